This is an optimization exercise on Yosys and OpenROAD, whose aim is small area, not a production implementation. RTL that was checked went through simulation tests only; none was proved equivalent to the original. The runs stand in the order in which they began. Some may have run side by side, so a run need not build on the results above it, and the first need not be the original design. Some runs may be left out. An edit can pass the tests and still lose a function that they never use. Only the layout flow was run in run 2; the RTL was not checked for function there.

File: design/flow/run.sh
#!/bin/bash
# synth_recipe.tcl (not shown) runs the flow's synth.tcl, then flattens the netlist and writes it again
# the make line also repeats each setting of config.mk as NAME=value (left out here)
make -C /OpenROAD-flow-scripts/flow DESIGN_CONFIG=/design/flow/config.mk WORK_HOME=/design/flow/orfs CLKGATE_MAP_FILE= SYNTH_SCRIPT=/design/flow/synth_recipe.tcl finish
File: design/flow/config.mk
export PLATFORM = sky130hd
export DESIGN_NAME = posit_mult_32_4
export DESIGN_NICKNAME = posit_mult_32_4
export VERILOG_FILES = /design/flow/design.v
export SDC_FILE = /design/flow/constraint.sdc
export NUM_CORES = 4
export LEC_CHECK = 0
export CAP_MARGIN = 20
export CORE_MARGIN = 2
export CORE_UTILIZATION = 40
export SLEW_MARGIN = 20
File: design/flow/design.v
module posit_mult_32_4 (
  input  wire        clk,
  input  wire [31:0] in1,
  input  wire [31:0] in2,
  input  wire        start,
  output wire [31:0] out,
  output wire        inf,
  output wire        zero,
  output wire        done
);
  reg [6:0] cnt;
  wire last = (cnt >= 7'd98);
  always @(posedge clk) cnt <= last ? 7'd0 : cnt + 7'd1;
  wire ph_fill = (cnt[6:5] == 2'b00);           
  wire ph_out  = (cnt >= 7'd65);                
  wire s1 = in1[31], s2 = in2[31];
  wire nz1 = |in1[30:0], nz2 = |in2[30:0];
  assign inf  = (s1 & ~nz1) | (s2 & ~nz2);
  assign zero = ~s1 & ~nz1 & ~s2 & ~nz2;
  assign done = start;
  wire special = inf | ~nz1 | ~nz2;
  wire ms = s1 ^ s2;
  reg  [4:0]  F1;       
  reg         A1;       
  reg         N1;       
  reg  [31:0] M1;       
  wire [31:0] v1 = {in1[30], in1[30:0]};
  wire [4:0]  idx1 = A1 ? F1 : ~cnt[4:0];
  wire        raw1 = v1[idx1];
  wire        term1 = ph_fill & ~A1 & (raw1 ^ in1[30]);
  wire        x1bit = A1 & (raw1 ^ (s1 & N1));
  always @(posedge clk) begin
    if (last) begin
      A1 <= 1'b0; F1 <= 5'd31; N1 <= 1'b0;
    end else begin
      if (term1) A1 <= 1'b1;
      if (ph_fill & (A1 | term1)) F1 <= F1 + 5'd1;
      if (ph_fill & A1) N1 <= N1 | raw1;
    end
    if (ph_fill) M1 <= {x1bit, M1[31:1]};
  end
  reg  [5:0]  J2;       
  reg         A2;
  reg         N2;
  reg  [3:0]  E2;       
  wire        frac2 = A2 & J2[5] & ~(&J2[5:2]) & (cnt <= 7'd63);
  wire [31:0] v2 = {in2[30], in2[30:0]};
  wire [4:0]  idx2 = frac2 ? J2[4:0] : ~cnt[4:0];
  wire        mux2 = v2[idx2];
  wire        raw2 = mux2 & (frac2 | ph_fill);
  wire        term2 = ~A2 & (cnt <= 7'd32) & (raw2 ^ in2[30]);
  wire        e2rd = A2 & (&J2[5:2]);
  wire        x2bit = mux2 ^ (s2 & N2);
  always @(posedge clk) begin
    if (last) begin
      A2 <= 1'b0; J2 <= 6'd60; N2 <= 1'b0;
    end else begin
      if (term2) A2 <= 1'b1;
      if (A2 & (cnt <= 7'd64)) J2 <= J2 + 6'd1;
      if (frac2) N2 <= N2 | mux2;
      if (e2rd) E2 <= {E2[2:0], raw2 ^ s2};
    end
  end
  wire        bq = frac2 ? x2bit : (cnt == 7'd64);
  reg  [28:0] acc;
  reg         S, D0, D1;
  wire [29:0] sum = {1'b0, acc} + (bq ? {2'b01, M1[27:0]} : 30'd0);
  reg         ovf;
  always @(posedge clk) if (cnt == 7'd65) ovf <= acc[28];
  wire        rc1 = in1[30] ^ s1, rc2 = in2[30] ^ s2;
  wire [6:0]  k1 = {2'b0, 5'd30 - F1};
  wire [6:0]  k2 = {2'b0, 5'd27 - J2[4:0]};        
  wire [6:0]  r1 = rc1 ? k1 - 7'd1 : 7'd0 - k1;
  wire [6:0]  r2 = rc2 ? k2 - 7'd1 : 7'd0 - k2;
  wire        c1 = s1 & ~N1, c2 = s2 & ~N2;
  wire [5:0]  esum = {2'b0, M1[31:28]} + {2'b0, E2} + {5'd0, c2} + {5'd0, ovf};
  wire [6:0]  Rp = r1 + r2 + {6'd0, c1} + {5'd0, esum[5:4]};
  wire [3:0]  e_o = esum[3:0];
  wire        sg = Rp[6];
  wire [6:0]  a = Rp ^ {7{sg}};
  wire [4:0]  bsh = (a >= 7'd31) ? 5'd31 : a[4:0] + 5'd1;
  wire        rnd_en = (a < 7'd25);
  wire [5:0]  t = cnt[5:0] - 6'd1;                 
  wire        esel = ph_out & (t >= {5'd0, ovf} + 6'd27);
  wire [5:0]  u = t - 6'd27 - {5'd0, ovf};
  wire        ebit = (u == 6'd0) ? e_o[0] : (u == 6'd1) ? e_o[1] :
                     (u == 6'd2) ? e_o[2] : (u == 6'd3) ? e_o[3] :
                     (u == 6'd4) ? sg : ~sg;
  wire        src = esel ? ebit : sum[0];
  always @(posedge clk) begin
    acc <= sum[29:1];
    D1 <= src;
    D0 <= D1;
    S  <= (cnt == 7'd33) ? 1'b0 : (S | D0);
  end
  wire [4:0]  oi = t[4:0] - 5'd1 - {4'd0, ovf} - bsh;
  wire        wen = ph_out & (t >= {5'd0, ovf} + 6'd1) & (t <= {5'd0, ovf} + 6'd32);
  reg         W, C;
  wire        L = src, G = D1, R = D0, St = S;
  wire        ulp = rnd_en & G & (L | R | St);
  wire        cin = (oi == 5'd0) ? ((G ^ ms) & (ulp ^ ms)) : C;
  wire        yv = (L ^ ms) ^ cin;
  wire        val = ~special & (W ? yv : (~sg ^ ms));
  reg  [30:0] outr;
  always @(posedge clk) begin
    W <= (cnt == 7'd65) ? 1'b0 : (W | (wen & (oi == 5'd31)));
    C <= (L ^ ms) & cin;
  end
  genvar gi;
  generate for (gi = 0; gi < 31; gi = gi + 1) begin : g_out
    always @(posedge clk) if (wen & (oi == gi)) outr[gi] <= val;
  end endgenerate
  assign out = {special ? inf : ms, outr};
endmodule
File: design/flow/constraint.sdc
create_clock -name core_clock -period 10.0 [get_ports {clk}]
set_input_delay 2.0000 -clock core_clock [delete_from_list [all_inputs] [get_ports {clk}]]
set_output_delay 2.0000 -clock core_clock [all_outputs]
set_load 0.01 [all_outputs]
==> results of run 1 <==
cells in the mapped netlist, types with 7 or more instances:
library cell and n:
fa_1 7, nand3_1 27, dfxtp_1 56, o21a_1 9, xor2_1 16, nand2_1 54, o31ai_1 10, nand2b_1 12
nor2_1 92, nor2b_1 11, mux2i_1 13, nor3_1 18, mux4_2 9, a21o_1 16, buf_2 8, a21oi_1 41
edfxtp_1 68, or3_1 7, nor4_1 16, xnor2_1 61, o21ai_0 32, a211oi_1 16, nand4_1 7, a311oi_1 10
clkbuf_1 14, inv_1 49, and2_1 35, ha_1 78
logic make-up (layout without fill, tap and decap cells):
family | count (synthesis) | after routing | share of synthesized area
multiplexers | 23 | 23 | 0.0404
AO/OA/AOI/OAI | 190 | 190 | 0.155
XOR/XNOR | 77 | 77 | 0.0792
AND/OR/NAND/NOR | 313 | 313 | 0.184
buffers and inverters | 77 | 187 | 0.0392
adder cells (fa/ha/maj) | 85 | 85 | 0.131
flip-flops | 124 | 124 | 0.371
final timing paths:
kind	from	to	slack, ns	cells past startpoint
min	D1$_DFF_P_	D0$_DFF_P_	0.36	0
max	in2[31]	outr[10]$_DFFE_PP_	0.68	33
min reg2reg	D1$_DFF_P_	D0$_DFF_P_	0.36	0
max reg2reg	M1[28]$_DFFE_PP_	outr[10]$_DFFE_PP_	2.35	31
area by class of cell:
class / instances / area (um^2)
Fill cell: 2041 / 10600
Multi-Input combinational cell: 688 / 5050
Sequential cell: 124 / 3160
Timing Repair Buffer: 106 / 1060
Clock buffer: 24 / 492
Tap cell: 275 / 344
Inverter: 49 / 184
Clock inverter: 8 / 115
layer usage:
layer	wire (um)	GRT usage	vias to the layer above	share of wire
li1	-	-	3440	-
met1	9300	0.239	3085	0.49
met2	8750	0.291	163	0.46
met3	774	0.0338	20	0.041
met4	221	0.0505	0	0.012
met5	0	0	-	0
worst max-delay path, delay by kind of cell:
kind                     cells  cell delay (ns)
adder cells (fa/ha/maj)      9             3.00
AO/OA/AOI/OAI               11             1.94
AND/OR/NAND/NOR              5             1.00
buffers and inverters        5             0.95
XOR/XNOR                     3             0.57
per-stage QoR:
stage | cell area (um^2) | setup slack [ns] | utilization
final | 10400 | 0.676 | 0.497
after CTS | 10400 | 0.428 | 0.495
after global routing | 10400 | 0.109 | 0.497
after detailed placement | 9760 | 0.0332 | 0.466
after floorplan | 8520 | 0.343 | -
after global placement | 9760 | 0.234 | 0.466
sequential cells by signal, summed over array words and instances, names as in the netlist:
register	flops
D1	1
ovf	1
A1	1
cnt	7
D0	1
E2	4
A2	1
F1	5
outr	31
N1	1
N2	1
M1	32
W	1
J2	6
C	1
S	1
acc	29
==> impl_results.md, run 1 <==
- Critical path arrival: 9.45 ns
- CTS root buf: clkbuf_16
- Vias per Instance: 5.27
- Netlist cell types: 75
- Port Buffers: between 90 and 100
- Unrepaired setup endpoints after global routing: no
- Max Clk Rate: 0.107 GHz
- Period utilization: 0.932
- Cts bufs inserted: 17
- Vias: about 6700
- Setup CP Type: primary input to flop
- Slew Limit Fails: 0
- Post-Route WL: 19000 um
- CP required: slightly above 10 ns
- Clk_skew: a little over 0.007 ns
- Hold Fails Final Rpt: 0
- EDFF count, synth: around 70
- Most common cell after layout, fill and taps aside: clkdlybuf4s50_1
- Vias in the first global route: between 6000 and 7000
- Detailed Route Iter0 Violations: 313
- Worst-Margin Slew: roughly 0.8 ns
- WL/cell: 14.9 um
- Outcome: timing/DRC/antenna clean
- Hold_ws: 0.363 ns
- Post-Place Cells: roughly 1200
- Max H-tree Level: 4
- Post-synth top area share: 0.240
- Register area share after synthesis: 0.371
- Setup TNS: 0 ns
- Die Y: approximately 150 um
- Async SR Flop Fraction: 0
- Non-Filler Instances: about 1300
- Hold_buf cts: 0
- Setup Fix Bufs, Post-CTS: 0
- Post-synthesis net count: 1040
- Post-route ant nets: 0
- Ant. Diodes: 0
- Worst Setup Start Kind: primary input
- Area Growth Syn to Fin: 22.1%
- Top cell by count, worst path: fa_1
- Slew headroom: 0.463
- Min cycle time layout: 9.32 ns
- Avg Synthesized Cell Area: 9.58 um^2
- Global-route wire length before repair: 32100 um
- Cell Area, Synth: about 0.0085 mm^2
- Initial antenna violation count: 0
- Yosys top cell by area: edfxtp_1
- Yosys reg bits: 124
- Final setup viols: 0
- Predominant post-synthesis flop cell: edfxtp_1
- Synth warn: 1
- Initial core utilization: 0.407
- Routability Congestion: 0.870
- Most frequent cells in the layout: 98 x clkdlybuf4s50_1, 91 x nor2_1, 78 x ha_1, 68 x edfxtp_1, 60 x xnor2_1
- Cells after Synth: 889
- Top cells by area, synth: edfxtp_1 24%, dfxtp_1 13%, ha_1 11%
- Max incr delay on CP: 0.51 ns
- Hold crit path type: flop to flop
- Largest net degree at the start of global routing: 37
- Grt total ovfl: 0
- Post_cts resized: 0
- Die ar.: 0.0225 mm^2
- Final nets: 1137
- Worst-path maximum fanout: 31
- Clock transition at path regs: ~0.05 ns
- Total GRT Usage: 0.177
- Skew-Pair Late Insertion Delay: between 0.4 and 0.5 ns
- Final routed DRC violation total: 0
- Rows: between 50 and 60
- Max-cap violations: 0
- Chip Width: 150 um
- Half-perimeter wire length after placement: around 15000 um
- CTS tree: built
- Ports: 101
- Max clock buf depth: 2
- Core area: about 0.021 mm^2
- Element type at the critical path end: flop
- First-pass detailed-route iteration total: 5
- Share of cells above drive strength 1: 0.0651
- CP max stage cell: clkdlybuf4s50_1
- CTS sink cnt: 124
Power of run 1 is not shown: the default activity estimate is doubtful for this run.
==> run 2, diff against run 1 <==
==> design/flow/design.v (replaced) <==
module posit_mult_32_4 (
  input  wire        clk,
  input  wire [31:0] in1,
  input  wire [31:0] in2,
  input  wire        start,
  output wire [31:0] out,
  output wire        inf,
  output wire        zero,
  output wire        done
);
  reg  [6:0] cnt;
  wire [6:0] cnt_inc;
  pm_inc #(7) u_cinc (.a(cnt), .s(cnt_inc));
  wire c_lo_0  = (cnt[4:0] == 5'd0);
  wire ph_fill = ~cnt[6] & ~cnt[5];                   
  wire ph_wr   = cnt[6] & cnt[5];                     
  wire at64    = cnt[6] & ~cnt[5] & c_lo_0;           
  wire at65    = cnt[6] & ~cnt[5] & (cnt[4:0] == 5'd1);
  wire last    = ph_wr & (&cnt[4:0]);                 
  reg  [28:0] acc;
  always @(posedge clk)
    cnt <= at65 ? (acc[28] ? 7'd65 : 7'd96) : cnt_inc;
  wire s1 = in1[31], s2 = in2[31];
  wire nz1 = |in1[30:0], nz2 = |in2[30:0];
  assign inf  = (s1 & ~nz1) | (s2 & ~nz2);
  assign zero = ~s1 & ~nz1 & ~s2 & ~nz2;
  assign done = start;
  wire special = inf | ~nz1 | ~nz2;
  wire ms = s1 ^ s2;
  reg  [4:0]  F1;       
  reg         A1;       
  reg         N1;       
  reg  [31:0] M1;       
  wire [4:0]  F1_inc;
  pm_inc #(5) u_finc (.a(F1), .s(F1_inc));
  wire [31:0] v1 = {in1[30], in1[30:0]};
  wire [4:0]  idx1 = A1 ? F1 : ~cnt[4:0];
  wire        raw1 = v1[idx1];
  wire        term1 = ph_fill & ~A1 & (raw1 ^ in1[30]);
  wire        x1bit = A1 & (raw1 ^ (s1 & N1));
  always @(posedge clk) begin
    if (last) begin
      A1 <= 1'b0; F1 <= 5'd31; N1 <= 1'b0;
    end else if (ph_fill) begin
      if (term1) A1 <= 1'b1;
      if (A1 | term1) F1 <= F1_inc;
      if (A1) N1 <= N1 | raw1;
    end
    if (ph_fill) M1 <= {x1bit, M1[31:1]};
  end
  reg  [5:0]  J2;       
  reg         A2;
  reg         N2;
  reg  [3:0]  E2;       
  wire [5:0]  J2_inc;
  pm_inc #(6) u_jinc (.a(J2), .s(J2_inc));
  wire        e2rd  = A2 & (&J2[5:2]);                
  wire        frac2 = A2 & J2[5] & ~(&J2[5:2]) & ~cnt[6];
  wire        scan2 = ph_fill | (~cnt[6] & cnt[5] & c_lo_0);    
  wire [31:0] v2 = {in2[30], in2[30:0]};
  wire [4:0]  idx2 = frac2 ? J2[4:0] : ~cnt[4:0];
  wire        mux2 = v2[idx2];
  wire        raw2 = mux2 & (frac2 | ph_fill);
  wire        term2 = ~A2 & scan2 & (raw2 ^ in2[30]);
  wire        x2bit = mux2 ^ (s2 & N2);
  always @(posedge clk) begin
    if (last) begin
      A2 <= 1'b0; J2 <= 6'd60; N2 <= 1'b0;
    end else begin
      if (term2) A2 <= 1'b1;
      if (A2 & (~cnt[6] | at64)) J2 <= J2_inc;
      if (frac2) N2 <= N2 | mux2;
      if (e2rd) E2 <= {E2[2:0], raw2 ^ s2};
    end
  end
  wire        bq = frac2 ? x2bit : at64;
  reg         S, D0, D1;
  wire [28:0] addend = {bq, M1[27:0] & {28{bq}}};
  wire [28:0] sum;
  wire        sum_co;
  pm_add #(29) u_acc (.a(acc), .b(addend), .ci(1'b0), .s(sum), .co(sum_co));
  reg         ovf;
  always @(posedge clk) if (at64) ovf <= sum_co;
  wire        rc1 = in1[30] ^ s1, rc2 = in2[30] ^ s2;
  wire        c1 = s1 & ~N1, c2 = s2 & ~N2;
  wire [4:0]  es;
  wire        es_co;
  pm_add #(4) u_es (.a(M1[31:28]), .b(E2), .ci(c2), .s(es[3:0]), .co(es_co));
  wire [3:0]  e_o;
  wire        eo_co;
  pm_inc1 #(4) u_eo (.a(es[3:0]), .ci(ovf), .s(e_o), .co(eo_co));
  wire        f_neg = &F1;
  wire [6:0]  opA = {f_neg, f_neg, F1} ^ {7{rc1}};
  wire [6:0]  opB = {1'b0, J2} ^ {7{rc2}};
  wire        w0 = c1 ^ es_co ^ eo_co;
  wire        w1 = (c1 & es_co) | (eo_co & (c1 ^ es_co));
  reg  [6:0]  kk;       
  always @(*) begin
    case ({rc1, rc2, w1, w0})
      4'b1100: kk = 7'd89;  4'b1101: kk = 7'd90;  4'b1110: kk = 7'd91;  4'b1111: kk = 7'd92;
      4'b1000: kk = 7'd99;  4'b1001: kk = 7'd100; 4'b1010: kk = 7'd101; 4'b1011: kk = 7'd102;
      4'b0100: kk = 7'd29;  4'b0101: kk = 7'd30;  4'b0110: kk = 7'd31;  4'b0111: kk = 7'd32;
      4'b0000: kk = 7'd39;  4'b0001: kk = 7'd40;  4'b0010: kk = 7'd41;  default: kk = 7'd42;
    endcase
  end
  wire [6:0]  cs_s, cs_c;
  pm_csa #(7) u_csa (.a(opA), .b(opB), .c(kk), .s(cs_s), .cy(cs_c));
  wire [6:0]  Rp;
  wire        rp_co;
  pm_add #(7) u_rp (.a(cs_s), .b({cs_c[5:0], 1'b0}), .ci(1'b0), .s(Rp), .co(rp_co));
  wire        sg = Rp[6];
  wire [6:0]  am = Rp ^ {7{sg}};                      
  wire        big = am[6] | am[5] | (&am[4:1]);        
  wire [4:0]  bsh_m1 = big ? 5'd30 : am[4:0];           
  wire        rnd_en = ~am[6] & ~am[5] & ~(am[4] & am[3] & (|am[2:0]));    
  wire [4:0]  cl = cnt[4:0];
  wire        esel = ph_wr & cl[4] & cl[3] & (cl[2:1] != 2'b00);    
  wire        ebit = cl[2] ? (cl[1] ? (cl[0] ? ~sg : sg) : (cl[0] ? e_o[3] : e_o[2]))
                           : (cl[0] ? e_o[1] : e_o[0]);
  wire        src = esel ? ebit : sum[0];
  always @(posedge clk) begin
    acc <= {sum_co, sum[28:1]};
    D1 <= src;
    D0 <= D1;
    S  <= ~ph_fill & (S | D0);
  end
  wire [4:0]  oi;
  wire        oi_co;
  pm_add #(5) u_oi (.a(cl), .b(~bsh_m1), .ci(1'b0), .s(oi), .co(oi_co));
  reg         C;
  wire        L = src, G = D1, R = D0, St = S;
  wire        ulp = rnd_en & G & (L | R | St);
  wire        first = (oi == 5'd0);
  wire        cin = first ? ((G ^ ms) & (ulp ^ ms)) : C;
  wire        yv = (L ^ ms) ^ cin;
  wire        val = ~special & (oi_co ? yv : (~sg ^ ms));
  reg  [30:0] outr;
  always @(posedge clk) C <= (L ^ ms) & cin;
  genvar gi;
  generate for (gi = 0; gi < 31; gi = gi + 1) begin : g_out
    always @(posedge clk) if (ph_wr & (oi == gi)) outr[gi] <= val;
  end endgenerate
  assign out = {special ? inf : ms, outr};
endmodule
module pm_add #(parameter W = 4) (
  input  wire [W-1:0] a, b,
  input  wire         ci,
  output wire [W-1:0] s,
  output wire         co
);
  wire [W:0] c;
  assign c[0] = ci;
  genvar i;
  generate for (i = 0; i < W; i = i + 1) begin : g
    assign s[i] = a[i] ^ b[i] ^ c[i];
    assign c[i+1] = (a[i] & b[i]) | (c[i] & (a[i] ^ b[i]));
  end endgenerate
  assign co = c[W];
endmodule
module pm_csa #(parameter W = 4) (
  input  wire [W-1:0] a, b, c,
  output wire [W-1:0] s, cy
);
  assign s  = a ^ b ^ c;
  assign cy = (a & b) | (c & (a ^ b));
endmodule
module pm_inc #(parameter W = 4) (
  input  wire [W-1:0] a,
  output wire [W-1:0] s
);
  wire [W:0] c;
  assign c[0] = 1'b1;
  genvar i;
  generate for (i = 0; i < W; i = i + 1) begin : g
    assign s[i] = a[i] ^ c[i];
    assign c[i+1] = a[i] & c[i];
  end endgenerate
endmodule
module pm_inc1 #(parameter W = 4) (
  input  wire [W-1:0] a,
  input  wire         ci,
  output wire [W-1:0] s,
  output wire         co
);
  wire [W:0] c;
  assign c[0] = ci;
  genvar i;
  generate for (i = 0; i < W; i = i + 1) begin : g
    assign s[i] = a[i] ^ c[i];
    assign c[i+1] = a[i] & c[i];
  end endgenerate
  assign co = c[W];
endmodule
==> run 2 against run 1 <==
Effect of this change: now fails the layout checks on negative setup slack; utilization rose by 8.1 points; first-iteration DRC count grew 5.1%; cell count fell by 12%; synthesized cell count shrank 25%; wire length is 2.0% higher; register-to-register slack worse by 4.5 ns; die area decreased by 12%; non-clock buffer count grew 114; sequential share of layout area shrank 0.43 points; hold slack improved by 0.0097 ns; global-route usage increased by 2.5 points; critical endpoint is now ovf$_DFFE_PP_.
==> impl_results.md, run 2 <==
- Setup CP Type: primary input to flop
- Die Y: 141 um (-6.2%)
- Reg2reg end: ovf$_DFFE_PP_
- Max incr delay on CP: 0.35 ns (-0.16 ns)
- Initial antenna violation count: 0 (unchanged)
- Worst Setup Start Kind: primary input
- Vias per Instance: 5.31 (+0.87%)
- Synth warn: 1 (unchanged)
- Post-synth top area share: 0.273 (+0.0336)
- Synth top cells by count: 69 x nor2_1, 68 x edfxtp_1, 55 x dfxtp_1
- Chip Width: 141 um (-6.2%)
- Slew headroom: 0.436 (-0.0272)
- Post-Route WL: 19400 um (+2.0%)
- Avg Synthesized Cell Area: 11.2 um^2 (+17%)
- WHS Path Cells: 0 (unchanged)
- Worst Reg-to-Reg Cells: 42 (+35%)
- Max H-tree Level: 4 (unchanged)
- Max Clk Rate: 0.0784 GHz (-27%)
- Predominant post-synthesis flop cell: edfxtp_1
- FF-to-FF setup slack: -2.14 ns (-4.49 ns)
- Max clock buf depth: 2 (unchanged)
- Area Growth Syn to Fin: 40.4%
- Clk_skew: 0.0108 ns (+0.00364 ns)
- Yosys top cell by area: edfxtp_1
- Worst Setup Slack, final: -2.75 ns (-3.43 ns)
- CP max stage cell: o311a_1
- Most frequent cells in the layout: 110 x buf_4, 70 x clkdlybuf4s50_1, 68 x edfxtp_1, 55 x dfxtp_1, 54 x nor2_1
- Period utilization: 1.28 (+0.343)
- Routability Congestion: 0.900 (+3.4%)
- Post-synthesis net count: 807 (-22%)
- Netlist cell types: 74 (-1.3%)
- CTS tree: built
- Slew Limit Fails: 0 (unchanged)
- Rows: 49 (-7.5%)
- Total GRT Usage: 0.202 (+0.0249)
- Min cycle time layout: 12.75 ns (+3.43 ns)
- Cts bufs inserted: 17 (unchanged)
- CTS root buf: clkbuf_16
- Hold_buf cts: 0 (unchanged)
- Unrepaired setup endpoints after global routing: yes
- Ant. Diodes: 0 (unchanged)
- Share of cells above drive strength 1: 0.371 (+0.306)
- CTS sink cnt: 123 (-0.81%)
- Top-count cell post-synth: nor2_1
- Outcome: failed layout checks
- Most common cell after layout, fill and taps aside: buf_4
- Critical path arrival: 12.92 ns (+3.47 ns)
- Worst-Margin Slew: 0.822 ns (+0.0234 ns)
- CP required: 10.17 ns (+0.04 ns)
- Post-route ant nets: 0 (unchanged)
- Max FFs per register: 32 (unchanged)
- Core area: 0.0181 mm^2 (-13%)
- Async SR Flop Fraction: 0 (unchanged)
- Ports: 101 (unchanged)
- Final routed DRC violation total: 0 (unchanged)
- Cells after Synth: 669 (-25%)
- Top cells by area, synth: edfxtp_1 27%, dfxtp_1 15%, fa_1 13%
- First-pass detailed-route iteration total: 5 (unchanged)
- Detailed Route Iter0 Violations: 329 (+5.1%)
- Yosys reg bits: 123 (-0.81%)
- Die ar.: 0.0198 mm^2 (-12%)
- WL/cell: 17.3 um (+16%)
- Setup Slack @ Placement: -3.70 ns (-3.73 ns)
- Hold Fails Final Rpt: 0 (unchanged)
- Final nets: 1017 (-11%)
- Largest net degree at the start of global routing: 37 (unchanged)
- Initial core utilization: 0.412 (+0.00519)
- Register area share after synthesis: 0.421 (+0.0494)
- R2r startpoint: A2$_SDFFE_PP0P_
- EDFF count, synth: 68 (unchanged)
- Top Registers: M1 (32), outr (31), acc (29)
- Skew-Pair Late Insertion Delay: 0.42 ns (about the same)
- Top cell by count, worst path: fa_2
- Port Buffers: 98 (unchanged)
- Clock transition at path regs: 0.06 ns (about the same)
- Half-perimeter wire length after placement: 14600 um (+0.28%)
- Vias: 5954 (-11%)
- Cell Area, Synth: 0.00747 mm^2 (-12%)
- Hold Crit Start: D1$_DFF_P_
- Biggest register: M1
- Grt total ovfl: 0 (unchanged)
- Violated checks: negative setup slack
- Global-route wire length before repair: 31600 um (-1.6%)
- Hold crit path type: flop to flop
- Final setup viols: 50 (+50)
- Worst-path maximum fanout: 4 (-87%)
- Hold Path End: D0$_DFF_P_
- Max-cap violations: 0 (unchanged)
- Element type at the critical path end: flop
- Vias in the first global route: 6214 (-6.7%)
## run 2: cell types whose count changed after synthesis, moves of 10 or more
| cell | previous run | this run |
|---|---|---|
| a21boi_2 | 0 | 19 |
| a21o_1 | 16 | 1 |
| a21oi_1 | 41 | 14 |
| and2_1 | 35 | 8 |
| fa_1 | 7 | 47 |
| ha_1 | 78 | 25 |
| nand2_1 | 54 | 41 |
| nand3_1 | 27 | 17 |
| nor2_1 | 92 | 69 |
| o21ai_0 | 32 | 18 |
| xnor2_1 | 61 | 22 |
| xor2_1 | 16 | 6 |
## run 2: critical path: cells and delay by family
family	cells	cell delay, ns
adder cells (fa/ha/maj)	29	9.34
AO/OA/AOI/OAI	5	0.83
buffers and inverters	5	0.46
AND/OR/NAND/NOR	1	0.28
## run 2: cell families (layout without fill, tap and decap cells)
family | Yosys count | in the layout | synth area share
and+or+nand+nor | 221 | 222 | 0.150
xor gates and xnor gates | 28 | 28 | 0.0328
muxes | 23 | 23 | 0.0417
DFF | 123 | 123 | 0.421
adders and majority gates | 72 | 72 | 0.168
AOI/OAI and AO/OA | 126 | 126 | 0.136
buffers and inverters | 76 | 298 | 0.0506
## run 2: routing by layer
metal | global-route usage | share of wire | up-vias
met4 | 0.0563 | 0.015 | 0
met1 | 0.264 | 0.44 | 2908
met2 | 0.342 | 0.49 | 209
met3 | 0.0428 | 0.053 | 23
li1 | - | - | 2814
met5 | 0 | 0 | -
## run 2: worst max path at each step
stage	start	to
after floorplan	in2[4]	ovf$_DFFE_PP_
after global placement	in2[4]	ovf$_DFFE_PP_
after detailed placement	in2[4]	ovf$_DFFE_PP_
after CTS	in2[7]	ovf$_DFFE_PP_
after global routing	in2[24]	ovf$_DFFE_PP_
final	in2[24]	ovf$_DFFE_PP_
## run 2: through the flow
step	setup TNS [ns]	hold slack [ns]	util	area [um^2]	instances
final	-43.18	0.373	0.578	10500	1121
after global routing	-67.11	0.390	0.578	10500	1121
after CTS	-43.18	0.374	0.570	10300	1116
after detailed placement	-143.88	0.367	0.525	9530	1069
after global placement	-130.87	0.366	0.525	9530	1069
after floorplan	-58.79	0.352	-	7700	669
## run 2: repair_timing
item | 4_1_cts | 5_1_grt
gates cloned | 2 | 1
endpoints found under the setup margin | 75 | 74
buffers inserted | 13 | 4
gates resized for setup | 122 | 32
pin swaps | 35 | 5
## run 2: final cells by class
class | instances | area (um^2)
clock buffers | 19 | 443
clock inverters | 13 | 90.1
fillers | 1506 | 7660
inverters | 46 | 173
multi-input cells | 471 | 4410
flip-flops and latches | 123 | 3140
well taps | 229 | 287
repair buffers | 220 | 1940
Power of run 2 is not shown: the default activity estimate is doubtful for this run.
==> run 3, diff against run 2 <==
==> design/flow/design.v (replaced) <==
module posit_mult_32_4 (
  input  wire        clk,
  input  wire [31:0] in1,
  input  wire [31:0] in2,
  input  wire        start,
  output wire [31:0] out,
  output wire        inf,
  output wire        zero,
  output wire        done
);
  reg  [6:0] cnt;
  wire [6:0] cnt_inc;
  pm_inc #(7) u_cinc (.a(cnt), .s(cnt_inc));
  wire c_lo_0  = (cnt[4:0] == 5'd0);
  wire ph_fill = ~cnt[6] & ~cnt[5];                   
  wire ph_wr   = cnt[6] & cnt[5];                     
  wire ph_b    = cnt[6] & ~cnt[5];                    
  wire at32    = ~cnt[6] & cnt[5] & c_lo_0;
  wire at64    = ph_b & c_lo_0;                       
  wire at65    = ph_b & (cnt[4:0] == 5'd1);           
  wire at66    = ph_b & (cnt[4:0] == 5'd2);           
  wire last    = ph_wr & (&cnt[4:0]);                 
  reg  [28:0] acc;
  always @(posedge clk)
    cnt <= at66 ? (acc[28] ? 7'd66 : 7'd96) : cnt_inc;
  wire s1 = in1[31], s2 = in2[31];
  wire nz1 = |in1[30:0], nz2 = |in2[30:0];
  assign inf  = (s1 & ~nz1) | (s2 & ~nz2);
  assign zero = ~s1 & ~nz1 & ~s2 & ~nz2;
  assign done = start;
  wire special = inf | ~nz1 | ~nz2;
  wire ms = s1 ^ s2;
  wire rc1 = in1[30] ^ s1, rc2 = in2[30] ^ s2;
  reg  [4:0]  F1;       
  reg         A1;       
  reg         N1;       
  reg  [31:0] M1;       
  wire [4:0]  F1_inc;
  pm_inc #(5) u_finc (.a(F1), .s(F1_inc));
  wire [31:0] v1 = {in1[30], in1[30:0]};
  wire [4:0]  idx1 = A1 ? F1 : ~cnt[4:0];
  wire        raw1 = v1[idx1];
  wire        term1 = ph_fill & ~A1 & (raw1 ^ in1[30]);
  wire        run1 = ph_fill & ~A1 & ~term1 & ~c_lo_0;     
  wire        x1bit = A1 & (raw1 ^ (s1 & N1));
  always @(posedge clk) begin
    if (last) begin
      A1 <= 1'b0; F1 <= 5'd0; N1 <= 1'b0;
    end else if (ph_fill) begin
      if (term1) A1 <= 1'b1;
      if (A1) F1 <= F1_inc;
      if (A1) N1 <= N1 | raw1;
    end
    if (ph_fill) M1 <= {x1bit, M1[31:1]};
  end
  reg  [5:0]  J2;       
  reg         A2;
  reg         N2;
  reg  [3:0]  E2;       
  wire [5:0]  J2_inc;
  pm_inc #(6) u_jinc (.a(J2), .s(J2_inc));
  wire        e2rd  = A2 & (&J2[5:2]);                
  wire        frac2 = A2 & J2[5] & ~(&J2[5:2]) & ~cnt[6];
  wire        scan2 = ph_fill | at32;                 
  wire [31:0] v2 = {in2[30], in2[30:0]};
  wire [4:0]  idx2 = frac2 ? J2[4:0] : ~cnt[4:0];
  wire        mux2 = v2[idx2];
  wire        raw2 = mux2 & (frac2 | ph_fill);
  wire        term2 = ~A2 & scan2 & (raw2 ^ in2[30]);
  wire        run2 = ~A2 & scan2 & ~term2 & ~c_lo_0;
  wire        x2bit = mux2 ^ (s2 & N2);
  always @(posedge clk) begin
    if (last) begin
      A2 <= 1'b0; J2 <= 6'd60; N2 <= 1'b0;
    end else begin
      if (term2) A2 <= 1'b1;
      if (A2 & (~cnt[6] | at64)) J2 <= J2_inc;
      if (frac2) N2 <= N2 | mux2;
      if (e2rd) E2 <= {E2[2:0], raw2 ^ s2};
    end
  end
  reg         bq;       
  always @(posedge clk) bq <= frac2 ? x2bit : at64;
  reg         S, D0, D1;
  wire [28:0] addend = {bq, M1[27:0] & {28{bq}}};
  wire [20:0] sum_lo;
  wire        c21;
  pm_add #(21) u_lo (.a(acc[20:0]), .b(addend[20:0]), .ci(1'b0), .s(sum_lo), .co(c21));
  wire [7:0]  hi0, hi1;
  wire        co0, co1;
  pm_add #(8) u_hi (.a(acc[28:21]), .b(addend[28:21]), .ci(1'b0), .s(hi0), .co(co0));
  pm_inc1 #(8) u_hi1 (.a(hi0), .ci(1'b1), .s(hi1), .co(co1));
  wire [28:0] sum = {c21 ? hi1 : hi0, sum_lo};
  wire        sum_co = c21 ? (co0 | co1) : co0;
  reg         ovf;
  always @(posedge clk) if (at65) ovf <= sum_co;
  wire        c1 = s1 & ~N1, c2 = s2 & ~N2;
  wire [3:0]  es;
  wire        es_co;
  pm_add #(4) u_es (.a(M1[31:28]), .b(E2), .ci(c2), .s(es), .co(es_co));
  wire [3:0]  e_o;
  wire        eo_co;
  pm_inc1 #(4) u_eo (.a(es), .ci(ovf), .s(e_o), .co(eo_co));
  reg  [6:0]  RA;
  reg         sgr;      
  reg         W;        
  wire        fin = at66 & ~acc[28];                  
  wire        big = RA[6] ? (~RA[5] | (RA[4:1] == 4'd0)) : (RA[5] | (&RA[4:1]));
  wire [6:0]  ra_clamp = big ? (RA[6] ? 7'b1100001 : 7'b0011110) : RA;
  wire        u1 = (run1 & rc1) | (at32 & c1) | (at64 & es_co) | (at66 & acc[28] & eo_co)
                 | (ph_wr & sgr);
  wire        n1 = (run1 & ~rc1) | (ph_wr & ~sgr);
  wire        u2 = run2 & rc2, n2 = run2 & ~rc2;
  wire        d0 = (u1 | n1) ^ (u2 | n2);
  wire        dneg = (n1 & ~u2) | (n2 & ~u1);
  wire        d1 = (u1 & u2) | dneg;
  wire [6:0]  ra_sum;
  wire        ra_co;
  pm_add #(7) u_ra (.a(RA), .b({{5{dneg}}, d1, d0}), .ci(1'b0), .s(ra_sum), .co(ra_co));
  always @(posedge clk) begin
    if (last) RA <= (rc1 & rc2) ? 7'b1111110 : ((rc1 | rc2) ? 7'b1111111 : 7'b0000000);
    else if (fin) RA <= ra_clamp;
    else RA <= ra_sum;
    if (fin) sgr <= RA[6];
    W <= at66 ? 1'b0 : (W | (ph_wr & (oi == 5'd31)));
  end
  wire [4:0]  oi = RA[4:0] ^ {5{~sgr}};
  wire [4:0]  cl = cnt[4:0];
  wire        esel = ph_wr & cl[4] & cl[3] & (cl[2:1] != 2'b00);    
  wire        ebit = cl[2] ? (cl[1] ? (cl[0] ? ~sgr : sgr) : (cl[0] ? e_o[3] : e_o[2]))
                           : (cl[0] ? e_o[1] : e_o[0]);
  wire        src = esel ? ebit : sum[0];
  always @(posedge clk) begin
    acc <= {sum_co, sum[28:1]};
    D1 <= src;
    D0 <= D1;
    S  <= ~ph_fill & (S | D0);
  end
  reg         C;
  wire        L = src, G = D1, R = D0, St = S;
  wire        first = (oi == 5'd0);
  wire        rnd_en = ~(cl[4] & cl[3] & (cl[2:1] != 2'b00));       
  wire        ulp = rnd_en & G & (L | R | St);
  wire        cin = first ? ((G ^ ms) & (ulp ^ ms)) : C;
  wire        yv = (L ^ ms) ^ cin;
  wire        val = ~special & (W ? yv : (~sgr ^ ms));
  reg  [30:0] outr;
  always @(posedge clk) C <= (L ^ ms) & cin;
  genvar gi;
  generate for (gi = 0; gi < 31; gi = gi + 1) begin : g_out
    always @(posedge clk) if (ph_wr & (oi == gi)) outr[gi] <= val;
  end endgenerate
  assign out = {special ? inf : ms, outr};
endmodule
module pm_add #(parameter W = 4) (
  input  wire [W-1:0] a, b,
  input  wire         ci,
  output wire [W-1:0] s,
  output wire         co
);
  wire [W:0] c;
  assign c[0] = ci;
  genvar i;
  generate for (i = 0; i < W; i = i + 1) begin : g
    assign s[i] = a[i] ^ b[i] ^ c[i];
    assign c[i+1] = (a[i] & b[i]) | (c[i] & (a[i] ^ b[i]));
  end endgenerate
  assign co = c[W];
endmodule
module pm_inc #(parameter W = 4) (
  input  wire [W-1:0] a,
  output wire [W-1:0] s
);
  wire [W:0] c;
  assign c[0] = 1'b1;
  genvar i;
  generate for (i = 0; i < W; i = i + 1) begin : g
    assign s[i] = a[i] ^ c[i];
    assign c[i+1] = a[i] & c[i];
  end endgenerate
endmodule
module pm_inc1 #(parameter W = 4) (
  input  wire [W-1:0] a,
  input  wire         ci,
  output wire [W-1:0] s,
  output wire         co
);
  wire [W:0] c;
  assign c[0] = ci;
  genvar i;
  generate for (i = 0; i < W; i = i + 1) begin : g
    assign s[i] = a[i] ^ c[i];
    assign c[i+1] = a[i] & c[i];
  end endgenerate
  assign co = c[W];
endmodule
==> run 3 against run 2 <==
Effect of this change: now clean on timing, DRC and antenna; count of clock-buffer cells in the layout grew 1; utilization is 7.5 points lower; final area is 9.7% lower.
==> impl_results.md, run 3 <==
- R2r startpoint: bq$_DFF_P_
- Predominant post-synthesis flop cell: edfxtp_1
- Post-Route WL: 17500 um (-9.7%)
- Top Registers: M1 (32), outr (31), acc (29)
- Area Growth Syn to Fin: 22.9%
- Synth warn: 1 (unchanged)
- Grt total ovfl: 0 (unchanged)
- Design Area, Final: 0.00947 mm^2 (-9.7%)
- Initial antenna violation count: 0 (unchanged)
- WL/cell: 15.8 um (-8.8%)
- Yosys reg bits: 133 (+8.1%)
- WHS Path Cells: 0 (unchanged)
- Global-route wire length before repair: 29000 um (-8.1%)
- Half-perimeter wire length after placement: 13100 um (-10%)
- CP max stage cell: fa_1
- Top cell by count, worst path: fa_1
- Core area: 0.0188 mm^2 (+3.8%)
- Max H-tree Level: 4 (unchanged)
- Skew-Pair Late Insertion Delay: 0.42 ns (about the same)
- Worst-path maximum fanout: 15 (+11)
- Final nets: 969 (-4.7%)
- Hold crit path type: flop to flop
- Synth top cells by count: 81 x nand2_1, 78 x nor2_1, 76 x edfxtp_1
- Element type at the critical path end: flop
- Post-DP Area: 0.00888 mm^2 (-6.8%)
- Die Y: 143 um (+1.5%)
- Most common cell after layout, fill and taps aside: clkdlybuf4s50_1
- Most frequent cells in the layout: 98 x clkdlybuf4s50_1, 81 x nand2_1, 77 x nor2_1, 76 x edfxtp_1, 57 x dfxtp_1
- Outcome: timing/DRC/antenna clean
- First-pass detailed-route iteration total: 5 (unchanged)
- Initial core utilization: 0.409 (-0.00251)
- Ports: 101 (unchanged)
- Period utilization: 0.885 (-0.390)
- Hold Fails Final Rpt: 0 (unchanged)
- Setup Fix Bufs, Post-CTS: 0 (-13)
- Post-Place Cells: 1077 (+0.75%)
- Worst Reg-to-Reg Cells: 27 (-36%)
- Cell Area, Synth: 0.00771 mm^2 (+3.1%)
- Worst Setup Start Kind: flop
- Yosys top cell by area: edfxtp_1
- Ant. Diodes: 0 (unchanged)
- Hold Crit Start: D1$_DFF_P_
- Biggest register: M1
- Max Clk Rate: 0.113 GHz (+44%)
- Top cells by area, synth: edfxtp_1 30%, dfxtp_1 15%, fa_1 9.4%
- Post-synthesis net count: 880 (+9.0%)
- CTS root buf: clkbuf_16
- Final setup viols: 0 (-100%)
- Total GRT Usage: 0.182 (-0.0205)
- CTS sink cnt: 133 (+8.1%)
- Slew Limit Fails: 0 (unchanged)
- CTS tree: built
- Die ar.: 0.0204 mm^2 (+3.0%)
- Final routed DRC violation total: 0 (unchanged)
- Post-route ant nets: 0 (unchanged)
- Chip Width: 143 um (+1.5%)
- Clock transition at path regs: 0.06 ns (about the same)
- Reg2reg end: acc[23]$_DFF_P_
- Rows: 50 (+2.0%)
- Post-synth top area share: 0.296 (+0.0229)
- Max clock buf depth: 2 (unchanged)
- Min cycle time layout: 8.85 ns (-3.90 ns)
- Setup TNS: 0 ns (+43.18 ns)
- Max FFs per register: 32 (unchanged)
- FF-to-FF setup slack: 1.15 ns (+3.29 ns)
- Detailed Route Iter0 Violations: 473 (+44%)
- Hold_buf cts: 0 (unchanged)
- Cts bufs inserted: 17 (unchanged)
- Clk_skew: 0.0133 ns (+0.00245 ns)
- Netlist cell types: 69 (-6.8%)
- Slew headroom: 0.454 (+0.0184)
- Largest net degree at the start of global routing: 41 (+11%)
- Cells after Synth: 747 (+12%)
- Top-count cell post-synth: nand2_1
- Vias in the first global route: 5811 (-6.5%)
- Vias per Instance: 5.28 (-0.62%)
- EDFF count, synth: 76 (+12%)
- Non-Filler Instances: 1109 (-1.1%)
- Worst-Margin Slew: 0.796 ns (-0.0269 ns)
- Max incr delay on CP: 0.58 ns (+0.23 ns)
- Avg Synthesized Cell Area: 10.3 um^2 (-7.6%)
- CP required: 10.31 ns (+0.14 ns)
- Critical path arrival: 9.16 ns (-3.76 ns)
- Vias: 5854 (-1.7%)
- Setup CP Type: flop to flop
- Max-cap violations: 0 (unchanged)
- Routability Congestion: 0.892 (-0.87%)
- Port Buffers: 98 (unchanged)
- Post_cts resized: 0 (-100%)
- Share of cells above drive strength 1: 0.0601 (-0.311)
- Unrepaired setup endpoints after global routing: no
- Async SR Flop Fraction: 0 (unchanged)
- Register area share after synthesis: 0.444 (+0.0236)
- Hold Path End: D0$_DFF_P_
-- run 3: changes by cell type in the layout (fill, tap and decap cells not counted), sizes merged, moves of 12 or more --
cell,before,now
a21boi,31,1
and2,9,27
buf,132,3
clkdlybuf4s50,70,98
dlygate4sd2,15,0
inv,52,64
nand2,42,81
nand3,17,29
-- run 3: layer usage --
metal  wire length, um  track usage  vias to the layer above
met5                 0            0                        -
met4               380       0.0662                        0
met1              7740        0.234                     2812
li1                  -            -                     2831
met2              8570        0.301                      185
met3               838       0.0416                       26
-- run 3: worst max-delay path by stage --
stage	startpoint	to	slack, ns
floorplan	bq$_DFF_P_	acc[25]$_DFF_P_	1.54
global placement	in2[31]	RA[6]$_DFFE_PP_	1.29
detailed placement	in2[31]	RA[6]$_DFFE_PP_	1.04
CTS	bq$_DFF_P_	acc[24]$_DFF_P_	1.07
global route	bq$_DFF_P_	ovf$_DFFE_PP_	0.68
finish	bq$_DFF_P_	acc[23]$_DFF_P_	1.15
-- run 3: cells by family (layout without fill, tap and decap cells) --
group	after synthesis	in the layout	synth area share
buffers and inverters	85	187	0.0471
muxes	27	27	0.0479
DFF	133	133	0.444
and+or+nand+nor	301	301	0.192
xor gates and xnor gates	18	18	0.0205
adders and majority gates	67	67	0.144
AOI/OAI and AO/OA	116	116	0.105
-- run 3: cell type report --
| class | instances | area (um^2) |
|---|---|---|
| Clock buffer | 20 | 489 |
| Clock inverter | 12 | 101 |
| Fill cell | 1718 | 9360 |
| Inverter | 54 | 203 |
| Multi-Input combinational cell | 529 | 3930 |
| Sequential cell | 133 | 3420 |
| Tap cell | 260 | 325 |
| Timing Repair Buffer | 101 | 1000 |
-- run 3: metrics by stage --
step	hold slack, ns	worst slack [ns]	util
after floorplan	0.352	1.54	-
after global placement	0.362	1.29	0.472
after detailed placement	0.379	1.04	0.472
after CTS	0.388	1.07	0.503
after global routing	0.402	0.677	0.503
final	0.383	1.15	0.503
-- run 3: worst max-delay path: cells and delay by family (launching register included) --
kind          cells  cell delay (ns)
simple gates      1             0.20
mux               1             0.34
buf+inv           4             0.24
flops             1             0.43
fa+ha+maj        21             7.52
Power of run 3 is not shown: the default activity estimate is doubtful for this run.
==> run 4, diff against run 3 <==
--- a/design/flow/design.v
+++ b/design/flow/design.v
@@ -24,7 +24,7 @@
   always @(posedge clk)
     cnt <= at66 ? (acc[28] ? 7'd66 : 7'd96) : cnt_inc;
   wire s1 = in1[31], s2 = in2[31];
-  wire nz1 = |in1[30:0], nz2 = |in2[30:0];
+  reg  nz1, nz2;        
   assign inf  = (s1 & ~nz1) | (s2 & ~nz2);
   assign zero = ~s1 & ~nz1 & ~s2 & ~nz2;
   assign done = start;
@@ -34,7 +34,7 @@
   reg  [4:0]  F1;       
   reg         A1;       
   reg         N1;       
-  reg  [31:0] M1;       
+  reg  [31:3] M1;       
   wire [4:0]  F1_inc;
   pm_inc #(5) u_finc (.a(F1), .s(F1_inc));
   wire [31:0] v1 = {in1[30], in1[30:0]};
@@ -51,7 +51,8 @@
       if (A1) F1 <= F1_inc;
       if (A1) N1 <= N1 | raw1;
     end
-    if (ph_fill) M1 <= {x1bit, M1[31:1]};
+    if (ph_fill) M1 <= {x1bit, M1[31:4]};
+    if (ph_fill & (&cnt[4:0])) nz1 <= in1[30] | A1 | term1;
   end
   reg  [5:0]  J2;       
   reg         A2;
@@ -77,21 +78,22 @@
       if (A2 & (~cnt[6] | at64)) J2 <= J2_inc;
       if (frac2) N2 <= N2 | mux2;
       if (e2rd) E2 <= {E2[2:0], raw2 ^ s2};
+      if (at32) nz2 <= in2[30] | A2 | term2;
     end
   end
   reg         bq;       
   always @(posedge clk) bq <= frac2 ? x2bit : at64;
   reg         S, D0, D1;
-  wire [28:0] addend = {bq, M1[27:0] & {28{bq}}};
-  wire [20:0] sum_lo;
-  wire        c21;
-  pm_add #(21) u_lo (.a(acc[20:0]), .b(addend[20:0]), .ci(1'b0), .s(sum_lo), .co(c21));
-  wire [7:0]  hi0, hi1;
+  wire [28:0] addend = {bq, M1[27:3] & {25{bq}}, 3'b000};
+  wire [21:3] sum_lo;
+  wire        chi;
+  pm_add #(19) u_lo (.a(acc[21:3]), .b(addend[21:3]), .ci(1'b0), .s(sum_lo), .co(chi));
+  wire [6:0]  hi0, hi1;
   wire        co0, co1;
-  pm_add #(8) u_hi (.a(acc[28:21]), .b(addend[28:21]), .ci(1'b0), .s(hi0), .co(co0));
-  pm_inc1 #(8) u_hi1 (.a(hi0), .ci(1'b1), .s(hi1), .co(co1));
-  wire [28:0] sum = {c21 ? hi1 : hi0, sum_lo};
-  wire        sum_co = c21 ? (co0 | co1) : co0;
+  pm_add #(7) u_hi (.a(acc[28:22]), .b(addend[28:22]), .ci(1'b0), .s(hi0), .co(co0));
+  pm_inc1 #(7) u_hi1 (.a(hi0), .ci(1'b1), .s(hi1), .co(co1));
+  wire [28:0] sum = {chi ? hi1 : hi0, sum_lo, acc[2:0]};
+  wire        sum_co = chi ? (co0 | co1) : co0;
   reg         ovf;
   always @(posedge clk) if (at65) ovf <= sum_co;
   wire        c1 = s1 & ~N1, c2 = s2 & ~N2;
@@ -108,8 +110,8 @@
   wire        big = RA[6] ? (~RA[5] | (RA[4:1] == 4'd0)) : (RA[5] | (&RA[4:1]));
   wire [6:0]  ra_clamp = big ? (RA[6] ? 7'b1100001 : 7'b0011110) : RA;
   wire        u1 = (run1 & rc1) | (at32 & c1) | (at64 & es_co) | (at66 & acc[28] & eo_co)
-                 | (ph_wr & sgr);
-  wire        n1 = (run1 & ~rc1) | (ph_wr & ~sgr);
+                 | ph_wr;
+  wire        n1 = run1 & ~rc1;
   wire        u2 = run2 & rc2, n2 = run2 & ~rc2;
   wire        d0 = (u1 | n1) ^ (u2 | n2);
   wire        dneg = (n1 & ~u2) | (n2 & ~u1);
@@ -119,12 +121,12 @@
   pm_add #(7) u_ra (.a(RA), .b({{5{dneg}}, d1, d0}), .ci(1'b0), .s(ra_sum), .co(ra_co));
   always @(posedge clk) begin
     if (last) RA <= (rc1 & rc2) ? 7'b1111110 : ((rc1 | rc2) ? 7'b1111111 : 7'b0000000);
-    else if (fin) RA <= ra_clamp;
+    else if (fin) RA <= ra_clamp ^ {7{~RA[6]}};     
     else RA <= ra_sum;
     if (fin) sgr <= RA[6];
     W <= at66 ? 1'b0 : (W | (ph_wr & (oi == 5'd31)));
   end
-  wire [4:0]  oi = RA[4:0] ^ {5{~sgr}};
+  wire [4:0]  oi = RA[4:0];
   wire [4:0]  cl = cnt[4:0];
   wire        esel = ph_wr & cl[4] & cl[3] & (cl[2:1] != 2'b00);    
   wire        ebit = cl[2] ? (cl[1] ? (cl[0] ? ~sgr : sgr) : (cl[0] ? e_o[3] : e_o[2]))
==> design/flow/flow/run.sh (new file) <==
#!/bin/bash
# Layout flow: the standard layout (standard.sh) with three changes.
#  - Synthesis: flow/synth.tcl, the standard synthesis script with ABC run
#    on an area-oriented script (flow/area.abc).
#  - Port buffers: buffer_ports uses sky130_fd_sc_hd__buf_1 instead of the
#    clkdlybuf4s50_1 delay cell it picks by default; every port still gets
#    its own buffer.
#  - Clock tree: clkbuf_4 buffers and no dummy loads.
# make's full output goes to flow_make.log in this folder; the ORFS step logs
# stay under orfs/logs/.
set -euo pipefail
export AREA_ABC_SCRIPT="$PWD/flow/area.abc"
bash standard.sh \
  "SYNTH_SCRIPT=$PWD/flow/synth.tcl" \
  "BUFFER_PORTS_ARGS=-buffer_cell sky130_fd_sc_hd__buf_1" \
  "CTS_ARGS=-sink_clustering_enable -repair_clock_nets -buf_list sky130_fd_sc_hd__clkbuf_4 -dont_use_dummy_load" \
  finish > flow_make.log 2>&1
==> design/flow/flow/area.abc (new file) <==
strash
dch
map -a
mfs2
strash
dch
map -a
topo
stime -c
buffer -c
upsize -c
dnsize -c
==> design/flow/flow/synth.tcl (new file) <==
# The standard synthesis (synth_recipe.tcl), with one change: ABC maps the
# logic with an area-oriented script (area.abc, beside this file) instead of
# ORFS's delay-oriented one. Registers are made before ABC runs, so their
# names and cells are those of the standard synthesis.
proc synth {args} { yosys synth -nofsm -noshare {*}$args }
proc abc {args} {
  set i [lsearch -exact $args -script]
  if {$i >= 0} { lset args [expr {$i+1}] $::env(AREA_ABC_SCRIPT) }
  yosys abc {*}$args
}
source $::env(SCRIPTS_DIR)/synth.tcl
# left out here: clear keep_hierarchy, flatten, clean up, hide names made inside functions, write 1_2_yosys.v
==> design/flow/standard.sh (new file) <==
#!/bin/bash
# synth_recipe.tcl (not shown) runs the flow's synth.tcl, then flattens the netlist and writes it again
# the make line also repeats each setting of config.mk as NAME=value (left out here)
make -C /OpenROAD-flow-scripts/flow DESIGN_CONFIG=/design/flow/config.mk WORK_HOME=/design/flow/orfs CLKGATE_MAP_FILE= SYNTH_SCRIPT=/design/flow/synth_recipe.tcl "${@:-finish}"
removed: design/flow/run.sh
==> run 4 against run 3 <==
Effect of this change: still clean; area after synthesis shrank 13%; sequential cell count down 1; cell count decreased by 8.2%; critical path type unchanged; largest cell class is now flip-flops and latches; highest routed layer unchanged.
==> impl_results.md, run 4 <==
- First-pass detailed-route iteration total: 6 (+1)
- Hold Crit Start: acc[1]$_DFF_P_
- Initial core utilization: 0.408 (-0.00150)
- Final setup viols: 0 (unchanged)
- Register area share after synthesis: 0.493 (+0.0490)
- Compound-Gate Fraction of Synth Area: 0.111 (+0.00649)
- Multi-input gate area: 0.00290 mm^2 (-26%)
- Worst Setup Slack, final: 1.93 ns (+0.782 ns)
- R2r startpoint: bq$_DFF_P_
- CTS sink cnt: 132 (-0.75%)
- Post-Route WL: 13200 um (-25%)
- Slew headroom: 0.333 (-0.122)
- WHS Path Cells: 0 (unchanged)
- Top cell by count, worst path: fa_1
- CTS root buf: clkbuf_4
- Half-perimeter wire length after placement: 9950 um (-24%)
- Biggest register: outr
- Predominant post-synthesis flop cell: edfxtp_1
- Final routed DRC violation total: 0 (unchanged)
- Unrepaired setup endpoints after global routing: no
- Post-synthesis net count: 825 (-6.3%)
- Die Y: 134 um (-6.3%)
- Met1 Resource Use GR: 0.220 (-0.0145)
- Combinational family with the most area after synthesis: adder cells
- Most Used Layer, Global Route: met2
- Period utilization: 0.807 (-0.0782)
- Yosys reg bits: 132 (-0.75%)
- Vias in the first global route: 4684 (-19%)
- Cell Area, Synth: 0.00674 mm^2 (-13%)
- Worst Setup Start Kind: flop
- Hold Fails Final Rpt: 0 (unchanged)
- Chip Width: 134 um (-6.3%)
- GR Layer Usage met2: 0.239 (-0.0618)
- Global-route wire length before repair: 22200 um (-24%)
- CP required: 10.42 ns (+0.11 ns)
- Area Growth Syn to Fin: 10.5%
- Core area: 0.0165 mm^2 (-12%)
- Share of cells above drive strength 1: 0.0539 (-0.00619)
- Hold_ws: 0.339 ns (-0.0437 ns)
- Hold crit path type: flop to flop
- Post-Synth XOR/XNOR Area: 0.0180 (-0.00244)
- Setup CP Type: flop to flop
- Total GRT Usage: 0.157 (-0.0247)
- Min cycle time layout: 8.07 ns (-0.782 ns)
- Vias: 4858 (-17%)
- Element type at the critical path end: flop
- Skew-Pair Late Insertion Delay: 0.54 ns (+0.12 ns)
- Worst Reg-to-Reg Cells: 26 (-3.7%)
- Mux share of post-synthesis cell area: 0.00167 (-0.0462)
- Rows: 47 (-6.0%)
- WL/cell: 13.0 um (-18%)
- Top cells by area, synth: edfxtp_1 30%, dfxtp_1 19%, fa_1 9.8%
- Buf+Inv Stages, Crit Path: 5 (+1)
- Setup TNS: 0 ns (unchanged)
- Async SR Flop Fraction: 0 (unchanged)
- Post-route ant nets: 0 (unchanged)
- Outcome: timing/DRC/antenna clean
- Slew Limit Fails: 0 (unchanged)
- Synth top cells by count: 108 x nor2_1, 107 x inv_1, 81 x nand2_1
- Critical path arrival: 8.49 ns (-0.67 ns)
- Met3 track demand over resource: 0.0427 (+0.00112)
- Max-cap violations: 0 (unchanged)
- Initial antenna violation count: 0 (unchanged)
- Register Area: 0.00332 mm^2 (-2.9%)
- Cts bufs inserted: 17 (unchanged)
- Port Buffers: 98 (unchanged)
- Clock transition at path regs: 0.11 ns (+0.05 ns)
- Max incr delay on CP: 0.55 ns (-0.03 ns)
- Ant. Diodes: 0 (unchanged)
- Most frequent cells in the layout: 107 x inv_1, 107 x nor2_1, 98 x buf_1, 81 x nand2_1, 68 x edfxtp_1
- Avg Synthesized Cell Area: 9.68 um^2 (-6.2%)
- Synth warn: 1 (unchanged)
- Die ar.: 0.0179 mm^2 (-12%)
- CP max stage cell: fa_1
- Setup Fix Bufs, Post-CTS: 0 (unchanged)
- Clk_skew: 0.0357 ns (+0.0224 ns)
- Max clock buf depth: 2 (unchanged)
- Final nets: 929 (-4.1%)
- CP Depth: 26 (-3.7%)
- Netlist cell types: 45 (-35%)
- Synth Area in Simple Gates: 0.144 (-0.0474)
- Cell family with most CP delay: adder cells
- Post_cts resized: 0 (unchanged)
- EDFF count, synth: 68 (-11%)
- Vias per Instance: 4.77 (-9.6%)
- Setup Slack @ Placement: 1.85 ns (+0.805 ns)
- Top-count cell post-synth: nor2_1
- Yosys top cell by area: edfxtp_1
- Max Clk Rate: 0.124 GHz (+9.7%)
- Hold_buf cts: 0 (unchanged)
- Post-synth top area share: 0.303 (+0.00691)
- Detailed Route Iter0 Violations: 247 (-48%)
- Worst-Margin Slew: 0.999 ns (+0.203 ns)
- Fillers: 1643 (-4.4%)
- Ports: 101 (unchanged)
- Worst-path maximum fanout: 19 (+4)
- Routability Congestion: 0.819 (-8.2%)
- Top Registers: outr (31), M1 (29), acc (29)
- Largest net degree at the start of global routing: 35 (-15%)
- Cells after Synth: 696 (-6.8%)
- Max FFs per register: 31 (-3.1%)
- Adder-Cell Fraction of Synth Area: 0.154 (+0.00991)
- Setup crit start: bq$_DFF_P_
- Max H-tree Level: 4 (unchanged)
- CTS tree: built
- Grt total ovfl: 0 (unchanged)
## run 4: area by class of cell
type	count	share of cell area
Clock buffer	17	0.0171
Timing Repair Buffer	100	0.0514
Sequential cell	132	0.446
Inverter	116	0.0585
Tap cell	220	0.0370
Multi-Input combinational cell	433	0.390
## run 4: path summary, 6_finish.rpt
check | end | slack (ns)
worst max-delay path | acc[25]$_DFF_P_ | 1.93
worst min-delay path | acc[0]$_DFF_P_ | 0.34
worst max register to register | acc[25]$_DFF_P_ | 1.93
worst min register to register | acc[0]$_DFF_P_ | 0.34
## run 4: worst register-to-register path, cell delays in order (launching register included)
cell	delay, ns
dfxtp_1	0.39
clkinv_1	0.33
nor2_1	0.10
ha_1	0.18
inv_1	0.06
fa_1	0.18
fa_1	0.16
inv_1	0.05
fa_1	0.37
fa_1	0.40
fa_1	0.39
fa_1	0.39
fa_1	0.39
fa_1	0.38
fa_1	0.38
fa_1	0.38
fa_1	0.38
fa_1	0.38
fa_1	0.38
fa_1	0.38
fa_1	0.36
inv_1	0.07
fa_1	0.15
inv_1	0.04
fa_1	0.38
fa_1	0.55
mux2_2	0.33
## run 4: per-layer routing
| layer | wire (um) | vias up |
|---|---|---|
| li1 | - | 2486 |
| met1 | 6450 | 2188 |
| met2 | 5750 | 167 |
| met3 | 816 | 17 |
| met4 | 208 | 0 |
| met5 | 0 | - |
## run 4: cell families after synthesis
logic type	Yosys count
and+or+nand+nor	236
buffers and inverters	131
muxes	1
adders and majority gates	63
AOI/OAI and AO/OA	120
xor gates and xnor gates	13
DFF	132
## run 4: metrics by stage
stage	util	cells	cell area [um^2]
after floorplan	-	696	6740
after global placement	0.443	1001	7320
after detailed placement	0.443	1001	7320
after CTS	0.451	1018	7450
after global routing	0.451	1018	7450
final	0.451	1018	7450
Power of run 4 is not shown: the default activity estimate is doubtful for this run.
==> run 5, diff against run 4 <==
--- a/design/flow/design.v
+++ b/design/flow/design.v
@@ -85,13 +85,13 @@
   always @(posedge clk) bq <= frac2 ? x2bit : at64;
   reg         S, D0, D1;
   wire [28:0] addend = {bq, M1[27:3] & {25{bq}}, 3'b000};
-  wire [21:3] sum_lo;
+  wire [24:3] sum_lo;
   wire        chi;
-  pm_add #(19) u_lo (.a(acc[21:3]), .b(addend[21:3]), .ci(1'b0), .s(sum_lo), .co(chi));
-  wire [6:0]  hi0, hi1;
+  pm_add #(22) u_lo (.a(acc[24:3]), .b(addend[24:3]), .ci(1'b0), .s(sum_lo), .co(chi));
+  wire [3:0]  hi0, hi1;
   wire        co0, co1;
-  pm_add #(7) u_hi (.a(acc[28:22]), .b(addend[28:22]), .ci(1'b0), .s(hi0), .co(co0));
-  pm_inc1 #(7) u_hi1 (.a(hi0), .ci(1'b1), .s(hi1), .co(co1));
+  pm_add #(4) u_hi (.a(acc[28:25]), .b(addend[28:25]), .ci(1'b0), .s(hi0), .co(co0));
+  pm_inc1 #(4) u_hi1 (.a(hi0), .ci(1'b1), .s(hi1), .co(co1));
   wire [28:0] sum = {chi ? hi1 : hi0, sum_lo, acc[2:0]};
   wire        sum_co = chi ? (co0 | co1) : co0;
   reg         ovf;
==> design/flow/flow/area.abc (replaced) <==
strash
dch
amap
==> run 5 against run 4 <==
Effect of this change: setup slack worse by 0.90 ns; via count is 3.0% lower; wire length fell by 1.9%; critical path type unchanged; largest cell class unchanged.
==> impl_results.md, run 5 <==
- Outcome: timing/DRC/antenna clean
- Cells after Synth: 569 (-18%)
- Post-synth top area share: 0.324 (+0.0206)
- Async SR Flop Fraction: 0 (unchanged)
- Post-route ant nets: 0 (unchanged)
- Worst-path maximum fanout: 8 (-11)
- Fillers: 1458 (-11%)
- Worst-Margin Slew: 0.982 ns (-0.0164 ns)
- Die ar.: 0.0168 mm^2 (-6.2%)
- Post-Route WL: 13000 um (-1.9%)
- Avg Synthesized Cell Area: 11.1 um^2 (+15%)
- Initial antenna violation count: 1 (+1)
- Setup Fix Bufs, Post-CTS: 0 (unchanged)
- Ports: 101 (unchanged)
- Max FFs per register: 31 (unchanged)
- Slew headroom: 0.345 (+0.0125)
- Final routed DRC violation total: 0 (unchanged)
- Post-synthesis net count: 695 (-16%)
- Met1 Resource Use GR: 0.229 (+0.00920)
- Final nets: 816 (-12%)
- Half-perimeter wire length after placement: 9450 um (-5.0%)
- Most Used Layer, Global Route: met2
- Rows: 45 (-4.3%)
- Most frequent cells in the layout: 98 x buf_1, 77 x nor2_1, 73 x clkinv_1, 68 x edfxtp_1, 64 x dfxtp_1
- EDFF count, synth: 68 (unchanged)
- Synth warn: 1 (unchanged)
- Top cell by count, worst path: fa_1
- Yosys reg bits: 132 (unchanged)
- Setup CP Type: flop to flop
- Share of cells above drive strength 1: 0.0378 (-0.0161)
- Global-route wire length before repair: 21300 um (-3.8%)
- Max H-tree Level: 4 (unchanged)
- First-pass detailed-route iteration total: 5 (-1)
- GR Layer Usage met2: 0.242 (+0.00304)
- Setup TNS: 0 ns (unchanged)
- Skew-Pair Late Insertion Delay: 0.53 ns (about the same)
- Hold_buf cts: 0 (unchanged)
- Port Buffers: 98 (unchanged)
- Slew Limit Fails: 0 (unchanged)
- Cell Area, Synth: 0.00631 mm^2 (-6.4%)
- Final setup viols: 0 (unchanged)
- Most common cell after layout, fill and taps aside: buf_1
- Grt total ovfl: 0 (unchanged)
- Clock transition at path regs: 0.10 ns (about the same)
- Max Clk Rate: 0.112 GHz (-10%)
- Routability Congestion: 0.866 (+5.7%)
- Hold crit path type: flop to flop
- Die Y: 130 um (-3.1%)
- Register Area: 0.00332 mm^2 (unchanged)
- Predominant post-synthesis flop cell: edfxtp_1
- Detailed Route Iter0 Violations: 305 (+23%)
- CP max stage cell: fa_1
- Top cells by area, synth: edfxtp_1 32%, dfxtp_1 20%, fa_1 10%
- Netlist cell types: 38 (-16%)
- Multi-input gate area: 0.00272 mm^2 (-6.3%)
- CTS sink cnt: 132 (unchanged)
- Cell family with most CP delay: adder cells
- Unrepaired setup endpoints after global routing: no
- Max clock buf depth: 2 (unchanged)
- Register area share after synthesis: 0.527 (+0.0334)
- CP required: 10.26 ns (-0.16 ns)
- Element type at the critical path end: flop
- Post-DP Area: 0.00698 mm^2 (-4.6%)
- Yosys top cell by area: edfxtp_1
- CTS root buf: clkbuf_4
- Synth top cells by count: 79 x nor2_1, 73 x clkinv_1, 68 x edfxtp_1
- Setup Slack @ Placement: 1.04 ns (-0.809 ns)
- Max incr delay on CP: 0.49 ns (-0.06 ns)
- Design Area, Final: 0.00712 mm^2 (-4.4%)
- Initial core utilization: 0.412 (+0.00427)
- Max-cap violations: 0 (unchanged)
- Largest net degree at the start of global routing: 35 (unchanged)
- Cts bufs inserted: 17 (unchanged)
- Vias in the first global route: 4466 (-4.7%)
- Biggest register: outr
- Total GRT Usage: 0.162 (+0.00522)
- Min cycle time layout: 8.96 ns (+0.896 ns)
- Worst Setup Slack, final: 1.04 ns (-0.896 ns)
- WL/cell: 14.4 um (+11%)
- CTS tree: built
- Met3 track demand over resource: 0.0467 (+0.00395)
- Hold Fails Final Rpt: 0 (unchanged)
- Core area: 0.0153 mm^2 (-7.3%)
- Clk_skew: 0.0413 ns (+0.00565 ns)
- Buf+Inv Stages, Crit Path: 5 (unchanged)
- Top Registers: outr (31), M1 (29), acc (29)
- Top-count cell post-synth: nor2_1
- Post_cts resized: 0 (unchanged)
- Chip Width: 130 um (-3.1%)
- Vias per Instance: 5.23 (+9.7%)
- Critical path arrival: 9.22 ns (+0.73 ns)
- Final Util: 0.465 (+0.0140)
- Area Growth Syn to Fin: 12.8%
- Period utilization: 0.896 (+0.0896)
- Worst Setup Start Kind: flop
- Vias: 4711 (-3.0%)
run 5: layout make-up:
| cell class | count | share of cell area |
|---|---|---|
| Sequential cell | 132 | 0.467 |
| Multi-Input combinational cell | 363 | 0.382 |
| Timing Repair Buffer | 103 | 0.0570 |
| Inverter | 73 | 0.0385 |
| Tap cell | 211 | 0.0371 |
| Clock buffer | 17 | 0.0179 |
| Antenna cell | 1 | 0.000352 |
run 5: stage by stage:
stage / hold slack, ns / instances
2_1_floorplan: 0.310 / 569
3_3_place_gp: 0.319 / 882
3_5_place_dp: 0.312 / 882
4_1_cts: 0.353 / 899
5_1_grt: 0.362 / 900
6_report: 0.352 / 900
run 5: worst paths after layout:
kind	startpoint	to	slack, ns	cells past startpoint
hold reg to reg	acc[2]$_DFF_P_	acc[1]$_DFF_P_	0.35	0
setup / recovery	M1[3]$_DFFE_PP_	ovf$_DFFE_PP_	1.04	29
hold / removal	acc[2]$_DFF_P_	acc[1]$_DFF_P_	0.35	0
setup reg to reg	M1[3]$_DFFE_PP_	ovf$_DFFE_PP_	1.04	29
run 5: cells by family (layout without fill, tap and decap cells):
logic type,after synthesis,in the layout,share of synthesized area
buf+inv,74,193,0.0446
other cells,0,1,0
simple gates,163,163,0.120
flops,132,132,0.527
compound gates,140,140,0.151
fa+ha+maj,60,60,0.158
run 5: routing by layer:
metal | up-vias | share of wire | wire length (um)
met5 | - | 0 | 0
met4 | 0 | 0.012 | 156
met3 | 15 | 0.067 | 871
met2 | 155 | 0.45 | 5790
met1 | 2225 | 0.47 | 6160
li1 | 2316 | - | -
Power of run 5 is not shown: the default activity estimate is doubtful for this run.
==> run 6, diff against run 5 <==
--- a/design/flow/design.v
+++ b/design/flow/design.v
@@ -105,7 +105,6 @@
   pm_inc1 #(4) u_eo (.a(es), .ci(ovf), .s(e_o), .co(eo_co));
   reg  [6:0]  RA;
   reg         sgr;      
-  reg         W;        
   wire        fin = at66 & ~acc[28];                  
   wire        big = RA[6] ? (~RA[5] | (RA[4:1] == 4'd0)) : (RA[5] | (&RA[4:1]));
   wire [6:0]  ra_clamp = big ? (RA[6] ? 7'b1100001 : 7'b0011110) : RA;
@@ -124,9 +123,9 @@
     else if (fin) RA <= ra_clamp ^ {7{~RA[6]}};     
     else RA <= ra_sum;
     if (fin) sgr <= RA[6];
-    W <= at66 ? 1'b0 : (W | (ph_wr & (oi == 5'd31)));
   end
   wire [4:0]  oi = RA[4:0];
+  wire        W = ~RA[6];                             
   wire [4:0]  cl = cnt[4:0];
   wire        esel = ph_wr & cl[4] & cl[3] & (cl[2:1] != 2'b00);    
   wire        ebit = cl[2] ? (cl[1] ? (cl[0] ? ~sgr : sgr) : (cl[0] ? e_o[3] : e_o[2]))
==> design/flow/flow/area.abc (replaced) <==
&get -n
&st
&syn2
&dch
&put
amap
==> run 6 against run 5 <==
Effect of this change: count of clock-buffer cells in the layout is the same; global-route usage is 0.37 points higher; utilization fell by 0.19 points; sequential share of layout area rose by 0.081 points; clock skew grew 0.0081 ns; die area shrank 0.96%; register-to-register slack got worse by 0.04 ns; first-iteration DRC count up 10%; still clean; final area decreased by 0.77%.
==> impl_results.md, run 6 <==
- Predominant post-synthesis flop cell: edfxtp_1
- Synth top cells by count: 81 x nor2_1, 70 x clkinv_1, 68 x edfxtp_1
- Post_cts resized: 0 (unchanged)
- Share of cells above drive strength 1: 0.0381 (+0.000277)
- Die Y: 129 um (-0.48%)
- Period utilization: 0.901 (+0.00428)
- Global-route wire length before repair: 21600 um (+1.4%)
- Initial core utilization: 0.409 (-0.00258)
- Skew-Pair Late Insertion Delay: 0.54 ns (about the same)
- Netlist cell types: 36 (-5.3%)
- Post-synth top area share: 0.327 (+0.00324)
- Most common cell after layout, fill and taps aside: buf_1
- Vias per Instance: 5.16 (-1.4%)
- Worst Setup Start Kind: flop
- Post-Route WL: 12800 um (-1.3%)
- Setup Fix Bufs, Post-CTS: 0 (unchanged)
- R2r startpoint: M1[3]$_DFFE_PP_
- Unrepaired setup endpoints after global routing: no
- Synth warn: 1 (unchanged)
- Fillers: 1408 (-3.4%)
- Avg Synthesized Cell Area: 11.1 um^2 (+0.24%)
- Cells after Synth: 562 (-1.2%)
- FF-to-FF setup slack: 0.99 ns (-0.04 ns)
- Initial antenna violation count: 1 (unchanged)
- Half-perimeter wire length after placement: 9640 um (+2.0%)
- Buf+Inv Stages, Crit Path: 5 (unchanged)
- Register Area: 0.00330 mm^2 (-0.60%)
- CTS root buf: clkbuf_4
- Hold_buf cts: 0 (unchanged)
- Post-route ant nets: 0 (unchanged)
- Grt total ovfl: 0 (unchanged)
- Cell family with most CP delay: adder cells
- Final routed DRC violation total: 0 (unchanged)
- Element type at the critical path end: flop
- Total GRT Usage: 0.166 (+0.00374)
- Top-count cell post-synth: nor2_1
- Hold Fails Final Rpt: 0 (unchanged)
- Max H-tree Level: 4 (unchanged)
- Vias: 4619 (-2.0%)
- Most frequent cells in the layout: 98 x buf_1, 80 x nor2_1, 70 x clkinv_1, 68 x edfxtp_1, 63 x dfxtp_1
- Setup CP Type: flop to flop
- Final setup viols: 0 (unchanged)
- Critical path arrival: 9.26 ns (+0.04 ns)
- Post-synthesis net count: 688 (-1.0%)
- Hold Path End: acc[1]$_DFF_P_
- Multi-input gate area: 0.00268 mm^2 (-1.4%)
- Max FFs per register: 31 (unchanged)
- CTS tree: built
- Yosys top cell by area: edfxtp_1
- Vias in the first global route: 4488 (+0.49%)
- Max incr delay on CP: 0.46 ns (-0.03 ns)
- Max Clk Rate: 0.111 GHz (-0.48%)
- Clock transition at path regs: 0.11 ns (about the same)
- Ports: 101 (unchanged)
- EDFF count, synth: 68 (unchanged)
- CP max stage cell: fa_1
- Yosys reg bits: 131 (-0.76%)
- Hold Crit Start: acc[2]$_DFF_P_
- Cts bufs inserted: 17 (unchanged)
- Worst-path maximum fanout: 6 (-2)
- CTS sink cnt: 131 (-0.76%)
- Area Growth Syn to Fin: 13.0%
- Slew Limit Fails: 0 (unchanged)
- WHS Path Cells: 0 (unchanged)
- Slew headroom: 0.381 (+0.0361)
- Die ar.: 0.0166 mm^2 (-0.96%)
- Worst-Margin Slew: 0.928 ns (-0.0542 ns)
- Reg2reg end: ovf$_DFFE_PP_
- WL/cell: 14.3 um (-0.74%)
- Worst Reg-to-Reg Cells: 29 (unchanged)
- Top Registers: outr (31), M1 (29), acc (29)
- First-pass detailed-route iteration total: 7 (+2)
- Register area share after synthesis: 0.529 (+0.00207)
- Port Buffers: 98 (unchanged)
- Hold crit path type: flop to flop
- Cell Area, Synth: 0.00625 mm^2 (-0.99%)
- Outcome: timing/DRC/antenna clean
- Largest net degree at the start of global routing: 35 (unchanged)
- Final nets: 811 (-0.61%)
- CP required: 10.26 ns (about the same)
- Routability Congestion: 0.847 (-2.2%)
- Min cycle time layout: 9.01 ns (+0.0428 ns)
- Rows: 45 (unchanged)
- Max clock buf depth: 2 (unchanged)
- Clk_skew: 0.0494 ns (+0.00811 ns)
- Chip Width: 129 um (-0.48%)
- Core area: 0.0153 mm^2 (-0.37%)
- Top cells by area, synth: edfxtp_1 33%, dfxtp_1 20%, fa_1 11%
- Biggest register: outr
- Setup TNS: 0 ns (unchanged)
- Detailed Route Iter0 Violations: 337 (+10%)
- Top cell by count, worst path: fa_1
- Max-cap violations: 0 (unchanged)
- Async SR Flop Fraction: 0 (unchanged)
-- run 6: cell count changes after synthesis, moves of 4 or more --
cell / delta
or2_0: +5
o22ai_1: -15
nand4_1: -4
a22oi_1: -14
nor3_1: +5
nand2_1: +6
a21oi_1: +18
a221oi_1: +11
o21ai_0: -21
-- run 6: through the flow --
stage | util | hold slack [ns] | instances | instance area, um^2 | worst slack [ns]
floorplan | - | 0.310 | 562 | 6250 | 1.13
global placement | 0.454 | 0.321 | 877 | 6930 | 1.16
detailed placement | 0.454 | 0.315 | 877 | 6930 | 0.984
CTS | 0.463 | 0.341 | 894 | 7060 | 0.954
global route | 0.463 | 0.356 | 895 | 7060 | 0.528
finish | 0.463 | 0.338 | 895 | 7060 | 0.993
-- run 6: cell type report --
type	instances	share of cell area
diodes	1	0.000354
clock buffers	17	0.0181
inverters	70	0.0372
multi-input cells	360	0.380
flip-flops and latches	131	0.468
well taps	211	0.0374
repair buffers	105	0.0595
-- run 6: worst max path at each step --
stage                                from             to  slack, ns  cells past startpoint
final                     M1[3]$_DFFE_PP_  ovf$_DFFE_PP_       0.99                     29
after global routing           bq$_DFF_P_  ovf$_DFFE_PP_       0.53                     30
after CTS                 M1[3]$_DFFE_PP_  ovf$_DFFE_PP_       0.95                     29
after floorplan                bq$_DFF_P_  ovf$_DFFE_PP_       1.13                     30
after global placement    M1[3]$_DFFE_PP_  ovf$_DFFE_PP_       1.16                     29
after detailed placement  M1[3]$_DFFE_PP_  ovf$_DFFE_PP_       0.98                     29
-- run 6: metal layers --
layer  global-route usage  share of wire  vias to the layer above  wire length [um]
li1                     -              -                     2275                 -
met1                0.223           0.46                     2191              5890
met2                0.261           0.47                      144              6040
met3               0.0511          0.059                        9               757
met4               0.0486         0.0096                        0               123
met5                    0              0                        -                 0
-- run 6: cell families (layout without fill, tap and decap cells) --
kind of cell / after synthesis / count (layout) / synth area share
fa+ha+maj: 60 / 60 / 0.160
simple gates: 172 / 172 / 0.125
other cells: 0 / 1 / 0
compound gates: 128 / 128 / 0.143
buf+inv: 71 / 192 / 0.0433
flops: 131 / 131 / 0.529
-- run 6: worst reg2reg max path, delay by kind of cell, from the launching register on --
kind / cells / cell delay [ns]
adders and majority gates: 22 / 7.73
buffers and inverters: 5 / 0.38
DFF: 1 / 0.37
and+or+nand+nor: 1 / 0.14
AOI/OAI and AO/OA: 1 / 0.12
Power of run 6 is not shown: the default activity estimate is doubtful for this run.
==> run 7, diff against run 6 <==
==> design/flow/flow/run.sh (replaced) <==
#!/bin/bash
# Layout flow: the standard layout (standard.sh) with three changes.
#  - Synthesis: flow/synth.tcl, the standard synthesis script with ABC run
#    on an area-oriented script (flow/area.abc).
#  - Port buffers: buffer_ports uses sky130_fd_sc_hd__buf_1 instead of the
#    clkdlybuf4s50_1 delay cell it picks by default; every port still gets
#    its own buffer.
#  - Clock tree: clkbuf_4 buffers, at most 10 sinks a cluster, no dummy
#    loads.
# make's full output goes to flow_make.log in this folder; the ORFS step logs
# stay under orfs/logs/.
set -euo pipefail
export AREA_ABC_SCRIPT="$PWD/flow/area.abc"
bash standard.sh \
  "SYNTH_SCRIPT=$PWD/flow/synth.tcl" \
  "BUFFER_PORTS_ARGS=-buffer_cell sky130_fd_sc_hd__buf_1" \
  "CTS_ARGS=-sink_clustering_enable -repair_clock_nets -buf_list sky130_fd_sc_hd__clkbuf_4 -sink_clustering_size 10 -dont_use_dummy_load" \
  finish > flow_make.log 2>&1
==> run 7 against run 6 <==
Effect of this change: cell count unchanged; global-route usage unchanged; die area unchanged; hold slack unchanged; critical path depth unchanged; via count unchanged; register-to-register slack about the same; setup slack unchanged; critical endpoint unchanged.
==> impl_results.md, run 7 <==
- Post-route ant nets: 0 (unchanged)
- Yosys reg bits: 131 (unchanged)
- Initial antenna violation count: 1 (unchanged)
- Die Y: 129 um (unchanged)
- Post-synth top area share: 0.327 (unchanged)
- Post-Route WL: 12800 um (unchanged)
- Detailed Route Iter0 Violations: 337 (unchanged)
- Highest routed layer: met4
- Max FFs per register: 31 (unchanged)
- CTS root buf: clkbuf_4
- CP required: 10.26 ns (about the same)
- Cells after Synth: 562 (unchanged)
- Slew headroom: 0.381 (unchanged)
- Clock transition at path regs: 0.11 ns (about the same)
- Post-Synth XOR/XNOR Area: 0 (unchanged)
- Top cells by area, synth: edfxtp_1 33%, dfxtp_1 20%, fa_1 11%
- Rows: 45 (unchanged)
- Predominant post-synthesis flop cell: edfxtp_1
- Final nets: 811 (unchanged)
- CTS tree: built
- Cell Area, Synth: 0.00625 mm^2 (unchanged)
- Min cycle time layout: 9.01 ns (unchanged)
- Initial core utilization: 0.409 (unchanged)
- Total GRT Usage: 0.166 (unchanged)
- Core area: 0.0153 mm^2 (unchanged)
- Final Util: 0.463 (unchanged)
- Hold crit path type: flop to flop
- Port Buffers: 98 (unchanged)
- Share of cells above drive strength 1: 0.0381 (unchanged)
- Buf+Inv Stages, Crit Path: 5 (unchanged)
- Setup Fix Bufs, Post-CTS: 0 (unchanged)
- Skew-Pair Late Insertion Delay: 0.54 ns (about the same)
- Post-synthesis net count: 688 (unchanged)
- Wire length on met3: 757 um (unchanged)
- Yosys top cell by area: edfxtp_1
- WL/cell: 14.3 um (unchanged)
- Global-route wire length before repair: 21600 um (unchanged)
- Ports: 101 (unchanged)
- Max H-tree Level: 4 (unchanged)
- Setup CP Type: flop to flop
- Period utilization: 0.901 (unchanged)
- Max incr delay on CP: 0.46 ns (about the same)
- Setup Slack @ Placement: 0.984 ns (unchanged)
- Hold_ws: 0.338 ns (unchanged)
- Outcome: timing/DRC/antenna clean
- Adder-Cell Fraction of Synth Area: 0.160 (unchanged)
- Combinational family with the most area after synthesis: adder cells
- Chip Width: 129 um (unchanged)
- Cts bufs inserted: 17 (unchanged)
- Cell family with most CP delay: adder cells
- Half-perimeter wire length after placement: 9640 um (unchanged)
- WL met2: 6040 um (unchanged)
- Biggest register: outr
- Routability Congestion: 0.847 (unchanged)
- Max Clk Rate: 0.111 GHz (unchanged)
- Die ar.: 0.0166 mm^2 (unchanged)
- Largest net degree at the start of global routing: 35 (unchanged)
- CP max stage cell: fa_1
- Clk_skew: 0.0494 ns (unchanged)
- Netlist cell types: 36 (unchanged)
- Vias in the first global route: 4488 (unchanged)
- Top Registers: outr (31), M1 (29), acc (29)
- Final routed DRC violation total: 0 (unchanged)
- Top cell by count, worst path: fa_1
- Slew Limit Fails: 0 (unchanged)
- CTS sink cnt: 131 (unchanged)
- First-pass detailed-route iteration total: 7 (unchanged)
- Mux share of post-synthesis cell area: 0 (unchanged)
- Final setup viols: 0 (unchanged)
- Synth warn: 1 (unchanged)
- Register area share after synthesis: 0.529 (unchanged)
- Worst-path maximum fanout: 6 (unchanged)
- Compound-Gate Fraction of Synth Area: 0.143 (unchanged)
- Vias: 4619 (unchanged)
- Synth top cells by count: 81 x nor2_1, 70 x clkinv_1, 68 x edfxtp_1
- Top-count cell post-synth: nor2_1
- Most frequent cells in the layout: 98 x buf_1, 80 x nor2_1, 70 x clkinv_1, 68 x edfxtp_1, 63 x dfxtp_1
- Max-cap violations: 0 (unchanged)
- Hold_buf cts: 0 (unchanged)
- WL met1: 5890 um (unchanged)
- Async SR Flop Fraction: 0 (unchanged)
- Synth Area in Simple Gates: 0.125 (unchanged)
- EDFF count, synth: 68 (unchanged)
- Setup TNS: 0 ns (unchanged)
- Worst-Margin Slew: 0.928 ns (unchanged)
- Unrepaired setup endpoints after global routing: no
- Critical path arrival: 9.26 ns (about the same)
- Avg Synthesized Cell Area: 11.1 um^2 (unchanged)
- Post_cts resized: 0 (unchanged)
- Max clock buf depth: 2 (unchanged)
- Area Growth Syn to Fin: 13.0% (unchanged)
- Most common cell after layout, fill and taps aside: buf_1
- Worst Setup Start Kind: flop
- Vias per Instance: 5.16 (unchanged)
- Grt total ovfl: 0 (unchanged)
- Element type at the critical path end: flop
- Worst Setup Slack, final: 0.993 ns (unchanged)
- Hold Fails Final Rpt: 0 (unchanged)
==> run 7: routing by layer <==
layer	track usage	vias up
met3	0.0511	9
met5	0	-
met1	0.223	2191
met4	0.0486	0
met2	0.261	144
li1	-	2275
==> run 7: kinds of logic after synthesis <==
group / count (synthesis)
compound gates: 128
buf+inv: 71
fa+ha+maj: 60
flops: 131
simple gates: 172
==> run 7: area by class of cell <==
| type | instances | area, um^2 |
|---|---|---|
| fill | 1408 | 8200 |
| sequential | 131 | 3300 |
| multi-input combinational | 360 | 2680 |
| timing repair buffer | 105 | 420 |
| tap | 211 | 264 |
| inverter | 70 | 263 |
| clock buffer | 17 | 128 |
| antenna | 1 | 2.50 |
==> run 7: metrics by stage <==
step           cells  area, um^2
2_1_floorplan    562        6250
3_3_place_gp     877        6930
3_5_place_dp     877        6930
4_1_cts          894        7060
5_1_grt          895        7060
6_report         895        7060
==> run 7: path summary, 6_finish.rpt <==
kind                    from        endpoint  slack [ns]  depth (start not counted)
max          M1[3]$_DFFE_PP_   ovf$_DFFE_PP_        0.99                         29
min           acc[2]$_DFF_P_  acc[1]$_DFF_P_        0.34                          0
max reg2reg  M1[3]$_DFFE_PP_   ovf$_DFFE_PP_        0.99                         29
min reg2reg   acc[2]$_DFF_P_  acc[1]$_DFF_P_        0.34                          0
Power of run 7 is not shown: the default activity estimate is doubtful for this run.
==> run 8, diff against run 7 <==
--- a/design/flow/design.v
+++ b/design/flow/design.v
@@ -85,13 +85,13 @@
   always @(posedge clk) bq <= frac2 ? x2bit : at64;
   reg         S, D0, D1;
   wire [28:0] addend = {bq, M1[27:3] & {25{bq}}, 3'b000};
-  wire [24:3] sum_lo;
+  wire [25:3] sum_lo;
   wire        chi;
-  pm_add #(22) u_lo (.a(acc[24:3]), .b(addend[24:3]), .ci(1'b0), .s(sum_lo), .co(chi));
-  wire [3:0]  hi0, hi1;
+  pm_add #(23) u_lo (.a(acc[25:3]), .b(addend[25:3]), .ci(1'b0), .s(sum_lo), .co(chi));
+  wire [2:0]  hi0, hi1;
   wire        co0, co1;
-  pm_add #(4) u_hi (.a(acc[28:25]), .b(addend[28:25]), .ci(1'b0), .s(hi0), .co(co0));
-  pm_inc1 #(4) u_hi1 (.a(hi0), .ci(1'b1), .s(hi1), .co(co1));
+  pm_add #(3) u_hi (.a(acc[28:26]), .b(addend[28:26]), .ci(1'b0), .s(hi0), .co(co0));
+  pm_inc1 #(3) u_hi1 (.a(hi0), .ci(1'b1), .s(hi1), .co(co1));
   wire [28:0] sum = {chi ? hi1 : hi0, sum_lo, acc[2:0]};
   wire        sum_co = chi ? (co0 | co1) : co0;
   reg         ovf;
==> design/flow/flow/run.sh (replaced) <==
#!/bin/bash
# Layout flow: the standard layout (standard.sh) with three changes.
#  - Synthesis: flow/synth.tcl, the standard synthesis script with ABC run
#    on an area-oriented script (flow/area.abc).
#  - Port buffers: buffer_ports uses sky130_fd_sc_hd__buf_1 instead of the
#    clkdlybuf4s50_1 delay cell it picks by default; every port still gets
#    its own buffer.
#  - Clock tree: clkbuf_4 buffers and no dummy loads.
# make's full output goes to flow_make.log in this folder; the ORFS step logs
# stay under orfs/logs/.
set -euo pipefail
export AREA_ABC_SCRIPT="$PWD/flow/area.abc"
bash standard.sh \
  "SYNTH_SCRIPT=$PWD/flow/synth.tcl" \
  "BUFFER_PORTS_ARGS=-buffer_cell sky130_fd_sc_hd__buf_1" \
  "CTS_ARGS=-sink_clustering_enable -repair_clock_nets -buf_list sky130_fd_sc_hd__clkbuf_4 -dont_use_dummy_load" \
  finish > flow_make.log 2>&1
--- a/design/flow/config.mk
+++ b/design/flow/config.mk
@@ -7,5 +7,5 @@
 export LEC_CHECK = 0
 export CAP_MARGIN = 20
 export CORE_MARGIN = 2
-export CORE_UTILIZATION = 40
+export CORE_UTILIZATION = 60
 export SLEW_MARGIN = 20
==> run 8 against run 7 <==
Effect of this change: wire length fell by 2.6%; hold slack improved by 0.0025 ns; die area fell by 33%; clock skew rose by 0.0081 ns; sequential share of layout area rose by 0.89 points; fmax fell by 3.9%; critical path type unchanged; largest cell class unchanged; highest routed layer unchanged.
==> impl_results.md, run 8 <==
- Core area: 0.0102 mm^2 (-33%)
- CP required: 10.26 ns (about the same)
- Initial core utilization: 0.610 (+0.201)
- Design Area, Final: 0.00693 mm^2 (-1.9%)
- Worst-path maximum fanout: 6 (unchanged)
- Avg Synthesized Cell Area: 11.2 um^2 (+0.94%)
- Element type at the critical path end: flop
- FF-to-FF setup slack: 0.63 ns (-0.36 ns)
- R2r startpoint: M1[3]$_DFFE_PP_
- Hold_buf cts: 0 (unchanged)
- Total GRT Usage: 0.240 (+0.0738)
- Setup Fix Bufs, Post-CTS: 0 (unchanged)
- Fillers: 805 (-43%)
- Predominant post-synthesis flop cell: edfxtp_1
- Slew headroom: 0.407 (+0.0259)
- Outcome: timing/DRC/antenna clean
- Hold Crit Start: acc[2]$_DFF_P_
- CTS root buf: clkbuf_4
- CTS tree: built
- Max FFs per register: 31 (unchanged)
- Biggest register: outr
- Share of cells above drive strength 1: 0.0386 (+0.000508)
- Post-synth top area share: 0.329 (+0.00164)
- Cts bufs inserted: 17 (unchanged)
- Skew-Pair Late Insertion Delay: 0.55 ns (about the same)
- Ports: 101 (unchanged)
- First-pass detailed-route iteration total: 8 (+1)
- Half-perimeter wire length after placement: 9470 um (-1.8%)
- WL/cell: 15.4 um (+7.7%)
- Multi-input gate area: 0.00267 mm^2 (-0.37%)
- Final nets: 801 (-1.2%)
- Detailed Route Iter0 Violations: 240 (-29%)
- Global-route wire length before repair: 20700 um (-4.1%)
- Max-cap violations: 0 (unchanged)
- Post-synthesis net count: 679 (-1.3%)
- Setup TNS: 0 ns (unchanged)
- Max H-tree Level: 4 (unchanged)
- Cell Area, Synth: 0.00622 mm^2 (-0.50%)
- Hold crit path type: flop to flop
- Worst Reg-to-Reg Cells: 30 (+3.4%)
- Register area share after synthesis: 0.531 (+0.00266)
- Most common cell after layout, fill and taps aside: buf_1
- Post_cts resized: 0 (unchanged)
- Netlist cell types: 36 (unchanged)
- Clk_skew: 0.0576 ns (+0.00813 ns)
- Yosys top cell by area: edfxtp_1
- Most frequent cells in the layout: 98 x buf_1, 73 x nor2_1, 68 x edfxtp_1, 66 x clkinv_1, 63 x dfxtp_1
- Grt total ovfl: 0 (unchanged)
- Clock transition at path regs: 0.10 ns (about the same)
- Setup CP Type: flop to flop
- Yosys reg bits: 131 (unchanged)
- Final Util: 0.680 (+0.218)
- Top Registers: outr (31), M1 (29), acc (29)
- Top cell by count, worst path: fa_1
- Register Area: 0.00330 mm^2 (unchanged)
- Area Growth Syn to Fin: 11.5%
- EDFF count, synth: 68 (unchanged)
- Chip Width: 106 um (-18%)
- Critical path arrival: 9.63 ns (+0.37 ns)
- Vias per Instance: 5.64 (+9.2%)
- Final routed DRC violation total: 0 (unchanged)
- Cells after Synth: 554 (-1.4%)
- Synth top cells by count: 74 x nor2_1, 68 x edfxtp_1, 66 x clkinv_1
- Hold Path End: acc[1]$_DFF_P_
- Post-route ant nets: 0 (unchanged)
- Unrepaired setup endpoints after global routing: no
- Final setup viols: 0 (unchanged)
- Max clock buf depth: 2 (unchanged)
- Worst Setup Start Kind: flop
- CTS sink cnt: 131 (unchanged)
- Die Y: 106 um (-18%)
- Synth warn: 1 (unchanged)
- Largest net degree at the start of global routing: 35 (unchanged)
- CP max stage cell: fa_1
- Min cycle time layout: 9.37 ns (+0.363 ns)
- Slew Limit Fails: 0 (unchanged)
- Max Clk Rate: 0.107 GHz (-3.9%)
- Rows: 37 (-18%)
- Routability Congestion: 0.849 (+0.19%)
- Post-Route WL: 12500 um (-2.6%)
- Reg2reg end: ovf$_DFFE_PP_
- Vias in the first global route: 4375 (-2.5%)
- Top-count cell post-synth: nor2_1
- Initial antenna violation count: 0 (-1)
- Worst-Margin Slew: 0.889 ns (-0.0389 ns)
- Ant. Diodes: 0 (-1)
- Max incr delay on CP: 0.47 ns (about the same)
- WHS Path Cells: 0 (unchanged)
- Period utilization: 0.937 (+0.0363)
- Port Buffers: 98 (unchanged)
- Async SR Flop Fraction: 0 (unchanged)
- Hold Fails Final Rpt: 0 (unchanged)
- Vias: 4565 (-1.2%)
- Top cells by area, synth: edfxtp_1 33%, dfxtp_1 20%, fa_1 11%
- Post-DP Area: 0.00680 mm^2 (-1.9%)
- Die ar.: 0.0112 mm^2 (-33%)
run 8: cell count changes in the layout (fill, tap and decap cells not counted), moves of 2 or more:
| cell | previous run | this run |
|---|---|---|
| nor2_1 | 80 | 73 |
| clkinv_1 | 70 | 66 |
| or3_1 | 0 | 8 |
| nand4_1 | 11 | 3 |
| buf_4 | 7 | 5 |
| nand3_1 | 4 | 7 |
| a221oi_1 | 12 | 14 |
| nor3_1 | 9 | 11 |
run 8: metal layers:
metal | up-vias | global-route usage | wire length, um
met5 | - | 0 | 0
met3 | 13 | 0.0748 | 742
met2 | 125 | 0.389 | 6240
met1 | 2173 | 0.316 | 5360
met4 | 0 | 0.0620 | 140
li1 | 2254 | - | -
run 8: worst max-delay path by stage:
| stage | to | slack [ns] | from |
|---|---|---|---|
| 2_1_floorplan | ovf$_DFFE_PP_ | 0.78 | bq$_DFF_P_ |
| 3_3_place_gp | ovf$_DFFE_PP_ | 0.86 | M1[3]$_DFFE_PP_ |
| 3_5_place_dp | ovf$_DFFE_PP_ | 0.60 | M1[3]$_DFFE_PP_ |
| 4_1_cts | ovf$_DFFE_PP_ | 0.59 | M1[3]$_DFFE_PP_ |
| 5_1_grt | ovf$_DFFE_PP_ | 0.24 | M1[3]$_DFFE_PP_ |
| 6_report | ovf$_DFFE_PP_ | 0.63 | M1[3]$_DFFE_PP_ |
run 8: critical path, delay by kind of cell (launching register included):
family	cells	cell delay, ns
AO/OA/AOI/OAI	1	0.13
AND/OR/NAND/NOR	1	0.13
flip-flops	1	0.36
buffers and inverters	5	0.35
adder cells (fa/ha/maj)	23	8.12
run 8: kinds of logic after synthesis:
logic type      share of synthesized area
buf+inv                            0.0411
fa+ha+maj                           0.159
simple gates                        0.124
flops                               0.531
compound gates                      0.145
run 8: cell type report:
class,instances,area share
repair buffers,104,0.0592
multi-input cells,356,0.385
well taps,136,0.0246
inverters,66,0.0357
flip-flops and latches,131,0.477
clock buffers,17,0.0184
run 8: metrics by stage:
stage | setup WS [ns] | hold WS [ns] | std cells
final | 0.630 | 0.340 | 810
after CTS | 0.586 | 0.346 | 810
after floorplan | 0.781 | 0.310 | 554
after global placement | 0.862 | 0.319 | 792
after detailed placement | 0.603 | 0.318 | 793
after global routing | 0.236 | 0.355 | 810
Power of run 8 is not shown: the default activity estimate is doubtful for this run.
==> run 9, diff against run 8 <==
--- a/design/flow/design.v
+++ b/design/flow/design.v
@@ -20,6 +20,8 @@
   wire at65    = ph_b & (cnt[4:0] == 5'd1);           
   wire at66    = ph_b & (cnt[4:0] == 5'd2);           
   wire last    = ph_wr & (&cnt[4:0]);                 
+  wire e1add   = ph_fill & cnt[4] & cnt[3] & cnt[2];       
+  wire e2add   = ~cnt[6] & cnt[5] & ~cnt[4] & cnt[3] & ~cnt[2];   
   reg  [28:0] acc;
   always @(posedge clk)
     cnt <= at66 ? (acc[28] ? 7'd66 : 7'd96) : cnt_inc;
@@ -34,7 +36,7 @@
   reg  [4:0]  F1;       
   reg         A1;       
   reg         N1;       
-  reg  [31:3] M1;       
+  reg  [27:3] M1;       
   wire [4:0]  F1_inc;
   pm_inc #(5) u_finc (.a(F1), .s(F1_inc));
   wire [31:0] v1 = {in1[30], in1[30:0]};
@@ -51,7 +53,7 @@
       if (A1) F1 <= F1_inc;
       if (A1) N1 <= N1 | raw1;
     end
-    if (ph_fill) M1 <= {x1bit, M1[31:4]};
+    if (ph_fill & ~e1add) M1 <= {x1bit, M1[27:4]};
     if (ph_fill & (&cnt[4:0])) nz1 <= in1[30] | A1 | term1;
   end
   reg  [5:0]  J2;       
@@ -77,7 +79,7 @@
       if (term2) A2 <= 1'b1;
       if (A2 & (~cnt[6] | at64)) J2 <= J2_inc;
       if (frac2) N2 <= N2 | mux2;
-      if (e2rd) E2 <= {E2[2:0], raw2 ^ s2};
+      if (e2rd | e2add) E2 <= {E2[2:0], e2rd & (raw2 ^ s2)};
       if (at32) nz2 <= in2[30] | A2 | term2;
     end
   end
@@ -97,33 +99,36 @@
   reg         ovf;
   always @(posedge clk) if (at65) ovf <= sum_co;
   wire        c1 = s1 & ~N1, c2 = s2 & ~N2;
-  wire [3:0]  es;
-  wire        es_co;
-  pm_add #(4) u_es (.a(M1[31:28]), .b(E2), .ci(c2), .s(es), .co(es_co));
-  wire [3:0]  e_o;
-  wire        eo_co;
-  pm_inc1 #(4) u_eo (.a(es), .ci(ovf), .s(e_o), .co(eo_co));
   reg  [6:0]  RA;
+  reg  [3:0]  RL;
   reg         sgr;      
   wire        fin = at66 & ~acc[28];                  
   wire        big = RA[6] ? (~RA[5] | (RA[4:1] == 4'd0)) : (RA[5] | (&RA[4:1]));
   wire [6:0]  ra_clamp = big ? (RA[6] ? 7'b1100001 : 7'b0011110) : RA;
-  wire        u1 = (run1 & rc1) | (at32 & c1) | (at64 & es_co) | (at66 & acc[28] & eo_co)
-                 | ph_wr;
+  wire        u1 = (run1 & rc1) | (at32 & c1) | ph_wr;
   wire        n1 = run1 & ~rc1;
   wire        u2 = run2 & rc2, n2 = run2 & ~rc2;
   wire        d0 = (u1 | n1) ^ (u2 | n2);
   wire        dneg = (n1 & ~u2) | (n2 & ~u1);
   wire        d1 = (u1 & u2) | dneg;
-  wire [6:0]  ra_sum;
-  wire        ra_co;
-  pm_add #(7) u_ra (.a(RA), .b({{5{dneg}}, d1, d0}), .ci(1'b0), .s(ra_sum), .co(ra_co));
-  always @(posedge clk) begin
-    if (last) RA <= (rc1 & rc2) ? 7'b1111110 : ((rc1 | rc2) ? 7'b1111111 : 7'b0000000);
-    else if (fin) RA <= ra_clamp ^ {7{~RA[6]}};     
-    else RA <= ra_sum;
+  wire        ebt = (e1add & x1bit) | (e2add & E2[3]);
+  wire [1:0]  epos = e1add ? cnt[1:0] : ~cnt[1:0];
+  wire        plus1 = (at64 & c2) | (at66 & acc[28]);
+  wire [3:0]  lo_add = ({3'b000, plus1})
+                     | ({4{ebt}} & {epos == 2'd3, epos == 2'd2, epos == 2'd1, epos == 2'd0});
+  wire [10:0] ex_sum;
+  wire        ex_co;
+  pm_add #(11) u_ex (.a({RA, RL}), .b({{5{dneg}}, d1, d0, lo_add}), .ci(1'b0),
+                     .s(ex_sum), .co(ex_co));
+  always @(posedge clk) begin
+    if (last) begin
+      RA <= (rc1 & rc2) ? 7'b1111110 : ((rc1 | rc2) ? 7'b1111111 : 7'b0000000);
+      RL <= 4'd0;
+    end else if (fin) RA <= ra_clamp ^ {7{~RA[6]}};     
+    else {RA, RL} <= ex_sum;
     if (fin) sgr <= RA[6];
   end
+  wire [3:0]  e_o = RL;
   wire [4:0]  oi = RA[4:0];
   wire        W = ~RA[6];                             
   wire [4:0]  cl = cnt[4:0];
==> run 9 against run 8 <==
Effect of this change: utilization grew 1.6 points; highest routed layer is now met5; hold slack got worse by 0.00053 ns; largest cell class unchanged; area after synthesis down 0.89%; global-route usage up 0.15 points; sequential share of layout area shrank 0.59 points; still clean; die area decreased by 0.86%; critical endpoint is now acc[26]$_DFF_P_; clock skew fell by 0.012 ns; count of clock-buffer cells in the layout is the same; final area fell by 0.90%; wire length grew 0.22%.
==> impl_results.md, run 9 <==
- Setup TNS: 0 ns (unchanged)
- Area Growth Syn to Fin: 11.5% (about the same)
- Yosys top cell by area: edfxtp_1
- Top cells by area, synth: edfxtp_1 31%, dfxtp_1 22%, fa_1 11%
- WL met2: 6040 um (-3.3%)
- Initial antenna violation count: 1 (+1)
- Ant. Diodes: 0 (unchanged)
- CTS root buf: clkbuf_4
- Rows: 36 (-2.7%)
- Routability Congestion: 0.890 (+4.8%)
- Highest routed layer: met5
- Global-route wire length before repair: 21000 um (+1.3%)
- Port Buffers: 98 (unchanged)
- Hold_buf cts: 0 (unchanged)
- CP required: 10.40 ns (+0.14 ns)
- Period utilization: 0.936 (about the same)
- Outcome: timing/DRC/antenna clean
- Cell Area, Synth: 0.00616 mm^2 (-0.89%)
- Setup Fix Bufs, Post-CTS: 0 (unchanged)
- Setup CP Type: flop to flop
- Initial core utilization: 0.625 (+0.0142)
- Max-cap violations: 0 (unchanged)
- First-pass detailed-route iteration total: 5 (-3)
- Max Clk Rate: 0.107 GHz (about the same)
- Slew Limit Fails: 0 (unchanged)
- CTS sink cnt: 130 (-0.76%)
- Synth top cells by count: 82 x nor2_1, 67 x clkinv_1, 67 x dfxtp_1
- Die Y: 105 um (-0.43%)
- EDFF count, synth: 63 (-7.4%)
- Detailed Route Iter0 Violations: 172 (-28%)
- Top cell by count, worst path: fa_1
- Post-route ant nets: 0 (unchanged)
- Netlist cell types: 36 (unchanged)
- Cells after Synth: 559 (+0.90%)
- Half-perimeter wire length after placement: 9420 um (-0.49%)
- Hold Fails Final Rpt: 0 (unchanged)
- Min cycle time layout: 9.36 ns (-0.00911 ns)
- Async SR Flop Fraction: 0 (unchanged)
- Biggest register: outr
- Chip Width: 105 um (-0.43%)
- Hold crit path type: flop to flop
- Worst-Margin Slew: 1.04 ns (+0.150 ns)
- Final nets: 798 (-0.37%)
- CP max stage cell: fa_1
- Final setup viols: 0 (unchanged)
- Max incr delay on CP: 0.46 ns (about the same)
- Max H-tree Level: 4 (unchanged)
- Most frequent cells in the layout: 98 x buf_1, 81 x nor2_1, 67 x dfxtp_1, 67 x clkinv_1, 63 x edfxtp_1
- Top Registers: outr (31), acc (29), M1 (25)
- Post-synthesis net count: 679 (unchanged)
- Total GRT Usage: 0.241 (+0.00147)
- Max clock buf depth: 2 (unchanged)
- Largest net degree at the start of global routing: 32 (-8.6%)
- Grt total ovfl: 0 (unchanged)
- WL/cell: 15.5 um (+0.35%)
- Avg Synthesized Cell Area: 11.0 um^2 (-1.8%)
- Wire length on met3: 568 um (-23%)
- Die ar.: 0.0111 mm^2 (-0.86%)
- Top-count cell post-synth: nor2_1
- Clock transition at path regs: 0.12 ns (+0.02 ns)
- Post-Route WL: 12500 um (+0.22%)
- Vias: 4609 (+0.96%)
- Most common cell after layout, fill and taps aside: buf_1
- Vias per Instance: 5.70 (+1.1%)
- Final routed DRC violation total: 0 (unchanged)
- Ports: 101 (unchanged)
- Worst Setup Start Kind: flop
- Synth warn: 1 (unchanged)
- Share of cells above drive strength 1: 0.0370 (-0.00159)
- Slew headroom: 0.301 (-0.106)
- Post-synth top area share: 0.307 (-0.0214)
- Vias in the first global route: 4516 (+3.2%)
- Predominant post-synthesis flop cell: dfxtp_1
- WL met1: 5590 um (+4.3%)
- CTS tree: built
- Yosys reg bits: 130 (-0.76%)
- Core area: 0.00986 mm^2 (-3.1%)
- Cts bufs inserted: 17 (unchanged)
- Element type at the critical path end: flop
- Worst-path maximum fanout: 6 (unchanged)
- Skew-Pair Late Insertion Delay: 0.55 ns (about the same)
- Unrepaired setup endpoints after global routing: no
- Register area share after synthesis: 0.525 (-0.00662)
- Max FFs per register: 31 (unchanged)
- Post_cts resized: 0 (unchanged)
- Critical path arrival: 9.76 ns (+0.13 ns)
- Clk_skew: 0.0455 ns (-0.0121 ns)
-- run 9: worst max-delay path, delay by kind of cell (launching register included) --
family                     cells  cell delay [ns]
buffers and inverters          4             0.26
DFF                            1             0.37
AOI/OAI and AO/OA              1             0.27
adders and majority gates     23             8.14
and+or+nand+nor                1             0.13
-- run 9: final timing paths --
path | from | end | slack (ns) | cells past startpoint
worst max-delay path | M1[3]$_DFFE_PP_ | acc[26]$_DFF_P_ | 0.64 | 29
worst min-delay path | acc[2]$_DFF_P_ | acc[1]$_DFF_P_ | 0.34 | 0
worst max register to register | M1[3]$_DFFE_PP_ | acc[26]$_DFF_P_ | 0.64 | 29
worst min register to register | acc[2]$_DFF_P_ | acc[1]$_DFF_P_ | 0.34 | 0
-- run 9: area by class of cell --
type	count	area, um^2
multi-input combinational	361	2700
fill	762	3000
inverter	67	251
sequential	130	3230
timing repair buffer	101	390
clock buffer	17	128
tap	133	166
-- run 9: per-stage QoR --
step	instance area, um^2	hold slack [ns]	worst slack, ns	cells	utilization
after global routing	6870	0.345	0.233	809	0.696
after floorplan	6160	0.310	0.849	559	-
after CTS	6850	0.342	0.596	809	0.694
after detailed placement	6720	0.313	0.683	792	0.682
final	6870	0.340	0.640	809	0.696
after global placement	6720	0.315	0.937	792	0.682
-- run 9: metal layers --
layer,up-vias,GRT usage
li1,2273,-
met1,2189,0.315
met2,118,0.387
met3,27,0.0588
met4,2,0.103
met5,-,0
-- run 9: logic make-up after synthesis --
logic type | synth area share
AOI/OAI and AO/OA | 0.153
adders and majority gates | 0.150
buffers and inverters | 0.0420
DFF | 0.525
and+or+nand+nor | 0.131
Power of run 9 is not shown: the default activity estimate is doubtful for this run.
==> run 10, diff against run 9 <==
--- a/design/flow/design.v
+++ b/design/flow/design.v
@@ -21,7 +21,6 @@
   wire at66    = ph_b & (cnt[4:0] == 5'd2);           
   wire last    = ph_wr & (&cnt[4:0]);                 
   wire e1add   = ph_fill & cnt[4] & cnt[3] & cnt[2];       
-  wire e2add   = ~cnt[6] & cnt[5] & ~cnt[4] & cnt[3] & ~cnt[2];   
   reg  [28:0] acc;
   always @(posedge clk)
     cnt <= at66 ? (acc[28] ? 7'd66 : 7'd96) : cnt_inc;
@@ -59,7 +58,6 @@
   reg  [5:0]  J2;       
   reg         A2;
   reg         N2;
-  reg  [3:0]  E2;       
   wire [5:0]  J2_inc;
   pm_inc #(6) u_jinc (.a(J2), .s(J2_inc));
   wire        e2rd  = A2 & (&J2[5:2]);                
@@ -79,7 +77,6 @@
       if (term2) A2 <= 1'b1;
       if (A2 & (~cnt[6] | at64)) J2 <= J2_inc;
       if (frac2) N2 <= N2 | mux2;
-      if (e2rd | e2add) E2 <= {E2[2:0], e2rd & (raw2 ^ s2)};
       if (at32) nz2 <= in2[30] | A2 | term2;
     end
   end
@@ -105,17 +102,21 @@
   wire        fin = at66 & ~acc[28];                  
   wire        big = RA[6] ? (~RA[5] | (RA[4:1] == 4'd0)) : (RA[5] | (&RA[4:1]));
   wire [6:0]  ra_clamp = big ? (RA[6] ? 7'b1100001 : 7'b0011110) : RA;
+  wire        eb1 = e1add & x1bit;
+  wire        eb2 = e2rd & (raw2 ^ s2);
+  wire [1:0]  ep1 = cnt[1:0], ep2 = ~J2[1:0];
+  wire [3:0]  oh1 = {4{eb1}} & {ep1 == 2'd3, ep1 == 2'd2, ep1 == 2'd1, ep1 == 2'd0};
+  wire [3:0]  oh2 = {4{eb2}} & {ep2 == 2'd3, ep2 == 2'd2, ep2 == 2'd1, ep2 == 2'd0};
+  wire        same = |(oh1 & oh2);
+  wire        plus1 = (at64 & c2) | (at66 & acc[28]);
+  wire [3:0]  lo_add = same ? {oh1[2:0], 1'b0} : (oh1 | oh2 | {3'b000, plus1});
+  wire        lo_c   = same & oh1[3];
   wire        u1 = (run1 & rc1) | (at32 & c1) | ph_wr;
   wire        n1 = run1 & ~rc1;
   wire        u2 = run2 & rc2, n2 = run2 & ~rc2;
-  wire        d0 = (u1 | n1) ^ (u2 | n2);
+  wire        d0 = ((u1 | n1) ^ (u2 | n2)) | lo_c;      
   wire        dneg = (n1 & ~u2) | (n2 & ~u1);
   wire        d1 = (u1 & u2) | dneg;
-  wire        ebt = (e1add & x1bit) | (e2add & E2[3]);
-  wire [1:0]  epos = e1add ? cnt[1:0] : ~cnt[1:0];
-  wire        plus1 = (at64 & c2) | (at66 & acc[28]);
-  wire [3:0]  lo_add = ({3'b000, plus1})
-                     | ({4{ebt}} & {epos == 2'd3, epos == 2'd2, epos == 2'd1, epos == 2'd0});
   wire [10:0] ex_sum;
   wire        ex_co;
   pm_add #(11) u_ex (.a({RA, RL}), .b({{5{dneg}}, d1, d0, lo_add}), .ci(1'b0),
==> run 10 against run 9 <==
Effect of this change: still clean on timing, DRC and antenna; fmax increased by 1.5%; cell count rose by 1.4%; register-to-register slack gained 0.14 ns; setup slack better by 0.14 ns; wire length rose by 1.6%; highest routed layer is now met4.
==> impl_results.md, run 10 <==
- CTS root buf: clkbuf_4
- Max incr delay on CP: 0.46 ns (about the same)
- Worst-Margin Slew: 0.874 ns (-0.166 ns)
- Area Growth Syn to Fin: 11.5% (about the same)
- Grt total ovfl: 0 (unchanged)
- Routability Congestion: 0.866 (-2.6%)
- CP required: 10.40 ns (about the same)
- Top Registers: outr (31), acc (29), M1 (25)
- Outcome: timing/DRC/antenna clean
- Element type at the critical path end: flop
- Detailed Route Iter0 Violations: 225 (+31%)
- Setup TNS: 0 ns (unchanged)
- Final setup viols: 0 (unchanged)
- Most frequent cells in the layout: 98 x buf_1, 75 x nor2_1, 74 x clkinv_1, 67 x dfxtp_1, 59 x edfxtp_1
- CTS tree: built
- Biggest register: outr
- CTS sink cnt: 126 (-3.1%)
- FF-to-FF setup slack: 0.78 ns (+0.14 ns)
- Cts bufs inserted: 17 (unchanged)
- Vias: 4735 (+2.7%)
- First-pass detailed-route iteration total: 4 (-1)
- Global-route wire length before repair: 22200 um (+5.6%)
- Half-perimeter wire length after placement: 9580 um (+1.6%)
- Max FFs per register: 31 (unchanged)
- WL/cell: 15.5 um (+0.23%)
- Ant. Diodes: 0 (unchanged)
- Wire length on met3: 718 um (+26%)
- Hold Fails Final Rpt: 0 (unchanged)
- Post-synthesis net count: 692 (+1.9%)
- Highest routed layer: met4
- Skew-Pair Late Insertion Delay: 0.54 ns (about the same)
- Critical path arrival: 9.62 ns (-0.14 ns)
- Final routed DRC violation total: 0 (unchanged)
- Min cycle time layout: 9.22 ns (-0.142 ns)
- Total GRT Usage: 0.252 (+0.0108)
- Share of cells above drive strength 1: 0.0364 (-0.000592)
- Vias per Instance: 5.77 (+1.4%)
- Setup Fix Bufs, Post-CTS: 0 (unchanged)
- Top cell by count, worst path: fa_1
- Max H-tree Level: 4 (unchanged)
- Clk_skew: 0.0464 ns (+0.000961 ns)
- Max-cap violations: 0 (unchanged)
- Register area share after synthesis: 0.506 (-0.0185)
- Period utilization: 0.922 (-0.0142)
- CP max stage cell: fa_1
- Slew Limit Fails: 0 (unchanged)
- Port Buffers: 98 (unchanged)
- Yosys reg bits: 126 (-3.1%)
- Yosys top cell by area: edfxtp_1
- Ports: 101 (unchanged)
- Initial core utilization: 0.623 (-0.00127)
- Hold crit path type: flop to flop
- Worst Setup Start Kind: flop
- Final nets: 813 (+1.9%)
- EDFF count, synth: 59 (-6.3%)
- Post-Route WL: 12700 um (+1.6%)
- Initial antenna violation count: 0 (-1)
- Vias in the first global route: 4704 (+4.2%)
- Unrepaired setup endpoints after global routing: no
- Post-synth top area share: 0.288 (-0.0189)
- Setup CP Type: flop to flop
- Clock transition at path regs: 0.09 ns (-0.03 ns)
- Most common cell after layout, fill and taps aside: buf_1
- Cell Area, Synth: 0.00615 mm^2 (-0.20%)
- Predominant post-synthesis flop cell: dfxtp_1
- Worst-path maximum fanout: 6 (unchanged)
- Top cells by area, synth: edfxtp_1 29%, dfxtp_1 22%, fa_1 11%
- Max Clk Rate: 0.108 GHz (+1.5%)
- Async SR Flop Fraction: 0 (unchanged)
- WL met2: 6180 um (+2.4%)
- Synth warn: 1 (unchanged)
- Post-route ant nets: 0 (unchanged)
- Avg Synthesized Cell Area: 10.8 um^2 (-1.8%)
- Largest net degree at the start of global routing: 32 (unchanged)
- Cells after Synth: 568 (+1.6%)
- WL met1: 5600 um (+0.11%)
- Rows: 36 (unchanged)
- Core area: 0.00986 mm^2 (unchanged)
- Die ar.: 0.0111 mm^2 (-0.19%)
- Hold_buf cts: 0 (unchanged)
- Synth top cells by count: 76 x nor2_1, 74 x clkinv_1, 67 x dfxtp_1
- Die Y: 105 um (about the same)
- Max clock buf depth: 2 (unchanged)
- Slew headroom: 0.413 (+0.112)
- Chip Width: 105 um (about the same)
- Post_cts resized: 0 (unchanged)
- Netlist cell types: 36 (unchanged)
- Top-count cell post-synth: nor2_1
==> run 10: worst paths after layout <==
check                                      from  cells past startpoint               to
worst max-delay path            M1[3]$_DFFE_PP_                     29  acc[26]$_DFF_P_
worst min-delay path             acc[2]$_DFF_P_                      0   acc[1]$_DFF_P_
worst max register to register  M1[3]$_DFFE_PP_                     29  acc[26]$_DFF_P_
worst min register to register   acc[2]$_DFF_P_                      0   acc[1]$_DFF_P_
==> run 10: cell families (layout without fill, tap and decap cells) <==
kind of cell,after synthesis,in the layout,share of synthesized area
buf+inv,75,194,0.0464
simple gates,167,167,0.126
compound gates,142,142,0.163
fa+ha+maj,58,58,0.158
flops,126,126,0.506
==> run 10: critical path: cells and delay by family, from the launching register on <==
kind / cells / cell delay [ns]
adders and majority gates: 23 / 8.06
DFF: 1 / 0.37
AOI/OAI and AO/OA: 1 / 0.26
and+or+nand+nor: 1 / 0.14
buffers and inverters: 4 / 0.26
==> run 10: per-stage QoR <==
stage,std cells,cell area [um^2],setup WS (ns),util,hold slack [ns]
2_1_floorplan,568,6150,0.849,-,0.310
3_3_place_gp,803,6730,0.967,0.682,0.318
3_5_place_dp,803,6730,0.752,0.682,0.315
4_1_cts,820,6850,0.730,0.695,0.345
5_1_grt,820,6860,0.266,0.695,0.351
6_report,820,6860,0.782,0.695,0.343
==> run 10: final cells by class <==
type                    instances  area, um^2
clock buffers                  17         128
fillers                       801        3010
inverters                      74         278
multi-input cells             367        2770
flip-flops and latches        126        3110
well taps                     133         166
repair buffers                103         405
==> run 10: layer usage <==
metal | global-route usage | vias up
li1 | - | 2309
met3 | 0.0711 | 21
met1 | 0.330 | 2251
met5 | 0 | -
met2 | 0.416 | 154
met4 | 0.0648 | 0
Power of run 10 is not shown: the default activity estimate is doubtful for this run.
==> run 11, diff against run 10 <==
--- a/design/flow/design.v
+++ b/design/flow/design.v
@@ -34,7 +34,6 @@
   wire rc1 = in1[30] ^ s1, rc2 = in2[30] ^ s2;
   reg  [4:0]  F1;       
   reg         A1;       
-  reg         N1;       
   reg  [27:3] M1;       
   wire [4:0]  F1_inc;
   pm_inc #(5) u_finc (.a(F1), .s(F1_inc));
@@ -43,14 +42,13 @@
   wire        raw1 = v1[idx1];
   wire        term1 = ph_fill & ~A1 & (raw1 ^ in1[30]);
   wire        run1 = ph_fill & ~A1 & ~term1 & ~c_lo_0;     
-  wire        x1bit = A1 & (raw1 ^ (s1 & N1));
+  wire        x1bit = A1 ? (raw1 ^ s1) : s1;
   always @(posedge clk) begin
     if (last) begin
-      A1 <= 1'b0; F1 <= 5'd0; N1 <= 1'b0;
+      A1 <= 1'b0; F1 <= 5'd0;
     end else if (ph_fill) begin
       if (term1) A1 <= 1'b1;
       if (A1) F1 <= F1_inc;
-      if (A1) N1 <= N1 | raw1;
     end
     if (ph_fill & ~e1add) M1 <= {x1bit, M1[27:4]};
     if (ph_fill & (&cnt[4:0])) nz1 <= in1[30] | A1 | term1;
@@ -86,7 +84,7 @@
   wire [28:0] addend = {bq, M1[27:3] & {25{bq}}, 3'b000};
   wire [25:3] sum_lo;
   wire        chi;
-  pm_add #(23) u_lo (.a(acc[25:3]), .b(addend[25:3]), .ci(1'b0), .s(sum_lo), .co(chi));
+  pm_add #(23) u_lo (.a(acc[25:3]), .b(addend[25:3]), .ci(bq & s1), .s(sum_lo), .co(chi));
   wire [2:0]  hi0, hi1;
   wire        co0, co1;
   pm_add #(3) u_hi (.a(acc[28:26]), .b(addend[28:26]), .ci(1'b0), .s(hi0), .co(co0));
@@ -95,7 +93,7 @@
   wire        sum_co = chi ? (co0 | co1) : co0;
   reg         ovf;
   always @(posedge clk) if (at65) ovf <= sum_co;
-  wire        c1 = s1 & ~N1, c2 = s2 & ~N2;
+  wire        c2 = s2 & ~N2;
   reg  [6:0]  RA;
   reg  [3:0]  RL;
   reg         sgr;      
@@ -111,10 +109,10 @@
   wire        plus1 = (at64 & c2) | (at66 & acc[28]);
   wire [3:0]  lo_add = same ? {oh1[2:0], 1'b0} : (oh1 | oh2 | {3'b000, plus1});
   wire        lo_c   = same & oh1[3];
-  wire        u1 = (run1 & rc1) | (at32 & c1) | ph_wr;
+  wire        u1 = (run1 & rc1) | ph_wr;
   wire        n1 = run1 & ~rc1;
-  wire        u2 = run2 & rc2, n2 = run2 & ~rc2;
-  wire        d0 = ((u1 | n1) ^ (u2 | n2)) | lo_c;      
+  wire        u2 = (run2 & rc2) | lo_c, n2 = run2 & ~rc2;
+  wire        d0 = (u1 | n1) ^ (u2 | n2);
   wire        dneg = (n1 & ~u2) | (n2 & ~u1);
   wire        d1 = (u1 & u2) | dneg;
   wire [10:0] ex_sum;
==> run 11 against run 10 <==
Effect of this change: still clean; area after synthesis decreased by 0.65%; die area fell by 0.63%; clock skew is 0.0011 ns lower; utilization increased by 0.57 points; register-to-register slack better by 0.33 ns; final area up 0.36%; sequential cell count fell by 1; fmax fell by 6.0%; hold slack got worse by 0.0080 ns; critical path depth did not move; via count shrank 0.13%; count of clock-buffer cells in the layout unchanged.
==> impl_results.md, run 11 <==
- Skew-Pair Late Insertion Delay: 0.51 ns (-0.03 ns)
- Global-route wire length before repair: 21400 um (-3.5%)
- Max FFs per register: 31 (unchanged)
- Clock transition at path regs: 0.09 ns (about the same)
- Async SR Flop Fraction: 0 (unchanged)
- Setup CP Type: primary input to flop
- Top-count cell post-synth: nor2_1
- Final Util: 0.701 (+0.00574)
- Vias: 4729 (-0.13%)
- Synth top cells by count: 76 x nor2_1, 71 x clkinv_1, 66 x dfxtp_1
- Predominant post-synthesis flop cell: dfxtp_1
- Chip Width: 105 um (-0.31%)
- First-pass detailed-route iteration total: 5 (+1)
- Total GRT Usage: 0.243 (-0.00883)
- Unrepaired setup endpoints after global routing: yes
- Ant. Diodes: 0 (unchanged)
- Cell family with most CP delay: adder cells
- Max Clk Rate: 0.102 GHz (-6.0%)
- Top Registers: outr (31), acc (29), M1 (25)
- Port Buffers: 98 (unchanged)
- Yosys reg bits: 125 (-0.79%)
- Max H-tree Level: 4 (unchanged)
- Worst-path maximum fanout: 6 (unchanged)
- Post-Place Cells: 800 (-0.37%)
- Synth warn: 1 (unchanged)
- Post-Route WL: 12500 um (-1.5%)
- Slew Limit Fails: 0 (unchanged)
- Setup Fix Bufs, Post-CTS: 0 (unchanged)
- Max incr delay on CP: 0.39 ns (-0.07 ns)
- Most frequent cells in the layout: 98 x buf_1, 75 x nor2_1, 70 x clkinv_1, 66 x dfxtp_1, 59 x edfxtp_1
- Ports: 101 (unchanged)
- Register area share after synthesis: 0.506 (about the same)
- Worst Reg-to-Reg Cells: 33 (+14%)
- Netlist cell types: 36 (unchanged)
- CTS sink cnt: 125 (-0.79%)
- Final routed DRC violation total: 0 (unchanged)
- Rows: 36 (unchanged)
- Final setup viols: 0 (unchanged)
- CTS tree: built
- Hold crit path type: flop to flop
- Outcome: timing/DRC/antenna clean
- Die Y: 105 um (-0.31%)
- Vias in the first global route: 4630 (-1.6%)
- Half-perimeter wire length after placement: 9370 um (-2.2%)
- Hold Fails Final Rpt: 0 (unchanged)
- Hold_buf cts: 0 (unchanged)
- Grt total ovfl: 0 (unchanged)
- Cell Area, Synth: 0.00611 mm^2 (-0.65%)
- Die ar.: 0.0110 mm^2 (-0.63%)
- Critical path arrival: 10.19 ns (+0.57 ns)
- Most common cell after layout, fill and taps aside: buf_1
- Worst-Margin Slew: 0.993 ns (+0.119 ns)
- CP Depth: 29 (unchanged)
- Initial core utilization: 0.622 (-0.00122)
- Yosys top cell by area: edfxtp_1
- Period utilization: 0.981 (+0.0593)
- Largest net degree at the start of global routing: 32 (unchanged)
- EDFF count, synth: 59 (unchanged)
- Cells after Synth: 562 (-1.1%)
- Max clock buf depth: 2 (unchanged)
- Top cell by count, worst path: fa_2
- WL/cell: 15.3 um (-1.2%)
- Max-cap violations: 0 (unchanged)
- Detailed Route Iter0 Violations: 267 (+19%)
- Vias per Instance: 5.79 (+0.24%)
- Final nets: 810 (-0.37%)
- Worst Setup Start Kind: primary input
- Post-route ant nets: 0 (unchanged)
- Hold_ws: 0.335 ns (-0.00803 ns)
- Avg Synthesized Cell Area: 10.9 um^2 (+0.41%)
- CTS root buf: clkbuf_4
- Min cycle time layout: 9.81 ns (+0.593 ns)
- WHS Path Cells: 0 (unchanged)
- Non-Filler Instances: 817 (-0.37%)
- CP required: 10.38 ns (-0.02 ns)
- CP max stage cell: fa_2
- Biggest register: outr
- Fillers: 772 (-3.6%)
- Cts bufs inserted: 17 (unchanged)
- Area Growth Syn to Fin: 12.7%
- Slew headroom: 0.333 (-0.0802)
- Routability Congestion: 0.904 (+4.4%)
- Element type at the critical path end: flop
- Share of cells above drive strength 1: 0.0716 (+0.0352)
- Buf+Inv Stages, Crit Path: 4 (unchanged)
- Clk_skew: 0.0453 ns (-0.00112 ns)
- Top cells by area, synth: edfxtp_1 29%, dfxtp_1 22%, fa_1 11%
- Post-synth top area share: 0.290 (+0.00189)
- Post-synthesis net count: 686 (-0.87%)
- Core area: 0.00982 mm^2 (-0.46%)
- Initial antenna violation count: 0 (unchanged)
==> run 11: changes by cell type after synthesis, moves of 3 or more <==
cell,previous run,this run
a31oi_1,6,10
a21oi_1,29,23
nand2_1,23,27
clkinv_1,74,71
==> run 11: cell type report <==
type,count,area (um^2),area share
Timing Repair Buffer,106,428,0.0622
Tap cell,133,166,0.0242
Multi-Input combinational cell,365,2800,0.407
Sequential cell,125,3090,0.449
Clock buffer,17,128,0.0185
Inverter,71,267,0.0387
==> run 11: cells by family (layout without fill, tap and decap cells) <==
kind of cell    after synthesis  in the layout  synth area share
compound gates              136            136             0.159
fa+ha+maj                    58             58             0.161
buf+inv                      72            194            0.0449
flops                       125            125             0.506
simple gates                171            171             0.129
==> run 11: worst paths after layout <==
check	start	to	slack [ns]
max	in1[31]	acc[26]$_DFF_P_	0.19
min	acc[2]$_DFF_P_	acc[1]$_DFF_P_	0.34
max reg2reg	J2[3]$_SDFFE_PP1P_	RA[6]$_DFF_P_	1.11
min reg2reg	acc[2]$_DFF_P_	acc[1]$_DFF_P_	0.34
==> run 11: routing by layer <==
metal	global-route usage	vias to the layer above	share of wire
met5	0	-	0
met4	0.0752	0	0.016
met3	0.0593	22	0.052
met2	0.404	151	0.50
met1	0.317	2257	0.43
li1	-	2299	-
==> run 11: through the flow <==
| step | setup WS (ns) | TNS (ns) | area [um^2] |
|---|---|---|---|
| 2_1_floorplan | 0.0325 | 0 | 6160 |
| 3_3_place_gp | -0.221 | -0.659 | 6750 |
| 3_5_place_dp | -0.332 | -1.25 | 6750 |
| 5_1_grt | -0.0481 | -0.0737 | 6880 |
| 6_report | 0.189 | 0 | 6880 |
| 4_1_cts | 0.153 | 0 | 6880 |
==> run 11: repair_timing <==
item / CTS / global route
endpoints found under the setup margin: 0 / 4
hold endpoints to repair: 0 / 0
resized for setup: 0 / 3
Power of run 11 is not shown: the default activity estimate is doubtful for this run.
==> run 12, diff against run 11 <==
--- a/design/flow/design.v
+++ b/design/flow/design.v
@@ -79,12 +79,17 @@
     end
   end
   reg         bq;       
-  always @(posedge clk) bq <= frac2 ? x2bit : at64;
+  reg         bqs;      
+  wire        bnext = frac2 ? x2bit : at64;
+  always @(posedge clk) begin
+    bq  <= bnext;
+    bqs <= bnext & s1;
+  end
   reg         S, D0, D1;
   wire [28:0] addend = {bq, M1[27:3] & {25{bq}}, 3'b000};
   wire [25:3] sum_lo;
   wire        chi;
-  pm_add #(23) u_lo (.a(acc[25:3]), .b(addend[25:3]), .ci(bq & s1), .s(sum_lo), .co(chi));
+  pm_add #(23) u_lo (.a(acc[25:3]), .b(addend[25:3]), .ci(bqs), .s(sum_lo), .co(chi));
   wire [2:0]  hi0, hi1;
   wire        co0, co1;
   pm_add #(3) u_hi (.a(acc[28:26]), .b(addend[28:26]), .ci(1'b0), .s(hi0), .co(co0));
==> run 12 against run 11 <==
Effect of this change: clock skew down 0.0053 ns; die area up 0.47%; sequential cell count up 1; via count down 0.13%; count of clock-buffer cells in the layout unchanged; register-to-register slack worse by 0.52 ns; cell count up 0.12%; hold slack worse by 0.013 ns; first-iteration DRC count down 12%.
==> impl_results.md, run 12 <==
- Top cells by area, synth: edfxtp_1 29%, dfxtp_1 22%, fa_1 11%
- Routability Congestion: 0.854 (-5.5%)
- Yosys top cell by area: edfxtp_1
- Share of cells above drive strength 1: 0.0380 (-0.0337)
- Setup crit start: M1[3]$_DFFE_PP_
- Setup Fix Bufs, Post-CTS: 0 (unchanged)
- Max FFs per register: 31 (unchanged)
- CTS tree: built
- Post-synth top area share: 0.289 (-0.00142)
- Global-route wire length before repair: 20900 um (-2.4%)
- Detailed Route Iter0 Violations: 235 (-12%)
- EDFF count, synth: 59 (unchanged)
- Slew Limit Fails: 0 (unchanged)
- CP required: 10.42 ns (+0.04 ns)
- Die Y: 105 um (+0.23%)
- Synth top cells by count: 79 x nor2_1, 72 x clkinv_1, 67 x dfxtp_1
- Design Area, Final: 0.00686 mm^2 (-0.40%)
- Top Registers: outr (31), acc (29), M1 (25)
- Yosys reg bits: 126 (+0.80%)
- Vias per Instance: 5.77 (-0.25%)
- Ant. Diodes: 0 (unchanged)
- Max incr delay on CP: 0.46 ns (+0.07 ns)
- Post-Route WL: 12200 um (-2.3%)
- Die ar.: 0.0111 mm^2 (+0.47%)
- Setup CP Type: flop to flop
- Hold_buf cts: 0 (unchanged)
- Period utilization: 0.941 (-0.0398)
- Unrepaired setup endpoints after global routing: no
- Initial core utilization: 0.622 (about the same)
- Final routed DRC violation total: 0 (unchanged)
- Biggest register: outr
- Final setup viols: 0 (unchanged)
- Max clock buf depth: 2 (unchanged)
- Cell family with most CP delay: adder cells
- Chip Width: 105 um (+0.23%)
- Vias in the first global route: 4478 (-3.3%)
- CP Depth: 28 (-3.4%)
- Buf+Inv Stages, Crit Path: 3 (-1)
- Skew-Pair Late Insertion Delay: 0.52 ns (about the same)
- Post-DP Area: 0.00673 mm^2 (-0.33%)
- Worst-Margin Slew: 0.862 ns (-0.131 ns)
- WL/cell: 15.0 um (-2.4%)
- Port Buffers: 98 (unchanged)
- Hold Fails Final Rpt: 0 (unchanged)
- Final nets: 811 (+0.12%)
- Predominant post-synthesis flop cell: dfxtp_1
- Top-count cell post-synth: nor2_1
- CP max stage cell: fa_1
- Post-synthesis net count: 689 (+0.44%)
- Grt total ovfl: 0 (unchanged)
- Max-cap violations: 0 (unchanged)
- Post_cts resized: 0 (unchanged)
- Most common cell after layout, fill and taps aside: buf_1
- Cts bufs inserted: 17 (unchanged)
- R2r startpoint: M1[3]$_DFFE_PP_
- Initial antenna violation count: 0 (unchanged)
- Vias: 4723 (-0.13%)
- Post-route ant nets: 0 (unchanged)
- Clk_skew: 0.0400 ns (-0.00533 ns)
- Max H-tree Level: 4 (unchanged)
- Reg2reg end: acc[26]$_DFF_P_
- Largest net degree at the start of global routing: 32 (unchanged)
- Critical path arrival: 9.83 ns (-0.36 ns)
- Min cycle time layout: 9.41 ns (-0.398 ns)
- Half-perimeter wire length after placement: 9220 um (-1.5%)
- Async SR Flop Fraction: 0 (unchanged)
- Setup TNS: 0 ns (unchanged)
- Worst Setup Start Kind: flop
- Area Growth Syn to Fin: 11.7%
- Total GRT Usage: 0.237 (-0.00636)
- Critical path endpoint: acc[26]$_DFF_P_
- Outcome: timing/DRC/antenna clean
- Clock transition at path regs: 0.11 ns (+0.02 ns)
- Slew headroom: 0.419 (+0.0862)
- Most frequent cells in the layout: 98 x buf_1, 78 x nor2_1, 72 x clkinv_1, 67 x dfxtp_1, 59 x edfxtp_1
- Register area share after synthesis: 0.507 (+0.000784)
- Netlist cell types: 38 (+5.6%)
- Rows: 36 (unchanged)
- Synth warn: 1 (unchanged)
- CTS root buf: clkbuf_4
- Worst-path maximum fanout: 6 (unchanged)
- First-pass detailed-route iteration total: 5 (unchanged)
- Avg Synthesized Cell Area: 10.9 um^2 (about the same)
- Cell Area, Synth: 0.00614 mm^2 (+0.49%)
- FF-to-FF setup slack: 0.59 ns (-0.52 ns)
- Worst Reg-to-Reg Cells: 28 (-15%)
- Ports: 101 (unchanged)
- Element type at the critical path end: flop
- Core area: 0.00986 mm^2 (+0.46%)
- Hold crit path type: flop to flop
- Top cell by count, worst path: fa_1
- CTS sink cnt: 126 (+0.80%)
- Max Clk Rate: 0.106 GHz (+4.2%)
- Cells after Synth: 565 (+0.53%)
run 12: cell count changes after synthesis, moves of 2 or more:
cell and change:
a311oi_1 -2, nor2_1 +3, nand2_1 -4, nor2b_1 +2
a21oi_1 +5, a221oi_1 -2, o221ai_1 +2, o21ai_0 -2
o311ai_0 -2
run 12: cells by family after synthesis:
kind of cell,synth area share
buffers and inverters,0.0453
AOI/OAI and AO/OA,0.160
adders and majority gates,0.160
DFF,0.507
and+or+nand+nor,0.128
run 12: stage by stage:
step | setup slack (ns) | std cells | hold slack, ns | util
3_3_place_gp | 0.817 | 801 | 0.318 | 0.682
5_1_grt | 0.00806 | 818 | 0.334 | 0.695
3_5_place_dp | 0.599 | 801 | 0.318 | 0.682
6_report | 0.587 | 818 | 0.323 | 0.695
2_1_floorplan | 0.939 | 565 | 0.310 | -
4_1_cts | 0.567 | 818 | 0.323 | 0.695
run 12: how the worst min path moves through the flow:
stage                         startpoint        endpoint  slack (ns)  cells past startpoint
after floorplan           acc[1]$_DFF_P_  acc[0]$_DFF_P_        0.31                      0
after global placement    acc[1]$_DFF_P_  acc[0]$_DFF_P_        0.32                      0
after detailed placement  acc[1]$_DFF_P_  acc[0]$_DFF_P_        0.32                      0
after CTS                 acc[1]$_DFF_P_  acc[0]$_DFF_P_        0.32                      0
after global routing      acc[1]$_DFF_P_  acc[0]$_DFF_P_        0.33                      0
final                     acc[1]$_DFF_P_  acc[0]$_DFF_P_        0.32                      0
run 12: per-layer routing:
layer / part of all wire / track usage / up-vias
met3: 0.055 / 0.0549 / 23
met1: 0.44 / 0.306 / 2235
met4: 0.016 / 0.0762 / 0
met5: 0 / 0 / -
li1: - / - / 2305
met2: 0.49 / 0.397 / 160
run 12: area by class of cell:
cell class | count | area, um^2
timing repair buffer | 104 | 413
inverter | 72 | 270
sequential | 126 | 3110
clock buffer | 17 | 128
fill | 763 | 3010
multi-input combinational | 366 | 2770
tap | 133 | 166
run 12: worst register-to-register path: cells and delay by family, from the launching register on:
family	cells	cell delay, ns
AOI/OAI and AO/OA	1	0.26
adders and majority gates	23	8.33
buffers and inverters	3	0.23
DFF	1	0.39
and+or+nand+nor	1	0.09
Power of run 12 is not shown: the default activity estimate is doubtful for this run.
==> run 13, diff against run 12 <==
--- a/design/flow/design.v
+++ b/design/flow/design.v
@@ -53,29 +53,30 @@
     if (ph_fill & ~e1add) M1 <= {x1bit, M1[27:4]};
     if (ph_fill & (&cnt[4:0])) nz1 <= in1[30] | A1 | term1;
   end
-  reg  [5:0]  J2;       
+  reg  [4:0]  J2;       
   reg         A2;
   reg         N2;
-  wire [5:0]  J2_inc;
-  pm_inc #(6) u_jinc (.a(J2), .s(J2_inc));
-  wire        e2rd  = A2 & (&J2[5:2]);                
-  wire        frac2 = A2 & J2[5] & ~(&J2[5:2]) & ~cnt[6];
-  wire        scan2 = ph_fill | at32;                 
+  wire [4:0]  J2_inc;
+  pm_inc #(5) u_jinc (.a(J2), .s(J2_inc));
+  wire        ph_m   = ~cnt[6] & cnt[5];              
+  wire        e2ph   = &J2[4:2];                      
+  wire        e2rd   = A2 & e2ph & ph_m;
+  wire        frac2  = A2 & ~e2ph & ph_m;
+  wire        scan2  = ph_m & ~c_lo_0;                
   wire [31:0] v2 = {in2[30], in2[30:0]};
-  wire [4:0]  idx2 = frac2 ? J2[4:0] : ~cnt[4:0];
+  wire [4:0]  idx2 = frac2 ? J2 : ~cnt[4:0];
   wire        mux2 = v2[idx2];
-  wire        raw2 = mux2 & (frac2 | ph_fill);
-  wire        term2 = ~A2 & scan2 & (raw2 ^ in2[30]);
-  wire        run2 = ~A2 & scan2 & ~term2 & ~c_lo_0;
+  wire        term2 = ~A2 & scan2 & (mux2 ^ in2[30]);
+  wire        run2 = ~A2 & scan2 & ~term2;
   wire        x2bit = mux2 ^ (s2 & N2);
   always @(posedge clk) begin
     if (last) begin
-      A2 <= 1'b0; J2 <= 6'd60; N2 <= 1'b0;
+      A2 <= 1'b0; J2 <= 5'd28; N2 <= 1'b0;
     end else begin
       if (term2) A2 <= 1'b1;
-      if (A2 & (~cnt[6] | at64)) J2 <= J2_inc;
+      if (A2 & ph_m) J2 <= J2_inc;
       if (frac2) N2 <= N2 | mux2;
-      if (at32) nz2 <= in2[30] | A2 | term2;
+      if (at64) nz2 <= in2[30] | A2;
     end
   end
   reg         bq;       
@@ -106,23 +107,21 @@
   wire        big = RA[6] ? (~RA[5] | (RA[4:1] == 4'd0)) : (RA[5] | (&RA[4:1]));
   wire [6:0]  ra_clamp = big ? (RA[6] ? 7'b1100001 : 7'b0011110) : RA;
   wire        eb1 = e1add & x1bit;
-  wire        eb2 = e2rd & (raw2 ^ s2);
-  wire [1:0]  ep1 = cnt[1:0], ep2 = ~J2[1:0];
-  wire [3:0]  oh1 = {4{eb1}} & {ep1 == 2'd3, ep1 == 2'd2, ep1 == 2'd1, ep1 == 2'd0};
-  wire [3:0]  oh2 = {4{eb2}} & {ep2 == 2'd3, ep2 == 2'd2, ep2 == 2'd1, ep2 == 2'd0};
-  wire        same = |(oh1 & oh2);
-  wire        plus1 = (at64 & c2) | (at66 & acc[28]);
-  wire [3:0]  lo_add = same ? {oh1[2:0], 1'b0} : (oh1 | oh2 | {3'b000, plus1});
-  wire        lo_c   = same & oh1[3];
-  wire        u1 = (run1 & rc1) | ph_wr;
-  wire        n1 = run1 & ~rc1;
-  wire        u2 = (run2 & rc2) | lo_c, n2 = run2 & ~rc2;
-  wire        d0 = (u1 | n1) ^ (u2 | n2);
-  wire        dneg = (n1 & ~u2) | (n2 & ~u1);
-  wire        d1 = (u1 & u2) | dneg;
+  wire        eb2 = e2rd & (mux2 ^ s2);
+  wire [1:0]  ep = e1add ? cnt[1:0] : ~J2[1:0];
+  wire        eb = eb1 | eb2;
+  wire        pend = ~A2 | e2ph;                      
+  wire        p16 = at64 & pend & s2 & (~A2 | (J2[1:0] == 2'd0));
+  wire [3:0]  p64 = pend ? ({4{s2 & A2}} & {J2[1:0] == 2'd1, J2[1:0] == 2'd2,
+                                             J2[1:0] == 2'd3, 1'b0})
+                         : {3'b000, c2};
+  wire [3:0]  lo_add = ({4{eb}} & {ep == 2'd3, ep == 2'd2, ep == 2'd1, ep == 2'd0})
+                     | ({4{at64}} & p64) | {3'b000, at66 & acc[28]};
+  wire        up = (run1 & rc1) | (run2 & rc2) | p16 | ph_wr;
+  wire        dn = (run1 & ~rc1) | (run2 & ~rc2);
   wire [10:0] ex_sum;
   wire        ex_co;
-  pm_add #(11) u_ex (.a({RA, RL}), .b({{5{dneg}}, d1, d0, lo_add}), .ci(1'b0),
+  pm_add #(11) u_ex (.a({RA, RL}), .b({{6{dn}}, up | dn, lo_add}), .ci(1'b0),
                      .s(ex_sum), .co(ex_co));
   always @(posedge clk) begin
     if (last) begin
==> run 13 against run 12 <==
Effect of this change: critical path type unchanged; still clean on timing, DRC and antenna; via count shrank 4.4%; first-iteration DRC count shrank 18%; register-to-register slack lost 0.09 ns; utilization shrank 0.55 points; area after synthesis shrank 2.5%; setup slack lost 0.089 ns; sequential share of layout area grew 0.70 points; largest cell class unchanged; synthesized cell count shrank 4.2%; final area shrank 2.2%.
==> impl_results.md, run 13 <==
- Outcome: timing/DRC/antenna clean
- Post-route ant nets: 0 (unchanged)
- Mux share of post-synthesis cell area: 0 (unchanged)
- Avg Synthesized Cell Area: 11.1 um^2 (+1.8%)
- Min cycle time layout: 9.50 ns (+0.0888 ns)
- Highest routed layer: met4
- Top Registers: outr (31), acc (29), M1 (25)
- EDFF count, synth: 59 (unchanged)
- Top-count cell post-synth: nor2_1
- WL met2: 5600 um (-6.1%)
- Hold Crit Start: acc[1]$_DFF_P_
- Worst Setup Start Kind: flop
- Hold Fails Final Rpt: 0 (unchanged)
- Most frequent cells in the layout: 98 x buf_1, 76 x nor2_1, 67 x clkinv_1, 66 x dfxtp_1, 59 x edfxtp_1
- Predominant post-synthesis flop cell: dfxtp_1
- Period utilization: 0.950 (+0.00888)
- Element type at the critical path end: flop
- Register area share after synthesis: 0.517 (+0.00959)
- Chip Width: 104 um (-1.2%)
- Cts bufs inserted: 17 (unchanged)
- Post_cts resized: 0 (unchanged)
- Post-Route WL: 11600 um (-4.9%)
- Slew headroom: 0.386 (-0.0332)
- Setup CP Type: flop to flop
- Rows: 36 (unchanged)
- Max incr delay on CP: 0.47 ns (about the same)
- Skew-Pair Late Insertion Delay: 0.52 ns (about the same)
- Vias per Instance: 5.67 (-1.8%)
- Combinational family with the most area after synthesis: adder cells
- Max clock buf depth: 2 (unchanged)
- WHS Path Cells: 0 (unchanged)
- Clock transition at path regs: 0.10 ns (about the same)
- Vias: 4515 (-4.4%)
- Final setup viols: 0 (unchanged)
- Share of cells above drive strength 1: 0.0407 (+0.00277)
- Hold crit path type: flop to flop
- Setup TNS: 0 ns (unchanged)
- WL/cell: 14.6 um (-2.3%)
- Initial core utilization: 0.615 (-0.00705)
- Core area: 0.00973 mm^2 (-1.4%)
- Slew Limit Fails: 0 (unchanged)
- Die ar.: 0.0108 mm^2 (-2.4%)
- Port Buffers: 98 (unchanged)
- Most common cell after layout, fill and taps aside: buf_1
- Cells after Synth: 541 (-4.2%)
- Synth Area in Simple Gates: 0.130 (+0.00139)
- Max-cap violations: 0 (unchanged)
- R2r startpoint: M1[3]$_DFFE_PP_
- Fillers: 765 (+0.26%)
- Wire length on met3: 626 um (-6.7%)
- Half-perimeter wire length after placement: 8820 um (-4.4%)
- Yosys reg bits: 125 (-0.79%)
- Worst-path maximum fanout: 6 (unchanged)
- Setup Fix Bufs, Post-CTS: 0 (unchanged)
- Area Growth Syn to Fin: 12.1%
- Max Clk Rate: 0.105 GHz (-0.93%)
- Hold_buf cts: 0 (unchanged)
- Post-synth top area share: 0.296 (+0.00736)
- Synth top cells by count: 77 x nor2_1, 67 x clkinv_1, 66 x dfxtp_1
- Grt total ovfl: 0 (unchanged)
- WL met1: 5220 um (-3.2%)
- Compound-Gate Fraction of Synth Area: 0.151 (-0.00889)
- Unrepaired setup endpoints after global routing: no
- Max FFs per register: 31 (unchanged)
- Vias in the first global route: 4389 (-2.0%)
- Max H-tree Level: 4 (unchanged)
- Hold Path End: acc[0]$_DFF_P_
- Largest net degree at the start of global routing: 32 (unchanged)
- Top cell by count, worst path: fa_1
- Global-route wire length before repair: 20100 um (-3.9%)
- Total GRT Usage: 0.231 (-0.00596)
- First-pass detailed-route iteration total: 5 (unchanged)
- Clk_skew: 0.0356 ns (-0.00435 ns)
- FF-to-FF setup slack: 0.50 ns (-0.09 ns)
- Synth warn: 1 (unchanged)
- CTS root buf: clkbuf_4
- Detailed Route Iter0 Violations: 192 (-18%)
- CP max stage cell: fa_1
- Final nets: 787 (-3.0%)
- Cell Area, Synth: 0.00599 mm^2 (-2.5%)
- CP required: 10.38 ns (-0.04 ns)
- Ports: 101 (unchanged)
- Routability Congestion: 0.865 (+1.3%)
- Top cells by area, synth: edfxtp_1 30%, dfxtp_1 22%, fa_1 11%
- Initial antenna violation count: 0 (unchanged)
- Adder-Cell Fraction of Synth Area: 0.160 (about the same)
- Post-synthesis net count: 663 (-3.8%)
- Async SR Flop Fraction: 0 (unchanged)
- Worst-Margin Slew: 0.921 ns (+0.0590 ns)
- CTS sink cnt: 125 (-0.79%)
- Final routed DRC violation total: 0 (unchanged)
- Biggest register: outr
- Reg2reg end: acc[26]$_DFF_P_
- Die Y: 104 um (-1.2%)
- Netlist cell types: 37 (-2.6%)
- Critical path arrival: 9.88 ns (+0.05 ns)
- CTS tree: built
- Ant. Diodes: 0 (unchanged)
- Worst Reg-to-Reg Cells: 28 (unchanged)
- Post-Synth XOR/XNOR Area: 0 (unchanged)
- Yosys top cell by area: edfxtp_1
-- run 13: changes by cell type after synthesis, moves of 5 or more --
| cell | previous run | this run |
|---|---|---|
| o21ai_0 | 13 | 6 |
| clkinv_1 | 72 | 67 |
| a21oi_1 | 28 | 23 |
| nor3_1 | 13 | 7 |
| o221ai_1 | 19 | 25 |
| a221o_1 | 7 | 2 |
-- run 13: worst max path at each step --
stage | start | to | slack [ns] | cells after the start
2_1_floorplan | M1[3]$_DFFE_PP_ | acc[26]$_DFF_P_ | 0.94 | 28
3_3_place_gp | M1[3]$_DFFE_PP_ | acc[26]$_DFF_P_ | 0.79 | 28
3_5_place_dp | M1[3]$_DFFE_PP_ | acc[26]$_DFF_P_ | 0.52 | 28
4_1_cts | M1[3]$_DFFE_PP_ | acc[26]$_DFF_P_ | 0.47 | 28
5_1_grt | A2$_SDFFE_PP0P_ | RA[6]$_DFF_P_ | 0.009 | 34
6_report | M1[3]$_DFFE_PP_ | acc[26]$_DFF_P_ | 0.50 | 28
-- run 13: logic make-up (layout without fill, tap and decap cells) --
logic type	Yosys count	count (layout)
AND/OR/NAND/NOR	166	166
adder cells (fa/ha/maj)	56	56
buffers and inverters	68	190
AO/OA/AOI/OAI	126	126
flip-flops	125	125
-- run 13: layout make-up --
type                    instances  area (um^2)  share of cell area
clock buffers                  17          128              0.0190
inverters                      67          251              0.0375
multi-input cells             348         2640               0.394
flip-flops and latches        125         3090               0.461
well taps                     133          166              0.0248
repair buffers                106          428              0.0638
-- run 13: metal layers --
metal,GRT usage,up-vias
met1,0.295,2120
met2,0.384,144
met4,0.0772,0
met3,0.0620,21
li1,-,2230
met5,0,-
-- run 13: critical path: cells and delay by family (launching register included) --
kind	cells	cell delay (ns)
AOI/OAI and AO/OA	1	0.27
adders and majority gates	23	8.39
and+or+nand+nor	1	0.11
DFF	1	0.38
buffers and inverters	3	0.21
-- run 13: through the flow --
stage / utilization / hold slack, ns / worst slack, ns / cells / area (um^2)
detailed placement: 0.676 / 0.325 / 0.523 / 779 / 6580
global route: 0.689 / 0.327 / 0.00905 / 796 / 6710
CTS: 0.689 / 0.326 / 0.472 / 796 / 6710
floorplan: - / 0.310 / 0.939 / 541 / 5990
finish: 0.689 / 0.321 / 0.498 / 796 / 6710
global placement: 0.676 / 0.317 / 0.785 / 779 / 6580
Power of run 13 is not shown: the default activity estimate is doubtful for this run.
==> run 14, diff against run 13 <==
--- a/design/flow/design.v
+++ b/design/flow/design.v
@@ -32,52 +32,41 @@
   wire special = inf | ~nz1 | ~nz2;
   wire ms = s1 ^ s2;
   wire rc1 = in1[30] ^ s1, rc2 = in2[30] ^ s2;
-  reg  [4:0]  F1;       
-  reg         A1;       
+  reg  [4:0]  FJ;       
+  reg         A;        
+  reg         N2;       
   reg  [27:3] M1;       
-  wire [4:0]  F1_inc;
-  pm_inc #(5) u_finc (.a(F1), .s(F1_inc));
+  wire [4:0]  FJ_inc;
+  pm_inc #(5) u_fjinc (.a(FJ), .s(FJ_inc));
+  wire        ph_m   = ~cnt[6] & cnt[5];              
+  wire        scan2  = ph_m & ~c_lo_0;                
+  wire        e2ph   = &FJ[4:2];                      
+  wire        e2rd   = A & e2ph & scan2;
+  wire        frac2  = A & ~e2ph & scan2;
+  wire [4:0]  idx    = (ph_fill ? A : frac2) ? FJ : ~cnt[4:0];
   wire [31:0] v1 = {in1[30], in1[30:0]};
-  wire [4:0]  idx1 = A1 ? F1 : ~cnt[4:0];
-  wire        raw1 = v1[idx1];
-  wire        term1 = ph_fill & ~A1 & (raw1 ^ in1[30]);
-  wire        run1 = ph_fill & ~A1 & ~term1 & ~c_lo_0;     
-  wire        x1bit = A1 ? (raw1 ^ s1) : s1;
-  always @(posedge clk) begin
-    if (last) begin
-      A1 <= 1'b0; F1 <= 5'd0;
-    end else if (ph_fill) begin
-      if (term1) A1 <= 1'b1;
-      if (A1) F1 <= F1_inc;
-    end
-    if (ph_fill & ~e1add) M1 <= {x1bit, M1[27:4]};
-    if (ph_fill & (&cnt[4:0])) nz1 <= in1[30] | A1 | term1;
-  end
-  reg  [4:0]  J2;       
-  reg         A2;
-  reg         N2;
-  wire [4:0]  J2_inc;
-  pm_inc #(5) u_jinc (.a(J2), .s(J2_inc));
-  wire        ph_m   = ~cnt[6] & cnt[5];              
-  wire        e2ph   = &J2[4:2];                      
-  wire        e2rd   = A2 & e2ph & ph_m;
-  wire        frac2  = A2 & ~e2ph & ph_m;
-  wire        scan2  = ph_m & ~c_lo_0;                
   wire [31:0] v2 = {in2[30], in2[30:0]};
-  wire [4:0]  idx2 = frac2 ? J2 : ~cnt[4:0];
-  wire        mux2 = v2[idx2];
-  wire        term2 = ~A2 & scan2 & (mux2 ^ in2[30]);
-  wire        run2 = ~A2 & scan2 & ~term2;
+  wire        raw1 = v1[idx];
+  wire        mux2 = v2[idx];
+  wire        term1 = ph_fill & ~A & (raw1 ^ in1[30]);
+  wire        run1 = ph_fill & ~A & ~term1 & ~c_lo_0;     
+  wire        term2 = ~A & scan2 & (mux2 ^ in2[30]);
+  wire        run2 = ~A & scan2 & ~term2;
+  wire        x1bit = A ? (raw1 ^ s1) : s1;
   wire        x2bit = mux2 ^ (s2 & N2);
   always @(posedge clk) begin
     if (last) begin
-      A2 <= 1'b0; J2 <= 5'd28; N2 <= 1'b0;
+      A <= 1'b0; FJ <= 5'd0; N2 <= 1'b0;
+    end else if (at32) begin
+      A <= 1'b0; FJ <= 5'd28;
     end else begin
-      if (term2) A2 <= 1'b1;
-      if (A2 & ph_m) J2 <= J2_inc;
+      if (term1 | term2) A <= 1'b1;
+      if (A & (ph_fill | ph_m)) FJ <= FJ_inc;
       if (frac2) N2 <= N2 | mux2;
-      if (at64) nz2 <= in2[30] | A2;
     end
+    if (ph_fill & ~e1add) M1 <= {x1bit, M1[27:4]};
+    if (ph_fill & (&cnt[4:0])) nz1 <= in1[30] | A | term1;
+    if (at64) nz2 <= in2[30] | A;
   end
   reg         bq;       
   reg         bqs;      
@@ -108,12 +97,12 @@
   wire [6:0]  ra_clamp = big ? (RA[6] ? 7'b1100001 : 7'b0011110) : RA;
   wire        eb1 = e1add & x1bit;
   wire        eb2 = e2rd & (mux2 ^ s2);
-  wire [1:0]  ep = e1add ? cnt[1:0] : ~J2[1:0];
+  wire [1:0]  ep = e1add ? cnt[1:0] : ~FJ[1:0];
   wire        eb = eb1 | eb2;
-  wire        pend = ~A2 | e2ph;                      
-  wire        p16 = at64 & pend & s2 & (~A2 | (J2[1:0] == 2'd0));
-  wire [3:0]  p64 = pend ? ({4{s2 & A2}} & {J2[1:0] == 2'd1, J2[1:0] == 2'd2,
-                                             J2[1:0] == 2'd3, 1'b0})
+  wire        pend = ~A | e2ph;                       
+  wire        p16 = at64 & pend & s2 & (~A | (FJ[1:0] == 2'd0));
+  wire [3:0]  p64 = pend ? ({4{s2 & A}} & {FJ[1:0] == 2'd1, FJ[1:0] == 2'd2,
+                                            FJ[1:0] == 2'd3, 1'b0})
                          : {3'b000, c2};
   wire [3:0]  lo_add = ({4{eb}} & {ep == 2'd3, ep == 2'd2, ep == 2'd1, ep == 2'd0})
                      | ({4{at64}} & p64) | {3'b000, at66 & acc[28]};
==> run 14 against run 13 <==
Effect of this change: still clean; wire length up 2.7%; fmax up 0.80%; critical path depth unchanged; non-clock buffer count down 2; area after synthesis down 4.1%; first-iteration DRC count down 6.3%; sequential cell count down 6; synthesized cell count down 3.9%; final area down 3.8%; critical endpoint unchanged.
==> impl_results.md, run 14 <==
- Outcome: timing/DRC/antenna clean
- Multi-input gate area: 0.00255 mm^2 (-3.6%)
- Post-Place Cells: 752 (-3.5%)
- Non-Filler Instances: 769 (-3.4%)
- Adder-Cell Fraction of Synth Area: 0.160 (+0.000214)
- Skew-Pair Late Insertion Delay: 0.49 ns (-0.03 ns)
- First-pass detailed-route iteration total: 5 (unchanged)
- Combinational family with the most area after synthesis: adder cells
- Clock transition at path regs: 0.12 ns (+0.02 ns)
- Setup CP Type: flop to flop
- Slew Limit Fails: 0 (unchanged)
- Post-synth top area share: 0.308 (+0.0125)
- Hold crit path type: flop to flop
- Top-count cell post-synth: nor2_1
- Unrepaired setup endpoints after global routing: no
- Slew headroom: 0.379 (-0.00713)
- CP max stage cell: fa_1
- Total GRT Usage: 0.242 (+0.0109)
- Final setup viols: 0 (unchanged)
- Worst-path maximum fanout: 6 (unchanged)
- Most common cell after layout, fill and taps aside: buf_1
- Rows: 35 (-2.8%)
- Post-Synth XOR/XNOR Area: 0 (unchanged)
- Mux share of post-synthesis cell area: 0 (unchanged)
- Cells after Synth: 520 (-3.9%)
- CP required: 10.38 ns (about the same)
- Async SR Flop Fraction: 0 (unchanged)
- Hold Fails Final Rpt: 0 (unchanged)
- Design Area, Final: 0.00645 mm^2 (-3.8%)
- EDFF count, synth: 59 (unchanged)
- Die Y: 102 um (-2.0%)
- Initial core utilization: 0.619 (+0.00337)
- Register area share after synthesis: 0.518 (+0.000925)
- Detailed Route Iter0 Violations: 180 (-6.3%)
- Synth Area in Simple Gates: 0.133 (+0.00330)
- Biggest register: outr
- Element type at the critical path end: flop
- Compound-Gate Fraction of Synth Area: 0.148 (-0.00234)
- Synth top cells by count: 71 x nor2_1, 61 x clkinv_1, 60 x dfxtp_1
- Cts bufs inserted: 17 (unchanged)
- Die ar.: 0.0104 mm^2 (-3.9%)
- Max FFs per register: 31 (unchanged)
- Top cells by area, synth: edfxtp_1 31%, dfxtp_1 21%, fa_1 12%
- Area Growth Syn to Fin: 12.4%
- Worst-Margin Slew: 0.925 ns (+0.00358 ns)
- Final routed DRC violation total: 0 (unchanged)
- Max clock buf depth: 2 (unchanged)
- Vias in the first global route: 4099 (-6.6%)
- Post-route ant nets: 0 (unchanged)
- Global-route wire length before repair: 19300 um (-3.7%)
- Yosys top cell by area: edfxtp_1
- Routability Congestion: 0.846 (-2.3%)
- Max incr delay on CP: 0.46 ns (about the same)
- CTS tree: built
- Register Area: 0.00297 mm^2 (-3.9%)
- Post-DP Area: 0.00632 mm^2 (-3.9%)
- Max H-tree Level: 4 (unchanged)
- Max-cap violations: 0 (unchanged)
- Vias per Instance: 5.72 (+0.81%)
- Yosys reg bits: 119 (-4.8%)
- Share of cells above drive strength 1: 0.0422 (+0.00146)
- Avg Synthesized Cell Area: 11.0 um^2 (-0.18%)
- Chip Width: 102 um (-2.0%)
- Initial antenna violation count: 0 (unchanged)
- Core area: 0.00928 mm^2 (-4.6%)
- Cell Area, Synth: 0.00574 mm^2 (-4.1%)
- Synth warn: 1 (unchanged)
- Clk_skew: 0.0492 ns (+0.0135 ns)
- Period utilization: 0.943 (-0.00759)
- Vias: 4397 (-2.6%)
- Predominant post-synthesis flop cell: dfxtp_1
- Max Clk Rate: 0.106 GHz (+0.80%)
- Min cycle time layout: 9.43 ns (-0.0759 ns)
- Setup TNS: 0 ns (unchanged)
- Half-perimeter wire length after placement: 9060 um (+2.8%)
- Fillers: 772 (+0.92%)
- Largest net degree at the start of global routing: 32 (unchanged)
- Top cell by count, worst path: fa_1
- WL/cell: 15.5 um (+6.3%)
- CTS root buf: clkbuf_4
- Setup Fix Bufs, Post-CTS: 0 (unchanged)
- Top Registers: outr (31), acc (29), M1 (25)
- Grt total ovfl: 0 (unchanged)
- Ant. Diodes: 0 (unchanged)
- Worst Setup Start Kind: flop
- CTS sink cnt: 119 (-4.8%)
- Most frequent cells in the layout: 98 x buf_1, 70 x nor2_1, 60 x dfxtp_1, 60 x clkinv_1, 59 x edfxtp_1
- Critical path arrival: 9.80 ns (-0.08 ns)
- Netlist cell types: 36 (-2.7%)
- Ports: 101 (unchanged)
- Post-Route WL: 12000 um (+2.7%)
- Port Buffers: 98 (unchanged)
- Final nets: 761 (-3.3%)
- Post-synthesis net count: 639 (-3.6%)
[run 14: cell types whose count changed in the layout (fill, tap and decap cells not counted), sizes merged, moves of 4 or more]
cell,delta
nor3,+11
nand4,-8
o221ai,-8
or3,+8
a22oi,-7
clkinv,-7
a221oi,+6
dfxtp,-6
nor2,-6
nand2,+5
o22ai,-4
[run 14: layout make-up]
cell class,count,area share
sequential,119,0.461
multi-input combinational,339,0.395
timing repair buffer,104,0.0640
inverter,61,0.0361
tap,129,0.0250
clock buffer,17,0.0198
[run 14: metrics by stage]
step	utilization	worst slack (ns)	hold WS [ns]
after CTS	0.695	0.534	0.336
after global placement	0.681	0.735	0.315
final	0.695	0.574	0.333
after detailed placement	0.681	0.587	0.313
after global routing	0.695	0.0738	0.340
after floorplan	-	0.350	0.310
[run 14: worst max-delay path, delay by kind of cell (launching register included)]
family | cells | cell delay, ns
buffers and inverters | 3 | 0.20
flip-flops | 1 | 0.37
AND/OR/NAND/NOR | 1 | 0.09
AO/OA/AOI/OAI | 1 | 0.26
adder cells (fa/ha/maj) | 23 | 8.40
[run 14: path summary, 6_finish.rpt]
path / from / to / slack, ns / cells after the start
max: M1[3]$_DFFE_PP_ / acc[26]$_DFF_P_ / 0.57 / 28
min: acc[2]$_DFF_P_ / acc[1]$_DFF_P_ / 0.33 / 0
max reg2reg: M1[3]$_DFFE_PP_ / acc[26]$_DFF_P_ / 0.57 / 28
min reg2reg: acc[2]$_DFF_P_ / acc[1]$_DFF_P_ / 0.33 / 0
[run 14: what timing repair did]
item                       in CTS  in global routing
setup endpoints to repair       0                  1
hold buffers                    0                  0
gates resized for setup         0                  1
[run 14: layer usage]
layer  track usage  wire length (um)
met3        0.0650               771
met4         0.102               422
met5             0                 0
met2         0.385              5730
met1         0.317              5030
[run 14: cells by family after synthesis]
| group | count (synthesis) |
|---|---|
| compound gates | 120 |
| fa+ha+maj | 53 |
| buf+inv | 62 |
| flops | 119 |
| simple gates | 166 |
Power of run 14 is not shown: the default activity estimate is doubtful for this run.
==> run 15, diff against run 14 <==
--- a/design/flow/design.v
+++ b/design/flow/design.v
@@ -48,10 +48,11 @@
   wire [31:0] v2 = {in2[30], in2[30:0]};
   wire        raw1 = v1[idx];
   wire        mux2 = v2[idx];
-  wire        term1 = ph_fill & ~A & (raw1 ^ in1[30]);
-  wire        run1 = ph_fill & ~A & ~term1 & ~c_lo_0;     
-  wire        term2 = ~A & scan2 & (mux2 ^ in2[30]);
-  wire        run2 = ~A & scan2 & ~term2;
+  wire        scan = ~A & (ph_fill | ph_m);
+  wire        term = scan & (ph_fill ? (raw1 ^ in1[30]) : (mux2 ^ in2[30]));
+  wire        run  = scan & ~term & ~c_lo_0;           
+  wire        term1 = term & ph_fill;
+  wire        rcs  = ph_fill ? rc1 : rc2;
   wire        x1bit = A ? (raw1 ^ s1) : s1;
   wire        x2bit = mux2 ^ (s2 & N2);
   always @(posedge clk) begin
@@ -60,7 +61,7 @@
     end else if (at32) begin
       A <= 1'b0; FJ <= 5'd28;
     end else begin
-      if (term1 | term2) A <= 1'b1;
+      if (term) A <= 1'b1;
       if (A & (ph_fill | ph_m)) FJ <= FJ_inc;
       if (frac2) N2 <= N2 | mux2;
     end
@@ -106,8 +107,8 @@
                          : {3'b000, c2};
   wire [3:0]  lo_add = ({4{eb}} & {ep == 2'd3, ep == 2'd2, ep == 2'd1, ep == 2'd0})
                      | ({4{at64}} & p64) | {3'b000, at66 & acc[28]};
-  wire        up = (run1 & rc1) | (run2 & rc2) | p16 | ph_wr;
-  wire        dn = (run1 & ~rc1) | (run2 & ~rc2);
+  wire        up = (run & rcs) | p16 | ph_wr;
+  wire        dn = run & ~rcs;
   wire [10:0] ex_sum;
   wire        ex_co;
   pm_add #(11) u_ex (.a({RA, RL}), .b({{6{dn}}, up | dn, lo_add}), .ci(1'b0),
==> run 15 against run 14 <==
Effect of this change: largest cell class unchanged; area after synthesis down 0.22%; critical path depth unchanged; count of clock-buffer cells in the layout unchanged; sequential share of layout area about the same; register-to-register slack about the same; utilization up 0.38 points; synthesized cell count down 1.9%; still clean on timing, DRC and antenna; die area down 0.21%; wire length up 2.8%; critical endpoint unchanged; setup slack better by 0.010 ns; global-route usage up 1.8 points.
==> impl_results.md, run 15 <==
- Max-cap violations: 0 (unchanged)
- Routability Congestion: 0.890 (+5.2%)
- Cells after Synth: 510 (-1.9%)
- Skew-Pair Late Insertion Delay: 0.51 ns (+0.02 ns)
- Initial core utilization: 0.620 (+0.00158)
- Max H-tree Level: 4 (unchanged)
- Yosys reg bits: 119 (unchanged)
- Rows: 35 (unchanged)
- CTS sink cnt: 119 (unchanged)
- Synth top cells by count: 67 x nor2_1, 64 x clkinv_1, 60 x dfxtp_1
- Cts bufs inserted: 17 (unchanged)
- Half-perimeter wire length after placement: 9380 um (+3.5%)
- Design Area, Final: 0.00646 mm^2 (about the same)
- Global-route wire length before repair: 20700 um (+6.9%)
- Synth warn: 1 (unchanged)
- Cell family with most CP delay: adder cells
- EDFF count, synth: 59 (unchanged)
- Final routed DRC violation total: 0 (unchanged)
- Max clock buf depth: 2 (unchanged)
- Die Y: 102 um (-0.10%)
- Post-Route WL: 12300 um (+2.8%)
- Min cycle time layout: 9.42 ns (-0.0103 ns)
- Top Registers: outr (31), acc (29), M1 (25)
- Post-route ant nets: 0 (unchanged)
- Worst-path maximum fanout: 6 (unchanged)
- Initial antenna violation count: 0 (unchanged)
- Hold crit path type: flop to flop
- Core area: 0.00924 mm^2 (-0.47%)
- Post-synth top area share: 0.309 (+0.000674)
- Total GRT Usage: 0.260 (+0.0182)
- Cell Area, Synth: 0.00573 mm^2 (-0.22%)
- Ant. Diodes: 0 (unchanged)
- Avg Synthesized Cell Area: 11.2 um^2 (+1.7%)
- Setup CP Type: flop to flop
- WL/cell: 16.2 um (+4.1%)
- CTS tree: built
- Max incr delay on CP: 0.46 ns (about the same)
- Worst-Margin Slew: 0.801 ns (-0.124 ns)
- Setup TNS: 0 ns (unchanged)
- Buf+Inv Stages, Crit Path: 3 (unchanged)
- Top cell by count, worst path: fa_1
- Setup Fix Bufs, Post-CTS: 0 (unchanged)
- Share of cells above drive strength 1: 0.0475 (+0.00536)
- Fillers: 724 (-6.2%)
- Outcome: timing/DRC/antenna clean
- Most frequent cells in the layout: 98 x buf_1, 66 x nor2_1, 62 x clkinv_1, 60 x dfxtp_1, 59 x edfxtp_1
- Port Buffers: 98 (unchanged)
- CTS root buf: clkbuf_4
- Post-DP Area: 0.00632 mm^2 (about the same)
- Grt total ovfl: 0 (unchanged)
- Final nets: 752 (-1.2%)
- Yosys top cell by area: edfxtp_1
- Unrepaired setup endpoints after global routing: no
- Max FFs per register: 31 (unchanged)
- Final setup viols: 0 (unchanged)
- Register area share after synthesis: 0.519 (+0.00113)
- Async SR Flop Fraction: 0 (unchanged)
- Area Growth Syn to Fin: 12.7%
- Vias: 4373 (-0.55%)
- Hold_ws: 0.328 ns (-0.00444 ns)
- Most common cell after layout, fill and taps aside: buf_1
- Final Util: 0.699 (+0.00384)
- Predominant post-synthesis flop cell: dfxtp_1
- Clock transition at path regs: 0.09 ns (-0.03 ns)
- Post-synthesis net count: 629 (-1.6%)
- Element type at the critical path end: flop
- Worst Setup Start Kind: flop
- Die ar.: 0.0103 mm^2 (-0.21%)
- Critical path arrival: 9.80 ns (about the same)
- Vias per Instance: 5.75 (+0.63%)
- Detailed Route Iter0 Violations: 256 (+42%)
- Vias in the first global route: 4327 (+5.6%)
- Biggest register: outr
- Hold Fails Final Rpt: 0 (unchanged)
- Top cells by area, synth: edfxtp_1 31%, dfxtp_1 21%, fa_1 12%
- Clk_skew: 0.0386 ns (-0.0105 ns)
- Top-count cell post-synth: nor2_1
- Netlist cell types: 33 (-8.3%)
- Max Clk Rate: 0.106 GHz (+0.11%)
- Chip Width: 102 um (-0.10%)
- Largest net degree at the start of global routing: 32 (unchanged)
- First-pass detailed-route iteration total: 5 (unchanged)
- CP max stage cell: fa_1
- CP required: 10.39 ns (about the same)
- Ports: 101 (unchanged)
- Slew headroom: 0.460 (+0.0817)
- Period utilization: 0.942 (-0.00103)
- Slew Limit Fails: 0 (unchanged)
## run 15: per-stage QoR
stage | cells | setup slack, ns
floorplan | 510 | 0.886
global placement | 743 | 0.792
detailed placement | 743 | 0.556
CTS | 760 | 0.543
global route | 760 | 0.0180
finish | 760 | 0.584
## run 15: what timing repair did
| action | 4_1_cts | 5_1_grt |
|---|---|---|
| hold endpoints to repair | 0 | 0 |
| hold buffers | 0 | 0 |
| setup endpoints to repair | 0 | 1 |
| gates resized for setup | 0 | 3 |
## run 15: path summary, 6_finish.rpt
check                           depth (start not counted)            start  slack, ns               to
worst min-delay path                                    0   acc[1]$_DFF_P_       0.33   acc[0]$_DFF_P_
worst min register to register                          0   acc[1]$_DFF_P_       0.33   acc[0]$_DFF_P_
worst max-delay path                                   28  M1[3]$_DFFE_PP_       0.58  acc[26]$_DFF_P_
worst max register to register                         28  M1[3]$_DFFE_PP_       0.58  acc[26]$_DFF_P_
## run 15: logic make-up (layout without fill, tap and decap cells)
group	count (synthesis)	after routing	synth area share
adders and majority gates	53	53	0.160
buffers and inverters	65	186	0.0432
AOI/OAI and AO/OA	113	113	0.149
and+or+nand+nor	160	160	0.129
DFF	119	119	0.519
## run 15: routing by layer
| metal | track usage | wire length (um) |
|---|---|---|
| met5 | 0 | 0 |
| met4 | 0.0738 | 120 |
| met3 | 0.0704 | 775 |
| met2 | 0.445 | 6170 |
| met1 | 0.326 | 5230 |
## run 15: final cells by class
| class | count | area (um^2) | area share |
|---|---|---|---|
| clock buffers | 17 | 128 | 0.0198 |
| well taps | 129 | 161 | 0.0250 |
| inverters | 64 | 248 | 0.0383 |
| multi-input cells | 326 | 2530 | 0.392 |
| flip-flops and latches | 119 | 2970 | 0.460 |
| repair buffers | 105 | 420 | 0.0651 |
Power of run 15 is not shown: the default activity estimate is doubtful for this run.
==> run 16, diff against run 15 <==
--- a/design/flow/design.v
+++ b/design/flow/design.v
@@ -22,6 +22,8 @@
   wire last    = ph_wr & (&cnt[4:0]);                 
   wire e1add   = ph_fill & cnt[4] & cnt[3] & cnt[2];       
   reg  [28:0] acc;
+  reg  [6:0]  RA;       
+  wire        fin = at66 & ~acc[28];                  
   always @(posedge clk)
     cnt <= at66 ? (acc[28] ? 7'd66 : 7'd96) : cnt_inc;
   wire s1 = in1[31], s2 = in2[31];
@@ -34,7 +36,7 @@
   wire rc1 = in1[30] ^ s1, rc2 = in2[30] ^ s2;
   reg  [4:0]  FJ;       
   reg         A;        
-  reg         N2;       
+  reg         NC;       
   reg  [27:3] M1;       
   wire [4:0]  FJ_inc;
   pm_inc #(5) u_fjinc (.a(FJ), .s(FJ_inc));
@@ -54,16 +56,18 @@
   wire        term1 = term & ph_fill;
   wire        rcs  = ph_fill ? rc1 : rc2;
   wire        x1bit = A ? (raw1 ^ s1) : s1;
-  wire        x2bit = mux2 ^ (s2 & N2);
+  wire        x2bit = mux2 ^ (s2 & NC);
+  wire        sgr = A;
+  wire        C = NC;
   always @(posedge clk) begin
     if (last) begin
-      A <= 1'b0; FJ <= 5'd0; N2 <= 1'b0;
+      A <= 1'b0; FJ <= 5'd0;
     end else if (at32) begin
       A <= 1'b0; FJ <= 5'd28;
     end else begin
       if (term) A <= 1'b1;
+      if (fin) A <= RA[6];
       if (A & (ph_fill | ph_m)) FJ <= FJ_inc;
-      if (frac2) N2 <= N2 | mux2;
     end
     if (ph_fill & ~e1add) M1 <= {x1bit, M1[27:4]};
     if (ph_fill & (&cnt[4:0])) nz1 <= in1[30] | A | term1;
@@ -89,11 +93,8 @@
   wire        sum_co = chi ? (co0 | co1) : co0;
   reg         ovf;
   always @(posedge clk) if (at65) ovf <= sum_co;
-  wire        c2 = s2 & ~N2;
-  reg  [6:0]  RA;
+  wire        c2 = s2 & ~NC;
   reg  [3:0]  RL;
-  reg         sgr;      
-  wire        fin = at66 & ~acc[28];                  
   wire        big = RA[6] ? (~RA[5] | (RA[4:1] == 4'd0)) : (RA[5] | (&RA[4:1]));
   wire [6:0]  ra_clamp = big ? (RA[6] ? 7'b1100001 : 7'b0011110) : RA;
   wire        eb1 = e1add & x1bit;
@@ -119,7 +120,6 @@
       RL <= 4'd0;
     end else if (fin) RA <= ra_clamp ^ {7{~RA[6]}};     
     else {RA, RL} <= ex_sum;
-    if (fin) sgr <= RA[6];
   end
   wire [3:0]  e_o = RL;
   wire [4:0]  oi = RA[4:0];
@@ -135,7 +135,6 @@
     D0 <= D1;
     S  <= ~ph_fill & (S | D0);
   end
-  reg         C;
   wire        L = src, G = D1, R = D0, St = S;
   wire        first = (oi == 5'd0);
   wire        rnd_en = ~(cl[4] & cl[3] & (cl[2:1] != 2'b00));       
@@ -144,7 +143,8 @@
   wire        yv = (L ^ ms) ^ cin;
   wire        val = ~special & (W ? yv : (~sgr ^ ms));
   reg  [30:0] outr;
-  always @(posedge clk) C <= (L ^ ms) & cin;
+  always @(posedge clk)
+    NC <= last ? 1'b0 : (ph_wr ? ((L ^ ms) & cin) : (frac2 ? (NC | mux2) : NC));
   genvar gi;
   generate for (gi = 0; gi < 31; gi = gi + 1) begin : g_out
     always @(posedge clk) if (ph_wr & (oi == gi)) outr[gi] <= val;
==> run 16 against run 15 <==
Effect of this change: final area is 0.70% lower; die area is 0.53% lower; still clean on timing, DRC and antenna; setup slack worse by 0.11 ns; wire length is 0.40% lower; global-route usage is 0.45 points higher; utilization is 0.49 points lower; critical endpoint unchanged; cell count is 0.53% higher; area after synthesis is 0.55% lower; critical path type unchanged.
==> impl_results.md, run 16 <==
- Synth top cells by count: 73 x nor2_1, 63 x clkinv_1, 59 x dfxtp_1
- Predominant post-synthesis flop cell: dfxtp_1
- WL/cell: 16.0 um (-0.92%)
- Element type at the critical path end: flop
- Chip Width: 101 um (-0.27%)
- CP max stage cell: fa_1
- Share of cells above drive strength 1: 0.0425 (-0.00502)
- EDFF count, synth: 58 (-1.7%)
- Grt total ovfl: 0 (unchanged)
- Max-cap violations: 0 (unchanged)
- Yosys reg bits: 117 (-1.7%)
- Most common cell after layout, fill and taps aside: buf_1
- Synth warn: 1 (unchanged)
- Hold_buf cts: 0 (unchanged)
- Core area: 0.00924 mm^2 (unchanged)
- Post-Route WL: 12200 um (-0.40%)
- Hold crit path type: flop to flop
- Fillers: 728 (+0.55%)
- Rows: 35 (unchanged)
- Initial antenna violation count: 0 (unchanged)
- Post-route ant nets: 0 (unchanged)
- Unrepaired setup endpoints after global routing: no
- Half-perimeter wire length after placement: 9110 um (-2.8%)
- Post-synthesis net count: 633 (+0.64%)
- Max incr delay on CP: 0.46 ns (about the same)
- Avg Synthesized Cell Area: 11.1 um^2 (-1.3%)
- Period utilization: 0.953 (+0.0114)
- Largest net degree at the start of global routing: 32 (unchanged)
- Setup crit start: M1[3]$_DFFE_PP_
- Global-route wire length before repair: 20600 um (-0.20%)
- Slew Limit Fails: 0 (unchanged)
- Yosys top cell by area: edfxtp_1
- Hold Fails Final Rpt: 0 (unchanged)
- Clock transition at path regs: 0.07 ns (-0.02 ns)
- Detailed Route Iter0 Violations: 210 (-18%)
- Final setup viols: 0 (unchanged)
- Vias per Instance: 5.79 (+0.55%)
- Max H-tree Level: 4 (unchanged)
- First-pass detailed-route iteration total: 5 (unchanged)
- Min cycle time layout: 9.53 ns (+0.114 ns)
- Ant. Diodes: 0 (unchanged)
- Worst-Margin Slew: 0.859 ns (+0.0582 ns)
- Skew-Pair Late Insertion Delay: 0.50 ns (about the same)
- Worst-path maximum fanout: 6 (unchanged)
- Setup Fix Bufs, Post-CTS: 0 (unchanged)
- Initial core utilization: 0.617 (-0.00339)
- Vias: 4420 (+1.1%)
- Cells after Synth: 514 (+0.78%)
- Area Growth Syn to Fin: 12.6%
- Cell Area, Synth: 0.00570 mm^2 (-0.55%)
- Die ar.: 0.0103 mm^2 (-0.53%)
- Final routed DRC violation total: 0 (unchanged)
- Vias in the first global route: 4313 (-0.32%)
- Top cell by count, worst path: fa_1
- Setup CP Type: flop to flop
- Register area share after synthesis: 0.513 (-0.00593)
- Die Y: 101 um (-0.27%)
- Outcome: timing/DRC/antenna clean
- CTS tree: built
- Max Clk Rate: 0.105 GHz (-1.2%)
- Biggest register: outr
- Setup TNS: 0 ns (unchanged)
- Post_cts resized: 0 (unchanged)
- Worst Setup Start Kind: flop
- Ports: 101 (unchanged)
- Top Registers: outr (31), acc (29), M1 (25)
- R2r startpoint: M1[3]$_DFFE_PP_
- Post-synth top area share: 0.306 (-0.00357)
- Async SR Flop Fraction: 0 (unchanged)
- Max clock buf depth: 2 (unchanged)
- Slew headroom: 0.425 (-0.0353)
- Most frequent cells in the layout: 98 x buf_1, 72 x nor2_1, 63 x clkinv_1, 59 x dfxtp_1, 58 x edfxtp_1
- CTS sink cnt: 117 (-1.7%)
- CTS root buf: clkbuf_4
- Clk_skew: 0.0315 ns (-0.00715 ns)
- Netlist cell types: 34 (+3.0%)
- Setup Slack @ Placement: 0.380 ns (-0.176 ns)
- Routability Congestion: 0.890 (about the same)
- Total GRT Usage: 0.265 (+0.00454)
- Cts bufs inserted: 17 (unchanged)
- Final nets: 756 (+0.53%)
- Hold Crit Start: acc[2]$_DFF_P_
- Top cells by area, synth: edfxtp_1 31%, dfxtp_1 21%, fa_1 12%
- CP required: 10.38 ns (about the same)
- Top-count cell post-synth: nor2_1
- Critical path arrival: 9.91 ns (+0.11 ns)
- Worst Setup Slack, final: 0.471 ns (-0.114 ns)
- Port Buffers: 98 (unchanged)
- Max FFs per register: 31 (unchanged)
## run 16: cell count changes in the layout (fill, tap and decap cells not counted), sizes merged, moves of 3 or more
cell	delta
nor2	+6
nand3	+3
o32ai	-4
nand2	-5
a21oi	+3
## run 16: kinds of logic (layout without fill, tap and decap cells)
family / count (synthesis) / in the layout / synth area share
flip-flops: 117 / 117 / 0.513
adder cells (fa/ha/maj): 53 / 53 / 0.161
AO/OA/AOI/OAI: 114 / 114 / 0.149
AND/OR/NAND/NOR: 166 / 166 / 0.134
buffers and inverters: 64 / 185 / 0.0428
## run 16: worst paths after layout
kind / to / slack (ns) / cells after the start
setup / recovery: acc[26]$_DFF_P_ / 0.47 / 28
hold / removal: acc[1]$_DFF_P_ / 0.33 / 0
setup reg to reg: acc[26]$_DFF_P_ / 0.47 / 28
hold reg to reg: acc[1]$_DFF_P_ / 0.33 / 0
## run 16: layout make-up
| type | count | area, um^2 | area share |
|---|---|---|---|
| clock buffers | 17 | 128 | 0.0199 |
| multi-input cells | 333 | 2550 | 0.397 |
| flip-flops and latches | 117 | 2920 | 0.456 |
| repair buffers | 105 | 420 | 0.0655 |
| well taps | 129 | 161 | 0.0252 |
| inverters | 63 | 236 | 0.0369 |
## run 16: worst max-delay path: cells and delay by family (launching register included)
family / cells / cell delay (ns)
compound gates: 1 / 0.26
flops: 1 / 0.39
buf+inv: 3 / 0.23
fa+ha+maj: 23 / 8.44
simple gates: 1 / 0.11
## run 16: metal layers
layer / vias to the layer above / routed length [um] / track usage
li1: 2126 / - / -
met1: 2152 / 5420 / 0.357
met2: 124 / 6000 / 0.424
met3: 18 / 674 / 0.0649
met4: 0 / 147 / 0.0894
met5: - / 0 / 0
## run 16: per-stage QoR
step	hold WS (ns)	utilization	area (um^2)	instances
2_1_floorplan	0.310	-	5700	514
3_3_place_gp	0.318	0.680	6290	747
3_5_place_dp	0.325	0.680	6290	747
4_1_cts	0.337	0.694	6410	764
5_1_grt	0.349	0.694	6410	764
6_report	0.332	0.694	6410	764
Power of run 16 is not shown: the default activity estimate is doubtful for this run.
==> run 17, diff against run 16 <==
--- a/design/flow/design.v
+++ b/design/flow/design.v
@@ -80,7 +80,7 @@
     bq  <= bnext;
     bqs <= bnext & s1;
   end
-  reg         S, D0, D1;
+  reg         S, D1;    
   wire [28:0] addend = {bq, M1[27:3] & {25{bq}}, 3'b000};
   wire [25:3] sum_lo;
   wire        chi;
@@ -132,13 +132,12 @@
   always @(posedge clk) begin
     acc <= {sum_co, sum[28:1]};
     D1 <= src;
-    D0 <= D1;
-    S  <= ~ph_fill & (S | D0);
+    S  <= ~ph_fill & (S | D1);
   end
-  wire        L = src, G = D1, R = D0, St = S;
+  wire        L = src, G = D1, RSt = S;               
   wire        first = (oi == 5'd0);
   wire        rnd_en = ~(cl[4] & cl[3] & (cl[2:1] != 2'b00));       
-  wire        ulp = rnd_en & G & (L | R | St);
+  wire        ulp = rnd_en & G & (L | RSt);
   wire        cin = first ? ((G ^ ms) & (ulp ^ ms)) : C;
   wire        yv = (L ^ ms) ^ cin;
   wire        val = ~special & (W ? yv : (~sgr ^ ms));
==> run 17 against run 16 <==
Effect of this change: wire length shrank 1.3%; critical endpoint unchanged; sequential cell count is 1 lower; critical path type unchanged; first-iteration DRC count rose by 23%; synthesized cell count rose by 0.39%; critical path depth is the same; largest cell class unchanged; setup slack gained 0.048 ns; cell count down 2.2%; sequential share of layout area rose by 0.053 points; area after synthesis decreased by 0.37%; still clean.
==> impl_results.md, run 17 <==
- Outcome: timing/DRC/antenna clean
- Initial core utilization: 0.617 (+0.000624)
- Die Y: 101 um (-0.18%)
- Ant. Diodes: 0 (unchanged)
- Hold crit path type: flop to flop
- Worst Setup Start Kind: flop
- Grt total ovfl: 0 (unchanged)
- Core area: 0.00920 mm^2 (-0.47%)
- Max FFs per register: 31 (unchanged)
- CTS sink cnt: 116 (-0.85%)
- Hold Fails Final Rpt: 0 (unchanged)
- Clock transition at path regs: 0.08 ns (about the same)
- CP required: 10.37 ns (about the same)
- EDFF count, synth: 58 (unchanged)
- Setup Fix Bufs, Post-CTS: 0 (unchanged)
- Top cells by area, synth: edfxtp_1 31%, dfxtp_1 20%, fa_1 12%
- Top cell by count, worst path: fa_1
- Synth warn: 1 (unchanged)
- Biggest register: outr
- Avg Synthesized Cell Area: 11.0 um^2 (-0.76%)
- Largest net degree at the start of global routing: 32 (unchanged)
- Hold_buf cts: 0 (unchanged)
- Chip Width: 101 um (-0.18%)
- First-pass detailed-route iteration total: 5 (unchanged)
- CP max stage cell: fa_1
- Element type at the critical path end: flop
- Post-synthesis net count: 635 (+0.32%)
- Yosys top cell by area: edfxtp_1
- Netlist cell types: 34 (unchanged)
- Max incr delay on CP: 0.46 ns (about the same)
- Post_cts resized: 0 (unchanged)
- Initial antenna violation count: 0 (unchanged)
- Die ar.: 0.0103 mm^2 (-0.35%)
- Yosys reg bits: 116 (-0.85%)
- Skew-Pair Late Insertion Delay: 0.50 ns (about the same)
- Top Registers: outr (31), acc (29), M1 (25)
- Total GRT Usage: 0.256 (-0.00821)
- Rows: 35 (unchanged)
- Global-route wire length before repair: 20100 um (-2.4%)
- Half-perimeter wire length after placement: 9120 um (+0.14%)
- Top-count cell post-synth: nor2_1
- Final routed DRC violation total: 0 (unchanged)
- Synth top cells by count: 77 x nor2_1, 61 x clkinv_1, 58 x dfxtp_1, 58 x edfxtp_1, 34 x fa_1
- Max Clk Rate: 0.105 GHz (+0.50%)
- Setup TNS: 0 ns (unchanged)
- Critical path arrival: 9.85 ns (-0.06 ns)
- Max H-tree Level: 4 (unchanged)
- Max clock buf depth: 2 (unchanged)
- Async SR Flop Fraction: 0 (unchanged)
- Final setup viols: 0 (unchanged)
- Final nets: 757 (+0.13%)
- Cell Area, Synth: 0.00568 mm^2 (-0.37%)
- Most frequent cells in the layout: 98 x buf_1, 76 x nor2_1, 61 x clkinv_1, 58 x dfxtp_1, 58 x edfxtp_1
- Share of cells above drive strength 1: 0.0409 (-0.00164)
- Period utilization: 0.948 (-0.00475)
- Register area share after synthesis: 0.511 (-0.00160)
- WL/cell: 16.2 um (+0.91%)
- Cells after Synth: 516 (+0.39%)
- Clk_skew: 0.0440 ns (+0.0125 ns)
- Post-Route WL: 12100 um (-1.3%)
- Vias per Instance: 5.92 (+2.3%)
- Vias in the first global route: 4262 (-1.2%)
- CTS root buf: clkbuf_4
- Cts bufs inserted: 17 (unchanged)
- Min cycle time layout: 9.48 ns (-0.0475 ns)
- Routability Congestion: 0.892 (+0.25%)
- Vias: 4419 (-0.023%)
- Slew headroom: 0.415 (-0.0106)
- Slew Limit Fails: 0 (unchanged)
- Worst-path maximum fanout: 6 (unchanged)
- Worst-Margin Slew: 0.878 ns (+0.0190 ns)
- Most common cell after layout, fill and taps aside: buf_1
- Area Growth Syn to Fin: 12.1%
- Post-route ant nets: 0 (unchanged)
- Detailed Route Iter0 Violations: 259 (+23%)
- Predominant post-synthesis flop cell: edfxtp_1
- Unrepaired setup endpoints after global routing: no
- CTS tree: built
- Ports: 101 (unchanged)
- Setup CP Type: flop to flop
- Port Buffers: 98 (unchanged)
- Post-synth top area share: 0.307 (+0.00114)
- Max-cap violations: 0 (unchanged)
run 17: cells by family after synthesis:
group	share of synthesized area
simple gates	0.134
compound gates	0.152
flops	0.511
buf+inv	0.0416
fa+ha+maj	0.162
run 17: per-layer routing:
metal / up-vias / GRT usage / part of all wire
li1: 2124 / - / -
met1: 2081 / 0.330 / 0.43
met4: 0 / 0.0967 / 0.024
met5: - / 0 / 0
met3: 28 / 0.0711 / 0.068
met2: 186 / 0.417 / 0.48
run 17: path summary, 6_finish.rpt:
check	start	endpoint	slack, ns	cells after the start
hold reg to reg	acc[2]$_DFF_P_	acc[1]$_DFF_P_	0.33	0
hold / removal	acc[2]$_DFF_P_	acc[1]$_DFF_P_	0.33	0
setup / recovery	M1[3]$_DFFE_PP_	acc[26]$_DFF_P_	0.52	28
setup reg to reg	M1[3]$_DFFE_PP_	acc[26]$_DFF_P_	0.52	28
run 17: layout make-up:
| type | instances | area [um^2] |
|---|---|---|
| Tap cell | 111 | 139 |
| Multi-Input combinational cell | 338 | 2550 |
| Timing Repair Buffer | 104 | 413 |
| Inverter | 61 | 229 |
| Clock buffer | 17 | 128 |
| Sequential cell | 116 | 2900 |
| Fill cell | 712 | 2830 |
run 17: per-stage QoR:
stage / util / hold slack [ns] / cells / worst slack, ns / area, um^2
floorplan: - / 0.310 / 516 / 0.789 / 5680
detailed placement: 0.678 / 0.312 / 730 / 0.448 / 6240
finish: 0.692 / 0.331 / 747 / 0.518 / 6360
CTS: 0.692 / 0.332 / 747 / 0.448 / 6360
global route: 0.692 / 0.351 / 747 / 0.0998 / 6360
global placement: 0.678 / 0.318 / 730 / 0.720 / 6240
run 17: worst max-delay path: cells and delay by family (launching register included):
family | cells | cell delay [ns]
compound gates | 1 | 0.26
buf+inv | 3 | 0.22
simple gates | 1 | 0.11
flops | 1 | 0.37
fa+ha+maj | 23 | 8.40
Power of run 17 is not shown: the default activity estimate is doubtful for this run.
==> run 18, diff against run 17 <==
--- a/design/flow/design.v
+++ b/design/flow/design.v
@@ -108,7 +108,7 @@
                          : {3'b000, c2};
   wire [3:0]  lo_add = ({4{eb}} & {ep == 2'd3, ep == 2'd2, ep == 2'd1, ep == 2'd0})
                      | ({4{at64}} & p64) | {3'b000, at66 & acc[28]};
-  wire        up = (run & rcs) | p16 | ph_wr;
+  wire        up = (run & rcs & ~(cnt[4:0] == 5'd1)) | p16 | ph_wr;
   wire        dn = run & ~rcs;
   wire [10:0] ex_sum;
   wire        ex_co;
@@ -116,7 +116,7 @@
                      .s(ex_sum), .co(ex_co));
   always @(posedge clk) begin
     if (last) begin
-      RA <= (rc1 & rc2) ? 7'b1111110 : ((rc1 | rc2) ? 7'b1111111 : 7'b0000000);
+      RA <= 7'd0;
       RL <= 4'd0;
     end else if (fin) RA <= ra_clamp ^ {7{~RA[6]}};     
     else {RA, RL} <= ex_sum;
==> run 18 against run 17 <==
Effect of this change: global-route usage rose by 0.52 points; final area fell by 0.22%; critical path depth is the same; register-to-register slack worse by 0.09 ns; wire length is essentially flat; fmax is 0.92% lower; cell count did not move; setup slack got worse by 0.088 ns; utilization is 0.15 points lower.
==> impl_results.md, run 18 <==
- Chip Width: 101 um (-0.18%)
- Detailed Route Iter0 Violations: 144 (-44%)
- CTS sink cnt: 116 (unchanged)
- Cell Area, Synth: 0.00566 mm^2 (-0.37%)
- First-pass detailed-route iteration total: 5 (unchanged)
- Setup CP Type: flop to flop
- Cells after Synth: 515 (-0.19%)
- Worst-path maximum fanout: 6 (unchanged)
- Outcome: timing/DRC/antenna clean
- Ant. Diodes: 0 (unchanged)
- Initial core utilization: 0.615 (-0.00231)
- Max-cap violations: 0 (unchanged)
- Post-Route WL: 12100 um (about the same)
- Avg Synthesized Cell Area: 11.0 um^2 (-0.18%)
- Grt total ovfl: 0 (unchanged)
- Hold crit path type: flop to flop
- Initial antenna violation count: 0 (unchanged)
- Routability Congestion: 0.884 (-0.98%)
- Vias: 4342 (-1.7%)
- Slew Limit Fails: 0 (unchanged)
- Async SR Flop Fraction: 0 (unchanged)
- Max H-tree Level: 4 (unchanged)
- Netlist cell types: 31 (-8.8%)
- Total GRT Usage: 0.262 (+0.00515)
- Top Registers: outr (31), acc (29), M1 (25)
- Slew headroom: 0.424 (+0.00966)
- Clk_skew: 0.0417 ns (-0.00230 ns)
- Top-count cell post-synth: nor2_1
- Non-Filler Instances: 747 (unchanged)
- Top cells by area, synth: edfxtp_1 31%, dfxtp_1 21%, fa_1 12%
- CTS root buf: clkbuf_4
- Global-route wire length before repair: 20600 um (+2.2%)
- Post-Place Cells: 730 (unchanged)
- Final setup viols: 0 (unchanged)
- Unrepaired setup endpoints after global routing: no
- Ports: 101 (unchanged)
- Clock transition at path regs: 0.11 ns (+0.03 ns)
- Synth warn: 1 (unchanged)
- Post-route ant nets: 0 (unchanged)
- Hold Fails Final Rpt: 0 (unchanged)
- CP required: 10.35 ns (-0.02 ns)
- Setup TNS: 0 ns (unchanged)
- Max clock buf depth: 2 (unchanged)
- Vias in the first global route: 4368 (+2.5%)
- Most frequent cells in the layout: 98 x buf_1, 75 x nor2_1, 62 x clkinv_1, 58 x dfxtp_1, 58 x edfxtp_1
- Final nets: 757 (unchanged)
- Worst Reg-to-Reg Cells: 28 (unchanged)
- R2r startpoint: M1[3]$_DFFE_PP_
- Cts bufs inserted: 17 (unchanged)
- WHS Path Cells: 0 (unchanged)
- Period utilization: 0.957 (+0.00881)
- Reg2reg end: acc[26]$_DFF_P_
- WL/cell: 16.2 um (about the same)
- Yosys reg bits: 116 (unchanged)
- Half-perimeter wire length after placement: 9220 um (+1.1%)
- EDFF count, synth: 58 (unchanged)
- Worst-Margin Slew: 0.860 ns (-0.0177 ns)
- Final routed DRC violation total: 0 (unchanged)
- Die Y: 101 um (-0.18%)
- Min cycle time layout: 9.57 ns (+0.0881 ns)
- Die ar.: 0.0102 mm^2 (-0.36%)
- Hold_ws: 0.333 ns (+0.00187 ns)
- Max FFs per register: 31 (unchanged)
- Post-synth top area share: 0.308 (+0.00115)
- Core area: 0.00920 mm^2 (unchanged)
- Hold_buf cts: 0 (unchanged)
- Setup Fix Bufs, Post-CTS: 0 (unchanged)
- Top cell by count, worst path: fa_1
- Rows: 35 (unchanged)
- Post-synthesis net count: 634 (-0.16%)
- Setup crit start: M1[3]$_DFFE_PP_
- Yosys top cell by area: edfxtp_1
- Post_cts resized: 0 (unchanged)
- Max incr delay on CP: 0.47 ns (about the same)
- CTS tree: built
- Port Buffers: 98 (unchanged)
- Area Growth Syn to Fin: 12.3%
- Biggest register: outr
- Largest net degree at the start of global routing: 32 (unchanged)
- Critical path endpoint: acc[26]$_DFF_P_
- Skew-Pair Late Insertion Delay: 0.50 ns (about the same)
- CP max stage cell: fa_1
- Most common cell after layout, fill and taps aside: buf_1
- Vias per Instance: 5.81 (-1.7%)
- Predominant post-synthesis flop cell: edfxtp_1
- Critical path arrival: 9.92 ns (+0.07 ns)
- Element type at the critical path end: flop
- Worst Setup Start Kind: flop
- Share of cells above drive strength 1: 0.0425 (+0.00157)
- FF-to-FF setup slack: 0.43 ns (-0.09 ns)
- Synth top cells by count: 76 x nor2_1, 62 x clkinv_1, 58 x dfxtp_1, 58 x edfxtp_1, 34 x fa_1
- Register area share after synthesis: 0.513 (+0.00192)
- Max Clk Rate: 0.104 GHz (-0.92%)
==> run 18: cell count changes after synthesis, moves of 3 or more <==
| cell | previous run | this run |
|---|---|---|
| o221ai_1 | 18 | 10 |
| a221oi_1 | 19 | 31 |
| nor3_1 | 13 | 21 |
| a221o_1 | 4 | 0 |
| a32oi_1 | 3 | 0 |
| nand3_1 | 7 | 4 |
==> run 18: worst max-delay path, delay by kind of cell, from the launching register on <==
| family | cells | cell delay (ns) |
|---|---|---|
| DFF | 1 | 0.37 |
| AOI/OAI and AO/OA | 1 | 0.26 |
| and+or+nand+nor | 1 | 0.09 |
| adders and majority gates | 23 | 8.48 |
| buffers and inverters | 3 | 0.22 |
==> run 18: area by class of cell <==
cell class,instances,area (um^2)
timing repair buffer,105,420
sequential,116,2900
inverter,62,233
fill,724,2850
tap,111,139
clock buffer,17,128
multi-input combinational,336,2530
==> run 18: routing by layer <==
layer / track usage / part of all wire
met4: 0.0821 / 0.0095
met2: 0.441 / 0.51
met3: 0.0680 / 0.052
met5: 0 / 0
met1: 0.331 / 0.43
==> run 18: per-stage QoR <==
stage,setup WS (ns),area (um^2),util
2_1_floorplan,0.518,5660,-
3_3_place_gp,0.793,6220,0.677
3_5_place_dp,0.487,6220,0.677
4_1_cts,0.408,6350,0.690
5_1_grt,0.0439,6350,0.690
6_report,0.430,6350,0.690
==> run 18: how the worst min path moves through the flow <==
stage	startpoint	to	slack, ns
after floorplan	acc[1]$_DFF_P_	acc[0]$_DFF_P_	0.31
after global placement	acc[1]$_DFF_P_	acc[0]$_DFF_P_	0.32
after detailed placement	acc[1]$_DFF_P_	acc[0]$_DFF_P_	0.32
after CTS	acc[1]$_DFF_P_	acc[0]$_DFF_P_	0.34
after global routing	acc[1]$_DFF_P_	acc[0]$_DFF_P_	0.36
final	acc[1]$_DFF_P_	acc[0]$_DFF_P_	0.33
==> run 18: cells by family (layout without fill, tap and decap cells) <==
family          after synthesis  count (layout)  share of synthesized area
flops                       116             116                      0.513
fa+ha+maj                    53              53                      0.162
simple gates                168             168                      0.136
buf+inv                      63             184                     0.0425
compound gates              115             115                      0.146
Power of run 18 is not shown: the default activity estimate is doubtful for this run.
==> run 19, diff against run 18 <==
--- a/design/flow/design.v
+++ b/design/flow/design.v
@@ -17,7 +17,6 @@
   wire ph_b    = cnt[6] & ~cnt[5];                    
   wire at32    = ~cnt[6] & cnt[5] & c_lo_0;
   wire at64    = ph_b & c_lo_0;                       
-  wire at65    = ph_b & (cnt[4:0] == 5'd1);           
   wire at66    = ph_b & (cnt[4:0] == 5'd2);           
   wire last    = ph_wr & (&cnt[4:0]);                 
   wire e1add   = ph_fill & cnt[4] & cnt[3] & cnt[2];       
@@ -91,8 +90,6 @@
   pm_inc1 #(3) u_hi1 (.a(hi0), .ci(1'b1), .s(hi1), .co(co1));
   wire [28:0] sum = {chi ? hi1 : hi0, sum_lo, acc[2:0]};
   wire        sum_co = chi ? (co0 | co1) : co0;
-  reg         ovf;
-  always @(posedge clk) if (at65) ovf <= sum_co;
   wire        c2 = s2 & ~NC;
   reg  [3:0]  RL;
   wire        big = RA[6] ? (~RA[5] | (RA[4:1] == 4'd0)) : (RA[5] | (&RA[4:1]));
==> run 19 against run 18 <==
Effect of this change: still clean on timing, DRC and antenna; sequential cell count did not move; count of clock-buffer cells in the layout did not move; first-iteration DRC count rose by 51%; wire length fell by 0.37%; global-route usage fell by 0.53 points; sequential share of layout area fell by 0.081 points; fmax rose by 0.22%; via count fell by 0.23%; register-to-register slack improved by 0.02 ns; utilization rose by 0.12 points; clock skew fell by 0.0037 ns; hold slack improved by 0.00082 ns.
==> impl_results.md, run 19 <==
- CP max stage cell: fa_1
- Combinational family with the most area after synthesis: adder cells
- Max FFs per register: 31 (unchanged)
- Routability Congestion: 0.921 (+4.2%)
- FF-to-FF setup slack: 0.45 ns (+0.02 ns)
- Total GRT Usage: 0.256 (-0.00529)
- Max clock buf depth: 2 (unchanged)
- Yosys top cell by area: edfxtp_1
- Highest routed layer: met4
- Worst Reg-to-Reg Cells: 28 (unchanged)
- Synth top cells by count: 76 x nor2_1, 62 x clkinv_1, 58 x dfxtp_1, 58 x edfxtp_1, 34 x fa_1
- Most frequent cells in the layout: 98 x buf_1, 75 x nor2_1, 61 x clkinv_1, 58 x dfxtp_1, 58 x edfxtp_1
- Die ar.: 0.0102 mm^2 (unchanged)
- Top cell by count, worst path: fa_1
- Ports: 101 (unchanged)
- Core area: 0.00920 mm^2 (unchanged)
- Post-route ant nets: 0 (unchanged)
- WL/cell: 16.1 um (-0.51%)
- WL met1: 5150 um (-1.7%)
- Netlist cell types: 31 (unchanged)
- Grt total ovfl: 0 (unchanged)
- Multi-input gate area: 0.00253 mm^2 (unchanged)
- Setup TNS: 0 ns (unchanged)
- Vias: 4332 (-0.23%)
- Compound-Gate Fraction of Synth Area: 0.146 (unchanged)
- Port Buffers: 98 (unchanged)
- Outcome: timing/DRC/antenna clean
- Top-count cell post-synth: nor2_1
- Register area share after synthesis: 0.513 (unchanged)
- Max incr delay on CP: 0.47 ns (about the same)
- Mux share of post-synthesis cell area: 0 (unchanged)
- Critical path arrival: 9.92 ns (about the same)
- Post-synth top area share: 0.308 (unchanged)
- Final nets: 758 (+0.13%)
- Post-synthesis net count: 634 (unchanged)
- Clock transition at path regs: 0.10 ns (about the same)
- Initial antenna violation count: 0 (unchanged)
- Worst-path maximum fanout: 6 (unchanged)
- Vias in the first global route: 4272 (-2.2%)
- Post-Synth XOR/XNOR Area: 0 (unchanged)
- Non-Filler Instances: 748 (+0.13%)
- Final routed DRC violation total: 0 (unchanged)
- Clk_skew: 0.0380 ns (-0.00369 ns)
- WL met2: 6110 um (-0.13%)
- Largest net degree at the start of global routing: 32 (unchanged)
- Hold crit path type: flop to flop
- Post-Route WL: 12000 um (-0.37%)
- Max Clk Rate: 0.105 GHz (+0.22%)
- Max-cap violations: 0 (unchanged)
- Worst-Margin Slew: 0.821 ns (-0.0395 ns)
- Synth warn: 1 (unchanged)
- Fillers: 728 (+0.55%)
- Reg2reg end: acc[26]$_DFF_P_
- Period utilization: 0.955 (-0.00208)
- Predominant post-synthesis flop cell: edfxtp_1
- Post-Place Cells: 731 (+0.14%)
- Initial core utilization: 0.615 (unchanged)
- Critical path endpoint: acc[26]$_DFF_P_
- Skew-Pair Late Insertion Delay: 0.50 ns (about the same)
- Cts bufs inserted: 17 (unchanged)
- Min cycle time layout: 9.55 ns (-0.0208 ns)
- Avg Synthesized Cell Area: 11.0 um^2 (unchanged)
- Share of cells above drive strength 1: 0.0455 (+0.00307)
- Top cells by area, synth: edfxtp_1 31%, dfxtp_1 21%, fa_1 12%
- Unrepaired setup endpoints after global routing: no
- Setup crit start: M1[3]$_DFFE_PP_
- Setup Fix Bufs, Post-CTS: 0 (unchanged)
- R2r startpoint: M1[3]$_DFFE_PP_
- Global-route wire length before repair: 20000 um (-2.6%)
- Yosys reg bits: 116 (unchanged)
- Cell Area, Synth: 0.00566 mm^2 (unchanged)
- Worst Setup Start Kind: flop
- Async SR Flop Fraction: 0 (unchanged)
- Ant. Diodes: 0 (unchanged)
- Chip Width: 101 um (unchanged)
- CP required: 10.37 ns (+0.02 ns)
- Vias per Instance: 5.79 (-0.36%)
- CTS root buf: clkbuf_4
- CTS tree: built
- Buf+Inv Stages, Crit Path: 3 (unchanged)
- Detailed Route Iter0 Violations: 217 (+51%)
- Half-perimeter wire length after placement: 9020 um (-2.2%)
- Rows: 35 (unchanged)
- Slew headroom: 0.451 (+0.0264)
- Biggest register: outr
- Most common cell after layout, fill and taps aside: buf_1
- Hold Fails Final Rpt: 0 (unchanged)
- Slew Limit Fails: 0 (unchanged)
- Final setup viols: 0 (unchanged)
- Max H-tree Level: 4 (unchanged)
- Area Growth Syn to Fin: 12.5%
- Synth Area in Simple Gates: 0.136 (unchanged)
- Cell family with most CP delay: adder cells
- CP Depth: 28 (unchanged)
- Final Util: 0.692 (+0.00123)
- Cells after Synth: 515 (unchanged)
- Register Area: 0.00290 mm^2 (unchanged)
- Adder-Cell Fraction of Synth Area: 0.162 (unchanged)
- Top Registers: outr (31), acc (29), M1 (25)
- Setup CP Type: flop to flop
- EDFF count, synth: 58 (unchanged)
- Element type at the critical path end: flop
- First-pass detailed-route iteration total: 5 (unchanged)
- Wire length on met3: 644 um (+2.9%)
- CTS sink cnt: 116 (unchanged)
- Die Y: 101 um (unchanged)
[run 19: cell counts after synthesis]
No cell type changed its count.
[run 19: worst min-delay path by stage]
stage,from,endpoint,slack [ns],cells after the start
2_1_floorplan,acc[1]$_DFF_P_,acc[0]$_DFF_P_,0.31,0
3_3_place_gp,acc[2]$_DFF_P_,acc[1]$_DFF_P_,0.32,0
3_5_place_dp,acc[1]$_DFF_P_,acc[0]$_DFF_P_,0.31,0
4_1_cts,acc[2]$_DFF_P_,acc[1]$_DFF_P_,0.33,0
5_1_grt,acc[2]$_DFF_P_,acc[1]$_DFF_P_,0.34,0
6_report,acc[2]$_DFF_P_,acc[1]$_DFF_P_,0.33,0
[run 19: worst reg2reg max path: cells and delay by family (launching register included)]
kind	cells	cell delay, ns
flops	1	0.38
simple gates	1	0.09
fa+ha+maj	23	8.47
buf+inv	3	0.22
compound gates	1	0.27
[run 19: what timing repair did]
action                                  in CTS  in global routing
resized for setup                            0                  1
endpoints found under the setup margin       0                  1
hold buffers                                 0                  0
hold endpoints to repair                     0                  0
[run 19: layer usage]
layer,global-route usage,up-vias
met5,0,-
met4,0.0676,0
met3,0.0693,13
met2,0.440,136
met1,0.321,2065
li1,-,2118
[run 19: layout make-up]
class | count | share of cell area
clock buffers | 17 | 0.0201
inverters | 62 | 0.0372
multi-input cells | 336 | 0.397
flip-flops and latches | 116 | 0.456
well taps | 111 | 0.0218
repair buffers | 106 | 0.0673
[run 19: cell families after synthesis]
logic type / Yosys count
simple gates: 168
fa+ha+maj: 53
buf+inv: 63
compound gates: 115
flops: 116
[run 19: per-stage QoR]
stage / worst slack [ns] / cell area [um^2] / hold slack, ns
after global placement: 0.781 / 6230 / 0.319
after CTS: 0.429 / 6360 / 0.333
after floorplan: 0.518 / 5660 / 0.310
after global routing: 0.0564 / 6360 / 0.342
after detailed placement: 0.453 / 6230 / 0.315
final: 0.451 / 6360 / 0.334
Power of run 19 is not shown: the default activity estimate is doubtful for this run.
==> run 20, diff against run 19 <==
--- a/design/flow/design.v
+++ b/design/flow/design.v
@@ -24,7 +24,11 @@
   reg  [6:0]  RA;       
   wire        fin = at66 & ~acc[28];                  
   always @(posedge clk)
-    cnt <= at66 ? (acc[28] ? 7'd66 : 7'd96) : cnt_inc;
+    if (~last) begin
+      if (~at66)        cnt <= cnt_inc;
+      else if (acc[28]) cnt <= 7'd66;
+      else              cnt <= 7'd96;
+    end else            cnt <= 7'd0;
   wire s1 = in1[31], s2 = in2[31];
   reg  nz1, nz2;        
   assign inf  = (s1 & ~nz1) | (s2 & ~nz2);
@@ -59,14 +63,14 @@
   wire        sgr = A;
   wire        C = NC;
   always @(posedge clk) begin
-    if (last) begin
-      A <= 1'b0; FJ <= 5'd0;
-    end else if (at32) begin
-      A <= 1'b0; FJ <= 5'd28;
-    end else begin
+    if (~last & ~at32) begin
       if (term) A <= 1'b1;
       if (fin) A <= RA[6];
       if (A & (ph_fill | ph_m)) FJ <= FJ_inc;
+    end else begin
+      A <= 1'b0;
+      if (~at32) FJ <= 5'd0;
+      else       FJ <= 5'd28;
     end
     if (ph_fill & ~e1add) M1 <= {x1bit, M1[27:4]};
     if (ph_fill & (&cnt[4:0])) nz1 <= in1[30] | A | term1;
@@ -112,11 +116,13 @@
   pm_add #(11) u_ex (.a({RA, RL}), .b({{6{dn}}, up | dn, lo_add}), .ci(1'b0),
                      .s(ex_sum), .co(ex_co));
   always @(posedge clk) begin
-    if (last) begin
+    if (~last) begin
+      if (fin) RA <= ra_clamp ^ {7{~RA[6]}};           
+      else {RA, RL} <= ex_sum;
+    end else begin
       RA <= 7'd0;
       RL <= 4'd0;
-    end else if (fin) RA <= ra_clamp ^ {7{~RA[6]}};     
-    else {RA, RL} <= ex_sum;
+    end
   end
   wire [3:0]  e_o = RL;
   wire [4:0]  oi = RA[4:0];
@@ -140,7 +146,8 @@
   wire        val = ~special & (W ? yv : (~sgr ^ ms));
   reg  [30:0] outr;
   always @(posedge clk)
-    NC <= last ? 1'b0 : (ph_wr ? ((L ^ ms) & cin) : (frac2 ? (NC | mux2) : NC));
+    if (~last) NC <= ph_wr ? ((L ^ ms) & cin) : (frac2 ? (NC | mux2) : NC);
+    else       NC <= 1'b0;
   genvar gi;
   generate for (gi = 0; gi < 31; gi = gi + 1) begin : g_out
     always @(posedge clk) if (ph_wr & (oi == gi)) outr[gi] <= val;
==> run 20 against run 19 <==
Effect of this change: still clean on timing, DRC and antenna; fmax is 1.5% higher; final area is 0.98% higher; area after synthesis is 0.55% higher; critical path depth unchanged; non-clock buffer count grew 1; wire length down 2.5%; first-iteration DRC count grew 34%; critical endpoint unchanged.
==> impl_results.md, run 20 <==
- Outcome: timing/DRC/antenna clean
- Post-synth top area share: 0.333 (+0.0247)
- Ports: 101 (unchanged)
- FF-to-FF setup slack: 0.59 ns (+0.14 ns)
- Post_cts resized: 0 (unchanged)
- Chip Width: 101 um (+0.27%)
- Skew-Pair Late Insertion Delay: 0.51 ns (about the same)
- Vias per Instance: 5.71 (-1.5%)
- Clk_skew: 0.0483 ns (+0.0103 ns)
- Post-route ant nets: 0 (unchanged)
- Cts bufs inserted: 17 (unchanged)
- Initial antenna violation count: 0 (unchanged)
- Hold_ws: 0.334 ns (+0.000645 ns)
- Grt total ovfl: 0 (unchanged)
- Cells after Synth: 509 (-1.2%)
- Async SR Flop Fraction: 0 (unchanged)
- Total GRT Usage: 0.251 (-0.00486)
- Final setup viols: 0 (unchanged)
- Setup TNS: 0 ns (unchanged)
- Hold crit path type: flop to flop
- Post-Route WL: 11700 um (-2.5%)
- Top-count cell post-synth: nor2_1
- Slew Limit Fails: 0 (unchanged)
- CP required: 10.37 ns (about the same)
- Element type at the critical path end: flop
- Max H-tree Level: 4 (unchanged)
- Worst-path maximum fanout: 6 (unchanged)
- Initial core utilization: 0.616 (about the same)
- CTS tree: built
- Die ar.: 0.0103 mm^2 (+0.54%)
- Hold_buf cts: 0 (unchanged)
- Global-route wire length before repair: 19600 um (-2.4%)
- CTS sink cnt: 116 (unchanged)
- Largest net degree at the start of global routing: 32 (unchanged)
- Biggest register: outr
- Vias: 4342 (+0.23%)
- Port Buffers: 98 (unchanged)
- Register area share after synthesis: 0.519 (+0.00598)
- Final routed DRC violation total: 0 (unchanged)
- Max-cap violations: 0 (unchanged)
- Setup crit start: M1[3]$_DFFE_PP_
- Worst-Margin Slew: 0.959 ns (+0.138 ns)
- Most frequent cells in the layout: 98 x buf_1, 67 x nor2_1, 63 x edfxtp_1, 57 x clkinv_1, 53 x dfxtp_1
- EDFF count, synth: 63 (+8.6%)
- Cell Area, Synth: 0.00569 mm^2 (+0.55%)
- Top cell by count, worst path: fa_1
- Vias in the first global route: 4177 (-2.2%)
- WL/cell: 15.4 um (-4.2%)
- Max FFs per register: 31 (unchanged)
- Min cycle time layout: 9.41 ns (-0.137 ns)
- Max clock buf depth: 2 (unchanged)
- Unrepaired setup endpoints after global routing: no
- Predominant post-synthesis flop cell: edfxtp_1
- Half-perimeter wire length after placement: 8980 um (-0.53%)
- Netlist cell types: 34 (+9.7%)
- Critical path endpoint: acc[26]$_DFF_P_
- Top Registers: outr (31), acc (29), M1 (25)
- Hold Fails Final Rpt: 0 (unchanged)
- Period utilization: 0.941 (-0.0137)
- Worst Reg-to-Reg Cells: 28 (unchanged)
- Ant. Diodes: 0 (unchanged)
- Setup Fix Bufs, Post-CTS: 0 (unchanged)
- Yosys reg bits: 116 (unchanged)
- Synth warn: 1 (unchanged)
- Slew headroom: 0.356 (-0.0946)
- Avg Synthesized Cell Area: 11.2 um^2 (+1.7%)
- Share of cells above drive strength 1: 0.0459 (+0.000360)
- Final nets: 753 (-0.66%)
- First-pass detailed-route iteration total: 5 (unchanged)
- R2r startpoint: M1[3]$_DFFE_PP_
- Max Clk Rate: 0.106 GHz (+1.5%)
- Fillers: 727 (-0.14%)
- Top cells by area, synth: edfxtp_1 33%, dfxtp_1 19%, fa_1 12%
- CP max stage cell: fa_1
- Die Y: 101 um (+0.27%)
- Yosys top cell by area: edfxtp_1
- Reg2reg end: acc[26]$_DFF_P_
- Max incr delay on CP: 0.46 ns (about the same)
- Post-synthesis net count: 628 (-0.95%)
- CTS root buf: clkbuf_4
- Worst Setup Start Kind: flop
- Most common cell after layout, fill and taps aside: buf_1
- Clock transition at path regs: 0.09 ns (about the same)
- Critical path arrival: 9.78 ns (-0.14 ns)
- Detailed Route Iter0 Violations: 290 (+34%)
- Core area: 0.00924 mm^2 (+0.48%)
- Area Growth Syn to Fin: 12.9%
- Routability Congestion: 0.943 (+2.4%)
- Setup CP Type: flop to flop
- Synth top cells by count: 68 x nor2_1, 63 x edfxtp_1, 57 x clkinv_1
- Rows: 35 (unchanged)
## run 20: changes by cell type in the layout (fill, tap and decap cells not counted), moves of 3 or more
cell / change
edfxtp_1: +5
dfxtp_1: -5
nor2_1: -8
o22a_1: +4
o221ai_1: -9
clkinv_1: -4
o21ai_0: +4
and3_1: +3
## run 20: routing by layer
layer | share of wire | global-route usage | vias up
met5 | 0 | 0 | -
met4 | 0.016 | 0.0884 | 0
met3 | 0.073 | 0.0890 | 20
met2 | 0.49 | 0.402 | 186
met1 | 0.43 | 0.320 | 2031
li1 | - | - | 2105
## run 20: worst max-delay path: cells and delay by family, from the launching register on
kind | cells | cell delay [ns]
adder cells (fa/ha/maj) | 23 | 8.32
AND/OR/NAND/NOR | 1 | 0.09
buffers and inverters | 3 | 0.21
AO/OA/AOI/OAI | 1 | 0.26
flip-flops | 1 | 0.38
## run 20: how the worst min path moves through the flow
| stage | end | startpoint | cells past startpoint |
|---|---|---|---|
| final | acc[1]$_DFF_P_ | acc[2]$_DFF_P_ | 0 |
| after CTS | acc[1]$_DFF_P_ | acc[2]$_DFF_P_ | 0 |
| after global routing | acc[1]$_DFF_P_ | acc[2]$_DFF_P_ | 0 |
| after detailed placement | acc[1]$_DFF_P_ | acc[2]$_DFF_P_ | 0 |
| after global placement | acc[1]$_DFF_P_ | acc[2]$_DFF_P_ | 0 |
| after floorplan | acc[0]$_DFF_P_ | acc[1]$_DFF_P_ | 0 |
## run 20: layout make-up
class,instances,area [um^2],share of cell area
multi-input combinational,335,2530,0.394
sequential,116,2950,0.460
inverter,57,214,0.0333
timing repair buffer,107,435,0.0678
tap,129,161,0.0251
clock buffer,17,128,0.0199
## run 20: cells by family after synthesis
logic type	after synthesis	share of synthesized area
DFF	116	0.519
adders and majority gates	53	0.161
and+or+nand+nor	165	0.135
buffers and inverters	58	0.0389
AOI/OAI and AO/OA	117	0.146
## run 20: stage by stage
step / utilization / cell area [um^2] / std cells / setup slack [ns]
global route: 0.695 / 6420 / 761 / 0.117
floorplan: - / 5690 / 509 / 0.559
detailed placement: 0.681 / 6290 / 744 / 0.606
global placement: 0.681 / 6290 / 744 / 0.781
finish: 0.695 / 6420 / 761 / 0.589
CTS: 0.695 / 6420 / 761 / 0.538
Power of run 20 is not shown: the default activity estimate is doubtful for this run.

[afterwards: timing with drivers on the ports]
The flow's constraints put no driver on any port. The routed layouts listed below were extracted and timed again, unchanged, in two steps. Step 1 assumes that a clkbuf_16 drives the clock port and a buf_2 every other input. Step 2, shift: input delay + t, output delay - t, t = (earliest + latest rising clock arrival at the registers) / 2. This alone moves slack from input paths to output paths. Slacks: ideal / step 1 / step 2; pairs: ideal / step 1.
run	shift t [ns]	setup WS [ns]	hold WS [ns]	worst slew at a driven data input, ns	cell pins on the clock port's net
run 1	0.450	0.676 / 0.688 / 0.239	0.363 / 0.363 / 0.363	0.06	1
run 2	0.459	-2.752 / -2.746 / -3.204	0.373 / 0.373 / 0.373	0.07	1
run 3	0.462	1.150 / 1.150 / 1.023	0.383 / 0.383 / 0.383	0.06	1
run 4	0.558	1.932 / 1.932 / 1.932	0.339 / 0.339 / 0.339	0.06	1
run 5	0.548	1.036 / 1.036 / 1.036	0.352 / 0.352 / 0.352	0.07	1
run 6	0.547	0.993 / 0.993 / 0.993	0.338 / 0.338 / 0.338	0.06	1
run 7	0.547	0.993 / 0.993 / 0.993	0.338 / 0.338 / 0.338	0.06	1
run 8	0.554	0.630 / 0.630 / 0.630	0.340 / 0.340 / 0.340	0.06	1
run 9	0.560	0.640 / 0.640 / 0.640	0.340 / 0.340 / 0.340	0.06	1
run 10	0.547	0.782 / 0.782 / 0.782	0.343 / 0.343 / 0.343	0.06	1
run 11	0.520	0.189 / 0.200 / -0.320	0.335 / 0.335 / 0.335	0.06	1
run 12	0.536	0.587 / 0.587 / 0.587	0.323 / 0.323 / 0.323	0.06	1
run 13	0.537	0.498 / 0.498 / 0.498	0.321 / 0.321 / 0.321	0.07	1
run 14	0.488	0.574 / 0.574 / 0.574	0.333 / 0.333 / 0.333	0.06	1
run 15	0.517	0.584 / 0.584 / 0.584	0.328 / 0.328 / 0.328	0.06	1
run 16	0.516	0.471 / 0.471 / 0.471	0.332 / 0.332 / 0.332	0.06	1
run 17	0.507	0.518 / 0.518 / 0.518	0.331 / 0.331 / 0.331	0.06	1
run 18	0.509	0.430 / 0.430 / 0.430	0.333 / 0.333 / 0.333	0.06	1
run 19	0.508	0.451 / 0.451 / 0.451	0.334 / 0.334 / 0.334	0.06	1
run 20	0.520	0.589 / 0.589 / 0.589	0.334 / 0.334 / 0.334	0.06	1
Met with ideal ports but missed after step 2: setup timing in run 11. For run 11, which loses most, drivers alone change the setup slack by +0.011 ns; drivers and shift together by -0.509 ns.
